This is an optimization exercise on Yosys and OpenROAD, whose aim is small area, not a production implementation. The RTL was checked by simulation tests, not by an equivalence proof against the original design. Runs are listed by start time; runs that overlapped did not see each other's results, and the first one shown may already differ from the original design. Some runs may be left out. An edit can pass the tests and still lose a function that they never use. No activity file was given, so power comes from the tool's default toggle rates.

File: flow/run.sh
#!/bin/bash
# synth_recipe.tcl (not shown) runs the flow's synth.tcl, then flattens the netlist and writes it again
# the make line also repeats each setting of config.mk as NAME=value (left out here)
make -C /OpenROAD-flow-scripts/flow DESIGN_CONFIG=/design/flow/config.mk WORK_HOME=/design/flow/orfs CLKGATE_MAP_FILE= SYNTH_SCRIPT=/design/flow/synth_recipe.tcl finish
File: flow/config.mk
export PLATFORM = sky130hd
export DESIGN_NAME = Processor
export DESIGN_NICKNAME = Processor
export VERILOG_FILES = /design/flow/design.v
export SDC_FILE = /design/flow/constraint.sdc
export NUM_CORES = 4
export LEC_CHECK = 0
export CAP_MARGIN = 20
export CORE_MARGIN = 2
export CORE_UTILIZATION = 40
export SLEW_MARGIN = 20
File: flow/constraint.sdc
create_clock -name core_clock -period 10.0 [get_ports {clk}]
set_input_delay 2.0000 -clock core_clock [delete_from_list [all_inputs] [get_ports {clk}]]
set_output_delay 2.0000 -clock core_clock [all_outputs]
set_load 0.01 [all_outputs]
File: flow/design.v
module alu(input [15:0] src0,src1,input [2:0] opcode, output reg [15:0] dst,output reg ov,zr,n);
   localparam Add=3'h0;
   localparam Sub=3'h1;
   localparam Xor=3'h2;
   localparam Sll=3'h3;
   localparam Srl=3'h4;
   localparam Sra=3'h5;
   localparam Llb=3'h6;
   localparam Lhb=3'h7;
   reg [15:0] Sum,src_temp,dst_ARI,dst_XOR,dst_SLL,dst_SRL,dst_SRA,dst_LHB,dst_LLB;
   reg    ov_temp;
   always @(*) begin
      src_temp=src1^{16{opcode[0]}};      
      Sum=src0+src_temp+opcode[0];
      if (Sum[15]!=src0[15]) begin
		  if (src0[15]==src_temp[15]) ov_temp= 1;
		  else ov_temp=0;
      end
      else ov_temp=0;
      if (ov_temp==0) dst_ARI=Sum;
      else  dst_ARI=16'h8000^{16{Sum[15]}};
      dst_XOR=src0^src1;
      dst_SLL=src0<<src1[3:0];
      dst_SRL=src0>>src1[3:0];
      dst_SRA={{15{src0[15]}},src0}>>src1[3:0];
      dst_LHB={src1[7:0],src0[7:0]};
	  dst_LLB={8'h00, src1[7:0]};
      case (opcode)
		  Add:  dst=dst_ARI;
		  Sub:  dst=dst_ARI;
		  Xor:  dst=dst_XOR;
		  Sll:  dst=dst_SLL;
		  Srl:  dst=dst_SRL;
		  Sra:  dst=dst_SRA;
		  Lhb:  dst=dst_LHB;
		  default: dst=dst_LLB;
      endcase
      zr=~|dst;                      
      ov=ov_temp;         
      n=dst[15];         
   end
endmodule
module BR(input [2:0] condition, input z, ov, n, taken, output reg miss);
localparam Eq = 3'h0;
localparam Gr = 3'h1;
localparam GrEq = 3'h2;
localparam Le = 3'h3;
localparam LeEq = 3'h4;
localparam NEq = 3'h5;
localparam Ov = 3'h6;
always @(*) begin
	case (condition)
		Eq:
			miss = z^taken;
		Gr: 
			miss = (~(z|n))^taken;
		GrEq:
			miss = (~n)^taken;
		Le:
			miss = n ^ taken;
		LeEq:
			miss = (z|n) ^ taken;
		NEq:
			miss = (~z) ^ taken;
		Ov:
			miss = ov ^ taken;
		default:
			miss = 0;
	endcase
end	
endmodule
module Bypass(input [3:0] p0_addr_ID, p1_addr_ID, dst_addr_EX, dst_addr_MEM, p0_addr_EX, p1_addr_EX, input we_ex, we_mem, input [15:0] dst_ex, dst_mem, output reg p0_ID_bypass, p1_ID_bypass, p0_EX_bypass, p1_EX_bypass, output reg [15:0] p0_bypass_in, p1_bypass_in);
always @(*) begin
	if (~|(dst_addr_EX ^ p0_addr_ID) & we_ex) begin
		p0_ID_bypass = 1;
		p0_bypass_in = dst_ex;
	end
	else if (~|(dst_addr_MEM ^ p0_addr_ID) & we_mem) begin
		p0_ID_bypass = 1;
		p0_bypass_in = dst_mem;
	end
	else begin
		p0_ID_bypass = 0;
		p0_bypass_in = 16'h0000;
	end
	if (~|(dst_addr_EX ^ p1_addr_ID) & we_ex) begin
		p1_ID_bypass = 1;
		p1_bypass_in = dst_ex;
	end
	else if (~|(dst_addr_MEM ^ p1_addr_ID) & we_mem) begin
		p1_ID_bypass = 1;
		p1_bypass_in = dst_mem;
	end
	else begin
		p1_ID_bypass = 0;
		p1_bypass_in = 16'h0000;
	end
	if (~|(p0_addr_EX ^ dst_addr_MEM) & we_mem) 
		p0_EX_bypass = 1;
	else
		p0_EX_bypass = 0;
	if (~|(p1_addr_EX ^ dst_addr_MEM) & we_mem) 
		p1_EX_bypass = 1;
	else
		p1_EX_bypass = 0;
end
endmodule
module Flags(input clk, rst, Z, OV, N, input[1:0] Mode, input [1:0] Update, output z_out, o_out, n_out);
reg Z_I, O_I, N_I, Z_U, O_U, N_U;
	always @(posedge clk) begin
		if (rst | ~|Mode) begin
			Z_I <= 0;
			O_I <= 0;
			N_I <= 0;
			Z_U <= 0;
			O_U <= 0;
			N_U <= 0;
		end
		else begin
			Z_U <= (~Mode[1] & Update[1])? Z: Z_U;
			O_U <= (~Mode[1] & Update[0])? OV: O_U;
			N_U <= (~Mode[1] & Update[0])? N: N_U ;
			Z_I <= ( Mode[1] & Update[1])? Z: Z_I;
			O_I <= ( Mode[1] & Update[0])? OV: O_I;
			N_I <= ( Mode[1] & Update[0])? N: N_I;
		end
	end
assign z_out = (Mode[1]) ? Z_I : Z_U;
assign n_out = (Mode[1]) ? N_I : N_U;
assign o_out = (Mode[1]) ? O_I : O_U;
endmodule
module ID(input [15:0] instr, output reg we, p1_sel, output reg[3:0] p0_addr, p1_addr, dst_addr, output reg [2:0] Alu_Op, output reg [7:0] Imme, output reg[1:0] Updateflag, output reg jump, output reg[15:0] new_PC, branch_PC, input [15:0] i_addr, output reg[2:0] condition, output reg taken, output reg J_sel, output reg [1:0] source_sel, output reg Mem_re, Mem_we, output reg [1:0] Mode_Set, Mem_sel, input [1:0] Mode, output reg Bad_Instr, output reg send_sel, output reg send, output reg [2:0] spart_addr, output reg wt, output reg [1:0] Accelerator_mode, output reg[4:0] Accelerator_addr, output reg Accelerator_rst);
localparam ADD = 4'h0;
localparam SUB = 4'h1;
localparam XOR = 4'h2;
localparam LOAD = 4'h3;
localparam STORE = 4'h4;
localparam LHIGH = 4'h5;
localparam LLOW = 4'h6;
localparam SHIFT = 4'h7;
localparam BRANCH = 4'h8;
localparam JLINK = 4'h9;
localparam JREG = 4'ha;
localparam CTRL = 4'hb;
localparam SEND = 4'hc;
localparam SET = 4'hd;
localparam RECV = 4'he;
localparam ADDI = 4'hf;
reg p0_re, p1_re;
always @(*) begin
	we = 0;
	p0_addr = 0;
	p1_addr = 0;
	dst_addr = 0;
	Updateflag = 2'b00;
	Alu_Op = 3'h0;
	Imme = instr[7:0];
	p1_sel = 0;
	jump = 0;
	new_PC =16'h0000;
	branch_PC= 16'h0000;
	condition = 3'h7;
	taken = 0;
	J_sel = 0;
	source_sel = 2'b00;
	Mem_re = 0;
	Mem_we = 0;
	Mem_sel = 0;
	Mode_Set = 0;
	send_sel = 0;
	send = 0;
	spart_addr = 3'h0;
	Bad_Instr = 0;
	p0_re = 0;
	p1_re = 0;
	wt = 0;
	Accelerator_mode = 0;  
	Accelerator_addr = 0;
	Accelerator_rst = 0;  
	case (instr[15:12])
		ADD: begin
			p0_addr = instr[7:4];
			p1_addr = instr[3:0];
			dst_addr = instr[11:8];
			we = |instr[11:8];
			Updateflag = {2{|instr[11:8]}};
			p0_re = 1;
			p1_re = 1;
		end
		SUB: begin
			p0_addr = instr[7:4];
			p1_addr = instr[3:0];
			dst_addr = instr[11:8];
			we = |instr[11:8];
			Alu_Op = 3'h1;
			Updateflag = {2{|instr[11:8]}};
			p0_re = 1;
			p1_re = 1;
		end
		XOR: begin
			p0_addr = instr[7:4];
			p1_addr = instr[3:0];
			dst_addr = instr[11:8];
			Alu_Op = 3'h2;
			we = |instr[11:8];
			Updateflag = {|instr[11:8],1'b0};
			p0_re = 1;
			p1_re = 1;
		end
		ADDI: begin
			p0_addr = instr[7:4];
			dst_addr = instr[11:8];
			we = |instr[11:8];
			p0_re = 1;
			Alu_Op = instr[3];  
			if (instr[3] == 1'b1)
				Imme ={4'h0, ~instr[3:0]} + 1;
			else
				Imme = {4'h0, instr[3:0]};
			p1_sel = 1;
		end
		SHIFT: begin
			we = |instr[11:8];
			dst_addr = instr[11:8];
			p0_addr = instr[11:8];
			case (instr[5:4])
				2'h0: Alu_Op = 3'h3;  
				2'h1: Alu_Op = 3'h4;  
				default: Alu_Op = 3'h5;  
			endcase
			Imme = {4'h0,instr[3:0]};
			p1_sel = 1;
		end
		LLOW: begin
			we = |instr[11:8];
			dst_addr = instr[11:8];
			p0_addr = instr[11:8];
			Alu_Op = 3'h6;
			p1_sel = 1;
		end
		LHIGH: begin
			we = |instr[11:8];
			dst_addr = instr[11:8];
			p0_addr = instr[11:8];
			Alu_Op = 3'h7;
			p1_sel = 1;
		end
		BRANCH: begin
			if (instr[11:9] == 3'h7) begin  
				new_PC = i_addr + {{7{instr[8]}},instr[8:0]};
				branch_PC = 16'h0000;
			end
			else if (instr[8] == 1'b1) begin
				new_PC = i_addr + {7'h7f,instr[8:0]};
				branch_PC = i_addr + 1;
			end
			else begin
				new_PC = 16'h0000;
				branch_PC = i_addr + instr[7:0];
			end
			jump = &instr[11:9] | instr[8];
			taken = (~&instr[11:9]) & instr[8];
			condition = instr[11:9];
		end
		JREG: begin
			jump =1;
			J_sel = 1;
			p0_addr = instr[11:8];
			if (Mode[1] == 1) 
				Mode_Set = instr[1:0];
			else
				Mode_Set = 2'b00;
			p0_re = 1;
		end
		JLINK: begin
			jump = 1;
			new_PC = i_addr + {{4{instr[11]}},instr[11:0]};
			branch_PC = i_addr + 1;  
			we = 1;
			dst_addr = 4'hc;
			source_sel = 2'b01;
		end
		LOAD: begin
			p0_addr = instr[7:4];
			dst_addr = instr[11:8];
			Mem_re = 1;
			Mem_sel = 1;
			we = |instr[11:8];
			p0_re = 1;
		end
		STORE: begin
			Mem_we = 1;
			we = 0;
			p0_addr = instr[7:4];
			p1_addr = instr[11:8];
			p0_re = 1;
			p1_re = 1;
			wt = instr[0];
		end
		SEND: begin
			Imme = instr[11:4];
			p1_addr = instr[11:8];
			p1_sel = instr[1];
			send_sel = instr[0];
			send = 1;
			p1_re = ~instr[1];
		end
		RECV: begin
			dst_addr = instr[11:8];
			we = |instr[11:8];
			case (instr[7])
				1'b0: begin
					source_sel = 2'b10;
					spart_addr = instr[2:0];
				end
				default: begin
					source_sel = 2'b00;
					spart_addr = 3'h0;
				end
			endcase
		end
		SET: begin
			Mode_Set = instr[11:10];
		end
		CTRL: begin
			Accelerator_mode = (&instr[7:6]&instr[4:0])? 0 : instr[7:6];
			Accelerator_addr = instr[4:0];
			Accelerator_rst = &instr[7:6]&instr[4:0];  
			p0_addr = instr[11:8];
			dst_addr = instr[11:8];
			we = (instr[7:6] ==2'b10)? 1 : 0;  
			p0_re = (instr[7:6]==2'b01 && instr[4] != 1)? 1 : 0;
			Mem_sel = 0;
			source_sel = 2'b11;
		end
		default:
			we = 0;
	endcase
	if (Mode == 2'b01 && ((p0_re && p0_addr > 4'hc) || (p1_re && p1_addr > 4'hc) || (we && dst_addr >4'hc) || (instr[15:12] == RECV && instr[7] == 1'b0)))
		Bad_Instr = 1;
	else
		Bad_Instr = 0;
end
endmodule
module Memory_Check (input [1:0] Mode, input [15:0] Current_PC, input memre, memwe, J, input[15:0] p0, output reg Illegal_PC, Illegal_Memory);
parameter RESERVE_AREA = 16'h0100;
reg Illegal_Jump, Illegal_Branch;
wire illegalPC, illegal_p0;
assign illegalPC = (Current_PC < RESERVE_AREA)? 1: 0;
assign illegal_p0 = (p0 < RESERVE_AREA)? 1: 0;
always @(*) begin
	Illegal_PC = ~J & ~Mode[1] & Mode[0] & illegalPC;
	Illegal_Memory = (memre|memwe) & ~Mode[1] & Mode[0] & illegal_p0;
end
endmodule
module Monitor(input clk, rst, miss, jump, input [15:0] new_PC, branch_PC, input [1:0] Mode_Set, output reg [15:0] J_R, output reg J, output reg [1:0] Mode, input Bad_Instr_in, input Illegal_PC_in, input Illegal_Memory_in, input Spart_RCV_in, output reg Store_Current, input IFID_Stall, input Accelerator_keyfound_in);
parameter Illegal_PC_Handler = 16'h0090;
parameter Illegal_Register_Access_Handler = 16'h0090;
parameter Illegal_Memory_Access_Handler = 16'h0100;
parameter Spart_Handler = 16'h0030;
parameter Accelerator_Handler = 16'h0500;
reg bad_instr, illegal_pc, illegal_memory, spart_rcv, accelerator_keyfound;
always @(posedge clk) begin
	bad_instr <= Bad_Instr_in & ~miss ; 
	illegal_pc <= Illegal_PC_in & ~miss ; 
	illegal_memory <= Illegal_Memory_in & ~miss; 
	spart_rcv <= (Spart_RCV_in & (~Mode[1])) & ~miss;
	accelerator_keyfound <= (Accelerator_keyfound_in & (~Mode[1])) & ~miss;
end
always @(posedge clk) begin
	if (rst) 
		Mode <= 2'b11;
	else if (((Bad_Instr_in|Illegal_PC_in| Illegal_Memory_in) & |Mode) |((Spart_RCV_in  | Accelerator_keyfound_in)& ~Mode[1])) 
		Mode <= {~miss, Mode[0]};
	else if (IFID_Stall)
		Mode <= Mode;
	else
		case (Mode_Set)
			2'b01: Mode <= 2'b00;
			2'b10: Mode <= 2'b01;
			2'b11: Mode <= {1'b0, Mode[0]};
			default: Mode <= Mode;
		endcase
end
always @(*) begin
	if (miss) begin
		J = 1;
		J_R = branch_PC;
		Store_Current = 0;
	end
	else if (IFID_Stall) begin
		J = 0;
		J_R = 0;
		Store_Current = 0;
	end
	else if (spart_rcv) begin
		J = 1;
		J_R = Spart_Handler;
		Store_Current = 1;
	end
	else if (accelerator_keyfound) begin
		J = 1;
		J_R = Accelerator_Handler;
		Store_Current = 1;
	end
	else if (illegal_pc) begin
		J = 1;
		J_R = Illegal_PC_Handler;
		Store_Current = 1;
	end
	else if (illegal_memory) begin
		J = 1;
		J_R = Illegal_Memory_Access_Handler;
		Store_Current = 1;
	end
	else if (bad_instr) begin
		J = 1;
		J_R = Illegal_Register_Access_Handler;
		Store_Current = 1;
	end
	else if (jump) begin
		J = 1;
		J_R = new_PC;
		Store_Current = 0;
	end
	else begin
		J = 0;
		J_R = 16'h0000;
		Store_Current = 0;
	end
end
endmodule
module Instr_MUX(input i_hit, jump, input[15:0] instr_i, output reg [15:0] instr_o);
	always @(*)
		if (jump)
			instr_o = 16'h0000;
		else
			instr_o = instr_i;
endmodule
module P1_MUX(input sel, input [7:0] imme, input [15:0] p1, output reg [15:0] data);
	always @(*) begin
		if (sel) 
			data = {8'h00,imme};
		else
			data = p1;
	end
endmodule
module JR_MUX(input sel, input [15:0] imme, input [15:0] Reg, output reg [15:0] J_R);
always @(*)
	if (sel)
		J_R = Reg;
	else 
		J_R = imme;
endmodule
module Source_MUX(input[1:0] sel, input [15:0] JL_PC, input[15:0] alu, input [15:0] spart, output reg [15:0] data, input [15:0] Acc);
always @(*)
	case (sel)
		2'b00:
			data = alu;
		2'b01:
			data = JL_PC;
		2'b10:
			data = spart;
		default:
			data = Acc;
	endcase
endmodule
module Memory_MUX(input[1:0] sel, input [15:0]  alu, input [15:0] mem, input [15:0] Acc, output reg [15:0] data);
always @(*)
	if (sel == 1)
		data = mem;
	else if (sel == 2)
		data = Acc;
	else
		data = alu;
endmodule
module Bypass_MUX(input sel, input [15:0] in, input [15:0] bypass, output reg [15:0] out);
always @(*)
	if (sel)
		out = bypass;
	else
		out = in;
endmodule
module SPART_MUX(input sel, input[15:0] p1, output reg[7:0] out);
always @(*)
	if (sel)
		out = p1[15:8];
	else
		out = p1[7:0];
endmodule
module PC(input clk, rst, i_hit, jump, stall, Mode, input [15:0] J_R, output reg[15:0] PC, output [15:0] next_PC);
	assign next_PC = (jump)? J_R:
				     (~i_hit|stall|~Mode) ? PC:
					 PC + 1;
	always @(posedge clk)
		if (rst)
			PC <= 16'h0b00;
		else
			PC <= next_PC;
endmodule
module IF_ID(clk, stall, flush, instr_in, instr_out, PC_in, PC_out, jump_in, jump_out);
	input clk, stall, jump_in, flush;
	input [15:0] instr_in, PC_in;
	output reg[15:0] instr_out, PC_out;
	output reg jump_out;
	always @(posedge clk) begin
		if (flush) begin
			PC_out <= PC_in;
			instr_out <= 0;
			jump_out <= 0;
		end
		else if (stall) begin
			PC_out <= PC_out;
			instr_out <= instr_out;
			jump_out <= jump_out;
		end
		else begin
			PC_out <= PC_in;
			instr_out <= instr_in;
			jump_out <= jump_in;
		end
	end
endmodule
module ID_EX(clk, stall, flush, full, store_current, Alu_Op_in, Alu_Op_out, we_in, we_out,
	dst_addr_in, dst_addr_out, Updateflag_in, Updateflag_out, p0_in, p0_out, p1_in, p1_out,
	condition_in, condition_out, taken_in, taken_out, branch_PC_in, branch_PC_out, source_sel_in,
	source_sel_out, Mem_re_in, Mem_re_out, Mem_we_in, Mem_we_out, Mem_sel_in, Mem_sel_out, p0_addr_in,
	p0_addr_out, p1_addr_in, p1_addr_out, Mode_in, Mode_out, send_sel_in, send_sel_out, send_in, send_out, 
	spart_addr_in, spart_addr_out, i_addr, wt_in, wt_out, Accelerator_mode_in, Accelerator_mode_out,
	Accelerator_addr_in, Accelerator_addr_out, Accelerator_rst_in, Accelerator_rst_out);
	input clk, we_in, stall, flush, full, store_current;
	input [3:0] dst_addr_in;
	input [1:0] Updateflag_in;
	input [2:0] Alu_Op_in;
	input [15:0] p0_in, p1_in, i_addr;
	output reg[3:0] dst_addr_out;
	output reg[1:0] Updateflag_out;
	output reg[2:0] Alu_Op_out;
	output reg[15:0] p0_out, p1_out;
	output reg we_out;
	input [2:0] condition_in;
	output reg[2:0] condition_out;
	input taken_in;
	output reg taken_out;
	input [15:0] branch_PC_in;
	output reg[15:0] branch_PC_out;
	input [1:0] source_sel_in, Mem_sel_in;
	output reg [1:0] source_sel_out, Mem_sel_out;
	input Mem_re_in, Mem_we_in;
	output reg Mem_re_out, Mem_we_out;
	input [3:0] p0_addr_in, p1_addr_in;
	output reg [3:0] p0_addr_out, p1_addr_out;
	input [1:0] Mode_in;
	output reg [1:0] Mode_out;
	input send_sel_in, send_in, wt_in;
	output reg send_sel_out, send_out, wt_out;
	input [2:0] spart_addr_in;
	output reg [2:0] spart_addr_out;
	input [1:0] Accelerator_mode_in;
	output reg[1:0] Accelerator_mode_out;
	input [4:0] Accelerator_addr_in;
	output reg[4:0] Accelerator_addr_out;
	input Accelerator_rst_in;
	output reg Accelerator_rst_out;
	always @(posedge clk) begin
		if (flush) begin
			Alu_Op_out <= 0;
			dst_addr_out <= 0;
			we_out <= 0;
			Updateflag_out <= 0;
			p0_out <=0;
			p1_out <=0;
			condition_out <= 3'h7;
			taken_out <= 0;
			branch_PC_out <= 16'h0000;
			source_sel_out <= 2'b00;
			Mem_re_out <= 0;
			Mem_we_out <= 0;
			Mem_sel_out <= 0;
			p0_addr_out <= 0;
			p1_addr_out <= 0;
			send_sel_out <= 0;
			send_out <= 0;
			Mode_out <= Mode_in;
			spart_addr_out <= 0;
			wt_out <= 0;
			Accelerator_mode_out <= 0;
			Accelerator_addr_out <= 0;
			Accelerator_rst_out <= 0;
		end
		else if (stall) begin
			Alu_Op_out <= Alu_Op_out;
			dst_addr_out <= dst_addr_out;
			we_out <= we_out;
			Updateflag_out <= Updateflag_out;
			p0_out <= p0_out;
			p1_out <= p1_out;
			condition_out <= condition_out;
			taken_out <= taken_out;
			branch_PC_out <= branch_PC_out;
			source_sel_out <= source_sel_out;
			Mem_re_out <= Mem_re_out;
			Mem_we_out <= Mem_we_out;
			Mem_sel_out <= Mem_sel_out;
			p0_addr_out <= p0_addr_out;
			p1_addr_out <= p1_addr_out;
			send_sel_out <= send_sel_out;
			send_out <= send_out & full;
			Mode_out <= Mode_in;
			spart_addr_out <= spart_addr_out;
			wt_out <= wt_in;
			if (Accelerator_mode_out == 2'b01 && Accelerator_addr_out == 5'h1f) begin
				Accelerator_mode_out <= 0;
				Accelerator_addr_out <= 0;
				Accelerator_rst_out <= 0;
			end
			else if (Accelerator_mode_out == 2'b10 && Accelerator_addr_out == 5'h10) begin
				Accelerator_mode_out <= 0;
				Accelerator_addr_out <= 0;
				Accelerator_rst_out <= 0;
			end
			else begin
				Accelerator_mode_out <= Accelerator_mode_out;
				Accelerator_addr_out <= Accelerator_addr_out;
				Accelerator_rst_out <= Accelerator_rst_out;
			end
		end
		else if (store_current) begin
			Alu_Op_out <= Alu_Op_in;
			dst_addr_out <= 4'hf;
			we_out <= 1;
			Updateflag_out <= 0;
			p0_out <= p0_in;
			p1_out <= p1_in;
			condition_out <= 3'h7;
			taken_out <= 0;
			branch_PC_out <= i_addr;
			source_sel_out <= 2'b01;
			Mem_re_out <= 0;
			Mem_we_out <= 0;
			Mem_sel_out <= 2'b00;
			p0_addr_out <= p0_addr_in;
			p1_addr_out <= p1_addr_in;
			send_sel_out<= 0;
			send_out <= 0;
			Mode_out <= Mode_in;
			spart_addr_out <= 0;
			wt_out <= 0;
			Accelerator_mode_out <= 0;
			Accelerator_addr_out <= 0;
			Accelerator_rst_out <= 0;
		end
		else begin
			Alu_Op_out <= Alu_Op_in;
			dst_addr_out <= dst_addr_in;
			we_out <= we_in;
			Updateflag_out <= Updateflag_in;
			p0_out <= p0_in;
			p1_out <= p1_in;
			condition_out <= condition_in;
			taken_out <= taken_in;
			branch_PC_out <= branch_PC_in;
			source_sel_out <= source_sel_in;
			Mem_re_out <= Mem_re_in;
			Mem_we_out <= Mem_we_in;
			Mem_sel_out <= Mem_sel_in;
			p0_addr_out <= p0_addr_in;
			p1_addr_out <= p1_addr_in;
			send_sel_out<= send_sel_in;
			send_out <= send_in;
			Mode_out <= Mode_in;
			spart_addr_out <= spart_addr_in;
			wt_out <= wt_in;
			Accelerator_mode_out <= Accelerator_mode_in;
			Accelerator_addr_out <= Accelerator_addr_in;
			Accelerator_rst_out <= Accelerator_rst_in;
		end
	end
endmodule
module EX_MEM(clk, stall, accelerator_stall, alu_in, alu_out, we_in, we_out, dst_addr_in, dst_addr_out, Mem_re_in, Mem_re_out, Mem_we_in, Mem_we_out, Mem_sel_in, Mem_sel_out, d_addr_in, d_addr_out, wrt_data_in, wrt_data_out, wt_in, wt_out);
	input clk, we_in, stall, accelerator_stall;
	output reg we_out;
	input [3:0] dst_addr_in;
	output reg[3:0] dst_addr_out;
	input [15:0] alu_in;
	output reg[15:0] alu_out;
	input Mem_re_in, Mem_we_in, wt_in;
	output reg Mem_re_out, Mem_we_out, wt_out;
	input [15:0] d_addr_in, wrt_data_in;
	output reg [15:0] d_addr_out, wrt_data_out;
	input [1:0] Mem_sel_in;
	output reg [1:0] Mem_sel_out;
	always @(posedge clk) begin
		if (stall) begin
			we_out <= we_out; 
			dst_addr_out <=dst_addr_out;
			alu_out <= alu_out;
			Mem_re_out <= Mem_re_out;
			Mem_we_out <= Mem_we_out;
			Mem_sel_out <= Mem_sel_out; 
			d_addr_out <= d_addr_out;
			wrt_data_out <= wrt_data_out;
			wt_out <= wt_in;
		end
		else begin
			we_out <= we_in;
			dst_addr_out <=dst_addr_in;
			alu_out <= alu_in;
			Mem_re_out <= Mem_re_in;
			Mem_we_out <= Mem_we_in;
			Mem_sel_out <= Mem_sel_in;
			d_addr_out <= d_addr_in;
			wrt_data_out <= wrt_data_in;
			wt_out <= wt_in;
		end
	end
endmodule
module RF(input clk, we, input[3:0] p0_addr, p1_addr, dst_addr, input[15:0] dst, output[15:0] p0, p1);
	reg [15:0] RF[0:15];
	assign	p0 = RF[p0_addr];
	assign 	p1 = RF[p1_addr];
	always @(posedge clk)
		if (we)
			RF[dst_addr] <= dst;
		else
			RF[dst_addr] <= RF[dst_addr];
endmodule
module Stall_Ctrl(input i_hit, d_hit, Mem_op, output reg PC_stall, IFID_stall, IDEX_stall, EXMEM_stall, MEMWB_stall, IDEX_flush, input Mem_re_EX, Mem_we_ID, input [3:0] dst_addr, p0_addr, p1_addr, input send, full, input accelerator_stall);
always @(*) begin
	if (~i_hit) begin
		PC_stall = 1;
		IFID_stall = 1;
		IDEX_stall = 1;
		EXMEM_stall = 1;
		MEMWB_stall = 1;
		IDEX_flush = 0;
	end
	else if ((Mem_op & ~d_hit) | accelerator_stall) begin  
		PC_stall = 1;
		IFID_stall = 1;
		IDEX_stall = 1;
		EXMEM_stall = 1;
		MEMWB_stall = 1;
		IDEX_flush = 0;
	end
	else if (Mem_re_EX & ~Mem_we_ID) begin  
		if (dst_addr == p0_addr || dst_addr == p1_addr) begin
			PC_stall = 1;
			IFID_stall = 1;
			IDEX_flush = 1;
		end
		else begin
			PC_stall = 0;
			IFID_stall = 0;
			IDEX_flush = 0;
		end
		IDEX_stall = 0;
		EXMEM_stall = 0;
		MEMWB_stall = 0;
	end
	else if (send & full) begin  
		PC_stall = 1;
		IFID_stall = 1;
		IDEX_stall = 1;
		IDEX_flush = 0;
		EXMEM_stall = 0;
		MEMWB_stall = 0;
	end
	else begin
		PC_stall = 0;
		IFID_stall = 0;
		IDEX_stall = 0;
		EXMEM_stall = 0;
		MEMWB_stall = 0;
		IDEX_flush = 0;
	end
end
endmodule
module Processor(clk, rst, i_hit, instr, i_addr, d_hit, d_addr, Mem_re, Mem_we, wrt_data, rd_data, send, send_data, full, Spart_RCV, spart_addr, spart_data, PC_in, d_addr_pre, wt_EXMEM_out, Accelerator_mode_out, Accelerator_rst_out, Accelerator_addr_out, Accelerator_send_data, Accelerator_receive_data, Accelerator_stall, Accelerator_keyfound);
	parameter RESERVED_AREA = 16'h1000;
	parameter Illegal_PC_Handler = 16'h0300;
	parameter Illegal_Register_Access_Handler = 16'h0200;
	parameter Illegal_Memory_Access_Handler = 16'h0400;
	parameter Spart_Handler = 16'h0030;
	parameter Accelerator_Handler = 16'h0500;
	input clk, rst, i_hit, d_hit, full, Spart_RCV, Accelerator_keyfound, Accelerator_stall;
	input [15:0] instr, rd_data, spart_data;
	output [15:0] i_addr, d_addr, wrt_data, PC_in, d_addr_pre;
	output Mem_re, Mem_we, send, wt_EXMEM_out;
	output [7:0] send_data;
	output [2:0] spart_addr;
	reg rst_cycle;
	wire miss;
	output [1:0] Accelerator_mode_out;
	output Accelerator_rst_out;
	output [4:0] Accelerator_addr_out;
	output [15:0] Accelerator_send_data;
	input [15:0] Accelerator_receive_data;
	always @(posedge clk)
		rst_cycle <= rst;
	wire Accelerator_rst, jump, wt_IDEX_in, wt_IDEX_out, PC_stall, IFID_stall, IDEX_stall, EXMEM_stall, MEMWB_stall, IDEX_flush, J, J_IFID_out, we_IDEX_in, we_IDEX_out, p1_sel, p0_ID_bypass, p1_ID_bypass, we_MEMWB_out, taken_IDEX_in, taken_IDEX_out, J_sel, Mem_re_IDEX_in, Mem_re_IDEX_out, Mem_we_IDEX_in, Mem_we_IDEX_out, Z_in, Z_out, OV_in, OV_out, N_in, N_out, p0_EX_bypass, p1_EX_bypass, we_EXMEM_out, Bad_Instr, Store_Current, jump_out, miss_out, Illegal_PC, Illegal_Memory, send_sel_IDEX_in, send_sel_IDEX_out, send_IDEX_in;
	wire [15:0] J_R, instr_IFID_out, PC_out, instr_out, p0_IDEX_in, p0_IDEX_out, p0_EXMEM_in, p0, p0_bypass_in, p1, p1_bypass_in, p1_bypass_out, p1_IDEX_in, p1_IDEX_out, alu_out, data_EXMEM_in, data_EXMEM_out, p1_EXMEM_in, data_MEMWB_out, J_PC, J_PC_out, branch_PC_IDEX_in, branch_PC_IDEX_out, data_MEMWB_in;
	wire [3:0] p0_addr, p1_addr, dst_addr_IDEX_in, dst_addr_IDEX_out, dst_addr_MEMWB_out, p0_addr_IDEX_out, p1_addr_IDEX_out, dst_addr_EXMEM_out;
	wire [2:0] Alu_Op_IDEX_in, Alu_Op_IDEX_out, condition_IDEX_in, condition_IDEX_out, spart_addr_IDEX_in;
	wire [7:0] Imme;
	wire [1:0] Updateflag_IDEX_in, Updateflag_IDEX_out, source_sel_IDEX_in, source_sel_IDEX_out, Mode_Set, Mode, Mode_IDEX_out, Accelerator_mode, Mem_sel_IDEX_in, Mem_sel_IDEX_out, Mem_sel_EXMEM_out;
	wire [4:0] Accelerator_addr;
	reg [1:0] Acc_Stall_Flag;
	reg [15:0] Acc_Data_Hold;
	assign d_addr_pre = (~d_hit & (Mem_re | Mem_we))? d_addr : p0_EXMEM_in;
	assign Accelerator_send_data = p0_IDEX_out;
	PC iPC(.clk(clk), .rst(rst), .i_hit(i_hit), .jump(J), .stall(PC_stall), .Mode(|Mode), .J_R(J_R), .PC(PC_in), .next_PC(i_addr));
	Instr_MUX iMUX1(.i_hit(i_hit), .jump(J | ~|Mode), .instr_i(instr), .instr_o(instr_out));
	IF_ID iREG1(.clk(clk), .stall(IFID_stall), .flush(miss), .instr_in(instr_out), .instr_out(instr_IFID_out), .PC_in(PC_in), .PC_out(PC_out), .jump_in(J), .jump_out(J_IFID_out));
	ID iID(.instr(instr_IFID_out), .we(we_IDEX_in), .p0_addr(p0_addr), .p1_addr(p1_addr), .dst_addr(dst_addr_IDEX_in),.Alu_Op(Alu_Op_IDEX_in), .Imme(Imme), .Updateflag(Updateflag_IDEX_in), .p1_sel(p1_sel), .jump(jump), .new_PC(J_PC), .branch_PC(branch_PC_IDEX_in), .i_addr(PC_out), .condition(condition_IDEX_in), .taken(taken_IDEX_in), .J_sel(J_sel), .source_sel(source_sel_IDEX_in), .Mem_re(Mem_re_IDEX_in), .Mem_we(Mem_we_IDEX_in), .Mem_sel(Mem_sel_IDEX_in), .Mode_Set(Mode_Set), .Mode(Mode), .Bad_Instr(Bad_Instr), .send_sel(send_sel_IDEX_in), .send(send_IDEX_in), .spart_addr(spart_addr_IDEX_in), .wt(wt_IDEX_in), .Accelerator_mode(Accelerator_mode), .Accelerator_rst(Accelerator_rst), .Accelerator_addr(Accelerator_addr));
	RF iRF(.clk(clk), .we(we_EXMEM_out& ~MEMWB_stall), .p0_addr(p0_addr), .p1_addr(p1_addr), .dst_addr(dst_addr_EXMEM_out), .dst(data_MEMWB_in), .p0(p0), .p1(p1));
	Bypass_MUX ip0IDBY(.sel(p0_ID_bypass), .in(p0), .bypass(p0_bypass_in), .out(p0_IDEX_in));
	Bypass_MUX ip1IDBY(.sel(p1_ID_bypass), .in(p1), .bypass(p1_bypass_in), .out(p1_bypass_out));
	P1_MUX iMUX2(.sel(p1_sel), .imme(Imme), .p1(p1_bypass_out), .data(p1_IDEX_in));
	JR_MUX iMUX4(.sel(J_sel), .imme(J_PC), .Reg(p0_IDEX_in), .J_R(J_PC_out));
	Memory_Check #(RESERVED_AREA) iMC(.Mode(Mode), .Current_PC(PC_out), .memre(Mem_re_IDEX_in), .memwe(Mem_we_IDEX_in), .J(J_IFID_out), .p0(p0_IDEX_in), .Illegal_PC(Illegal_PC), .Illegal_Memory(Illegal_Memory));
	Monitor #(Illegal_PC_Handler, Illegal_Register_Access_Handler, Illegal_Memory_Access_Handler, Spart_Handler, Accelerator_Handler) iMON(.clk(clk), .rst(rst_cycle), .miss(miss), .jump(jump), .new_PC(J_PC_out), .branch_PC(branch_PC_IDEX_out), .Mode_Set(Mode_Set), .J_R(J_R), .J(J), .Mode(Mode), .Bad_Instr_in(Bad_Instr), .Illegal_PC_in(Illegal_PC), .Illegal_Memory_in(Illegal_Memory), .Spart_RCV_in(Spart_RCV), .Store_Current(Store_Current), .IFID_Stall(IFID_stall), .Accelerator_keyfound_in(Accelerator_keyfound));
	ID_EX iREG2(.clk(clk), .stall(IDEX_stall), .flush((~|Mode) | miss|IDEX_flush|Bad_Instr|Illegal_PC|Illegal_Memory), .full(full), .store_current(Store_Current), .Alu_Op_in(Alu_Op_IDEX_in), .Alu_Op_out(Alu_Op_IDEX_out), .we_in(we_IDEX_in), .we_out(we_IDEX_out), .dst_addr_in(dst_addr_IDEX_in),
			.dst_addr_out(dst_addr_IDEX_out), .Updateflag_in(Updateflag_IDEX_in), .Updateflag_out(Updateflag_IDEX_out), .p0_in(p0_IDEX_in), .p0_out(p0_IDEX_out), .p1_in(p1_IDEX_in), .p1_out(p1_IDEX_out), .condition_in(condition_IDEX_in), .condition_out(condition_IDEX_out), .taken_in(taken_IDEX_in),
			.taken_out(taken_IDEX_out), .branch_PC_in(branch_PC_IDEX_in), .branch_PC_out(branch_PC_IDEX_out), .source_sel_in(source_sel_IDEX_in), .source_sel_out(source_sel_IDEX_out), .Mem_re_in(Mem_re_IDEX_in), .Mem_re_out(Mem_re_IDEX_out), .Mem_we_in(Mem_we_IDEX_in), .Mem_we_out(Mem_we_IDEX_out),
			.Mem_sel_in(Mem_sel_IDEX_in), .Mem_sel_out(Mem_sel_IDEX_out), .p0_addr_in(p0_addr), .p0_addr_out(p0_addr_IDEX_out), .p1_addr_in(p1_addr), .p1_addr_out(p1_addr_IDEX_out), .Mode_in(Mode), .Mode_out(Mode_IDEX_out), .send_sel_in(send_sel_IDEX_in), .send_sel_out(send_sel_IDEX_out), .send_in(send_IDEX_in),
			.send_out(send), .spart_addr_in(spart_addr_IDEX_in), .spart_addr_out(spart_addr), .i_addr(PC_out), .wt_in(wt_IDEX_in), .wt_out(wt_IDEX_out), .Accelerator_mode_in(Accelerator_mode), .Accelerator_mode_out(Accelerator_mode_out), .Accelerator_addr_in(Accelerator_addr), .Accelerator_addr_out(Accelerator_addr_out), .Accelerator_rst_in(Accelerator_rst), .Accelerator_rst_out(Accelerator_rst_out));
	alu iALU(.src0(p0_IDEX_out), .src1(p1_IDEX_out), .opcode(Alu_Op_IDEX_out), .dst(alu_out), .zr(Z_in), .ov(OV_in), .n(N_in));
	Flags iFLAG(.clk(clk), .rst(rst), .Z(Z_in), .OV(OV_in), .N(N_in), .Mode(Mode_IDEX_out), .Update(Updateflag_IDEX_out), .z_out(Z_out), .o_out(OV_out), .n_out(N_out));
	BR iBR(.condition(condition_IDEX_out), .z(Z_out), .ov(OV_out), .n(N_out), .taken(taken_IDEX_out), .miss(miss));
	always @(posedge clk)
		if (Accelerator_stall) Acc_Stall_Flag <= 1;
		else if (Acc_Stall_Flag == 1) Acc_Stall_Flag <= 2;
		else if (Acc_Stall_Flag == 2 & IDEX_stall) Acc_Stall_Flag <= 2;
		else Acc_Stall_Flag <= 3;
	always @(posedge clk)
		if (~Accelerator_stall & Acc_Stall_Flag) Acc_Data_Hold <= Accelerator_receive_data;
		else Acc_Data_Hold <= Acc_Data_Hold;
	Source_MUX iMUX5(.sel(source_sel_IDEX_out), .JL_PC(branch_PC_IDEX_out), .alu(alu_out), .spart(spart_data), .data(data_EXMEM_in), .Acc((Acc_Stall_Flag == 2) ? Acc_Data_Hold : Accelerator_receive_data));
	SPART_MUX iSPART(.sel(send_sel_IDEX_out), .p1(p1_IDEX_out), .out(send_data));
	Bypass_MUX ip0EX(.sel(p0_EX_bypass), .in(p0_IDEX_out), .bypass(data_MEMWB_in), .out(p0_EXMEM_in));
	Bypass_MUX ip1EX(.sel(p1_EX_bypass), .in(p1_IDEX_out), .bypass(data_MEMWB_in), .out(p1_EXMEM_in));
	EX_MEM iREG3(.clk(clk), .stall(EXMEM_stall), .accelerator_stall(Accelerator_stall), .alu_in(data_EXMEM_in), .alu_out(data_EXMEM_out), .we_in(we_IDEX_out), .we_out(we_EXMEM_out), .dst_addr_in(dst_addr_IDEX_out), .dst_addr_out(dst_addr_EXMEM_out), .Mem_re_in(Mem_re_IDEX_out), .Mem_re_out(Mem_re), .Mem_we_in(Mem_we_IDEX_out), .Mem_we_out(Mem_we), .Mem_sel_in(Mem_sel_IDEX_out), .Mem_sel_out(Mem_sel_EXMEM_out), .d_addr_in(p0_EXMEM_in), .d_addr_out(d_addr), .wrt_data_in(p1_EXMEM_in), .wrt_data_out(wrt_data), .wt_in(wt_IDEX_out), .wt_out(wt_EXMEM_out));
	Memory_MUX iMUX6(.sel(Mem_sel_EXMEM_out), .alu(data_EXMEM_out), .mem(rd_data), .Acc(Accelerator_receive_data), .data(data_MEMWB_in));
	Stall_Ctrl iSTL(.i_hit(i_hit), .d_hit(d_hit), .Mem_op(Mem_re|Mem_we), .PC_stall(PC_stall), .IFID_stall(IFID_stall), .IDEX_stall(IDEX_stall), .EXMEM_stall(EXMEM_stall), .MEMWB_stall(MEMWB_stall), .IDEX_flush(IDEX_flush), .Mem_re_EX(Mem_re_IDEX_out), .Mem_we_ID(Mem_we_IDEX_in), .dst_addr(dst_addr_IDEX_out), .p0_addr(p0_addr), .p1_addr(p1_addr), .send(send), .full(full), .accelerator_stall(Accelerator_stall));
	Bypass iBY(.p0_addr_ID(p0_addr), .p1_addr_ID(p1_addr), .dst_addr_EX(dst_addr_IDEX_out), .dst_addr_MEM(dst_addr_EXMEM_out), .p0_addr_EX(p0_addr_IDEX_out), .p1_addr_EX(p1_addr_IDEX_out), .we_ex(we_IDEX_out), .we_mem(we_EXMEM_out), .dst_ex(data_EXMEM_in), .dst_mem(data_MEMWB_in), .p0_ID_bypass(p0_ID_bypass), .p1_ID_bypass(p1_ID_bypass), .p0_bypass_in(p0_bypass_in), .p1_bypass_in(p1_bypass_in), .p0_EX_bypass(p0_EX_bypass), .p1_EX_bypass(p1_EX_bypass));
endmodule
==> results of run 1 <==
## cells by family (layout without fill, tap and decap cells)
group / after synthesis / in the layout
AO/OA/AOI/OAI: 825 / 825
flip-flops: 483 / 483
XOR/XNOR: 101 / 101
adder cells (fa/ha/maj): 44 / 44
buffers and inverters: 348 / 452
AND/OR/NAND/NOR: 1358 / 1358
multiplexers: 134 / 134
## cell usage after synthesis, types with 43 or more instances
| library cell | instances | area share |
|---|---|---|
| sky130_fd_sc_hd__mux2i_1 | 54 | 0.018 |
| sky130_fd_sc_hd__a21oi_1 | 190 | 0.032 |
| sky130_fd_sc_hd__dfxtp_1 | 140 | 0.094 |
| sky130_fd_sc_hd__a311oi_1 | 74 | 0.022 |
| sky130_fd_sc_hd__xnor2_1 | 49 | 0.014 |
| sky130_fd_sc_hd__o21ai_0 | 128 | 0.021 |
| sky130_fd_sc_hd__clkbuf_1 | 186 | 0.023 |
| sky130_fd_sc_hd__mux2_2 | 43 | 0.016 |
| sky130_fd_sc_hd__nor2_1 | 238 | 0.030 |
| sky130_fd_sc_hd__xor2_1 | 52 | 0.015 |
| sky130_fd_sc_hd__and3_1 | 66 | 0.014 |
| sky130_fd_sc_hd__nor3_1 | 69 | 0.012 |
| sky130_fd_sc_hd__nand3_1 | 227 | 0.038 |
| sky130_fd_sc_hd__nand2_1 | 609 | 0.076 |
| sky130_fd_sc_hd__inv_1 | 65 | 0.0081 |
| sky130_fd_sc_hd__edfxtp_1 | 343 | 0.34 |
| sky130_fd_sc_hd__a211oi_1 | 68 | 0.017 |
## per-layer routing
| layer | wire (um) | share of wire | global-route usage | up-vias |
|---|---|---|---|---|
| met5 | 9 | 0.000075 | 0 | - |
| met4 | 6114 | 0.051 | 0.1371 | 2 |
| met3 | 12740 | 0.11 | 0.04910 | 311 |
| met2 | 53150 | 0.44 | 0.4629 | 1678 |
| met1 | 47950 | 0.40 | 0.4177 | 13510 |
| li1 | - | - | - | 12420 |
## area by class of cell
class	instances	area, sq um	share of cell area
Multi-Input combinational cell	2462	15530	0.4510
Clock buffer	69	1429	0.04149
Timing Repair Buffer	283	2600	0.07549
Inverter	69	259.0	0.007520
Clock inverter	31	304.0	0.008828
Sequential cell	483	13110	0.3805
Tap cell	969	1212	0.03520
## worst max-delay path, cell delays in order (launching register included)
cell and delay, ps:
sky130_fd_sc_hd__dfxtp_1 830, sky130_fd_sc_hd__and3b_1 580, sky130_fd_sc_hd__a32oi_2 240, sky130_fd_sc_hd__buf_4 280, sky130_fd_sc_hd__nand2_4 490, sky130_fd_sc_hd__buf_4 570
sky130_fd_sc_hd__mux4_2 300, sky130_fd_sc_hd__o22ai_1 80, sky130_fd_sc_hd__o311ai_1 780, sky130_fd_sc_hd__nand2_1 270, sky130_fd_sc_hd__a221oi_1 400, sky130_fd_sc_hd__or3_1 210
sky130_fd_sc_hd__clkdlybuf4s50_1 540
## stage by stage
| stage | setup slack, ps | cell area [sq um] | cells | hold WS, ps |
|---|---|---|---|---|
| 6_report | 1724 | 34440 | 4366 | 326.4 |
| 5_1_grt | 1579 | 34440 | 4366 | 355.6 |
| 4_1_cts | 1860 | 34440 | 4366 | 329.8 |
| 3_5_place_dp | 2112 | 32710 | 4266 | 316.0 |
| 3_3_place_gp | 2143 | 32710 | 4266 | 311.9 |
| 2_1_floorplan | 1522 | 29970 | 3293 | 309.6 |
## state kept, by name, indices dropped and copies added (netlist names), 3 cells and up
signal	flops
iREG1.instr_out	16
Acc_Data_Hold	16
iREG2.p0_out	16
iREG2.dst_addr_out	4
iREG2.Accelerator_addr_out	5
iREG2.spart_addr_out	3
iREG2.condition_out	3
iRF.RF	256
iREG1.PC_out	16
iREG3.d_addr_out	16
iREG2.branch_PC_out	16
iREG2.p1_out	16
iREG2.Alu_Op_out	3
iREG3.wrt_data_out	16
iPC.PC	16
iREG2.p1_addr_out	4
iREG2.p0_addr_out	4
iREG3.alu_out	16
iREG3.dst_addr_out	4
## cell usage in the layout (no fill, tap or decap), types with 14 or more instances in the layout
cell type                           n
sky130_fd_sc_hd__and3_1            66
sky130_fd_sc_hd__nand2b_1          16
sky130_fd_sc_hd__a31oi_1           30
sky130_fd_sc_hd__mux4_2            24
sky130_fd_sc_hd__o22ai_1           15
sky130_fd_sc_hd__and2_1            18
sky130_fd_sc_hd__a21oi_1          190
sky130_fd_sc_hd__clkbuf_16         55
sky130_fd_sc_hd__a32oi_1           16
sky130_fd_sc_hd__a221oi_1          24
sky130_fd_sc_hd__a211oi_1          68
sky130_fd_sc_hd__clkdlybuf4s50_1  190
sky130_fd_sc_hd__nand4_1           29
sky130_fd_sc_hd__buf_4             93
sky130_fd_sc_hd__nor2_1           222
sky130_fd_sc_hd__a21o_1            21
sky130_fd_sc_hd__mux2i_1           54
sky130_fd_sc_hd__edfxtp_1         343
sky130_fd_sc_hd__dfxtp_1          138
sky130_fd_sc_hd__a22o_1            24
sky130_fd_sc_hd__ha_1              42
sky130_fd_sc_hd__nor3_1            65
sky130_fd_sc_hd__nand2_1          607
sky130_fd_sc_hd__xor2_1            52
sky130_fd_sc_hd__o21ai_0          127
sky130_fd_sc_hd__xnor2_1           49
sky130_fd_sc_hd__a311oi_1          74
sky130_fd_sc_hd__inv_1             65
sky130_fd_sc_hd__a22oi_1           25
sky130_fd_sc_hd__clkbuf_1          14
sky130_fd_sc_hd__nand3_1          227
sky130_fd_sc_hd__mux2_2            43
sky130_fd_sc_hd__o211ai_1          28
## final timing paths
| kind | startpoint | to | slack, ps |
|---|---|---|---|
| min | iREG2.wt_out$_SDFF_PP0_ | iREG3.wt_out$_DFF_P_ | 330 |
| max | iREG1.instr_out[15]$_SDFFE_PP0P_ | i_addr[15] | 1720 |
| min reg2reg | iREG2.wt_out$_SDFF_PP0_ | iREG3.wt_out$_DFF_P_ | 330 |
| max reg2reg | iREG1.instr_out[15]$_SDFFE_PP0P_ | iREG2.wt_out$_SDFF_PP0_ | 3490 |
## power groups by stage
stage	combinational, uW	sequential, uW	clock, uW
4_1_cts	7480	2980	2010
3_3_place_gp	7440	3020	0
5_1_grt	8120	3010	2080
3_5_place_dp	7460	3010	0
6_report	7690	3000	1990
2_1_floorplan	4920	2750	0
==> results by group, run 1 <==
Power and ir drop
  – Proportion of power drawn by combinational gates: 0.607
  – Total Power Consumption: 12680 uW
  – Flop pwr share: 0.236
  – Net switching component of the power: roughly 6500 uW
  – Leak Pwr: roughly 0.012 uW
  – Part of the power in the clock network: 0.157
  – Fraction of power spent switching nets: 0.5112
  – Internal Power: 6197 uW
  – VDD IR-drop max: between 0.0002 and 0.00025 V
  – Power density over the cells: 368.1 nW/um^2

Global route
  – Antenna violations before repair: 2
  – Vias in the first global route: ~26000
  – Largest net degree at the start of global routing: 86
  – Combined global-route utilization of all metal layers: 0.3017
  – Total global routing overflow: 0
  – Wire length of the first global-routing pass: 175600 um

Route
  – Mean routed wirelength per cell: 27.48 um
  – Number of nets with antenna violations after detailed routing: 0
  – Via density: 6.394
  – Routed wire length: ~120000 um
  – Number of iterations in the first detailed-routing pass: 6
  – Post-route DRC violation count: 0
  – Number of DRC markers in iteration 0: 3651
  – Total number of vias: 27920

Floorplan
  – Starting density of the core: 0.4032
  – Die outline area: 77120 sq um
  – Chip Width: roughly 280 um
  – Die boundary height: approximately 280 um
  – Core footprint: ~74000 sq um
  – Boundary Pins: 191
  – Site Rows: 100

Hold path
  – Class of the worst hold path: register to register
  – Number of instances on the worst hold path: 0

Synthesis
  – Compound-Gate Fraction of Synth Area: 0.1959
  – Proportion of synthesized chip area in sequential cells: 0.4372
  – EDFF count, synth: 343
  – Synth Net Count: 3409
  – Xor and xnor area share after synthesis: 0.02952
  – Count of distinct cell types in the synthesized netlist: 108
  – Fraction of registers with async set/reset: 0
  – Dominant synthesized flop cell: sky130_fd_sc_hd__edfxtp_1
  – Share of synthesized area spent on multiplexers: 0.06351
  – Synth warn: 21
  – Mapped Area: roughly 30000 sq um
  – Number of synthesized register bits: 483
  – Post-synthesis adder-cell area fraction: 0.01887
  – Average instance area after synthesis: ~9.1 sq um
  – Area fraction in and, or, nand and nor cells after synthesis: 0.2044
  – Combinational family with the most area after synthesis: simple AND/OR/NAND/NOR gates
  – Syn Inst Count: 3293

Critical path
  – Highest fanout seen on the critical path: 54
  – Critical path type: register to output pin
  – Path depth of the worst reg2reg path: 12
  – Kind of end point of the critical path: output pin
  – Data arrival time of the critical path: ~6300 ps
  – Critical path launch point type: register
  – Required @ worst endpoint: 8000 ps

Layout
  – Core occupancy in the finished layout: 0.4634
  – FILL cells: 7097
  – Nets: between 3000 and 4000
  – Share of layout cells above drive strength 1: 0.09685
  – Number of antenna cells inserted: 0
  – Area delta synth->final: 14.93%

STA
  – Final period util: 0.8276
  – Worst clock skew on the final layout: between 30 and 40 ps
  – Number of setup violations in the final report: 0
  – Max Clk Rate: 120.8 MHz
  – Total negative slack for setup checks: 0 ps
  – Number of hold violations in the final report: 0
  – Slew margin rel.: 0.2306
  – Final min period: 8276 ps
  – Slew at the pin closest to its max-slew limit: around 1200 ps
  – Count of pins over their slew limit: 0
  – Unrepaired setup endpoints after global routing: false

Clock tree
  – TritonCTS clock tree: yes
  – Clk slew on worst S/H paths: approximately 60 ps
  – Post-cts hold buffer count: 0
  – Number of buffers created by CTS: 54
  – Clock Tree Root: sky130_fd_sc_hd__clkbuf_16
  – Clock sink total: 483
  – Post-CTS Setup Repair Bufs: 0
  – CTS resizes: 0
  – Count of H-tree levels built during CTS: 2
  – Clock Path Buffers: 3
  – Later-pin clock latency in the skew report: approximately 650 ps

Place
  – Half-perimeter wire length after detailed placement: 81460 um
  – Routability-driven placement congestion ratio: roughly 1.0
  – Port Buf Inserts: 190

Job
  – Number of violations of the max-capacitance limit: 0

Status
  – Run status: complete, no violations
==> inputs of run 2 (changes only) <==
==> flow/design.v (replaced) <==
module Processor(clk, rst, i_hit, instr, i_addr, d_hit, d_addr, Mem_re, Mem_we, wrt_data, rd_data, send, send_data, full, Spart_RCV, spart_addr, spart_data, PC_in, d_addr_pre, wt_EXMEM_out, Accelerator_mode_out, Accelerator_rst_out, Accelerator_addr_out, Accelerator_send_data, Accelerator_receive_data, Accelerator_stall, Accelerator_keyfound);
	parameter RESERVED_AREA = 16'h1000;
	parameter Illegal_PC_Handler = 16'h0300;
	parameter Illegal_Register_Access_Handler = 16'h0200;
	parameter Illegal_Memory_Access_Handler = 16'h0400;
	parameter Spart_Handler = 16'h0030;
	parameter Accelerator_Handler = 16'h0500;
	input clk, rst, i_hit, d_hit, full, Spart_RCV, Accelerator_keyfound, Accelerator_stall;
	input [15:0] instr, rd_data, spart_data;
	output [15:0] i_addr, d_addr, wrt_data, PC_in, d_addr_pre;
	output Mem_re, Mem_we, send, wt_EXMEM_out;
	output [7:0] send_data;
	output [2:0] spart_addr;
	output [1:0] Accelerator_mode_out;
	output Accelerator_rst_out;
	output [4:0] Accelerator_addr_out;
	output [15:0] Accelerator_send_data;
	input [15:0] Accelerator_receive_data;
	reg rst_cycle;
	reg [15:0] PC;
	reg [15:0] ifid_instr, ifid_pc;
	reg ifid_j;
	reg [2:0] ex_aluop;
	reg [3:0] ex_dst, ex_p0a, ex_p1a;
	reg ex_we, ex_taken, ex_mre, ex_mwe, ex_sendsel, ex_wt;
	reg [1:0] ex_upd, ex_srcsel, ex_mode;
	reg [2:0] ex_cond;
	reg [15:0] ex_p0;
	reg [15:0] ex_p1;           
	reg send_r;
	reg [2:0] spart_r;
	reg [1:0] accm_r;
	reg [4:0] acca_r;
	reg accr_r;
	reg mem_we, Mem_re_r, Mem_we_r, wt_r;
	reg [3:0] mem_dst;
	reg [15:0] mem_data;        
	reg [15:0] wrt_r;
	reg [2:0] intr_q;           
	reg [1:0] Mode;
	reg Z_I, O_I, N_I, Z_U, O_U, N_U;
	reg [1:0] Acc_Stall_Flag;
	reg [15:0] Acc_Data_Hold;
	reg [15:0] RF [0:15];
	wire mem_op = Mem_re_r | Mem_we_r;
	wire s_all = ~i_hit | (mem_op & ~d_hit) | Accelerator_stall;
	wire [3:0] p0_addr, p1_addr;
	wire id_mwe;
	wire lu_cond = ex_mre & ~id_mwe;
	wire lu_hit = (ex_dst == p0_addr) | (ex_dst == p1_addr);
	wire send_full = send_r & full;
	wire IFID_stall = s_all | (lu_cond ? lu_hit : send_full);
	wire IDEX_stall = s_all | (~lu_cond & send_full);
	wire IDEX_flush = ~s_all & lu_cond & lu_hit;
	wire [15:0] ins = ifid_instr;
	reg id_we, p1_sel, jump, J_sel, id_mre, id_mwe_r, send_sel, id_send, wt_in, Bad_Instr, id_br, id_jal, taken_in;
	reg [3:0] p0_addr_r, p1_addr_r;
	reg [2:0] Alu_Op, condition, id_spart;
	reg [15:0] Imme;
	reg [1:0] Updateflag, source_sel, Mode_Set, acc_mode;
	reg [4:0] acc_addr;
	reg acc_rst, p0_re, p1_re;
	assign p0_addr = p0_addr_r;
	assign p1_addr = p1_addr_r;
	assign id_mwe = id_mwe_r;
	wire [3:0] id_dst = id_jal ? 4'hc : ins[11:8];
	always @(*) begin
		id_we = 0;
		p0_addr_r = 0;
		p1_addr_r = 0;
		Updateflag = 2'b00;
		Alu_Op = 3'h0;
		Imme = {8'h00, ins[7:0]};
		p1_sel = 0;
		jump = 0;
		condition = 3'h7;
		taken_in = ins[8];
		J_sel = 0;
		source_sel = 2'b00;
		id_mre = 0;
		id_mwe_r = 0;
		Mode_Set = 0;
		send_sel = ins[0];
		id_send = 0;
		id_spart = 3'h0;
		p0_re = 0;
		p1_re = 0;
		wt_in = 0;
		acc_mode = 0;
		acc_addr = 0;
		acc_rst = 0;
		id_br = 0;
		id_jal = 0;
		case (ins[15:12])
			4'h0, 4'h1, 4'h2: begin  
				p0_addr_r = ins[7:4];
				p1_addr_r = ins[3:0];
				id_we = |ins[11:8];
				Alu_Op = {1'b0, ins[13:12]};
				Updateflag = {|ins[11:8], (|ins[11:8]) & ~ins[13]};
				p0_re = 1;
				p1_re = 1;
			end
			4'hf: begin  
				p0_addr_r = ins[7:4];
				id_we = |ins[11:8];
				p0_re = 1;
				Imme = {{12{ins[3]}}, ins[3:0]};
				p1_sel = 1;
			end
			4'h7: begin  
				id_we = |ins[11:8];
				p0_addr_r = ins[11:8];
				case (ins[5:4])
					2'h0: Alu_Op = 3'h3;
					2'h1: Alu_Op = 3'h4;
					default: Alu_Op = 3'h5;
				endcase
				p1_sel = 1;
			end
			4'h6: begin  
				id_we = |ins[11:8];
				p0_addr_r = ins[11:8];
				Alu_Op = 3'h6;
				p1_sel = 1;
			end
			4'h5: begin  
				id_we = |ins[11:8];
				p0_addr_r = ins[11:8];
				Alu_Op = 3'h7;
				p1_sel = 1;
			end
			4'h8: begin  
				jump = &ins[11:9] | ins[8];
				condition = ins[11:9];
				id_br = 1;
			end
			4'ha: begin  
				jump = 1;
				J_sel = 1;
				p0_addr_r = ins[11:8];
				if (Mode[1] == 1)
					Mode_Set = ins[1:0];
				else
					Mode_Set = 2'b00;
				p0_re = 1;
			end
			4'h9: begin  
				jump = 1;
				id_we = 1;
				source_sel = 2'b01;
				id_jal = 1;
			end
			4'h3: begin  
				p0_addr_r = ins[7:4];
				id_mre = 1;
				id_we = |ins[11:8];
				p0_re = 1;
			end
			4'h4: begin  
				id_mwe_r = 1;
				p0_addr_r = ins[7:4];
				p1_addr_r = ins[11:8];
				p0_re = 1;
				p1_re = 1;
				wt_in = ins[0];
			end
			4'hc: begin  
				Imme = {8'h00, ins[11:4]};
				p1_addr_r = ins[11:8];
				p1_sel = ins[1];
				id_send = 1;
				p1_re = ~ins[1];
			end
			4'he: begin  
				id_we = |ins[11:8];
				if (ins[7] == 1'b0) begin
					source_sel = 2'b10;
					id_spart = ins[2:0];
				end
			end
			4'hd: begin  
				Mode_Set = ins[11:10];
			end
			default: begin  
				acc_mode = (&ins[7:6] & ins[0]) ? 2'b00 : ins[7:6];
				acc_addr = ins[4:0];
				acc_rst = &ins[7:6] & ins[0];
				p0_addr_r = ins[11:8];
				id_we = (ins[7:6] == 2'b10);
				p0_re = (ins[7:6] == 2'b01 && ins[4] != 1);
				source_sel = 2'b11;
			end
		endcase
		if (Mode == 2'b01 && ((p0_re && p0_addr_r > 4'hc) || (p1_re && p1_addr_r > 4'hc) || (id_we && id_dst > 4'hc) || (ins[15:12] == 4'he && ins[7] == 1'b0)))
			Bad_Instr = 1;
		else
			Bad_Instr = 0;
	end
	wire [15:0] br_off = id_jal ? {{4{ins[11]}}, ins[11:0]} : {{7{ins[8]}}, ins[8:0]};
	wire [15:0] target = ifid_pc + br_off;
	wire [15:0] data_EXMEM_in, data_MEMWB_in;
	wire h0e = (ex_dst == p0_addr) & ex_we;
	wire h0m = (mem_dst == p0_addr) & mem_we;
	wire h1e = (ex_dst == p1_addr) & ex_we;
	wire h1m = (mem_dst == p1_addr) & mem_we;
	wire [15:0] p0v = h0e ? data_EXMEM_in : h0m ? data_MEMWB_in : RF[p0_addr];
	wire [15:0] p1r = h1e ? data_EXMEM_in : h1m ? data_MEMWB_in : RF[p1_addr];
	wire [15:0] p1v = p1_sel ? Imme : p1r;
	wire miss;
	wire Illegal_PC = ~ifid_j & (Mode == 2'b01) & (ifid_pc < RESERVED_AREA);
	wire Illegal_Memory = (id_mre | id_mwe) & (Mode == 2'b01) & (p0v < RESERVED_AREA);
	wire Store_Current = ~miss & ~IFID_stall & (|intr_q);
	reg [15:0] intr_vec;
	always @(*)
		case (intr_q)
			3'd1: intr_vec = Spart_Handler;
			3'd2: intr_vec = Accelerator_Handler;
			3'd3: intr_vec = Illegal_PC_Handler;
			3'd4: intr_vec = Illegal_Memory_Access_Handler;
			default: intr_vec = Illegal_Register_Access_Handler;
		endcase
	wire J = miss | (~IFID_stall & ((|intr_q) | jump));
	wire [15:0] J_R = miss ? ex_p1 : (|intr_q) ? intr_vec : J_sel ? p0v : target;
	wire spart_req = Spart_RCV & ~Mode[1];
	wire acc_req = Accelerator_keyfound & ~Mode[1];
	always @(posedge clk) begin
		if (miss)
			intr_q <= 3'd0;
		else if (spart_req)
			intr_q <= 3'd1;
		else if (acc_req)
			intr_q <= 3'd2;
		else if (Illegal_PC)
			intr_q <= 3'd3;
		else if (Illegal_Memory)
			intr_q <= 3'd4;
		else if (Bad_Instr)
			intr_q <= 3'd5;
		else
			intr_q <= 3'd0;
	end
	always @(posedge clk) begin
		if (rst_cycle)
			Mode <= 2'b11;
		else if (Bad_Instr | Illegal_PC | Illegal_Memory | spart_req | acc_req)
			Mode <= {~miss, Mode[0]};
		else if (IFID_stall)
			Mode <= Mode;
		else
			case (Mode_Set)
				2'b01: Mode <= 2'b00;
				2'b10: Mode <= 2'b01;
				2'b11: Mode <= {1'b0, Mode[0]};
				default: Mode <= Mode;
			endcase
	end
	always @(posedge clk)
		rst_cycle <= rst;
	wire mode0 = ~|Mode;
	assign i_addr = J ? J_R : (IFID_stall | mode0) ? PC : PC + 16'd1;
	assign PC_in = PC;
	always @(posedge clk)
		if (rst)
			PC <= 16'h0b00;
		else
			PC <= i_addr;
	always @(posedge clk) begin
		if (miss) begin
			ifid_pc <= PC;
			ifid_instr <= 0;
			ifid_j <= 0;
		end
		else if (!IFID_stall) begin
			ifid_pc <= PC;
			ifid_instr <= (J | mode0) ? 16'h0000 : instr;
			ifid_j <= J;
		end
	end
	wire flush = mode0 | miss | IDEX_flush | Bad_Instr | Illegal_PC | Illegal_Memory;
	wire sc = Store_Current;
	wire [15:0] inc = ifid_pc + {15'd0, ~sc};
	wire use_target = id_br & ~ins[8] & ~sc;
	wire use_inc = id_br | id_jal | sc;
	wire [15:0] p1_next = use_target ? target : use_inc ? inc : p1v;
	always @(posedge clk) begin
		ex_mode <= Mode;
		if (!IDEX_stall) begin
			ex_aluop <= Alu_Op;
			ex_dst <= sc ? 4'hf : id_dst;
			ex_p0a <= p0_addr;
			ex_p1a <= p1_addr;
			ex_p0 <= p0v;
			ex_p1 <= p1_next;
			ex_taken <= taken_in;
			ex_srcsel <= sc ? 2'b01 : source_sel;
			ex_sendsel <= send_sel;
		end
		if (flush) begin
			ex_we <= 0;
			ex_upd <= 0;
			ex_cond <= 3'h7;
			ex_mre <= 0;
			ex_mwe <= 0;
			send_r <= 0;
			spart_r <= 0;
			ex_wt <= 0;
			accm_r <= 0;
			acca_r <= 0;
			accr_r <= 0;
		end
		else if (IDEX_stall) begin
			send_r <= send_r & full;
			ex_wt <= wt_in;
			if ((accm_r == 2'b01 && acca_r == 5'h1f) || (accm_r == 2'b10 && acca_r == 5'h10)) begin
				accm_r <= 0;
				acca_r <= 0;
				accr_r <= 0;
			end
		end
		else if (sc) begin
			ex_we <= 1;
			ex_upd <= 0;
			ex_cond <= 3'h7;
			ex_mre <= 0;
			ex_mwe <= 0;
			send_r <= 0;
			spart_r <= 0;
			ex_wt <= 0;
			accm_r <= 0;
			acca_r <= 0;
			accr_r <= 0;
		end
		else begin
			ex_we <= id_we;
			ex_upd <= Updateflag;
			ex_cond <= condition;
			ex_mre <= id_mre;
			ex_mwe <= id_mwe;
			send_r <= id_send;
			spart_r <= id_spart;
			ex_wt <= wt_in;
			accm_r <= acc_mode;
			acca_r <= acc_addr;
			accr_r <= acc_rst;
		end
	end
	assign send = send_r;
	assign spart_addr = spart_r;
	assign Accelerator_mode_out = accm_r;
	assign Accelerator_addr_out = acca_r;
	assign Accelerator_rst_out = accr_r;
	assign Accelerator_send_data = ex_p0;
	wire [15:0] src0 = ex_p0, src1 = ex_p1;
	wire sub = (ex_aluop == 3'h1);
	wire [15:0] src_t = src1 ^ {16{sub}};
	wire [15:0] Sum = src0 + src_t + {15'd0, sub};
	wire ov = (Sum[15] != src0[15]) & (src0[15] == src_t[15]);
	wire [15:0] dst_ARI = ov ? (16'h8000 ^ {16{Sum[15]}}) : Sum;
	wire sh_left = (ex_aluop == 3'h3);
	wire sh_fill = (ex_aluop == 3'h5) & src0[15];
	wire [15:0] sh_x, sh_r;
	wire [31:0] sh_w = {{16{sh_fill}}, sh_x} >> src1[3:0];
	genvar gk;
	generate
		for (gk = 0; gk < 16; gk = gk + 1) begin : rev
			assign sh_x[gk] = sh_left ? src0[15-gk] : src0[gk];
			assign sh_r[gk] = sh_left ? sh_w[15-gk] : sh_w[gk];
		end
	endgenerate
	reg [15:0] alu_out;
	always @(*)
		case (ex_aluop)
			3'h0, 3'h1: alu_out = dst_ARI;
			3'h2: alu_out = src0 ^ src1;
			3'h3, 3'h4, 3'h5: alu_out = sh_r;
			3'h7: alu_out = {src1[7:0], src0[7:0]};
			default: alu_out = {8'h00, src1[7:0]};
		endcase
	wire Z_in = ~|alu_out;
	wire N_in = alu_out[15];
	wire OV_in = ov;
	always @(posedge clk) begin
		if (rst | ~|ex_mode) begin
			Z_I <= 0;
			O_I <= 0;
			N_I <= 0;
			Z_U <= 0;
			O_U <= 0;
			N_U <= 0;
		end
		else begin
			if (~ex_mode[1] & ex_upd[1]) Z_U <= Z_in;
			if (~ex_mode[1] & ex_upd[0]) begin O_U <= OV_in; N_U <= N_in; end
			if (ex_mode[1] & ex_upd[1]) Z_I <= Z_in;
			if (ex_mode[1] & ex_upd[0]) begin O_I <= OV_in; N_I <= N_in; end
		end
	end
	wire z = ex_mode[1] ? Z_I : Z_U;
	wire n = ex_mode[1] ? N_I : N_U;
	wire o = ex_mode[1] ? O_I : O_U;
	reg br_miss;
	always @(*)
		case (ex_cond)
			3'h0: br_miss = z ^ ex_taken;
			3'h1: br_miss = (~(z | n)) ^ ex_taken;
			3'h2: br_miss = (~n) ^ ex_taken;
			3'h3: br_miss = n ^ ex_taken;
			3'h4: br_miss = (z | n) ^ ex_taken;
			3'h5: br_miss = (~z) ^ ex_taken;
			3'h6: br_miss = o ^ ex_taken;
			default: br_miss = 0;
		endcase
	assign miss = br_miss;
	always @(posedge clk) begin
		if (Accelerator_stall) Acc_Stall_Flag <= 1;
		else if (Acc_Stall_Flag == 1) Acc_Stall_Flag <= 2;
		else if (Acc_Stall_Flag == 2 & IDEX_stall) Acc_Stall_Flag <= 2;
		else Acc_Stall_Flag <= 3;
		Acc_Data_Hold <= Accelerator_receive_data;
	end
	wire [15:0] acc_data = (Acc_Stall_Flag == 2) ? Acc_Data_Hold : Accelerator_receive_data;
	reg [15:0] src_mux;
	always @(*)
		case (ex_srcsel)
			2'b00: src_mux = alu_out;
			2'b01: src_mux = ex_p1;
			2'b10: src_mux = spart_data;
			default: src_mux = acc_data;
		endcase
	assign data_EXMEM_in = src_mux;
	assign send_data = ex_sendsel ? ex_p1[15:8] : ex_p1[7:0];
	wire b0 = (ex_p0a == mem_dst) & mem_we;
	wire b1 = (ex_p1a == mem_dst) & mem_we;
	wire [15:0] addr_in = b0 ? data_MEMWB_in : ex_p0;
	wire [15:0] wdata_in = b1 ? data_MEMWB_in : ex_p1;
	always @(posedge clk) begin
		wt_r <= ex_wt;
		if (!s_all) begin
			mem_we <= ex_we;
			mem_dst <= ex_dst;
			Mem_re_r <= ex_mre;
			Mem_we_r <= ex_mwe;
			mem_data <= (ex_mre | ex_mwe) ? addr_in : data_EXMEM_in;
			wrt_r <= wdata_in;
		end
	end
	assign Mem_re = Mem_re_r;
	assign Mem_we = Mem_we_r;
	assign d_addr = mem_data;
	assign wrt_data = wrt_r;
	assign wt_EXMEM_out = wt_r;
	assign d_addr_pre = (~d_hit & mem_op) ? mem_data : addr_in;
	assign data_MEMWB_in = Mem_re_r ? rd_data : mem_data;
	always @(posedge clk)
		if (mem_we & ~s_all)
			RF[mem_dst] <= data_MEMWB_in;
endmodule
--- a/flow/config.mk
+++ b/flow/config.mk
@@ -5,7 +5,8 @@
 export SDC_FILE = /design/flow/constraint.sdc
 export NUM_CORES = 4
 export LEC_CHECK = 0
+export ABC_AREA = 1
 export CAP_MARGIN = 20
 export CORE_MARGIN = 2
-export CORE_UTILIZATION = 40
+export CORE_UTILIZATION = 60
 export SLEW_MARGIN = 20
==> run 2 against run 1 <==
Worst setup slack better by 240 ps; largest cell class is now sequential cells; maximum frequency is 2.9% higher; sequential power fell by about 10%; still clean; register-to-register slack gained 450 ps.
==> results by group, run 2 <==
Critical path
  – Kind of end point of the critical path: output pin
  – Path depth of the worst reg2reg path: 28 (+16)
  – Data arrival time of the critical path: 6040 ps (-240 ps)
  – Worst reg-to-reg setup slack: 3940 ps (+450 ps)
  – Highest fanout seen on the critical path: 17 (-69%)
  – Critical path type: register to output pin
  – Critical path launch point type: register
  – Required @ worst endpoint: 8000 ps (about the same)

Layout
  – Most common cell after layout, fill and taps aside: sky130_fd_sc_hd__nand2_1
  – Share of layout cells above drive strength 1: 0.05414 (-0.04271)
  – Storage element area: 12610 sq um (-3.8%)
  – Area delta synth->final: 13.84%
  – Number of flip-flops under the largest register name: 256 (unchanged)
  – Number of antenna cells inserted: 0 (unchanged)
  – Leading cell types in the layout, fill and taps excluded: sky130_fd_sc_hd__nand2_1 (672), sky130_fd_sc_hd__nand3_1 (422), sky130_fd_sc_hd__edfxtp_1 (362)
  – Core occupancy in the finished layout: 0.6940 (+0.2306)
  – FILL cells: 3421 (-52%)
  – Post-route cell area: 30760 sq um (-11%)
  – Final cell count without fillers: 4083 (-6.5%)
  – Biggest register: RF
  – Total area of multi-input combinational cells: 12190 sq um (-22%)
  – Nets: 3562 (+2.7%)

Route
  – Number of DRC markers in iteration 0: 4884 (+34%)
  – Mean routed wirelength per cell: 26.17 um (-4.8%)
  – Number of nets with antenna violations after detailed routing: 0 (unchanged)
  – Number of iterations in the first detailed-routing pass: 7 (+1)
  – Post-route DRC violation count: 0 (unchanged)
  – Via density: 6.714 (+5.0%)
  – Total number of vias: 27410 (-1.8%)
  – Routed wire length: 106900 um (-11%)

Floorplan
  – Chip Width: 216.2 um (-22%)
  – Starting density of the core: 0.6097 (+0.2065)
  – Die outline area: 46750 sq um (-39%)
  – Die boundary height: 216.2 um (-22%)
  – Boundary Pins: 191 (unchanged)
  – Site Rows: 77 (-23%)
  – Core footprint: 44320 sq um (-40%)

Global route
  – Antenna violations before repair: 1 (-1)
  – Largest net degree at the start of global routing: 261 (+200%)
  – Vias in the first global route: 26250 (+2.5%)
  – Wire length of the first global-routing pass: 157400 um (-10%)
  – Total global routing overflow: 0 (unchanged)
  – Combined global-route utilization of all metal layers: 0.4462 (+0.1446)

Clock tree
  – Clock sink total: 449 (-7.0%)
  – Number of buffers created by CTS: 47 (-13%)
  – Clock Path Buffers: 3 (unchanged)
  – Clk slew on worst S/H paths: 60 ps (about the same)
  – Count of H-tree levels built during CTS: 2 (unchanged)
  – Clock Tree Root: sky130_fd_sc_hd__clkbuf_16
  – Post-cts hold buffer count: 0 (unchanged)
  – CTS resizes: 0 (unchanged)
  – Later-pin clock latency in the skew report: 610 ps (-40 ps)
  – TritonCTS clock tree: yes
  – Post-CTS Setup Repair Bufs: 0 (unchanged)

STA
  – Slew at the pin closest to its max-slew limit: 1209 ps (+54.74 ps)
  – Max Clk Rate: 124.4 MHz (+2.9%)
  – Unrepaired setup endpoints after global routing: false
  – Final min period: 8040 ps (-235.8 ps)
  – Slew margin rel.: 0.1941 (-0.03649)
  – Number of hold violations in the final report: 0 (unchanged)
  – Tightest hold margin: 327.8 ps (+1.390 ps)
  – Number of setup violations in the final report: 0 (unchanged)
  – Total negative slack for setup checks: 0 ps (unchanged)
  – Worst clock skew on the final layout: 16.86 ps (-16.21 ps)
  – Count of pins over their slew limit: 0 (unchanged)
  – Final period util: 0.8040 (-0.02358)

Power and ir drop
  – Flop pwr share: 0.265 (+0.029)
  – Net switching component of the power: 5108 uW (-21%)
  – Proportion of power drawn by combinational gates: 0.562 (-0.045)
  – Part of the power in the clock network: 0.173 (+0.016)
  – Internal Power: 5046 uW (-19%)
  – Power density over the cells: 330.1 nW/um^2 (-10%)
  – VDD IR-drop max: 0.0004686 V (+99%)
  – Leak Pwr: 0.01196 uW (-4.1%)
  – Fraction of power spent switching nets: 0.5031 (-0.008135)

Hold path
  – Class of the worst hold path: register to register
  – Number of instances on the worst hold path: 0 (unchanged)

Synthesis
  – Count of distinct cell types in the synthesized netlist: 64 (-41%)
  – Leading post-synthesis cells by instance count: sky130_fd_sc_hd__nand2_1 (673), sky130_fd_sc_hd__nand3_1 (422), sky130_fd_sc_hd__edfxtp_1 (362), sky130_fd_sc_hd__inv_1 (352), sky130_fd_sc_hd__o21ai_0 (320)
  – Synth warn: 1 (-95%)
  – Number of synthesized register bits: 449 (-7.0%)
  – Dominant synthesized flop cell: sky130_fd_sc_hd__edfxtp_1
  – Leading cell types by total area after synthesis: sky130_fd_sc_hd__edfxtp_1 (40%), sky130_fd_sc_hd__nand2_1 (9.3%), sky130_fd_sc_hd__nand3_1 (7.8%)
  – Proportion of synthesized chip area in sequential cells: 0.4668 (+0.02953)
  – EDFF count, synth: 362 (+5.5%)
  – Dominant cell by count in the synthesized netlist: sky130_fd_sc_hd__nand2_1
  – Cell taking the most area after synthesis: sky130_fd_sc_hd__edfxtp_1
  – Syn Inst Count: 3347 (+1.6%)
  – Average instance area after synthesis: 8.073 sq um (-11%)
  – Fraction of registers with async set/reset: 0 (unchanged)
  – Synth Net Count: 3455 (+1.3%)
  – Mapped Area: 27020 sq um (-9.8%)
  – Share of Yosys cell area claimed by the top area cell type: 0.4023 (+0.05860)

Job
  – Number of violations of the max-capacitance limit: 0 (unchanged)

Status
  – Run status: complete, no violations

Place
  – Cell Count Post-Placement: 3997 (-6.3%)
  – Half-perimeter wire length after detailed placement: 73450 um (-9.8%)
  – Port Buf Inserts: 190 (unchanged)
  – Standard cell area after detailed placement: 29250 sq um (-11%)
  – Routability-driven placement congestion ratio: 1.084 (+5.9%)
run 2: cell types whose count changed in the layout (fill, tap and decap cells not counted), sizes merged, moves of 43 or more:
cell    change
inv       +293
o21ai     +201
nand3     +198
o211ai    +131
nand2      +82
a311oi     -72
a211oi     -68
and3       -65
dfxtp      -53
mux2i      -53
nor2       -52
a21oi      +51
mux2       -43
run 2: kinds of logic after synthesis:
logic type      after synthesis  synth area share
mux                           2         0.0007409
simple gates               1380            0.2229
xor+xnor                     83           0.02690
buf+inv                     557           0.08391
flops                       449            0.4668
fa+ha+maj                    36           0.01723
compound gates              840            0.1815
run 2: cell type report:
| type | count | share of cell area |
|---|---|---|
| clock buffers | 67 | 0.04235 |
| clock inverters | 19 | 0.006753 |
| inverters | 373 | 0.04552 |
| multi-input cells | 2341 | 0.3963 |
| flip-flops and latches | 449 | 0.4100 |
| well taps | 592 | 0.02408 |
| repair buffers | 242 | 0.07493 |
run 2: final timing paths:
check	endpoint	from
max	i_addr[7]	ex_aluop[2]$_DFFE_PP_
min reg2reg	wt_r$_DFF_P_	ex_wt$_SDFF_PP0_
max reg2reg	ex_p1[14]$_DFFE_PP_	ifid_instr[13]$_SDFFE_PP0N_
min	wt_r$_DFF_P_	ex_wt$_SDFF_PP0_
run 2: through the flow:
step | setup WS [ps] | total power [uW]
after floorplan | 547.7 | 6045
after global placement | 2382 | 7971
after detailed placement | 2329 | 8087
after CTS | 2102 | 9851
after global routing | 1754 | 10530
final | 1960 | 10150
run 2: worst max-delay path, stage by stage, from the launching register on:
cell	delay, ps
sky130_fd_sc_hd__edfxtp_1	500
sky130_fd_sc_hd__nor2_2	250
sky130_fd_sc_hd__nand2_1	580
sky130_fd_sc_hd__xor2_1	340
sky130_fd_sc_hd__ha_1	390
sky130_fd_sc_hd__nand2_1	130
sky130_fd_sc_hd__inv_1	60
sky130_fd_sc_hd__a21oi_1	200
sky130_fd_sc_hd__nor2_1	70
sky130_fd_sc_hd__nor2_1	290
sky130_fd_sc_hd__nand3_1	120
sky130_fd_sc_hd__nand2_1	100
sky130_fd_sc_hd__nand2_2	260
sky130_fd_sc_hd__nand2_1	150
sky130_fd_sc_hd__nand2_1	60
sky130_fd_sc_hd__nand4_1	140
sky130_fd_sc_hd__nand3_1	80
sky130_fd_sc_hd__o21ai_0	110
sky130_fd_sc_hd__nand2_1	180
sky130_fd_sc_hd__o21ai_0	580
sky130_fd_sc_hd__o21ai_1	170
sky130_fd_sc_hd__nand2_1	120
sky130_fd_sc_hd__clkdlybuf4s50_1	540
run 2: metal layers:
metal  GRT usage  wire (um)  part of all wire
met5           0         10          0.000094
met4      0.2902       7935             0.074
met3      0.1144      14440              0.14
met2      0.6627      45550              0.43
met1      0.5812      38910              0.36
run 2: power by group through the flow:
stage | clock (uW) | combinational [uW] | sequential (uW)
final | 1760 | 5710 | 2690
after global routing | 1810 | 6030 | 2680
after CTS | 1740 | 5450 | 2660
after detailed placement | 0 | 5390 | 2690
after global placement | 0 | 5270 | 2700
after floorplan | 0 | 3500 | 2540
==> inputs of run 3 (changes only) <==
--- a/flow/design.v
+++ b/flow/design.v
@@ -21,7 +21,8 @@
 	reg [15:0] ifid_instr, ifid_pc;
 	reg ifid_j;
 	reg [2:0] ex_aluop;
-	reg [3:0] ex_dst, ex_p0a, ex_p1a;
+	reg [3:0] ex_dst;
+	reg ex_fix0, ex_fix1;       
 	reg ex_we, ex_taken, ex_mre, ex_mwe, ex_sendsel, ex_wt;
 	reg [1:0] ex_upd, ex_srcsel, ex_mode;
 	reg [2:0] ex_cond;
@@ -198,7 +199,16 @@
 			Bad_Instr = 0;
 	end
 	wire [15:0] br_off = id_jal ? {{4{ins[11]}}, ins[11:0]} : {{7{ins[8]}}, ins[8:0]};
-	wire [15:0] target = ifid_pc + br_off;
+	wire [15:0] target;
+	wire [16:0] tc;
+	assign tc[0] = 1'b0;
+	genvar gt;
+	generate
+		for (gt = 0; gt < 16; gt = gt + 1) begin : tadd
+			assign target[gt] = ifid_pc[gt] ^ br_off[gt] ^ tc[gt];
+			assign tc[gt+1] = (ifid_pc[gt] & br_off[gt]) | (tc[gt] & (ifid_pc[gt] ^ br_off[gt]));
+		end
+	endgenerate
 	wire [15:0] data_EXMEM_in, data_MEMWB_in;
 	wire h0e = (ex_dst == p0_addr) & ex_we;
 	wire h0m = (mem_dst == p0_addr) & mem_we;
@@ -258,7 +268,17 @@
 	always @(posedge clk)
 		rst_cycle <= rst;
 	wire mode0 = ~|Mode;
-	assign i_addr = J ? J_R : (IFID_stall | mode0) ? PC : PC + 16'd1;
+	wire [15:0] pc_inc;
+	wire [16:0] pcc;
+	assign pcc[0] = 1'b1;
+	genvar gp;
+	generate
+		for (gp = 0; gp < 16; gp = gp + 1) begin : pinc
+			assign pc_inc[gp] = PC[gp] ^ pcc[gp];
+			assign pcc[gp+1] = PC[gp] & pcc[gp];
+		end
+	endgenerate
+	assign i_addr = J ? J_R : (IFID_stall | mode0) ? PC : pc_inc;
 	assign PC_in = PC;
 	always @(posedge clk)
 		if (rst)
@@ -279,7 +299,16 @@
 	end
 	wire flush = mode0 | miss | IDEX_flush | Bad_Instr | Illegal_PC | Illegal_Memory;
 	wire sc = Store_Current;
-	wire [15:0] inc = ifid_pc + {15'd0, ~sc};
+	wire [15:0] inc;
+	wire [16:0] ic;
+	assign ic[0] = ~sc;
+	genvar gi;
+	generate
+		for (gi = 0; gi < 16; gi = gi + 1) begin : iinc
+			assign inc[gi] = ifid_pc[gi] ^ ic[gi];
+			assign ic[gi+1] = ifid_pc[gi] & ic[gi];
+		end
+	endgenerate
 	wire use_target = id_br & ~ins[8] & ~sc;
 	wire use_inc = id_br | id_jal | sc;
 	wire [15:0] p1_next = use_target ? target : use_inc ? inc : p1v;
@@ -288,8 +317,8 @@
 		if (!IDEX_stall) begin
 			ex_aluop <= Alu_Op;
 			ex_dst <= sc ? 4'hf : id_dst;
-			ex_p0a <= p0_addr;
-			ex_p1a <= p1_addr;
+			ex_fix0 <= h0e & ex_mre;
+			ex_fix1 <= h1e & ex_mre;
 			ex_p0 <= p0v;
 			ex_p1 <= p1_next;
 			ex_taken <= taken_in;
@@ -354,7 +383,16 @@
 	wire [15:0] src0 = ex_p0, src1 = ex_p1;
 	wire sub = (ex_aluop == 3'h1);
 	wire [15:0] src_t = src1 ^ {16{sub}};
-	wire [15:0] Sum = src0 + src_t + {15'd0, sub};
+	wire [15:0] Sum;
+	wire [16:0] cy;
+	assign cy[0] = sub;
+	genvar ga;
+	generate
+		for (ga = 0; ga < 16; ga = ga + 1) begin : aadd
+			assign Sum[ga] = src0[ga] ^ src_t[ga] ^ cy[ga];
+			assign cy[ga+1] = (src0[ga] & src_t[ga]) | (cy[ga] & (src0[ga] ^ src_t[ga]));
+		end
+	endgenerate
 	wire ov = (Sum[15] != src0[15]) & (src0[15] == src_t[15]);
 	wire [15:0] dst_ARI = ov ? (16'h8000 ^ {16{Sum[15]}}) : Sum;
 	wire sh_left = (ex_aluop == 3'h3);
@@ -430,10 +468,8 @@
 		endcase
 	assign data_EXMEM_in = src_mux;
 	assign send_data = ex_sendsel ? ex_p1[15:8] : ex_p1[7:0];
-	wire b0 = (ex_p0a == mem_dst) & mem_we;
-	wire b1 = (ex_p1a == mem_dst) & mem_we;
-	wire [15:0] addr_in = b0 ? data_MEMWB_in : ex_p0;
-	wire [15:0] wdata_in = b1 ? data_MEMWB_in : ex_p1;
+	wire [15:0] addr_in = ex_fix0 ? data_MEMWB_in : ex_p0;
+	wire [15:0] wdata_in = ex_fix1 ? data_MEMWB_in : ex_p1;
 	always @(posedge clk) begin
 		wt_r <= ex_wt;
 		if (!s_all) begin
==> flow/flow/run.sh (new file) <==
#!/bin/bash
# Own layout flow: the standard ORFS flow, with three changes:
#  - synthesis maps the logic with an area-oriented ABC script (flow/area.abc);
#    everything else in synthesis, registers included, is the standard synthesis;
#  - ports are buffered with the smallest buffer (buf_1);
#  - clock tree with small clock buffers and no dummy loads.
# Each tool's full output stays in orfs/logs/...; make's output goes to flow_make.log here.
set -euo pipefail
W=$(pwd)
F="$W/flow"
{
  printf 'proc abc {args} { set i [lsearch $args -script]; if {$i >= 0} {lset args [expr {$i + 1}] %s}; yosys abc {*}$args }\n' "$F/area.abc"
  cat "$W/synth_recipe.tcl"
} > "$W/own_synth.tcl"
sed "s#SYNTH_SCRIPT=[^ ]*synth_recipe.tcl#SYNTH_SCRIPT=$W/own_synth.tcl#" "$W/standard.sh" > "$W/own_standard.sh"
grep -q own_synth.tcl "$W/own_standard.sh"
export BUFFER_PORTS_ARGS="-buffer_cell sky130_fd_sc_hd__buf_1"
export CTS_ARGS="-sink_clustering_enable -repair_clock_nets -dont_use_dummy_load -buf_list sky130_fd_sc_hd__clkbuf_8"
bash "$W/own_standard.sh" finish > "$W/flow_make.log" 2>&1
==> flow/flow/area.abc (new file) <==
strash
&get -n
&fraig -x
&put
scorr
dc2
dretime
strash
dch -f
amap -F 6 -A 20
==> flow/standard.sh (new file) <==
#!/bin/bash
# synth_recipe.tcl (not shown) runs the flow's synth.tcl, then flattens the netlist and writes it again
# the make line also repeats each setting of config.mk as NAME=value (left out here)
make -C /OpenROAD-flow-scripts/flow DESIGN_CONFIG=/design/flow/config.mk WORK_HOME=/design/flow/orfs CLKGATE_MAP_FILE= SYNTH_SCRIPT=/design/flow/synth_recipe.tcl "${@:-finish}"
--- a/flow/config.mk
+++ b/flow/config.mk
@@ -5,7 +5,6 @@
 export SDC_FILE = /design/flow/constraint.sdc
 export NUM_CORES = 4
 export LEC_CHECK = 0
-export ABC_AREA = 1
 export CAP_MARGIN = 20
 export CORE_MARGIN = 2
 export CORE_UTILIZATION = 60
removed: flow/run.sh
==> run 3 against run 2 <==
The layout now fails its checks (negative setup slack); clock-buffer cell count is 5 higher; critical path type unchanged; synthesized cell count is 39% lower; utilization is 5.5 points higher; sequential share of layout area is 3.2 points higher.
==> results by group, run 3 <==
Clock tree
  – Clock sink total: 443 (-1.3%)
  – Later-pin clock latency in the skew report: 680 ps (+70 ps)
  – Clock Path Buffers: 3 (unchanged)
  – Post-cts hold buffer count: 0 (unchanged)
  – Clock Tree Root: sky130_fd_sc_hd__clkbuf_8
  – Clk slew on worst S/H paths: 60 ps (about the same)
  – Count of H-tree levels built during CTS: 3 (+1)
  – Number of buffers created by CTS: 72 (+53%)
  – TritonCTS clock tree: yes

STA
  – Worst clock skew on the final layout: 72.77 ps (+55.92 ps)
  – Max Clk Rate: 92.26 MHz (-26%)
  – Slew at the pin closest to its max-slew limit: 1319 ps (+110.0 ps)
  – Final period util: 1.084 (+0.2799)
  – Number of setup violations in the final report: 18 (+18)
  – Number of hold violations in the final report: 0 (unchanged)
  – Final min period: 10840 ps (+2799 ps)
  – Unrepaired setup endpoints after global routing: true
  – Tightest hold margin: 338.5 ps (+10.72 ps)
  – Worst Setup Slack, final: -838.8 ps (-2799 ps)
  – Count of pins over their slew limit: 0 (unchanged)
  – Slew margin rel.: 0.1208 (-0.07333)

Synthesis
  – Cell taking the most area after synthesis: sky130_fd_sc_hd__edfxtp_1
  – Mapped Area: 22850 sq um (-15%)
  – Synth Net Count: 2178 (-37%)
  – Syn Inst Count: 2046 (-39%)
  – Fraction of registers with async set/reset: 0 (unchanged)
  – Dominant cell by count in the synthesized netlist: sky130_fd_sc_hd__edfxtp_1
  – Number of synthesized register bits: 443 (-1.3%)
  – Count of distinct cell types in the synthesized netlist: 49 (-23%)
  – Average instance area after synthesis: 11.17 sq um (+38%)
  – Leading post-synthesis cells by instance count: sky130_fd_sc_hd__edfxtp_1 (356), sky130_fd_sc_hd__o22ai_1 (317), sky130_fd_sc_hd__clkinv_1 (218), sky130_fd_sc_hd__nor2_1 (147), sky130_fd_sc_hd__a22oi_1 (132)
  – EDFF count, synth: 356 (-1.7%)
  – Leading cell types by total area after synthesis: sky130_fd_sc_hd__edfxtp_1 (47%), sky130_fd_sc_hd__o22ai_1 (8.7%), sky130_fd_sc_hd__dfxtp_1 (7.6%)
  – Dominant synthesized flop cell: sky130_fd_sc_hd__edfxtp_1
  – Proportion of synthesized chip area in sequential cells: 0.5441 (+0.07728)
  – Synth warn: 1 (unchanged)
  – Share of Yosys cell area claimed by the top area cell type: 0.4678 (+0.06552)

Hold path
  – Launch instance of the worst min-delay path: ex_wt$_SDFF_PP0_
  – Sink of the worst hold path: wt_r$_DFF_P_
  – Class of the worst hold path: register to register
  – Number of instances on the worst hold path: 0 (unchanged)

Place
  – Half-perimeter wire length after detailed placement: 67390 um (-8.3%)
  – Routability-driven placement congestion ratio: 1.024 (-5.5%)
  – Port Buf Inserts: 190 (unchanged)
  – Standard cell area after detailed placement: 25310 sq um (-13%)

Layout
  – Biggest register: RF
  – Number of flip-flops under the largest register name: 256 (unchanged)
  – Area delta synth->final: 23.11%
  – Nets: 2716 (-24%)
  – Post-route cell area: 28130 sq um (-8.5%)
  – Core occupancy in the finished layout: 0.7486 (+0.05457)
  – Leading cell types in the layout, fill and taps excluded: sky130_fd_sc_hd__edfxtp_1 (356), sky130_fd_sc_hd__o22ai_1 (296), sky130_fd_sc_hd__buf_4 (241)
  – Most common cell after layout, fill and taps aside: sky130_fd_sc_hd__edfxtp_1
  – FILL cells: 2537 (-26%)
  – Share of layout cells above drive strength 1: 0.1855 (+0.1314)

Floorplan
  – Chip Width: 199.2 um (-7.9%)
  – Core footprint: 37580 sq um (-15%)
  – Boundary Pins: 191 (unchanged)
  – Starting density of the core: 0.6081 (-0.001586)
  – Die boundary height: 199.2 um (-7.9%)
  – Site Rows: 71 (-7.8%)
  – Die outline area: 39660 sq um (-15%)

Critical path
  – Critical path type: register to output pin
  – Biggest cell delay along the critical path: 420 ps (-160 ps)
  – Worst R2R Start: ex_aluop[2]$_DFFE_PP_
  – Capture point of the worst reg-to-reg path: Z_U$_SDFFE_PP0P_
  – Worst reg-to-reg setup slack: -730 ps (-4670 ps)
  – Path depth of the worst reg2reg path: 64 (+130%)
  – Crit path buf inv count: 8 (+6)
  – Cell occurring most often along the worst timing path: sky130_fd_sc_hd__fa_2
  – Critical path launch point type: register
  – Highest fanout seen on the critical path: 5 (-12)
  – Data arrival time of the critical path: 8840 ps (+2800 ps)
  – Worst path top cell family by delay: adder cells
  – Required @ worst endpoint: 8000 ps (about the same)
  – Slowest cell on crit path: sky130_fd_sc_hd__a221oi_2
  – Kind of end point of the critical path: output pin

Global route
  – Total global routing overflow: 0 (unchanged)
  – Combined global-route utilization of all metal layers: 0.5183 (+0.07203)
  – Wire length of the first global-routing pass: 148000 um (-6.0%)
  – Antenna violations before repair: 4 (+3)
  – Largest net degree at the start of global routing: 89 (-66%)
  – Vias in the first global route: 22830 (-13%)

Power and ir drop
  – Leak Pwr: 0.009405 uW (-21%)
  – Power density over the cells: 377.7 nW/um^2 (+14%)
  – VDD IR-drop max: 0.0004900 V (+4.6%)

Route
  – Post-route DRC violation count: 0 (unchanged)
  – Number of iterations in the first detailed-routing pass: 12 (+5)
  – Number of nets with antenna violations after detailed routing: 0 (unchanged)
  – Via density: 7.859 (+17%)
  – Total number of vias: 24330 (-11%)
  – Number of DRC markers in iteration 0: 4558 (-6.7%)
  – Mean routed wirelength per cell: 33.36 um (+27%)
  – Routed wire length: 103300 um (-3.4%)

Job
  – Number of violations of the max-capacitance limit: 0 (unchanged)

Status
  – List of failed layout checks: negative setup slack
  – Run status: failed layout checks
-- run 3: cell types whose count changed after synthesis, moves of 58 or more --
cell                       delta
sky130_fd_sc_hd__a21oi_1    -161
sky130_fd_sc_hd__nand2_1    -613
sky130_fd_sc_hd__clkbuf_1    -90
sky130_fd_sc_hd__inv_1      -352
sky130_fd_sc_hd__o22a_1      +58
sky130_fd_sc_hd__o221ai_1   +106
sky130_fd_sc_hd__o21ai_0    -208
sky130_fd_sc_hd__clkinv_1   +208
sky130_fd_sc_hd__o22ai_1    +294
sky130_fd_sc_hd__a22oi_1    +119
sky130_fd_sc_hd__nand3_1    -403
sky130_fd_sc_hd__o211ai_1   -146
-- run 3: timing repair --
action,in CTS,in global routing
gates resized for setup,74,97
setup buffers,151,30
setup endpoints to repair,16,23
pin swaps,51,55
-- run 3: metrics by stage --
| stage | cells | power, uW | setup TNS, ps | worst slack, ps |
|---|---|---|---|---|
| final | 3095 | 10630 | -12210 | -838.8 |
| after global routing | 3094 | 10830 | -16470 | -1064 |
| after CTS | 3095 | 9879 | -11040 | -750.5 |
| after detailed placement | 2872 | 8063 | -6466 | -600.2 |
| after global placement | 2872 | 7997 | -4486 | -485.0 |
| after floorplan | 2046 | 5730 | 0 | 6.530 |
-- run 3: metal layers --
| layer | track usage | up-vias | share of wire |
|---|---|---|---|
| li1 | - | 9657 | - |
| met1 | 0.6597 | 11210 | 0.33 |
| met2 | 0.7305 | 2744 | 0.41 |
| met3 | 0.2073 | 713 | 0.18 |
| met4 | 0.3391 | 4 | 0.085 |
| met5 | 0.01149 | - | 0.00088 |
-- run 3: power by group --
| part | internal, uW | leakage [uW] | switching [uW] | total, uW |
|---|---|---|---|---|
| clock network | 634 | 0.000518 | 670 | 1300 |
| registers | 2310 | 0.00394 | 273 | 2580 |
| logic | 2400 | 0.00495 | 4340 | 6740 |
| total | 5340 | 0.00941 | 5280 | 10600 |
-- run 3: cell families (layout without fill, tap and decap cells) --
group                      after synthesis  count (layout)  share of synthesized area
buffers and inverters                  218             754                    0.03581
DFF                                    443             443                     0.5441
xor gates and xnor gates                 1               1                  0.0003834
AOI/OAI and AO/OA                     1019            1019                     0.3190
other                                    0               2                          0
adders and majority gates               60              60                    0.04205
and+or+nand+nor                        305             305                    0.05875
-- run 3: cell type report --
cell class              count  area (sq um)  area share
well taps                 511         639.4     0.02273
inverters                 218         839.6     0.02984
flip-flops and latches    443         12430      0.4419
repair buffers            464          2924      0.1039
clock buffers              72         991.0     0.03523
multi-input cells        1385         10300      0.3661
diodes                      2         5.005   0.0001779
-- run 3: worst max-delay path by stage --
stage / from / to / slack (ps) / cells after the start
after floorplan: ifid_instr[13]$_SDFFE_PP0N_ / ex_p1[15]$_DFFE_PP_ / 7 / 33
after global placement: ex_aluop[2]$_DFFE_PP_ / i_addr[10] / -480 / 33
after detailed placement: ex_aluop[2]$_DFFE_PP_ / i_addr[8] / -600 / 35
after CTS: ex_aluop[1]$_DFFE_PP_ / i_addr[10] / -750 / 33
after global routing: ex_aluop[2]$_DFFE_PP_ / i_addr[3] / -1060 / 33
final: ex_aluop[2]$_DFFE_PP_ / i_addr[8] / -840 / 35
-- run 3: worst reg2reg max path: cells and delay by family, from the launching register on --
family                     cells  cell delay, ps
DFF                            1             410
AOI/OAI and AO/OA              6             670
adders and majority gates     14            4860
buffers and inverters         39            3830
and+or+nand+nor                5             850
==> inputs of run 4 (changes only) <==
--- a/flow/design.v
+++ b/flow/design.v
@@ -214,8 +214,19 @@
 	wire h0m = (mem_dst == p0_addr) & mem_we;
 	wire h1e = (ex_dst == p1_addr) & ex_we;
 	wire h1m = (mem_dst == p1_addr) & mem_we;
-	wire [15:0] p0v = h0e ? data_EXMEM_in : h0m ? data_MEMWB_in : RF[p0_addr];
-	wire [15:0] p1r = h1e ? data_EXMEM_in : h1m ? data_MEMWB_in : RF[p1_addr];
+	wire [15:0] s0, s1;
+	wire [255:0] rf_flat;
+	genvar gs;
+	generate
+		for (gs = 0; gs < 16; gs = gs + 1) begin : rsel
+			assign s0[gs] = (p0_addr == gs) & ~h0e & ~h0m;
+			assign s1[gs] = (p1_addr == gs) & ~h1e & ~h1m;
+			assign rf_flat[16*gs +: 16] = RF[gs];
+		end
+	endgenerate
+	wire [15:0] p0v, p1r;
+	RF_read rd0(.sel(s0), .sel_e(h0e), .sel_m(h0m & ~h0e), .rf(rf_flat), .d_e(data_EXMEM_in), .d_m(data_MEMWB_in), .q(p0v));
+	RF_read rd1(.sel(s1), .sel_e(h1e), .sel_m(h1m & ~h1e), .rf(rf_flat), .d_e(data_EXMEM_in), .d_m(data_MEMWB_in), .q(p1r));
 	wire [15:0] p1v = p1_sel ? Imme : p1r;
 	wire miss;
 	wire Illegal_PC = ~ifid_j & (Mode == 2'b01) & (ifid_pc < RESERVED_AREA);
@@ -278,7 +289,16 @@
 			assign pcc[gp+1] = PC[gp] & pcc[gp];
 		end
 	endgenerate
-	assign i_addr = J ? J_R : (IFID_stall | mode0) ? PC : pc_inc;
+	wire hold_pc = IFID_stall | mode0;
+	wire nj = ~miss & ~IFID_stall;
+	wire s_miss = miss;
+	wire s_intr = nj & (|intr_q);
+	wire s_jr = nj & ~(|intr_q) & jump & J_sel;
+	wire s_tgt = nj & ~(|intr_q) & jump & ~J_sel;
+	wire s_hold = ~J & hold_pc;
+	wire s_inc = ~J & ~hold_pc;
+	assign i_addr = ({16{s_miss}} & ex_p1) | ({16{s_intr}} & intr_vec) | ({16{s_jr}} & p0v)
+		| ({16{s_tgt}} & target) | ({16{s_hold}} & PC) | ({16{s_inc}} & pc_inc);
 	assign PC_in = PC;
 	always @(posedge clk)
 		if (rst)
@@ -383,16 +403,7 @@
 	wire [15:0] src0 = ex_p0, src1 = ex_p1;
 	wire sub = (ex_aluop == 3'h1);
 	wire [15:0] src_t = src1 ^ {16{sub}};
-	wire [15:0] Sum;
-	wire [16:0] cy;
-	assign cy[0] = sub;
-	genvar ga;
-	generate
-		for (ga = 0; ga < 16; ga = ga + 1) begin : aadd
-			assign Sum[ga] = src0[ga] ^ src_t[ga] ^ cy[ga];
-			assign cy[ga+1] = (src0[ga] & src_t[ga]) | (cy[ga] & (src0[ga] ^ src_t[ga]));
-		end
-	endgenerate
+	wire [15:0] Sum = src0 + src_t + {15'd0, sub};
 	wire ov = (Sum[15] != src0[15]) & (src0[15] == src_t[15]);
 	wire [15:0] dst_ARI = ov ? (16'h8000 ^ {16{Sum[15]}}) : Sum;
 	wire sh_left = (ex_aluop == 3'h3);
@@ -492,3 +503,13 @@
 		if (mem_we & ~s_all)
 			RF[mem_dst] <= data_MEMWB_in;
 endmodule
+module RF_read(input [15:0] sel, input sel_e, sel_m, input [255:0] rf, input [15:0] d_e, d_m, output [15:0] q);
+	reg [15:0] o;
+	integer i;
+	always @(*) begin
+		o = (d_e & {16{sel_e}}) | (d_m & {16{sel_m}});
+		for (i = 0; i < 16; i = i + 1)
+			o = o | (rf[16*i +: 16] & {16{sel[i]}});
+	end
+	assign q = o;
+endmodule
--- a/flow/flow/run.sh
+++ b/flow/flow/run.sh
@@ -15,5 +15,5 @@
 sed "s#SYNTH_SCRIPT=[^ ]*synth_recipe.tcl#SYNTH_SCRIPT=$W/own_synth.tcl#" "$W/standard.sh" > "$W/own_standard.sh"
 grep -q own_synth.tcl "$W/own_standard.sh"
 export BUFFER_PORTS_ARGS="-buffer_cell sky130_fd_sc_hd__buf_1"
-export CTS_ARGS="-sink_clustering_enable -repair_clock_nets -dont_use_dummy_load -buf_list sky130_fd_sc_hd__clkbuf_8"
+export CTS_ARGS="-sink_clustering_enable -repair_clock_nets -dont_use_dummy_load -buf_list sky130_fd_sc_hd__clkbuf_8 -sink_clustering_size 10 -sink_clustering_max_diameter 50"
 bash "$W/own_standard.sh" finish > "$W/flow_make.log" 2>&1
==> run 4 against run 3 <==
Now clean on timing, DRC and antenna; flip-flop and latch count did not move; die area fell by 4.0%; sequential share of layout area increased by 5.7 points; wire length fell by 6.2%; utilization down 5.2 points; worst hold slack hardly changed; critical path depth grew 8; global-route usage shrank 1.8 points; critical endpoint is now i_addr[10]; highest routed layer is now met4.
==> results by group, run 4 <==
STA
  – Final period util: 0.9369 (-0.1470)
  – Number of setup violations in the final report: 0 (-18)
  – Max Clk Rate: 106.7 MHz (+16%)
  – Worst clock skew on the final layout: 69.13 ps (-3.645 ps)
  – Slew margin rel.: 0.07261 (-0.04814)
  – Number of hold violations in the final report: 0 (unchanged)
  – Final min period: 9369 ps (-1470 ps)
  – Tightest hold margin: 338.6 ps (+0.1000 ps)
  – Slew at the pin closest to its max-slew limit: 1377 ps (+57.66 ps)
  – Count of pins over their slew limit: 0 (unchanged)

Place
  – Routability-driven placement congestion ratio: 1.079 (+5.3%)
  – Standard cell area after detailed placement: 24070 sq um (-4.9%)
  – Half-perimeter wire length after detailed placement: 66620 um (-1.1%)
  – Port Buf Inserts: 190 (unchanged)

Power and ir drop
  – VDD IR-drop max: 0.0002356 V (-52%)
  – Leak Pwr: 0.008154 uW (-13%)
  – Power density over the cells: 320.2 nW/um^2 (-15%)

Floorplan
  – Site Rows: 69 (-2.8%)
  – Boundary Pins: 191 (unchanged)
  – Core footprint: 35740 sq um (-4.9%)
  – Die outline area: 38070 sq um (-4.0%)
  – Die boundary height: 195.1 um (-2.0%)
  – Starting density of the core: 0.6131 (+0.005044)
  – Chip Width: 195.1 um (-2.0%)

Critical path
  – Kind of end point of the critical path: output pin
  – Cell occurring most often along the worst timing path: sky130_fd_sc_hd__nor2_1
  – Biggest cell delay along the critical path: 510 ps (+90 ps)
  – Required @ worst endpoint: 8000 ps (about the same)
  – Highest fanout seen on the critical path: 16 (+11)
  – Slowest cell on crit path: sky130_fd_sc_hd__a221oi_1
  – Data arrival time of the critical path: 7370 ps (-1470 ps)
  – Critical path type: register to output pin
  – Critical path launch point type: register

Hold path
  – Class of the worst hold path: register to register

Synthesis
  – Number of synthesized register bits: 443 (unchanged)
  – Share of Yosys cell area claimed by the top area cell type: 0.4878 (+0.01998)
  – Synth Net Count: 2120 (-2.7%)
  – Leading cell types by total area after synthesis: sky130_fd_sc_hd__edfxtp_1 (49%), sky130_fd_sc_hd__dfxtp_1 (7.9%), sky130_fd_sc_hd__a222oi_1 (5.0%)
  – Leading post-synthesis cells by instance count: sky130_fd_sc_hd__edfxtp_1 (356), sky130_fd_sc_hd__nor2_1 (251), sky130_fd_sc_hd__clkinv_1 (201), sky130_fd_sc_hd__o22ai_1 (165), sky130_fd_sc_hd__a222oi_1 (109)
  – Count of distinct cell types in the synthesized netlist: 53 (+8.2%)
  – Synth warn: 2 (+1)
  – Average instance area after synthesis: 11.03 sq um (-1.2%)
  – Cell taking the most area after synthesis: sky130_fd_sc_hd__edfxtp_1
  – Syn Inst Count: 1987 (-2.9%)
  – Fraction of registers with async set/reset: 0 (unchanged)
  – Dominant synthesized flop cell: sky130_fd_sc_hd__edfxtp_1
  – Mapped Area: 21910 sq um (-4.1%)
  – Dominant cell by count in the synthesized netlist: sky130_fd_sc_hd__edfxtp_1
  – Proportion of synthesized chip area in sequential cells: 0.5673 (+0.02323)
  – EDFF count, synth: 356 (unchanged)

Layout
  – Share of layout cells above drive strength 1: 0.08237 (-0.1031)
  – Biggest register: RF
  – Area delta synth->final: 13.63%
  – Leading cell types in the layout, fill and taps excluded: sky130_fd_sc_hd__edfxtp_1 (356), sky130_fd_sc_hd__nor2_1 (245), sky130_fd_sc_hd__clkinv_1 (198)
  – Core occupancy in the finished layout: 0.6967 (-0.05187)
  – Most common cell after layout, fill and taps aside: sky130_fd_sc_hd__edfxtp_1
  – Nets: 2466 (-9.2%)
  – Number of flip-flops under the largest register name: 256 (unchanged)
  – Storage element area: 12430 sq um (unchanged)
  – Post-route cell area: 24900 sq um (-11%)
  – FILL cells: 2674 (+5.4%)
  – Total area of multi-input combinational cells: 8945 sq um (-13%)

Clock tree
  – Later-pin clock latency in the skew report: 680 ps (about the same)
  – Number of buffers created by CTS: 51 (-29%)
  – Clock sink total: 443 (unchanged)
  – Count of H-tree levels built during CTS: 2 (-1)
  – TritonCTS clock tree: yes
  – Clock Tree Root: sky130_fd_sc_hd__clkbuf_8
  – Clk slew on worst S/H paths: 70 ps (about the same)
  – Clock Path Buffers: 3 (unchanged)

Route
  – Number of nets with antenna violations after detailed routing: 0 (unchanged)
  – Via density: 7.968 (+1.4%)
  – Number of iterations in the first detailed-routing pass: 15 (+3)
  – Post-route DRC violation count: 0 (unchanged)
  – Number of DRC markers in iteration 0: 4486 (-1.6%)
  – Total number of vias: 22260 (-8.5%)
  – Mean routed wirelength per cell: 34.69 um (+4.0%)
  – Routed wire length: 96880 um (-6.2%)

Global route
  – Combined global-route utilization of all metal layers: 0.5001 (-0.01814)
  – Total global routing overflow: 0 (unchanged)
  – Antenna violations before repair: 2 (-2)
  – Vias in the first global route: 20720 (-9.2%)
  – Wire length of the first global-routing pass: 138400 um (-6.5%)
  – Largest net degree at the start of global routing: 59 (-34%)

Job
  – Number of violations of the max-capacitance limit: 0 (unchanged)

Status
  – Run status: complete, no violations
run 4: metrics by stage:
stage               cells  setup TNS, ps  power, uW  setup slack, ps
floorplan            1987              0       4737            175.9
global placement     2738              0       6518            753.9
detailed placement   2739              0       6551            645.8
CTS                  2790              0       7596            207.1
global route         2792         -5.405       8135           -5.405
finish               2793              0       7974            631.2
run 4: cells by family (layout without fill, tap and decap cells):
| family | Yosys count | after routing | share of synthesized area |
|---|---|---|---|
| compound gates | 771 | 771 | 0.2560 |
| xor+xnor | 1 | 1 | 0.0003997 |
| fa+ha+maj | 61 | 61 | 0.03997 |
| buf+inv | 201 | 545 | 0.03443 |
| flops | 443 | 443 | 0.5673 |
| other cells | 0 | 1 | 0 |
| simple gates | 510 | 510 | 0.1020 |
run 4: repair_timing:
action,4_1_cts,5_1_grt
gates cloned,0,0
hold buffers,0,0
buffers inserted,0,2
gates resized for setup,2,17
endpoints found under the setup margin,2,12
pin swaps,0,1
run 4: worst paths after layout:
check	start	endpoint	slack, ps	cells after the start
worst min register to register	ex_wt$_SDFF_PP0_	wt_r$_DFF_P_	340	0
worst max register to register	ifid_instr[15]$_SDFFE_PP0N_	ex_p1[15]$_DFFE_PP_	920	29
worst max-delay path	ex_aluop[2]$_DFFE_PP_	i_addr[10]	630	43
worst min-delay path	ex_wt$_SDFF_PP0_	wt_r$_DFF_P_	340	0
run 4: final cells by class:
cell class | instances | area share
flip-flops and latches | 443 | 0.4992
well taps | 461 | 0.02316
diodes | 1 | 0.0001005
clock buffers | 51 | 0.02819
multi-input cells | 1343 | 0.3592
repair buffers | 293 | 0.05959
inverters | 201 | 0.03055
run 4: routing by layer:
layer / wire (um) / global-route usage
met1: 31410 / 0.6344
met2: 38960 / 0.7095
met3: 18000 / 0.2007
met4: 8512 / 0.3282
met5: 0 / 0.005109
run 4: critical path, delay by kind of cell (launching register included):
kind | cells | cell delay (ps)
AOI/OAI and AO/OA | 9 | 2250
adders and majority gates | 1 | 280
buffers and inverters | 8 | 1480
DFF | 1 | 450
and+or+nand+nor | 25 | 2300
run 4: where the power goes:
group | total [uW] | switching, uW | internal [uW]
clock | 1070 | 624 | 450
sequential | 2640 | 329 | 2310
combinational | 4260 | 2960 | 1300
==> inputs of run 5 (changes only) <==
--- a/flow/design.v
+++ b/flow/design.v
@@ -23,7 +23,7 @@
 	reg [2:0] ex_aluop;
 	reg [3:0] ex_dst;
 	reg ex_fix0, ex_fix1;       
-	reg ex_we, ex_taken, ex_mre, ex_mwe, ex_sendsel, ex_wt;
+	reg ex_we, ex_taken, ex_mre, ex_mwe, ex_wt;
 	reg [1:0] ex_upd, ex_srcsel, ex_mode;
 	reg [2:0] ex_cond;
 	reg [15:0] ex_p0;
@@ -54,7 +54,7 @@
 	wire IDEX_stall = s_all | (~lu_cond & send_full);
 	wire IDEX_flush = ~s_all & lu_cond & lu_hit;
 	wire [15:0] ins = ifid_instr;
-	reg id_we, p1_sel, jump, J_sel, id_mre, id_mwe_r, send_sel, id_send, wt_in, Bad_Instr, id_br, id_jal, taken_in;
+	reg id_we, p1_sel, jump, J_sel, id_mre, id_mwe_r, id_send, wt_in, Bad_Instr, id_br, id_jal, id_lhb, taken_in;
 	reg [3:0] p0_addr_r, p1_addr_r;
 	reg [2:0] Alu_Op, condition, id_spart;
 	reg [15:0] Imme;
@@ -81,7 +81,7 @@
 		id_mre = 0;
 		id_mwe_r = 0;
 		Mode_Set = 0;
-		send_sel = ins[0];
+		id_lhb = 0;
 		id_send = 0;
 		id_spart = 3'h0;
 		p0_re = 0;
@@ -122,14 +122,16 @@
 			4'h6: begin  
 				id_we = |ins[11:8];
 				p0_addr_r = ins[11:8];
-				Alu_Op = 3'h6;
+				source_sel = 2'b01;  
 				p1_sel = 1;
 			end
 			4'h5: begin  
 				id_we = |ins[11:8];
 				p0_addr_r = ins[11:8];
-				Alu_Op = 3'h7;
+				source_sel = 2'b01;  
+				Imme = {ins[7:0], 8'h00};
 				p1_sel = 1;
+				id_lhb = 1;
 			end
 			4'h8: begin  
 				jump = &ins[11:9] | ins[8];
@@ -227,7 +229,9 @@
 	wire [15:0] p0v, p1r;
 	RF_read rd0(.sel(s0), .sel_e(h0e), .sel_m(h0m & ~h0e), .rf(rf_flat), .d_e(data_EXMEM_in), .d_m(data_MEMWB_in), .q(p0v));
 	RF_read rd1(.sel(s1), .sel_e(h1e), .sel_m(h1m & ~h1e), .rf(rf_flat), .d_e(data_EXMEM_in), .d_m(data_MEMWB_in), .q(p1r));
-	wire [15:0] p1v = p1_sel ? Imme : p1r;
+	wire [15:0] p1v0 = p1_sel ? Imme : p1r;
+	wire [7:0] p1v_lo = id_lhb ? p0v[7:0] : (id_send & ins[0]) ? p1v0[15:8] : p1v0[7:0];
+	wire [15:0] p1v = {p1v0[15:8], p1v_lo};
 	wire miss;
 	wire Illegal_PC = ~ifid_j & (Mode == 2'b01) & (ifid_pc < RESERVED_AREA);
 	wire Illegal_Memory = (id_mre | id_mwe) & (Mode == 2'b01) & (p0v < RESERVED_AREA);
@@ -331,7 +335,8 @@
 	endgenerate
 	wire use_target = id_br & ~ins[8] & ~sc;
 	wire use_inc = id_br | id_jal | sc;
-	wire [15:0] p1_next = use_target ? target : use_inc ? inc : p1v;
+	wire id_sub = (ins[15:12] == 4'h1);
+	wire [15:0] p1_next = use_target ? target : use_inc ? inc : (p1v ^ {16{id_sub}});
 	always @(posedge clk) begin
 		ex_mode <= Mode;
 		if (!IDEX_stall) begin
@@ -343,7 +348,6 @@
 			ex_p1 <= p1_next;
 			ex_taken <= taken_in;
 			ex_srcsel <= sc ? 2'b01 : source_sel;
-			ex_sendsel <= send_sel;
 		end
 		if (flush) begin
 			ex_we <= 0;
@@ -402,7 +406,7 @@
 	assign Accelerator_send_data = ex_p0;
 	wire [15:0] src0 = ex_p0, src1 = ex_p1;
 	wire sub = (ex_aluop == 3'h1);
-	wire [15:0] src_t = src1 ^ {16{sub}};
+	wire [15:0] src_t = src1;
 	wire [15:0] Sum = src0 + src_t + {15'd0, sub};
 	wire ov = (Sum[15] != src0[15]) & (src0[15] == src_t[15]);
 	wire [15:0] dst_ARI = ov ? (16'h8000 ^ {16{Sum[15]}}) : Sum;
@@ -422,9 +426,7 @@
 		case (ex_aluop)
 			3'h0, 3'h1: alu_out = dst_ARI;
 			3'h2: alu_out = src0 ^ src1;
-			3'h3, 3'h4, 3'h5: alu_out = sh_r;
-			3'h7: alu_out = {src1[7:0], src0[7:0]};
-			default: alu_out = {8'h00, src1[7:0]};
+			default: alu_out = sh_r;
 		endcase
 	wire Z_in = ~|alu_out;
 	wire N_in = alu_out[15];
@@ -478,9 +480,12 @@
 			default: src_mux = acc_data;
 		endcase
 	assign data_EXMEM_in = src_mux;
-	assign send_data = ex_sendsel ? ex_p1[15:8] : ex_p1[7:0];
-	wire [15:0] addr_in = ex_fix0 ? data_MEMWB_in : ex_p0;
-	wire [15:0] wdata_in = ex_fix1 ? data_MEMWB_in : ex_p1;
+	assign send_data = ex_p1[7:0];
+	wire [15:0] addr_in = ex_fix0 ? rd_data : ex_p0;
+	wire [15:0] wdata_in = ex_fix1 ? rd_data : ex_p1;
+	wire [15:0] mem_data_next = s_all ? mem_data : (ex_mre | ex_mwe) ? addr_in : data_EXMEM_in;
+	always @(posedge clk)
+		mem_data <= mem_data_next;
 	always @(posedge clk) begin
 		wt_r <= ex_wt;
 		if (!s_all) begin
@@ -488,7 +493,6 @@
 			mem_dst <= ex_dst;
 			Mem_re_r <= ex_mre;
 			Mem_we_r <= ex_mwe;
-			mem_data <= (ex_mre | ex_mwe) ? addr_in : data_EXMEM_in;
 			wrt_r <= wdata_in;
 		end
 	end
@@ -497,7 +501,7 @@
 	assign d_addr = mem_data;
 	assign wrt_data = wrt_r;
 	assign wt_EXMEM_out = wt_r;
-	assign d_addr_pre = (~d_hit & mem_op) ? mem_data : addr_in;
+	assign d_addr_pre = mem_data_next;
 	assign data_MEMWB_in = Mem_re_r ? rd_data : mem_data;
 	always @(posedge clk)
 		if (mem_we & ~s_all)
==> run 5 against run 4 <==
Global-route usage is 3.5 points lower; worst setup slack worse by 9.5 ps; via count decreased by 4.2%; clock skew is 12 ps higher; design area decreased by 0.78%; worst hold slack improved by 22 ps; maximum frequency decreased by 0.10%; synthesized cell count increased by 2.8%; power up 2.8%; critical path depth up 3; wire length fell by 7.6%; critical path type unchanged.
==> results by group, run 5 <==
STA
  – Total negative slack for setup checks: 0 ps (unchanged)
  – Count of pins over their slew limit: 0 (unchanged)
  – Number of hold violations in the final report: 0 (unchanged)
  – Max Clk Rate: 106.6 MHz (-0.10%)
  – Final min period: 9378 ps (+9.496 ps)
  – Final period util: 0.9378 (+0.0009496)
  – Worst clock skew on the final layout: 81.56 ps (+12.43 ps)
  – Slew at the pin closest to its max-slew limit: 1162 ps (-214.9 ps)
  – Number of setup violations in the final report: 0 (unchanged)
  – Unrepaired setup endpoints after global routing: false
  – Slew margin rel.: 0.2247 (+0.1521)

Layout
  – Number of flip-flops under the largest register name: 256 (unchanged)
  – Leading cell types in the layout, fill and taps excluded: sky130_fd_sc_hd__edfxtp_1 (339), sky130_fd_sc_hd__nor2_1 (238), sky130_fd_sc_hd__clkinv_1 (213)
  – Post-route cell area: 24710 sq um (-0.78%)
  – Biggest register: RF
  – Most common cell after layout, fill and taps aside: sky130_fd_sc_hd__edfxtp_1
  – Share of layout cells above drive strength 1: 0.06889 (-0.01348)
  – Nets: 2503 (+1.5%)
  – Area delta synth->final: 12.41%

Synthesis
  – Proportion of synthesized chip area in sequential cells: 0.5569 (-0.01036)
  – Share of Yosys cell area claimed by the top area cell type: 0.4631 (-0.02470)
  – EDFF count, synth: 339 (-4.8%)
  – Dominant cell by count in the synthesized netlist: sky130_fd_sc_hd__edfxtp_1
  – Cell taking the most area after synthesis: sky130_fd_sc_hd__edfxtp_1
  – Number of synthesized register bits: 442 (-0.23%)
  – Fraction of registers with async set/reset: 0 (unchanged)
  – Syn Inst Count: 2042 (+2.8%)
  – Dominant synthesized flop cell: sky130_fd_sc_hd__edfxtp_1
  – Synth warn: 2 (unchanged)
  – Average instance area after synthesis: 10.76 sq um (-2.4%)
  – Mapped Area: 21980 sq um (+0.30%)
  – Count of distinct cell types in the synthesized netlist: 51 (-3.8%)
  – Leading cell types by total area after synthesis: sky130_fd_sc_hd__edfxtp_1 (46%), sky130_fd_sc_hd__dfxtp_1 (9.4%), sky130_fd_sc_hd__a222oi_1 (5.3%)
  – Synth Net Count: 2177 (+2.7%)
  – Leading post-synthesis cells by instance count: sky130_fd_sc_hd__edfxtp_1 (339), sky130_fd_sc_hd__nor2_1 (248), sky130_fd_sc_hd__clkinv_1 (215), sky130_fd_sc_hd__o21ai_0 (143), sky130_fd_sc_hd__nand2_1 (130)

Critical path
  – Kind of end point of the critical path: output pin
  – Slowest cell on crit path: sky130_fd_sc_hd__o211ai_1
  – Critical path launch point type: register
  – Biggest cell delay along the critical path: 550 ps (+40 ps)
  – Critical path type: register to output pin
  – Data arrival time of the critical path: 7380 ps (about the same)
  – Highest fanout seen on the critical path: 21 (+5)
  – Required @ worst endpoint: 8000 ps (about the same)
  – Cell occurring most often along the worst timing path: sky130_fd_sc_hd__nor2_1

Global route
  – Largest net degree at the start of global routing: 58 (-1.7%)
  – Total global routing overflow: 0 (unchanged)
  – Antenna violations before repair: 3 (+1)
  – Vias in the first global route: 20050 (-3.2%)
  – Wire length of the first global-routing pass: 129900 um (-6.1%)
  – Combined global-route utilization of all metal layers: 0.4654 (-0.03478)

Floorplan
  – Die outline area: 38180 sq um (+0.30%)
  – Site Rows: 70 (+1.4%)
  – Chip Width: 195.4 um (+0.15%)
  – Boundary Pins: 191 (unchanged)
  – Starting density of the core: 0.6048 (-0.008391)
  – Core footprint: 36350 sq um (+1.7%)
  – Die boundary height: 195.4 um (+0.15%)

Job
  – Number of violations of the max-capacitance limit: 0 (unchanged)

Route
  – Routed wire length: 89540 um (-7.6%)
  – Number of DRC markers in iteration 0: 4312 (-3.9%)
  – Number of nets with antenna violations after detailed routing: 0 (unchanged)
  – Via density: 7.519 (-5.6%)
  – Post-route DRC violation count: 0 (unchanged)
  – Total number of vias: 21330 (-4.2%)
  – Mean routed wirelength per cell: 31.57 um (-9.0%)
  – Number of iterations in the first detailed-routing pass: 13 (-2)

Clock tree
  – Clk slew on worst S/H paths: 80 ps (about the same)
  – Clock sink total: 442 (-0.23%)
  – Number of buffers created by CTS: 53 (+3.9%)
  – Clock Path Buffers: 3 (unchanged)
  – CTS resizes: 0 (-2)
  – Post-cts hold buffer count: 0 (unchanged)
  – Later-pin clock latency in the skew report: 670 ps (about the same)
  – Post-CTS Setup Repair Bufs: 0 (unchanged)
  – Clock Tree Root: sky130_fd_sc_hd__clkbuf_8
  – TritonCTS clock tree: yes
  – Count of H-tree levels built during CTS: 2 (unchanged)

Power and ir drop
  – Leak Pwr: 0.008175 uW (+0.26%)
  – VDD IR-drop max: 0.0001961 V (-17%)
  – Power density over the cells: 331.8 nW/um^2 (+3.6%)
  – Total Power Consumption: 8199 uW (+2.8%)

Place
  – Standard cell area after detailed placement: 23970 sq um (-0.43%)
  – Port Buf Inserts: 190 (unchanged)
  – Routability-driven placement congestion ratio: 1.048 (-2.9%)
  – Half-perimeter wire length after detailed placement: 61210 um (-8.1%)

Status
  – Run status: complete, no violations

Hold path
  – Class of the worst hold path: register to register
run 5: cell types whose count changed after synthesis, moves of 20 or more:
cell	delta
sky130_fd_sc_hd__o22ai_1	-62
sky130_fd_sc_hd__o21ai_0	+39
sky130_fd_sc_hd__a22oi_1	-30
sky130_fd_sc_hd__nand2_1	+26
sky130_fd_sc_hd__a221oi_1	-21
sky130_fd_sc_hd__o32ai_1	+20
run 5: cell families (layout without fill, tap and decap cells):
group                    Yosys count  in the layout  share of synthesized area
buffers and inverters            223            547                    0.03945
AND/OR/NAND/NOR                  543            543                     0.1086
flip-flops                       442            442                     0.5569
adder cells (fa/ha/maj)           63             63                    0.04133
AO/OA/AOI/OAI                    770            770                     0.2533
XOR/XNOR                           1              1                  0.0003985
other                              0              2                          0
run 5: path summary, 6_finish.rpt:
path                                             startpoint                   to  slack (ps)  depth (start not counted)
worst min register to register             ex_wt$_SDFF_PP0_         wt_r$_DFF_P_         360                          0
worst max register to register  ifid_instr[13]$_SDFFE_PP0N_  ex_p1[14]$_DFFE_PP_        1590                         34
worst min-delay path                       ex_wt$_SDFF_PP0_         wt_r$_DFF_P_         360                          0
worst max-delay path                     ex_p1[0]$_DFFE_PP_           i_addr[12]         620                         46
run 5: critical path, delay by kind of cell, from the launching register on:
family                   cells  cell delay, ps
AND/OR/NAND/NOR             29            2720
AO/OA/AOI/OAI                7            1900
buffers and inverters        9            1580
flip-flops                   1             360
adder cells (fa/ha/maj)      1             210
run 5: area by class of cell:
cell class | count | area, sq um
diodes | 2 | 5.005
repair buffers | 279 | 1381
fillers | 2834 | 11640
inverters | 215 | 807.0
flip-flops and latches | 442 | 12240
clock buffers | 53 | 729.5
multi-input cells | 1377 | 8959
well taps | 468 | 585.6
run 5: power breakdown:
group / switching, uW / total (uW) / internal, uW / leakage, uW
clock network: 622 / 1090 / 467 / 0.000381
registers: 324 / 2670 / 2350 / 0.00394
logic: 3060 / 4440 / 1380 / 0.00385
run 5: metal layers:
metal / vias to the layer above / global-route usage / share of wire
li1: 8842 / - / -
met1: 9818 / 0.6009 / 0.34
met2: 2075 / 0.6819 / 0.42
met3: 588 / 0.1468 / 0.16
met4: 2 / 0.2991 / 0.080
met5: - / 0 / 0.00013
run 5: through the flow:
step                        util  hold slack, ps  std cells  setup WS (ps)
after floorplan                -           309.6       2042          161.7
after global placement    0.6593           341.5       2781           1276
after detailed placement  0.6593           339.0       2781           1214
after CTS                 0.6794           359.6       2834          439.2
after global routing      0.6797           363.7       2835          112.4
final                     0.6798           360.8       2836          621.7
==> inputs of run 6 (changes only) <==
--- a/flow/design.v
+++ b/flow/design.v
@@ -405,29 +405,9 @@
 	assign Accelerator_rst_out = accr_r;
 	assign Accelerator_send_data = ex_p0;
 	wire [15:0] src0 = ex_p0, src1 = ex_p1;
-	wire sub = (ex_aluop == 3'h1);
-	wire [15:0] src_t = src1;
-	wire [15:0] Sum = src0 + src_t + {15'd0, sub};
-	wire ov = (Sum[15] != src0[15]) & (src0[15] == src_t[15]);
-	wire [15:0] dst_ARI = ov ? (16'h8000 ^ {16{Sum[15]}}) : Sum;
-	wire sh_left = (ex_aluop == 3'h3);
-	wire sh_fill = (ex_aluop == 3'h5) & src0[15];
-	wire [15:0] sh_x, sh_r;
-	wire [31:0] sh_w = {{16{sh_fill}}, sh_x} >> src1[3:0];
-	genvar gk;
-	generate
-		for (gk = 0; gk < 16; gk = gk + 1) begin : rev
-			assign sh_x[gk] = sh_left ? src0[15-gk] : src0[gk];
-			assign sh_r[gk] = sh_left ? sh_w[15-gk] : sh_w[gk];
-		end
-	endgenerate
-	reg [15:0] alu_out;
-	always @(*)
-		case (ex_aluop)
-			3'h0, 3'h1: alu_out = dst_ARI;
-			3'h2: alu_out = src0 ^ src1;
-			default: alu_out = sh_r;
-		endcase
+	wire [15:0] alu_out;
+	wire ov;
+	ALU alu(.src0(src0), .src1(src1), .ex_aluop(ex_aluop), .alu_out(alu_out), .ov(ov));
 	wire Z_in = ~|alu_out;
 	wire N_in = alu_out[15];
 	wire OV_in = ov;
@@ -517,3 +497,29 @@
 	end
 	assign q = o;
 endmodule
+module ALU(input [15:0] src0, src1, input [2:0] ex_aluop, output [15:0] alu_out, output ov);
+	wire sub = (ex_aluop == 3'h1);
+	wire [15:0] src_t = src1;
+	wire [15:0] Sum = src0 + src_t + {15'd0, sub};
+	assign ov = (Sum[15] != src0[15]) & (src0[15] == src_t[15]);
+	wire [15:0] dst_ARI = ov ? (16'h8000 ^ {16{Sum[15]}}) : Sum;
+	wire sh_left = (ex_aluop == 3'h3);
+	wire sh_fill = (ex_aluop == 3'h5) & src0[15];
+	wire [15:0] sh_x, sh_r;
+	wire [31:0] sh_w = {{16{sh_fill}}, sh_x} >> src1[3:0];
+	genvar gk;
+	generate
+		for (gk = 0; gk < 16; gk = gk + 1) begin : rev
+			assign sh_x[gk] = sh_left ? src0[15-gk] : src0[gk];
+			assign sh_r[gk] = sh_left ? sh_w[15-gk] : sh_w[gk];
+		end
+	endgenerate
+	reg [15:0] alu_o;
+	always @(*)
+		case (ex_aluop)
+			3'h0, 3'h1: alu_o = dst_ARI;
+			3'h2: alu_o = src0 ^ src1;
+			default: alu_o = sh_r;
+		endcase
+	assign alu_out = alu_o;
+endmodule
--- a/flow/config.mk
+++ b/flow/config.mk
@@ -9,3 +9,4 @@
 export CORE_MARGIN = 2
 export CORE_UTILIZATION = 60
 export SLEW_MARGIN = 20
+export SYNTH_HIERARCHICAL = 1
==> run 6 against run 5 <==
Still clean on timing, DRC and antenna; synthesized cell count down 2.8%; first-iteration DRC count grew 0.63%; cell count is 1.7% lower; clock skew decreased by 9.6 ps; utilization up 1.3 points; flip-flop and latch count unchanged; critical path type unchanged; largest cell class unchanged; highest routed layer unchanged.
==> results by group, run 6 <==
Clock tree
  – Later-pin clock latency in the skew report: 690 ps (+20 ps)
  – Count of H-tree levels built during CTS: 2 (unchanged)
  – TritonCTS clock tree: yes
  – Clock sink total: 442 (unchanged)
  – Number of buffers created by CTS: 52 (-1.9%)
  – Clock Tree Root: sky130_fd_sc_hd__clkbuf_8
  – Clock Path Buffers: 3 (unchanged)
  – Clk slew on worst S/H paths: 60 ps (-20 ps)

Global route
  – Met2 global-route usage: 0.6637 (-0.01813)
  – GR Layer Usage met3: 0.1668 (+0.01995)
  – Vias in the first global route: 19810 (-1.2%)
  – Routing layer with the top usage in global route: met2
  – Largest net degree at the start of global routing: 60 (+3.4%)
  – Combined global-route utilization of all metal layers: 0.4591 (-0.006209)
  – Total global routing overflow: 0 (unchanged)
  – Wire length of the first global-routing pass: 127400 um (-1.9%)
  – Antenna violations before repair: 2 (-1)
  – Met1 Use GR: 0.6007 (about the same)

Power and ir drop
  – Flop pwr share: 0.327 (about the same)
  – Part of the power in the clock network: 0.133 (about the same)
  – Internal Power: 4232 uW (+0.93%)
  – Fraction of power spent switching nets: 0.4793 (-0.009202)
  – Leak Pwr: 0.008372 uW (+2.4%)
  – VDD IR-drop max: 0.0002132 V (+8.7%)
  – Power density over the cells: 329.2 nW/um^2 (-0.79%)
  – Net switching component of the power: 3897 uW (-2.7%)
  – Proportion of power drawn by combinational gates: 0.541 (about the same)

STA
  – Number of hold violations in the final report: 0 (unchanged)
  – Unrepaired setup endpoints after global routing: true
  – Count of pins over their slew limit: 0 (unchanged)
  – Tightest hold margin: 341.0 ps (-19.78 ps)
  – Max Clk Rate: 104.5 MHz (-2.0%)
  – Worst Setup Slack, final: 428.6 ps (-193.1 ps)
  – Slew at the pin closest to its max-slew limit: 1328 ps (+166.6 ps)
  – Worst clock skew on the final layout: 71.97 ps (-9.595 ps)
  – Number of setup violations in the final report: 0 (unchanged)
  – Final period util: 0.9571 (+0.01931)
  – Final min period: 9571 ps (+193.1 ps)
  – Slew margin rel.: 0.1136 (-0.1112)

Place
  – Routability-driven placement congestion ratio: 1.002 (-4.4%)
  – Half-perimeter wire length after detailed placement: 62390 um (+1.9%)
  – Port Buf Inserts: 190 (unchanged)
  – Post-place setup slack: 790.2 ps (-424.1 ps)

Synthesis
  – Dominant cell by count in the synthesized netlist: sky130_fd_sc_hd__edfxtp_1
  – Leading post-synthesis cells by instance count: sky130_fd_sc_hd__edfxtp_1 (339), sky130_fd_sc_hd__nor2_1 (231), sky130_fd_sc_hd__o21ai_0 (179), sky130_fd_sc_hd__clkinv_1 (178), sky130_fd_sc_hd__a222oi_1 (156)
  – Count of distinct cell types in the synthesized netlist: 48 (-5.9%)
  – Synth Net Count: 2120 (-2.6%)
  – Cell taking the most area after synthesis: sky130_fd_sc_hd__edfxtp_1
  – Proportion of synthesized chip area in sequential cells: 0.5626 (+0.005701)
  – Average instance area after synthesis: 10.97 sq um (+1.9%)
  – Leading cell types by total area after synthesis: sky130_fd_sc_hd__edfxtp_1 (47%), sky130_fd_sc_hd__dfxtp_1 (9.5%), sky130_fd_sc_hd__a222oi_1 (7.2%)
  – Synth warn: 9 (+7)
  – Mapped Area: 21760 sq um (-1.0%)
  – Number of synthesized register bits: 442 (unchanged)
  – Share of Yosys cell area claimed by the top area cell type: 0.4679 (+0.004740)
  – Fraction of registers with async set/reset: 0 (unchanged)
  – EDFF count, synth: 339 (unchanged)
  – Syn Inst Count: 1984 (-2.8%)
  – Dominant synthesized flop cell: sky130_fd_sc_hd__edfxtp_1

Floorplan
  – Die boundary height: 194.4 um (-0.50%)
  – Core footprint: 35660 sq um (-1.9%)
  – Site Rows: 69 (-1.4%)
  – Boundary Pins: 191 (unchanged)
  – Chip Width: 194.4 um (-0.50%)
  – Die outline area: 37800 sq um (-1.0%)
  – Starting density of the core: 0.6102 (+0.005489)

Critical path
  – Biggest cell delay along the critical path: 460 ps (-90 ps)
  – Highest fanout seen on the critical path: 14 (-33%)
  – Cell occurring most often along the worst timing path: sky130_fd_sc_hd__nor2_1
  – Data arrival time of the critical path: 7570 ps (+190 ps)
  – Critical path type: register to output pin
  – Slowest cell on crit path: sky130_fd_sc_hd__fa_1
  – Required @ worst endpoint: 8000 ps (about the same)
  – Critical path launch point type: register
  – Kind of end point of the critical path: output pin
  – Worst reg-to-reg setup slack: 1530 ps (-60 ps)

Route
  – Via density: 7.529 (+0.13%)
  – Routed wire length: 88140 um (-1.6%)
  – Number of DRC markers in iteration 0: 4339 (+0.63%)
  – Total number of vias: 20990 (-1.6%)
  – Number of iterations in the first detailed-routing pass: 30 (+17)
  – Mean routed wirelength per cell: 31.61 um (+0.13%)
  – Number of nets with antenna violations after detailed routing: 0 (unchanged)
  – Post-route DRC violation count: 0 (unchanged)

Status
  – Run status: complete, no violations

Hold path
  – Class of the worst hold path: register to register

Job
  – Number of violations of the max-capacitance limit: 0 (unchanged)

Layout
  – Share of layout cells above drive strength 1: 0.08942 (+0.02053)
  – Nets: 2464 (-1.6%)
  – Area delta synth->final: 13.49%
  – Number of flip-flops under the largest register name: 256 (unchanged)
  – Leading cell types in the layout, fill and taps excluded: sky130_fd_sc_hd__edfxtp_1 (339), sky130_fd_sc_hd__nor2_1 (206), sky130_fd_sc_hd__buf_1 (187)
  – Biggest register: RF
  – Most common cell after layout, fill and taps aside: sky130_fd_sc_hd__edfxtp_1
==> run 6: timing repair <==
| item | 4_1_cts | 5_1_grt |
|---|---|---|
| resized for setup | 0 | 43 |
| buffers inserted | 0 | 17 |
| hold buffers | 0 | 0 |
| setup endpoints to repair | 0 | 16 |
==> run 6: metrics by stage <==
step | util | total power (uW) | instance area (sq um) | setup TNS (ps) | cells
global route | 0.6925 | 8387 | 24690 | -915.6 | 2787
CTS | 0.6854 | 7772 | 24440 | 0 | 2769
detailed placement | 0.6654 | 6721 | 23720 | 0 | 2717
floorplan | - | 4981 | 21760 | 0 | 1984
finish | 0.6926 | 8129 | 24690 | 0 | 2788
global placement | 0.6654 | 6683 | 23720 | 0 | 2717
==> run 6: layout make-up <==
| cell class | count | area (sq um) |
|---|---|---|
| Antenna cell | 1 | 2.502 |
| Sequential cell | 442 | 12240 |
| Multi-Input combinational cell | 1356 | 8937 |
| Fill cell | 2754 | 10960 |
| Timing Repair Buffer | 298 | 1548 |
| Tap cell | 461 | 576.8 |
| Clock buffer | 52 | 715.7 |
| Inverter | 178 | 671.9 |
==> run 6: critical path, delay by kind of cell (launching register included) <==
family / cells / cell delay [ps]
flops: 1 / 410
compound gates: 8 / 1790
simple gates: 33 / 3050
buf+inv: 6 / 870
fa+ha+maj: 2 / 810
==> run 6: path summary, 6_finish.rpt <==
kind / startpoint / end / depth (start not counted)
worst max-delay path: ex_aluop[2]$_DFFE_PP_ / i_addr[2] / 49
worst min-delay path: ex_wt$_SDFF_PP0_ / wt_r$_DFF_P_ / 0
worst max register to register: ex_aluop[2]$_DFFE_PP_ / ex_mwe$_SDFFE_PP0P_ / 51
worst min register to register: ex_wt$_SDFF_PP0_ / wt_r$_DFF_P_ / 0
==> run 6: Yosys stat by module (local to each module, per instance) <==
module / copies in the design / cell area, sq um / flip-flops and latches / cells
ALU: 1 / 1615 / 0 / 273
RF_read: 2 / 1286 / 0 / 172
Processor: 1 / 17570 / 442 / 1367
==> run 6: power by group through the flow <==
stage,clock (uW),combinational [uW],sequential (uW)
floorplan,0,2370,2610
global placement,0,4010,2670
detailed placement,0,4040,2680
CTS,1070,4060,2640
global route,1130,4590,2670
finish,1080,4390,2660
==> run 6: per-layer routing <==
layer | routed length (um) | up-vias | share of wire
met1 | 29710 | 9753 | 0.34
li1 | - | 8732 | -
met4 | 5589 | 2 | 0.063
met3 | 15900 | 383 | 0.18
met2 | 36930 | 2121 | 0.42
met5 | 8 | - | 0.000091
==> run 6: cells by family (layout without fill, tap and decap cells) <==
family,after synthesis,count (layout),share of synthesized area
buf+inv,186,528,0.03347
compound gates,775,775,0.2572
other cells,0,1,0
simple gates,516,516,0.1037
xor+xnor,1,1,0.0004026
flops,442,442,0.5626
fa+ha+maj,64,64,0.04267
==> inputs of run 7 (changes only) <==
--- a/flow/design.v
+++ b/flow/design.v
@@ -18,7 +18,7 @@
 	input [15:0] Accelerator_receive_data;
 	reg rst_cycle;
 	reg [15:0] PC;
-	reg [15:0] ifid_instr, ifid_pc;
+	reg [15:0] ifid_instr_n, ifid_pc;    
 	reg ifid_j;
 	reg [2:0] ex_aluop;
 	reg [3:0] ex_dst;
@@ -53,7 +53,7 @@
 	wire IFID_stall = s_all | (lu_cond ? lu_hit : send_full);
 	wire IDEX_stall = s_all | (~lu_cond & send_full);
 	wire IDEX_flush = ~s_all & lu_cond & lu_hit;
-	wire [15:0] ins = ifid_instr;
+	wire [15:0] ins = ~ifid_instr_n;
 	reg id_we, p1_sel, jump, J_sel, id_mre, id_mwe_r, id_send, wt_in, Bad_Instr, id_br, id_jal, id_lhb, taken_in;
 	reg [3:0] p0_addr_r, p1_addr_r;
 	reg [2:0] Alu_Op, condition, id_spart;
@@ -312,12 +312,12 @@
 	always @(posedge clk) begin
 		if (miss) begin
 			ifid_pc <= PC;
-			ifid_instr <= 0;
+			ifid_instr_n <= 16'hffff;
 			ifid_j <= 0;
 		end
 		else if (!IFID_stall) begin
 			ifid_pc <= PC;
-			ifid_instr <= (J | mode0) ? 16'h0000 : instr;
+			ifid_instr_n <= (J | mode0) ? 16'hffff : ~instr;
 			ifid_j <= J;
 		end
 	end
--- a/flow/config.mk
+++ b/flow/config.mk
@@ -7,6 +7,6 @@
 export LEC_CHECK = 0
 export CAP_MARGIN = 20
 export CORE_MARGIN = 2
-export CORE_UTILIZATION = 60
+export CORE_UTILIZATION = 55
 export SLEW_MARGIN = 20
 export SYNTH_HIERARCHICAL = 1
==> run 7 against run 6 <==
Clock-buffer cell count up 1; power up 5.6%; cell count up 1.2%; worst hold slack better by 12 ps; wire length up 0.17%; sequential share of layout area up 0.11 points; area after synthesis down 0.24%; worst setup slack worse by 160 ps; global-route usage down 3.7 points; first-iteration DRC count down 8.6%; via count down 2.8%; critical endpoint is now i_addr[15]; largest cell class unchanged; highest routed layer unchanged.
==> results by group, run 7 <==
Status
  – Run status: complete, no violations

Global route
  – Wire length of the first global-routing pass: 126600 um (-0.60%)
  – Vias in the first global route: 19330 (-2.4%)
  – GR Layer Usage met3: 0.1287 (-0.03802)
  – Combined global-route utilization of all metal layers: 0.4223 (-0.03686)
  – Antenna violations before repair: 2 (unchanged)
  – Total global routing overflow: 0 (unchanged)
  – Met1 Use GR: 0.5716 (-0.02915)
  – Largest net degree at the start of global routing: 60 (unchanged)
  – Met2 global-route usage: 0.6163 (-0.04743)
  – Routing layer with the top usage in global route: met2

Critical path
  – Worst setup path end: i_addr[15]
  – Kind of end point of the critical path: output pin
  – Critical path, cell by cell: clkinv_1, ha_1, clkinv_1, fa_1, fa_1, fa_1, fa_1, fa_1, fa_1, fa_1, fa_1, fa_1, fa_1, fa_1, clkinv_1, fa_1, clkinv_1, fa_1, fa_1, nor2_1, a21oi_1, o21ai_0, o221ai_1, buf_1
  – Worst R2R Start: ifid_instr_n[13]$_SDFFE_PP1N_
  – Required @ worst endpoint: 8000 ps (about the same)
  – Capture point of the worst reg-to-reg path: ex_p1[15]$_DFFE_PP_
  – Biggest cell delay along the critical path: 460 ps (about the same)
  – Worst reg-to-reg setup slack: 660 ps (-870 ps)
  – Slowest cell on crit path: sky130_fd_sc_hd__fa_1
  – Critical path launch point type: register
  – Critical path type: register to output pin
  – Launching element of the worst setup path: ifid_instr_n[0]$_SDFFE_PP1N_
  – Highest fanout seen on the critical path: 2 (-12)
  – Cell occurring most often along the worst timing path: sky130_fd_sc_hd__fa_1
  – Path depth of the worst reg2reg path: 34 (-33%)
  – Data arrival time of the critical path: 7730 ps (+160 ps)

Synthesis
  – Number of synthesized register bits: 442 (unchanged)
  – EDFF count, synth: 339 (unchanged)
  – Synth Net Count: 2106 (-0.66%)
  – Dominant cell by count in the synthesized netlist: sky130_fd_sc_hd__edfxtp_1
  – Syn Inst Count: 1970 (-0.71%)
  – Proportion of synthesized chip area in sequential cells: 0.5640 (+0.001330)
  – Count of distinct cell types in the synthesized netlist: 51 (+6.3%)
  – Share of Yosys cell area claimed by the top area cell type: 0.4690 (+0.001106)
  – Leading cell types by total area after synthesis: sky130_fd_sc_hd__edfxtp_1 (47%), sky130_fd_sc_hd__dfxtp_1 (9.5%), sky130_fd_sc_hd__a222oi_1 (7.2%)
  – Average instance area after synthesis: 11.02 sq um (+0.47%)
  – Leading post-synthesis cells by instance count: sky130_fd_sc_hd__edfxtp_1 (339), sky130_fd_sc_hd__nor2_1 (245), sky130_fd_sc_hd__clkinv_1 (186), sky130_fd_sc_hd__o21ai_0 (157), sky130_fd_sc_hd__a222oi_1 (156)
  – Cell taking the most area after synthesis: sky130_fd_sc_hd__edfxtp_1
  – Mapped Area: 21710 sq um (-0.24%)
  – Fraction of registers with async set/reset: 0 (unchanged)
  – Dominant synthesized flop cell: sky130_fd_sc_hd__edfxtp_1
  – Synth warn: 9 (unchanged)

Clock tree
  – Clock Path Buffers: 3 (unchanged)
  – Count of H-tree levels built during CTS: 2 (unchanged)
  – Post-cts hold buffer count: 0 (unchanged)
  – Number of buffers created by CTS: 53 (+1.9%)
  – Clk slew on worst S/H paths: 80 ps (+20 ps)
  – Clock Tree Root: sky130_fd_sc_hd__clkbuf_8
  – Later-pin clock latency in the skew report: 690 ps (about the same)
  – TritonCTS clock tree: yes
  – Clock sink total: 442 (unchanged)

Place
  – Standard cell area after detailed placement: 23790 sq um (+0.27%)
  – Routability-driven placement congestion ratio: 1.089 (+8.7%)
  – Port Buf Inserts: 190 (unchanged)
  – Post-place setup slack: 766.2 ps (-24.03 ps)
  – Half-perimeter wire length after detailed placement: 62180 um (-0.34%)

Route
  – Number of nets with antenna violations after detailed routing: 0 (unchanged)
  – Via density: 7.235 (-3.9%)
  – Number of DRC markers in iteration 0: 3968 (-8.6%)
  – Mean routed wirelength per cell: 31.30 um (-1.0%)
  – Total number of vias: 20410 (-2.8%)
  – Post-route DRC violation count: 0 (unchanged)
  – Number of iterations in the first detailed-routing pass: 13 (-57%)
  – Routed wire length: 88290 um (+0.17%)

Floorplan
  – Die boundary height: 202.7 um (+4.2%)
  – Boundary Pins: 191 (unchanged)
  – Chip Width: 202.7 um (+4.2%)
  – Die outline area: 41070 sq um (+8.7%)
  – Site Rows: 72 (+4.3%)
  – Starting density of the core: 0.5591 (-0.05117)
  – Core footprint: 38830 sq um (+8.9%)

STA
  – Number of hold violations in the final report: 0 (unchanged)
  – Count of pins over their slew limit: 0 (unchanged)
  – Total negative slack for setup checks: 0 ps (unchanged)
  – Slew margin rel.: 0.1451 (+0.03150)
  – Tightest hold margin: 353.4 ps (+12.39 ps)
  – Max Clk Rate: 102.7 MHz (-1.7%)
  – Slew at the pin closest to its max-slew limit: 1281 ps (-47.20 ps)
  – Number of setup violations in the final report: 0 (unchanged)
  – Final period util: 0.9733 (+0.01614)
  – Final min period: 9733 ps (+161.4 ps)
  – Unrepaired setup endpoints after global routing: false
  – Worst Setup Slack, final: 267.2 ps (-161.4 ps)
  – Worst clock skew on the final layout: 129.8 ps (+57.83 ps)

Power and ir drop
  – Leak Pwr: 0.008260 uW (-1.3%)
  – VDD IR-drop max: 0.0001875 V (-12%)
  – Power density over the cells: 348.5 nW/um^2 (+5.9%)

Layout
  – Post-route cell area: 24640 sq um (-0.23%)
  – Leading cell types in the layout, fill and taps excluded: sky130_fd_sc_hd__edfxtp_1 (339), sky130_fd_sc_hd__nor2_1 (216), sky130_fd_sc_hd__buf_1 (188)
  – FILL cells: 3217 (+17%)
  – Number of antenna cells inserted: 0 (-1)
  – Biggest register: RF
  – Nets: 2441 (-0.93%)
  – Area delta synth->final: 13.50% (about the same)
  – Share of layout cells above drive strength 1: 0.08684 (-0.002581)
  – Number of flip-flops under the largest register name: 256 (unchanged)
  – Most common cell after layout, fill and taps aside: sky130_fd_sc_hd__edfxtp_1

Hold path
  – Class of the worst hold path: register to register

Job
  – Number of violations of the max-capacitance limit: 0 (unchanged)
[run 7: cell count changes in the layout (fill, tap and decap cells not counted), moves of 5 or more]
cell and change:
sky130_fd_sc_hd__o221ai_1 +18, sky130_fd_sc_hd__clkinv_1 +5, sky130_fd_sc_hd__buf_4 -10, sky130_fd_sc_hd__o32ai_1 +5, sky130_fd_sc_hd__nand2_1 -38, sky130_fd_sc_hd__o21ai_0 -19
sky130_fd_sc_hd__nand3_1 +5, sky130_fd_sc_hd__a21boi_0 -5, sky130_fd_sc_hd__o22a_1 -5, sky130_fd_sc_hd__a22oi_1 -8, sky130_fd_sc_hd__a21oi_1 +19, sky130_fd_sc_hd__nor2_1 +10
[run 7: what timing repair did]
| item | in CTS | in global routing |
|---|---|---|
| setup buffers | 0 | 7 |
| setup endpoints to repair | 0 | 18 |
| gates resized for setup | 0 | 21 |
[run 7: how the worst min path moves through the flow]
| stage | startpoint | endpoint | slack, ps | cells after the start |
|---|---|---|---|---|
| 2_1_floorplan | ex_wt$_SDFF_PP0_ | wt_r$_DFF_P_ | 310 | 0 |
| 3_3_place_gp | ex_wt$_SDFF_PP0_ | wt_r$_DFF_P_ | 320 | 0 |
| 3_5_place_dp | ex_wt$_SDFF_PP0_ | wt_r$_DFF_P_ | 320 | 0 |
| 4_1_cts | ex_wt$_SDFF_PP0_ | wt_r$_DFF_P_ | 360 | 0 |
| 5_1_grt | ex_wt$_SDFF_PP0_ | wt_r$_DFF_P_ | 360 | 0 |
| 6_report | ex_wt$_SDFF_PP0_ | wt_r$_DFF_P_ | 350 | 0 |
[run 7: power by group]
part | internal, uW | switching, uW
combinational | 1510 | 3240
clock | 467 | 624
sequential | 2380 | 365
total | 4360 | 4230
[run 7: area by class of cell]
class                           count  area (sq um)  area share
Timing Repair Buffer              288          1459     0.05921
Multi-Input combinational cell   1334          8857      0.3595
Tap cell                          518         648.1     0.02631
Clock buffer                       53         729.5     0.02961
Sequential cell                   442         12240      0.4969
Inverter                          186         701.9     0.02849
[run 7: critical path, delay by kind of cell (launching register included)]
family                     cells  cell delay [ps]
DFF                            1              320
adders and majority gates     15             5630
AOI/OAI and AO/OA              3              550
and+or+nand+nor                1              100
buffers and inverters          5              470
[run 7: Yosys stat by module, one instance, submodules excluded]
module     cells inside  cell area, sq um  copies in the design
ALU                 273              1615                     1
Processor          1353             17520                     1
RF_read             172              1286                     2
[run 7: metal layers]
layer / part of all wire / vias up
met5: 0.00011 / -
met2: 0.42 / 1841
met4: 0.060 / 2
li1: - / 8666
met1: 0.36 / 9539
met3: 0.16 / 363
[run 7: cells by family (layout without fill, tap and decap cells)]
family | after synthesis | count (layout) | share of synthesized area
compound gates | 769 | 769 | 0.2560
simple gates | 500 | 500 | 0.1020
flops | 442 | 442 | 0.5640
buf+inv | 194 | 527 | 0.03493
fa+ha+maj | 64 | 64 | 0.04277
xor+xnor | 1 | 1 | 0.0004036
[run 7: metrics by stage]
step	utilization	power (uW)	std cells
floorplan	-	5287	1970
global placement	0.6123	7209	2759
detailed placement	0.6127	7253	2760
CTS	0.6315	8323	2813
global route	0.6345	8914	2821
finish	0.6345	8587	2821

[separate check: timing with driven ports]
No port has a modelled driver above. Below, the same layouts with a new extraction and two added sets of constraints. Step 1 (the two cells are an assumption about what drives the block):
set clk [get_ports {clk}]
set_driving_cell -lib_cell sky130_fd_sc_hd__clkbuf_16 $clk
set_driving_cell -lib_cell sky130_fd_sc_hd__buf_2 [delete_from_list [all_inputs] $clk]
Step 2 adds t to the input delays and takes it off the output delays; t is the mean of the earliest and latest rising clock arrival at the registers after step 1. Input paths then give back, and output paths get back, about the clock's delay inside the block. Slacks: ideal ports / drivers / drivers and shift; pairs: ideal ports / drivers.
| run | t, ns | setup WS [ns] | latest minus earliest clock arrival (ns) |
|---|---|---|---|
| run 1 | 0.701 | 1.724 / 1.658 / 2.081 | 0.041 / 0.042 |
| run 2 | 0.663 | 1.960 / 1.899 / 2.174 | 0.023 / 0.024 |
| run 3 | 0.698 | -0.839 / -0.896 / -0.726 | 0.076 / 0.076 |
| run 4 | 0.705 | 0.631 / 0.576 / 0.919 | 0.070 / 0.070 |
| run 5 | 0.684 | 0.622 / 0.567 / 1.251 | 0.082 / 0.082 |
| run 6 | 0.704 | 0.429 / 0.374 / 1.078 | 0.072 / 0.072 |
| run 7 | 0.686 | 0.267 / 0.209 / 0.660 | 0.136 / 0.136 |
